From an optimization exercise on the open Yosys and OpenROAD flow, aimed at small area; shortcuts taken in it are not production practice.
At most, simulation tests tie the RTL to the original design; equivalence was not proved.
Runs are listed by start time; runs that overlapped did not see each other's results, and the first one shown may already differ from the original design.
The series may have gaps, and a smaller design here may also do less where the tests do not look.
Function not checked in runs 4 to 9 and 11: the RTL went through the layout flow alone.
The clock port is modelled as an ideal driver; clocking choices that lean on that would not hold on a real chip.

File: design.v
`timescale 1ns / 1ps
module uart(
            input          mclk,    
            input          rst_n,           
            input  [ 3:0]  baud_set,      
            input  [7:0]  data_byte,    
            input          send_en,      
            output  reg   rs232_tx,     
            output  reg   tx_done       
    );
reg           uart_state;
reg   [15:0]  bps_DR;    
reg           bps_clk;    
reg    [15:0] div_cnt;    
reg    [ 3:0] bps_cnt;    
reg    [7:0] r_data_byte;   
parameter START_BIT = 0,
            STOP_BIT = 1;
 always @(posedge mclk or negedge rst_n)
 begin
     if(!rst_n)
          bps_DR <= 16'b0;    
      else 
      begin
      case(baud_set)
        0: bps_DR <= 31; 
        1: bps_DR <= 2603; 
        2: bps_DR <= 1302; 
        3: bps_DR <= 867; 
        default: bps_DR <= 5207; 
        endcase
        end
 end
 always @(posedge mclk, negedge rst_n)
 begin
    if(!rst_n)
    begin
        bps_clk <= 1'b0;
        div_cnt <= 1'b0;
    end
    else if(uart_state)
    begin
        if(div_cnt == bps_DR) 
        begin
            bps_clk <= 1;
            div_cnt <= 0;
        end
        else
        begin
            bps_clk <= 0;
            div_cnt <= div_cnt + 1;
        end
    end
 end               
	 always @(posedge mclk or negedge rst_n) 
 begin
    if(!rst_n)
        bps_cnt <= 0;
    else if(tx_done)
        bps_cnt <= 0;
    else 
    begin
        if (bps_cnt == 11)
            bps_cnt <= 0;
        else if(bps_clk)
            bps_cnt <= bps_cnt + 1;
        else 
            bps_cnt <= bps_cnt;
    end
 end
always @(posedge mclk or negedge rst_n)
      begin
         if(!rst_n)
             r_data_byte <= 8'b0;
         else if(send_en == 1)           
             r_data_byte <= data_byte;       
      end
 always @(posedge mclk or negedge rst_n)
      begin
         if(!rst_n)
             rs232_tx <= 0;
         else 
         begin
             case(bps_cnt)
             0:rs232_tx <= 1; 
             1:rs232_tx <= START_BIT;
             2:rs232_tx <= r_data_byte[0];
             3:rs232_tx <= r_data_byte[1];
             4:rs232_tx <= r_data_byte[2];
             5:rs232_tx <= r_data_byte[3];
             6:rs232_tx <= r_data_byte[4];
             7:rs232_tx <= r_data_byte[5];
             8:rs232_tx <= r_data_byte[6];
             9:rs232_tx <= r_data_byte[7];    
              10:rs232_tx <= STOP_BIT;
             default:rs232_tx <= 1;
             endcase
         end
      end   
  always @(posedge mclk or negedge rst_n)
  begin
          if(!rst_n)
                  tx_done <= 0;
           else if(bps_cnt == 14)
                  tx_done <= 1;
                else
                  tx_done <= 0;
  end    
  always @(posedge mclk or negedge rst_n)
      begin
         if(!rst_n)
             uart_state <= 0;
         else if(send_en)
             uart_state <= 1;
         else if(tx_done)
             uart_state <= 0;
         else 
             uart_state <= uart_state;
     end
endmodule
module smg_control_module
(
    input CLK,
    input RSTn,
    input [23:0]Number_Sig,
    output [3:0]Number_Data
);
    parameter T1MS = 6'd49;             
    reg [5:0]C1;
    always @ ( posedge CLK or negedge RSTn )
        if( !RSTn )
            C1 <= 6'd0;
        else if( C1 == T1MS )
            C1 <= 6'd0;
        else
            C1 <= C1 + 1'b1;
    reg [3:0]i;
    reg [3:0]rNumber;
    always @ ( posedge CLK or negedge RSTn )
        if( !RSTn )
            begin
                i <= 4'd0;
                rNumber <= 4'd0;
            end
        else  begin
            case( i )
                0:
                if( C1 == T1MS ) i <= i + 1'b1;
                else rNumber <= Number_Sig[23:20];    
                1:
                if( C1 == T1MS ) i <= i + 1'b1;
                else rNumber <= Number_Sig[19:16];    
                2:
                if( C1 == T1MS ) i <= i + 1'b1;
                else rNumber <= Number_Sig[15:12];    
                3:
                if( C1 == T1MS ) i <= i + 1'b1;
                else rNumber <= Number_Sig[11:8];     
                4:
                if( C1 == T1MS ) i <= i + 1'b1;
                else rNumber <= Number_Sig[7:4];      
                5:
                if( C1 == T1MS ) i <= 4'd0;
                else rNumber <= Number_Sig[3:0];      
            endcase
        end
    assign Number_Data = rNumber;
endmodule
module smg_scan_module
(
    input CLK,
    input RSTn,
    output [5:0]Scan_Sig
);
    parameter T1MS = 6'd49;             
    reg [5:0]C1;
    always @ ( posedge CLK or negedge RSTn )
        if( !RSTn )
            C1 <= 6'd0;
        else if( C1 == T1MS )
            C1 <= 6'd0;
        else
            C1 <= C1 + 1'b1;
    reg [3:0]i;
    reg [5:0]rScan;
    always @ ( posedge CLK or negedge RSTn )
        if( !RSTn )
            begin
                i <= 4'd0;
                rScan <= 6'b100_000;
            end
        else
            case( i )
                0:
                if( C1 == T1MS ) i <= i + 1'b1;
                else rScan <= 6'b011_111;     
                1:
                if( C1 == T1MS ) i <= i + 1'b1;
                else rScan <= 6'b101_111;     
                2:
                if( C1 == T1MS ) i <= i + 1'b1;
                else rScan <= 6'b110_111;     
                3:
                if( C1 == T1MS ) i <= i + 1'b1;
                else rScan <= 6'b111_011;     
                4:
                if( C1 == T1MS ) i <= i + 1'b1;
                else rScan <= 6'b111_101;     
                5:
                if( C1 == T1MS ) i <= 4'd0;
                else rScan <= 6'b111_110;     
            endcase
    assign Scan_Sig = rScan;
endmodule
module smg_encode_module
(
    input CLK,
    input RSTn,
    input [3:0]Number_Data,
    output [7:0]SMG_Data
);
    parameter _0 = 8'b1100_0000, _1 = 8'b1111_1001, _2 = 8'b1010_0100,
              _3 = 8'b1011_0000, _4 = 8'b1001_1001, _5 = 8'b1001_0010,
              _6 = 8'b1000_0010, _7 = 8'b1111_1000, _8 = 8'b1000_0000,
              _9 = 8'b1001_0000,_X = 8'b1011_1111;
    reg [7:0]rSMG;
    always @ ( posedge CLK or negedge RSTn )
        if( !RSTn )
            begin
                rSMG <= 8'b1111_1111;
            end
        else
            case( Number_Data )
                4'd0 : rSMG <= _0;
                4'd1 : rSMG <= _1;
                4'd2 : rSMG <= _2;
                4'd3 : rSMG <= _3;
                4'd4 : rSMG <= _4;
                4'd5 : rSMG <= _5;
                4'd6 : rSMG <= _6;
                4'd7 : rSMG <= _7;
                4'd8 : rSMG <= _8;
                4'd9 : rSMG <= _9;
                4'd10 : rSMG <= _X;
                default : ;
            endcase
    assign SMG_Data = rSMG;
endmodule
module smg_interface
(
    input CLK,
    input RSTn,
    input [23:0]Number_Sig,
    output [7:0]SMG_Data,
    output [5:0]Scan_Sig
);
    wire [3:0]Number_Data;
    smg_control_module U1
    (
        .CLK( CLK ),
        .RSTn( RSTn ),
        .Number_Sig( Number_Sig ),     
        .Number_Data( Number_Data )    
    );
    smg_encode_module U2
    (
        .CLK( CLK ),
        .RSTn( RSTn ),
        .Number_Data( Number_Data ),   
        .SMG_Data( SMG_Data )          
    );
    smg_scan_module U3
    (
        .CLK( CLK ),
        .RSTn( RSTn ),
        .Scan_Sig( Scan_Sig )          
    );
endmodule
module demo_control_module(
	input clk,
	input rst,
	input confirm,
	input key,
	output [23:0]number_sig,
	output [3:0]led,
	output [7:0]data,
	output flag_reg_8s
);
reg  key_confirm , key_key;
reg [9:0] count;
always@(posedge clk)
begin if(!rst)
	begin
		count <= 10'd0;
		key_confirm <= 1'b1;
		key_key <= 1'b1;
	end
		else
begin if(count == 10'd999)
     begin
       count <= 10'b0;
		 key_confirm <= confirm ;
		 key_key <= key;
     end
	    else  count <= count +10'b1;
		 end  end
reg  led_guide;
reg [4:0]count_confirm;
reg flag_confirm;
always@(posedge clk)
if(!rst) begin count_confirm <= 0;  led_guide<= 1; flag_confirm <= 1; end
else begin case(key_confirm)
			  1'b0: begin if(flag_confirm)  begin
					 count_confirm <= count_confirm +1'b1; flag_confirm<=0; led_guide <= led_guide +1'b1; end
							  else count_confirm <= count_confirm ; end
			  1'b1: begin flag_confirm <= 1; end
            endcase  end
reg [7:0]count_key;
reg flag_key;
always@(posedge clk)
if(!rst) begin count_key[7:0] <= 0; flag_key <= 1; end
else begin case(key_key)
			  1'b0: begin if(flag_key) begin
					 count_key[count_confirm] <= 1'b1; flag_key <= 0; end
									else count_key<= count_key ; end
				1'b1:begin flag_key <= 1; end
				endcase end
reg flag_led1, flag_led2, flag_final;
always@(posedge clk)
if(!rst) begin  flag_led1 <= 0; flag_led2 <= 0; flag_final <= 0; end
else  case(count_confirm)
		5'd4:     begin flag_led1 <= 1; flag_led2 <= 0; flag_final <= 0; end
		5'd8:     begin flag_led1 <= 0; flag_led2 <= 1; flag_final <= 1; end
		default : begin flag_led1 <= 0; flag_led2 <= 0; flag_final <= 0; end
      endcase
reg led_reg1, led_reg2;
assign led={(flag_led1|led_reg1),(flag_led2^led_reg2)};
reg [3:0]number1;
reg flag_record1;
always@(posedge clk)
	if(!rst)
	begin number1 <= 0;   flag_record1 <= 1; end
	else if(flag_led1&flag_record1)
	     begin number1 <= count_key[3:0]; flag_record1 <= 0; end
reg [3:0]number2;
reg flag_record2;
always@(posedge clk)
	if(!rst)
	begin number2 <= 0;   flag_record2 <= 1; end
	else if(flag_led2&flag_record2)
		  begin number2 <= count_key[7:4]; flag_record2 <= 0; end
reg [3:0]number_large;
reg flag_1,flag_2,flag_m;
always@(posedge clk)
	if((!rst)|(!flag_final)) begin number_large <= 0; flag_1 <=0; flag_2<=0; flag_m <=0; end
	else if(number1 > number2) begin number_large <= number1; flag_1 <=1; flag_m <=0; flag_2 <=0;end
			else if( number1 == number2) begin number_large <= number1 ; flag_m <= 1;flag_1 <=0; flag_2 <=0; end
					else begin number_large <= number2; flag_2 <= 1; flag_m <=0; flag_1 <=0;end
reg [23:0] lins;
always@(posedge clk)
begin
lins[3:0] <= number_large;
lins[19:16] <= number2;
lins[23:20] <= number1;
lins[11:8] <=number_large;
lins[15:12] <= 4'd10;
lins[7:4] <=4'd10;
end
reg flag;
always@(posedge clk) begin
if(!rst)
begin flag <= 0; end
else if(count_confirm > 5'd7) begin flag <= 1; end
end
reg flag_8s;
reg [18:0] counter;
reg [15:0]count05;
always@(posedge clk) begin
if(!flag) begin counter <= 0; flag_8s <= 0; count05 <= 0; end
else begin  count05 <= count05 + 1'b1;
				if(counter == 19'd399999) begin
				flag_8s <= 1;
				counter <=0;
				end
				else counter <= counter +1'b1; end
		end
always@(posedge clk)  begin
if(!rst) begin led_reg1 <= 0; led_reg2 <= 0; end
else begin if(count05< 16'd34500) begin
		case({flag_1,flag_2,flag_m})
		3'b100: begin led_reg1 <= 1; led_reg2 <= 0; end
		3'b010: begin led_reg1 <= 0; led_reg2 <= 1; end
		3'b001: begin led_reg1 <= 1; led_reg2 <= 1; end
		default: ;
		endcase  end
		else begin led_reg1 <= 0; led_reg2 <= 0;  end end end
assign flag_reg_8s = flag_8s;
assign number_sig[23:0] = lins[23:0] ;
assign data = {4'd0,lins[11:8]};
endmodule
module smg_interface_demo
(
    input CLK,                       
    input RSTn,                      
    input R1,                        
    input key,                       
    output [7:0]SMG_Data,            
    output [5:0]Scan_Sig,            
    output [3:0] led,
    output rx                        
);
wire flag_8s;
wire rst_int = RSTn & ~flag_8s;
    wire [23:0]Number_Sig;
    wire [7:0] data;
    demo_control_module U1
    (
        .clk( CLK ),
        .rst( rst_int ),
        .confirm(R1),
        .key(key),
        .number_sig( Number_Sig ),
        .led(led),
        .data(data),
        .flag_reg_8s(flag_8s)
    );
    smg_interface U2
    (
        .CLK( CLK ),
        .RSTn( rst_int ),
        .Number_Sig( Number_Sig ),
        .SMG_Data( SMG_Data ),
        .Scan_Sig( Scan_Sig )
    );
    uart u_uart(
    .mclk(CLK),
    .rst_n(RSTn),
    .baud_set(4'd1),
    .data_byte(data),
    .send_en(1'd1),
    .rs232_tx(rx),
    .tx_done()
    );
endmodule
File: run.sh
#!/bin/bash
# synth_recipe.tcl (not shown) runs the flow's synth.tcl, then flattens the netlist and writes it again
# the make line also repeats each setting of config.mk as NAME=value (left out here)
make -C /OpenROAD-flow-scripts/flow DESIGN_CONFIG=/design/flow/config.mk WORK_HOME=/design/flow/orfs CLKGATE_MAP_FILE= SYNTH_SCRIPT=/design/flow/synth_recipe.tcl finish
File: config.mk
export PLATFORM = sky130hd
export DESIGN_NAME = smg_interface_demo
export DESIGN_NICKNAME = smg_interface_demo
export VERILOG_FILES = /design/flow/design.v
export SDC_FILE = /design/flow/constraint.sdc
export NUM_CORES = 4
export LEC_CHECK = 0
export CAP_MARGIN = 20
export CORE_MARGIN = 2
export CORE_UTILIZATION = 40
export SLEW_MARGIN = 20
File: constraint.sdc
create_clock -name core_clock -period 10.0 [get_ports {CLK}]
set_input_delay 2.0000 -clock core_clock [delete_from_list [all_inputs] [get_ports {CLK}]]
set_output_delay 2.0000 -clock core_clock [all_outputs]
set_load 0.01 [all_outputs]
==> results of run 1 <==
## cells in the mapped netlist, types with 12 or more instances
| master | number | share of area |
|---|---|---|
| sky130_fd_sc_hd__a21oi_1 | 29 | 0.021 |
| sky130_fd_sc_hd__clkbuf_1 | 25 | 0.013 |
| sky130_fd_sc_hd__dfrtp_1 | 57 | 0.20 |
| sky130_fd_sc_hd__dfxtp_1 | 97 | 0.28 |
| sky130_fd_sc_hd__ha_1 | 18 | 0.032 |
| sky130_fd_sc_hd__inv_1 | 22 | 0.012 |
| sky130_fd_sc_hd__nand2_1 | 54 | 0.029 |
| sky130_fd_sc_hd__nand2b_1 | 12 | 0.011 |
| sky130_fd_sc_hd__nand3_1 | 40 | 0.029 |
| sky130_fd_sc_hd__nand4_1 | 16 | 0.014 |
| sky130_fd_sc_hd__nor2_1 | 100 | 0.054 |
| sky130_fd_sc_hd__nor3_1 | 25 | 0.018 |
| sky130_fd_sc_hd__nor4_1 | 14 | 0.012 |
| sky130_fd_sc_hd__o21ai_0 | 29 | 0.021 |
| sky130_fd_sc_hd__xnor2_1 | 40 | 0.050 |
| sky130_fd_sc_hd__xor2_1 | 31 | 0.039 |
## metal layers
metal	up-vias	track usage	share of wire
li1	2597	-	-
met1	2434	0.179	0.47
met2	59	0.247	0.49
met3	15	0.0373	0.029
met4	0	0.0590	0.012
met5	-	0	0
## cell families after synthesis
| family | count (synthesis) |
|---|---|
| AND/OR/NAND/NOR | 318 |
| flip-flops | 162 |
| AO/OA/AOI/OAI | 108 |
| XOR/XNOR | 71 |
| buffers and inverters | 54 |
| adder cells (fa/ha/maj) | 18 |
| multiplexers | 6 |
| other | 2 |
## flip-flops by register name (all words and copies together) (netlist names), 4 cells and up
signal,flops
U2.U3.C1,6
U1.counter,19
U2.U2.rSMG,7
U2.U1.rNumber,4
U2.U3.rScan,6
u_uart.bps_cnt,4
u_uart.div_cnt,16
U1.number_large,4
U2.U1.i,4
u_uart.r_data_byte,4
U1.count05,16
U1.count_key,8
U1.number1,4
U1.count,10
U2.U1.C1,6
U1.count_confirm,5
U2.U3.i,4
U1.lins,12
U1.number2,4
## worst max path at each step
stage,end,from,slack [ps]
floorplan,U1.flag_record1,RSTn,6050
global placement,U1.led_reg2,RSTn,5190
detailed placement,U1.led_reg2,RSTn,5090
CTS,U1.led_reg2,RSTn,5540
global route,U1.led_reg2,RSTn,5240
finish,U1.led_reg2,RSTn,5660
## placed cells by master, fill, tap and decap left out, types with 3 or more instances in the layout
master and count:
sky130_fd_sc_hd__clkinv_2 4, sky130_fd_sc_hd__or4_1 5, sky130_fd_sc_hd__nand2b_1 12, sky130_fd_sc_hd__a21oi_1 29, sky130_fd_sc_hd__nor4bb_1 4, sky130_fd_sc_hd__and2_1 6, sky130_fd_sc_hd__and3_1 8, sky130_fd_sc_hd__nor4_1 14
sky130_fd_sc_hd__a31oi_1 6, sky130_fd_sc_hd__nor2_1 100, sky130_fd_sc_hd__nand3_1 40, sky130_fd_sc_hd__clkdlybuf4s50_1 19, sky130_fd_sc_hd__o21a_1 4, sky130_fd_sc_hd__dfstp_2 8, sky130_fd_sc_hd__nand4_1 16, sky130_fd_sc_hd__clkbuf_1 4
sky130_fd_sc_hd__nand3b_1 7, sky130_fd_sc_hd__ha_1 18, sky130_fd_sc_hd__mux2i_1 4, sky130_fd_sc_hd__xnor2_1 40, sky130_fd_sc_hd__a22o_1 3, sky130_fd_sc_hd__inv_1 22, sky130_fd_sc_hd__clkbuf_16 19, sky130_fd_sc_hd__conb_1 4
sky130_fd_sc_hd__xor2_1 31, sky130_fd_sc_hd__nand2_1 54, sky130_fd_sc_hd__a22oi_1 3, sky130_fd_sc_hd__dfxtp_1 97, sky130_fd_sc_hd__nor3_1 25, sky130_fd_sc_hd__o31ai_1 6, sky130_fd_sc_hd__dfrtp_1 57, sky130_fd_sc_hd__nor2b_1 7
sky130_fd_sc_hd__o21ai_0 29, sky130_fd_sc_hd__or3_1 4, sky130_fd_sc_hd__and4_1 5
## metrics by stage
stage	instance area (µm²)	setup slack, ps	utilization	cells
floorplan	7020	6050	-	741
global placement	7380	5190	0.428	957
detailed placement	7380	5090	0.428	957
CTS	7960	5540	0.462	989
global route	7960	5240	0.462	989
finish	7960	5660	0.462	989
## final cells by class
| cell class | count | area share |
|---|---|---|
| Inverter | 24 | 0.0113 |
| Clock buffer | 24 | 0.0633 |
| Multi-Input combinational cell | 525 | 0.405 |
| Tap cell | 225 | 0.0354 |
| Timing Repair Buffer | 21 | 0.0258 |
| Sequential cell | 162 | 0.449 |
| Clock inverter | 8 | 0.00943 |
==> results.cfg, run 1 <==
[yosys]
synth_top_family_by_area = simple AND/OR/NAND/NOR gates
count_of_different_cell_masters_after_synthesis = 65
edff_count_synth = 0
synth-warning-count = 5
syn-cell-area_um2 = 7010
syn-mean-instance-area_um2 = 9.48
yosys.area_share.adder = 0.0321
async_s_r_ff_share_synth = 0.401
yosys_most_used_dff = sky130_fd_sc_hd__dfxtp_1
synthesis.instances = 739
post_synth_mux_area_share = 0.00893
post_synth_xor_area_fraction = 0.0887
synthSimpleGateAreaFrac = 0.230
synth-compound-area-share = 0.0982
synth-seq-cells = 162
synth_sequential_area_ratio = 0.511

[floorplan]
die_x_um = 136
initial_utilization = 0.407
core_region_area_um2 = 17200
core.rowCount = 48
design.portCount = 23
die_area_um2 = 18600
fp.dieH_um = 136

[drt]
routed-via-count = 5105
detailedRoute.firstIterationViolations = 270
number_of_routed_nets_with_antenna_violations = 0
routed_wire_length_per_instance_um = 13.0
postRouteWirelength_mm = 12.9
drt-vias-per-instance = 5.16
remaining_drc_errors = 0
detail_route.first_pass.iterations = 4

[worst_setup_path]
path_max_fanout = 43
timing_worst_setup_path_type = in -> reg
cp_slowest_cell = sky130_fd_sc_hd__nand2b_1
worstSetupPathDepth = 7
timing.critical_path.from_type = input pin
max_stage_delay_ps = 550
regToRegStartpoint = U1.flag_8s
reg2reg_slack_ps = 7710
rr_endpoint = U1.led_reg2
cp_data_arrival_time_ps = 4680
timing.critical_path.cells = clkdlybuf4s50_1 > buf_4 > nand2b_1 > inv_2 > buf_4 > o211ai_1 > a211oi_1
reg2regPathDepth = 5
required_ps = 10340
path_common_cell = sky130_fd_sc_hd__buf_4
worst-path-buf-inv = 4
end_kind = flip-flop
path_delay_family = buffers and inverters

[placement]
place.detailed.hpwl_mm = 8.91
gpl.final_weighted_congestion = 0.829
portBuffers = 19

[sta]
finalCriticalPeriod_ps = 4340
report.final.slew_viol_count = 0
clock_skew_ps = 9.96
slew_headroom = 0.312
max_slew.worst_pin.slew_ps = 1020
grt_setup_unrepaired = false
timing.final.crit_share = 0.434
finalSetupTns_ps = 0
timing.final.setup_violations = 0
report.final.hold_viol_count = 0
fmaxAchievable_mhz = 230
worst_hold_slack_across_all_endpoints_ps = 334

[global_route]
grt_max_degree = 44
grt.total_usage = 0.147
grt_antenna_before_repair = 0
globalRoute.totalOverflow = 0
first_pass_grt_wire_length_mm = 22.2
via_count_of_the_first_global_routing_pass = 4919

[clock_tree]
cts-resized-gates = 0
clk_latency_ps = 420
cts_made_buffers = 17
cts.sinks = 162
cts_tree = built
cts_max_level = 4
cts-hold-fix-buffers = 0
clkSlewWorstSetupHoldPaths_ps = 60
post_cts_buffers = 0
clk_root_buffer_cell = sky130_fd_sc_hd__clkbuf_16
max-clock-path-buffers = 2

[layout]
flow.area_growth_from_synthesis_pct = 13.6
finish.net_count = 773
post_route_cells_drive_above_1_share = 0.0668
multi_input_logic_area_um2 = 3230
fillCellCount = 1592
ff_latch_area_um2 = 3580
antenna_cells_inserted = 0

[min_path]
holdCritPathClass = reg -> reg
hold_path_startpoint = U1.number_large[1]
hold_path_depth = 0
holdPathEnd = U1.lins[9]

[status]
status = timing/DRC/antenna clean

[job]
cap_violations = 0
Power of run 1 is not shown: the default activity estimate is doubtful for this run.
==> run 2: changes to the inputs <==
==> design.v (replaced) <==
module smg_interface_demo
(
    input CLK,                       
    input RSTn,                      
    input R1,                        
    input key,                       
    output [7:0]SMG_Data,            
    output [5:0]Scan_Sig,            
    output [3:0] led,
    output rx                        
);
reg f8;
wire rst = RSTn & ~f8;
reg [5:0] c1;
reg [4:0] q;
wire c1_end = (c1 == 6'd49);
wire samp = c1_end & (q == 5'd19);            
wire cnt0 = (q == 5'd0);
wire ph01  = cnt0 & (c1[5:1] == 5'd0);        
wire ph012 = cnt0 & (c1 <= 6'd2);             
wire ph0   = cnt0 & (c1 == 6'd0);             
always @(posedge CLK)
    if (!rst) begin
        c1 <= 6'd0;
        q <= 5'd0;
    end else begin
        c1 <= c1_end ? 6'd0 : c1 + 6'd1;
        if (c1_end) q <= (q == 5'd19) ? 5'd0 : q + 5'd1;
    end
reg kc, kk, p;
wire pc = samp & kc & ~R1;
wire pk = samp & kk & ~key;
reg [4:0] cc;            
reg [7:0] ck;            
reg rec1, rec2;          
reg F;                   
reg [18:0] E;            
reg lr1, lr2;
always @(posedge CLK)
    if (!rst) begin
        kc <= 1'b1; kk <= 1'b1; p <= 1'b0;
    end else if (samp) begin
        kc <= R1; kk <= key; p <= pc;
    end
wire [4:0] cc_m1 = cc - 5'd1;
wire [4:0] cc_o1 = (ph01 & p) ? cc_m1 : cc;      
wire [4:0] cc_o2 = (ph012 & p) ? cc_m1 : cc;     
wire fl1 = (cc_o1 == 5'd4);
wire ff  = (cc_o1 == 5'd8);
wire v   = (cc_o2 == 5'd8);
wire c1rec = (cc_o2 == 5'd4);
wire cc_ge8 = (ph0 & p) ? (cc_m1[4] | cc_m1[3]) : (cc[4] | cc[3]);
wire [3:0] n1d = rec1 ? ck[3:0] : 4'd0;
wire [3:0] n2d = rec2 ? ck[7:4] : 4'd0;
wire gt = n1d > n2d;
wire eq = n1d == n2d;
wire f1 = v & gt;
wire f2 = v & ~gt & ~eq;
wire fm = v & eq;
wire [3:0] nl = v ? (gt ? n1d : n2d) : 4'd0;
always @(posedge CLK)
    if (!rst) begin
        cc <= 5'd0; ck <= 8'd0; rec1 <= 1'b0; rec2 <= 1'b0; F <= 1'b0;
        lr1 <= 1'b0; lr2 <= 1'b0;
    end else begin
        if (pc) cc <= cc + 5'd1;
        if (pk & ~cc[4] & ~cc[3] & ~(cc[2] ? rec2 : rec1)) ck[cc[2:0]] <= 1'b1;
        rec1 <= rec1 | c1rec;
        rec2 <= rec2 | v;
        F <= F | cc_ge8;
        if (E[15:0] < 16'd34500) begin
            if (f1) begin lr1 <= 1'b1; lr2 <= 1'b0; end
            else if (f2) begin lr1 <= 1'b0; lr2 <= 1'b1; end
            else if (fm) begin lr1 <= 1'b1; lr2 <= 1'b1; end
        end else begin
            lr1 <= 1'b0; lr2 <= 1'b0;
        end
    end
always @(posedge CLK)
    if (!F) begin
        E <= 19'd0; f8 <= 1'b0;
    end else begin
        E <= E + 19'd1;
        if (E == 19'd399999) f8 <= 1'b1;
    end
assign led = {2'b00, fl1 | lr1, ff ^ lr2};
reg [3:0] nld;           
always @(posedge CLK) nld <= nl;
reg [2:0] j;
reg [3:0] rnum;
reg [3:0] dn;            
wire [2:0] dig = (j == 3'd7) ? 3'd0 :
                 (c1 == 6'd0) ? ((j == 3'd5) ? 3'd0 : j + 3'd1) : j;
reg [3:0] selv;
always @(*)
    case (dig)
        3'd0: selv = n1d;
        3'd1: selv = n2d;
        3'd3, 3'd5: selv = nld;
        default: selv = 4'd10;
    endcase
always @(posedge CLK or negedge rst)
    if (!rst) begin
        j <= 3'd7; rnum <= 4'd0; dn <= 4'd0;
    end else begin
        j <= dig;
        if (!c1_end) rnum <= selv;
        if (rnum <= 4'd10) dn <= ~rnum;
    end
reg [5:0] scan;
always @(*)
    case (j)
        3'd0: scan = 6'b011_111;
        3'd1: scan = 6'b101_111;
        3'd2: scan = 6'b110_111;
        3'd3: scan = 6'b111_011;
        3'd4: scan = 6'b111_101;
        3'd5: scan = 6'b111_110;
        default: scan = 6'b100_000;
    endcase
assign Scan_Sig = scan;
reg [7:0] seg;
always @(*)
    case (~dn)
        4'd0: seg = 8'b1100_0000;
        4'd1: seg = 8'b1111_1001;
        4'd2: seg = 8'b1010_0100;
        4'd3: seg = 8'b1011_0000;
        4'd4: seg = 8'b1001_1001;
        4'd5: seg = 8'b1001_0010;
        4'd6: seg = 8'b1000_0010;
        4'd7: seg = 8'b1111_1000;
        4'd8: seg = 8'b1000_0000;
        4'd9: seg = 8'b1001_0000;
        4'd10: seg = 8'b1011_1111;
        default: seg = 8'b1111_1111;
    endcase
assign SMG_Data = seg;
reg [11:0] div;          
reg [3:0] bc;            
reg b, tx;
wire div0 = (div == 12'd2603);
wire [3:0] bc_n = div0 ? ((bc == 4'd10) ? 4'd0 : bc + 4'd1) : bc;
reg bit_n;
always @(*)
    case (bc_n)
        4'd1: bit_n = 1'b0;
        4'd2: bit_n = nld[0];
        4'd3: bit_n = nld[1];
        4'd4: bit_n = nld[2];
        4'd5: bit_n = nld[3];
        4'd6, 4'd7, 4'd8, 4'd9: bit_n = 1'b0;
        default: bit_n = 1'b1;
    endcase
always @(posedge CLK or negedge RSTn)
    if (!RSTn) begin
        div <= 12'd0; bc <= 4'd15; b <= 1'b1; tx <= 1'b0;
    end else begin
        div <= (div == 12'd0) ? 12'd2603 : div - 12'd1;
        bc <= bc_n;
        b <= bit_n;
        tx <= b;
    end
assign rx = tx;
endmodule
==> results.cfg, run 2 <==
[status]
status = timing/DRC/antenna clean

[clock_tree]
cts_max_level = 3
max-clock-path-buffers = 2
cts-resized-gates = 0
cts-hold-fix-buffers = 0
post_cts_buffers = 0
clk_root_buffer_cell = sky130_fd_sc_hd__clkbuf_16
clkSlewWorstSetupHoldPaths_ps = 60
cts_made_buffers = 9
cts_tree = built
cts.sinks = 85
clk_latency_ps = 340

[floorplan]
initial_utilization = 0.407
die_area_um2 = 13100
die_x_um = 114
core.rowCount = 40
fp.dieH_um = 114
design.portCount = 23
core_region_area_um2 = 12000

[global_route]
first_pass_grt_wire_length_mm = 17.5
grt_antenna_before_repair = 0
globalRoute.totalOverflow = 0
via_count_of_the_first_global_routing_pass = 3714
grt_max_degree = 26
grt.total_usage = 0.165

[layout]
finish.utilization = 0.458
ff_latch_area_um2 = 1860
top_register = E
multi_input_logic_area_um2 = 2830
most_common_library_cell_in_the_layout_ignoring_fill_and_taps = sky130_fd_sc_hd__nor2_1
final_cell_count_no_fill = 729
fillCellCount = 1164
max_ffs_per_register = 19
flow.area_growth_from_synthesis_pct = 12.3
antenna_cells_inserted = 0
post_route_cells_drive_above_1_share = 0.0619
largestRegisters = E: 19 flops, div: 12 flops, ck: 8 flops
layout_common_cells = sky130_fd_sc_hd__nor2_1 (63), sky130_fd_sc_hd__dfxtp_1 (56), sky130_fd_sc_hd__nand2_1 (46)
finish.net_count = 610

[worst_setup_path]
path_max_fanout = 12
max_stage_delay_ps = 560
timing.critical_path.from_type = flip-flop
reg2reg_slack_ps = 7420
regToRegStartpoint = c1[3]
reg2regPathDepth = 5
rr_endpoint = lr1
end_kind = primary output
timing.critical_path.cells = inv_1 > ha_1 > nor3b_1 > xnor2_1 > nand3_1 > a211oi_1 > xor2_1 > clkdlybuf4s50_1
critPathLaunch = cc[0]
crit_end = led[0]
cp_slowest_cell = sky130_fd_sc_hd__clkdlybuf4s50_1
cp_data_arrival_time_ps = 3100
required_ps = 8000
timing_worst_setup_path_type = reg -> out

[drt]
postRouteWirelength_mm = 9.91
routed_wire_length_per_instance_um = 13.6
detail_route.first_pass.iterations = 5
drt-vias-per-instance = 5.36
detailedRoute.firstIterationViolations = 124
remaining_drc_errors = 0
number_of_routed_nets_with_antenna_violations = 0
routed-via-count = 3904

[yosys]
synth-warning-count = 1
count_of_different_cell_masters_after_synthesis = 61
syn-cell-area_um2 = 4870
synth-seq-cells = 85
yosys_most_used_dff = sky130_fd_sc_hd__dfxtp_1
synth.top_cells.by_count = sky130_fd_sc_hd__nor2_1 (63), sky130_fd_sc_hd__dfxtp_1 (56), sky130_fd_sc_hd__nand2_1 (46), sky130_fd_sc_hd__a21oi_1 (36), sky130_fd_sc_hd__ha_1 (29)
edff_count_synth = 0
synth_area_leader_cell = sky130_fd_sc_hd__dfxtp_1
synthesis.instances = 569
syn-mean-instance-area_um2 = 8.56
synth_top_area_share = 0.230
synth_sequential_area_ratio = 0.381
async_s_r_ff_share_synth = 0.341
netlist_top_cells_area = sky130_fd_sc_hd__dfxtp_1 (23%), sky130_fd_sc_hd__dfrtp_1 (11%), sky130_fd_sc_hd__ha_1 (7.4%)
synth_most_common_cell = sky130_fd_sc_hd__nor2_1

[placement]
portBuffers = 19
place.detailed.hpwl_mm = 7.04
numPlacedInstances = 713
gpl.final_weighted_congestion = 0.857

[sta]
finalCriticalPeriod_ps = 5100
report.final.slew_viol_count = 0
max_slew.worst_pin.slew_ps = 847
finalSetupTns_ps = 0
grt_setup_unrepaired = false
clock_skew_ps = 7.11
slew_headroom = 0.430
timing.final.crit_share = 0.510
timing.final.setup_violations = 0
fmaxAchievable_mhz = 196
report.final.hold_viol_count = 0

[min_path]
holdCritPathClass = reg -> reg

[job]
cap_violations = 0
## run 2: cell types whose count changed after synthesis, moves of 7 or more
cell                      delta
sky130_fd_sc_hd__nor2_1     -37
sky130_fd_sc_hd__nor3_1      -8
sky130_fd_sc_hd__nand3_1    -19
sky130_fd_sc_hd__ha_1       +11
sky130_fd_sc_hd__dfxtp_1    -41
sky130_fd_sc_hd__nand2_1     -8
sky130_fd_sc_hd__dfrtp_1    -36
sky130_fd_sc_hd__and2_1     +15
sky130_fd_sc_hd__o21ai_0    -13
sky130_fd_sc_hd__xor2_1     -14
sky130_fd_sc_hd__xnor2_1    -16
sky130_fd_sc_hd__a21oi_1     +7
## run 2: metal layers
layer,vias up,part of all wire,GRT usage,wire length (µm)
li1,2017,-,-,-
met1,1797,0.50,0.225,4910
met2,75,0.45,0.258,4460
met3,15,0.036,0.0318,352
met4,0,0.019,0.0626,188
met5,-,0,0,0
## run 2: cell families (layout without fill, tap and decap cells)
logic type | after synthesis | in the layout | share of synthesized area
AOI/OAI and AO/OA | 98 | 98 | 0.128
xor gates and xnor gates | 41 | 41 | 0.0737
adders and majority gates | 29 | 29 | 0.0745
buffers and inverters | 48 | 60 | 0.0395
DFF | 85 | 85 | 0.381
muxes | 10 | 10 | 0.0218
other | 2 | 3 | 0.00154
and+or+nand+nor | 256 | 256 | 0.280
## run 2: worst min path at each step
stage                     end  cells past startpoint  slack, ps  from
after floorplan            tx                      0        380     b
after global placement     tx                      0        380     b
after detailed placement   tx                      0        380     b
after CTS                  tx                      0        390     b
after global routing       tx                      0        400     b
final                      tx                      0        390     b
## run 2: per-stage QoR
stage	setup WS (ps)	hold slack, ps	cell area (µm²)
CTS	4870	390	5470
global placement	5310	381	5160
global route	4660	399	5470
detailed placement	5310	382	5160
finish	4900	388	5470
floorplan	5920	379	4880
## run 2: layout make-up
class,count,share of cell area
clock buffer,13,0.0496
clock inverter,3,0.00777
inverter,23,0.0158
multi-input combinational,437,0.517
sequential,85,0.339
tap,147,0.0336
timing repair buffer,21,0.0375
## run 2: worst max-delay path, delay by kind of cell, from the launching register on
family                     cells  cell delay, ps
AOI/OAI and AO/OA              1             390
xor gates and xnor gates       2             410
buffers and inverters          2             690
adders and majority gates      1             330
DFF                            1             410
and+or+nand+nor                2             530
Power of run 2 is not shown: the default activity estimate is doubtful for this run.
==> run 3: changes to the inputs <==
--- a/design.v
+++ b/design.v
@@ -34,7 +34,6 @@
 reg [7:0] ck;            
 reg rec1, rec2;          
 reg F;                   
-reg [18:0] E;            
 reg lr1, lr2;
 always @(posedge CLK)
     if (!rst) begin
@@ -68,7 +67,7 @@
         rec1 <= rec1 | c1rec;
         rec2 <= rec2 | v;
         F <= F | cc_ge8;
-        if (E[15:0] < 16'd34500) begin
+        if (L) begin
             if (f1) begin lr1 <= 1'b1; lr2 <= 1'b0; end
             else if (f2) begin lr1 <= 1'b0; lr2 <= 1'b1; end
             else if (fm) begin lr1 <= 1'b1; lr2 <= 1'b1; end
@@ -76,12 +75,20 @@
             lr1 <= 1'b0; lr2 <= 1'b0;
         end
     end
+reg [15:0] B;
+reg [2:0] K;
+reg L;
+wire bfb = B[15] ^ B[14] ^ B[12] ^ B[3] ^ (B[14:0] == 15'd0);
+wire bwrap = (B == 16'h8000);                
 always @(posedge CLK)
     if (!F) begin
-        E <= 19'd0; f8 <= 1'b0;
+        B <= 16'd0; K <= 3'd0; L <= 1'b1; f8 <= 1'b0;
     end else begin
-        E <= E + 19'd1;
-        if (E == 19'd399999) f8 <= 1'b1;
+        B <= {B[14:0], bfb};
+        if (bwrap) K <= K + 3'd1;
+        if (B == 16'hc099) L <= 1'b0;           
+        else if (bwrap) L <= 1'b1;
+        if (K == 3'd6 && B == 16'h177c) f8 <= 1'b1;    
     end
 assign led = {2'b00, fl1 | lr1, ff ^ lr2};
 reg [3:0] nld;           
@@ -136,10 +143,13 @@
         default: seg = 8'b1111_1111;
     endcase
 assign SMG_Data = seg;
-reg [11:0] div;          
+reg [1:0] uj;
+reg [1:0] u3;
+reg [2:0] u7;
+reg [4:0] u31;
 reg [3:0] bc;            
 reg b, tx;
-wire div0 = (div == 12'd2603);
+wire div0 = (uj == 2'b01) & (u3 == 2'b11) & (u7 == 3'b010) & (u31 == 5'b00010);
 wire [3:0] bc_n = div0 ? ((bc == 4'd10) ? 4'd0 : bc + 4'd1) : bc;
 reg bit_n;
 always @(*)
@@ -154,9 +164,13 @@
     endcase
 always @(posedge CLK or negedge RSTn)
     if (!RSTn) begin
-        div <= 12'd0; bc <= 4'd15; b <= 1'b1; tx <= 1'b0;
+        uj <= 2'b00; u3 <= 2'b01; u7 <= 3'b001; u31 <= 5'b00001;
+        bc <= 4'd15; b <= 1'b1; tx <= 1'b0;
     end else begin
-        div <= (div == 12'd0) ? 12'd2603 : div - 12'd1;
+        uj <= {uj[0], ~uj[1]};
+        u3 <= {u3[0], u3[1] ^ u3[0]};
+        u7 <= {u7[1:0], u7[2] ^ u7[1]};
+        u31 <= {u31[3:0], u31[4] ^ u31[2]};
         bc <= bc_n;
         b <= bit_n;
         tx <= b;
==> results.cfg, run 3 <==
[floorplan]
design.portCount = 23
die_x_um = 110
fp.dieH_um = 110
initial_utilization = 0.414
core_region_area_um2 = 10900
core.rowCount = 38
die_area_um2 = 12200

[status]
status = timing/DRC/antenna clean

[layout]
largestRegisters = B: 16 flops, ck: 8 flops, c1: 6 flops
ff_latch_area_um2 = 1880
fillCellCount = 1057
top_register = B
max_ffs_per_register = 16
finish.net_count = 538
post_route_cells_drive_above_1_share = 0.0848
multi_input_logic_area_um2 = 2400
finish.utilization = 0.463
antenna_cells_inserted = 0
flow.area_growth_from_synthesis_pct = 11.9
layout_common_cells = sky130_fd_sc_hd__dfxtp_1 (57), sky130_fd_sc_hd__nor2_1 (45), sky130_fd_sc_hd__a21oi_1 (36)
most_common_library_cell_in_the_layout_ignoring_fill_and_taps = sky130_fd_sc_hd__dfxtp_1

[min_path]
holdCritPathClass = reg -> reg
hold_path_depth = 0

[placement]
portBuffers = 19
place.detailed.hpwl_mm = 6.21
gpl.final_weighted_congestion = 0.815

[worst_setup_path]
worst-path-buf-inv = 2
reg2regPathDepth = 8
worstSetupPathDepth = 9
critPathLaunch = q[0]
end_kind = primary output
timing_worst_setup_path_type = reg -> out
path_max_fanout = 5
reg2reg_slack_ps = 7340
timing.critical_path.cells = inv_1 > ha_1 > or4bb_1 > nor4_1 > nand2_1 > xnor2_1 > nor3b_1 > xor2_1 > clkdlybuf4s50_1
path_delay_family = simple AND/OR/NAND/NOR gates
required_ps = 8000
cp_slowest_cell = sky130_fd_sc_hd__clkdlybuf4s50_1
timing.critical_path.from_type = flip-flop
rr_endpoint = lr2
cp_data_arrival_time_ps = 3290
max_stage_delay_ps = 560
regToRegStartpoint = q[0]
crit_end = led[0]

[drt]
detailedRoute.firstIterationViolations = 158
drt-vias-per-instance = 5.20
routed_wire_length_per_instance_um = 13.3
detail_route.first_pass.iterations = 4
remaining_drc_errors = 0
postRouteWirelength_mm = 8.59
number_of_routed_nets_with_antenna_violations = 0
routed-via-count = 3366

[yosys]
syn-cell-area_um2 = 4530
synth.top_cells.by_count = sky130_fd_sc_hd__dfxtp_1 (57), sky130_fd_sc_hd__nor2_1 (45), sky130_fd_sc_hd__a21oi_1 (36), sky130_fd_sc_hd__ha_1 (32), sky130_fd_sc_hd__nand2_1 (32)
edff_count_synth = 0
netlist_top_cells_area = sky130_fd_sc_hd__dfxtp_1 (25%), sky130_fd_sc_hd__dfrtp_1 (9.9%), sky130_fd_sc_hd__ha_1 (8.8%)
async_s_r_ff_share_synth = 0.337
yosys_most_used_dff = sky130_fd_sc_hd__dfxtp_1
synth_most_common_cell = sky130_fd_sc_hd__dfxtp_1
synth-warning-count = 1
synth_sequential_area_ratio = 0.415
synthesis.instances = 494
synth-seq-cells = 86
synth_top_area_share = 0.252
count_of_different_cell_masters_after_synthesis = 63
synth_area_leader_cell = sky130_fd_sc_hd__dfxtp_1
syn-mean-instance-area_um2 = 9.17

[sta]
clock_skew_ps = 7.47
timing.final.setup_violations = 0
max_slew.worst_pin.slew_ps = 883
finalCriticalPeriod_ps = 5290
report.final.slew_viol_count = 0
timing.final.crit_share = 0.529
slew_headroom = 0.411
report.final.hold_viol_count = 0
finalSetupTns_ps = 0
grt_setup_unrepaired = false
fmaxAchievable_mhz = 189

[clock_tree]
clkSlewWorstSetupHoldPaths_ps = 60
cts.sinks = 86
cts_tree = built
cts-resized-gates = 0
cts_max_level = 3
post_cts_buffers = 0
clk_latency_ps = 330
clk_root_buffer_cell = sky130_fd_sc_hd__clkbuf_16
cts-hold-fix-buffers = 0
max-clock-path-buffers = 2
cts_made_buffers = 9

[global_route]
grt_antenna_before_repair = 0
globalRoute.totalOverflow = 0
grt.total_usage = 0.147
grt_max_degree = 25
first_pass_grt_wire_length_mm = 15.1
via_count_of_the_first_global_routing_pass = 3202

[job]
cap_violations = 0
[run 3: cell count changes in the layout (fill, tap and decap cells not counted), sizes merged, moves of 8 or more]
| cell | before | now |
|---|---|---|
| and2 | 21 | 29 |
| nor2 | 64 | 45 |
| nand3 | 21 | 11 |
| xnor2 | 24 | 11 |
| nand2 | 46 | 32 |
| inv | 23 | 32 |
[run 3: area by class of cell]
type,count,area share
Clock buffer,10,0.0452
Tap cell,140,0.0346
Inverter,31,0.0230
Multi-Input combinational cell,354,0.474
Timing Repair Buffer,20,0.0390
Clock inverter,6,0.0136
Sequential cell,86,0.371
[run 3: kinds of logic after synthesis]
logic type | count (synthesis) | synth area share
AND/OR/NAND/NOR | 187 | 0.224
AO/OA/AOI/OAI | 96 | 0.141
flip-flops | 86 | 0.415
buffers and inverters | 55 | 0.0558
adder cells (fa/ha/maj) | 32 | 0.0884
XOR/XNOR | 22 | 0.0425
multiplexers | 14 | 0.0312
other | 2 | 0.00166
[run 3: worst register-to-register path: cells and delay by family (launching register included)]
kind                       cells  cell delay, ps
and+or+nand+nor                2             600
AOI/OAI and AO/OA              2             820
buffers and inverters          1              70
muxes                          2             560
DFF                            1             350
adders and majority gates      1             130
[run 3: routing by layer]
metal / track usage / routed length, µm / vias to the layer above
met1: 0.197 / 4240 / 1568
met5: 0 / 0 / -
li1: - / - / 1737
met2: 0.237 / 3960 / 49
met3: 0.0329 / 269 / 12
met4: 0.0467 / 126 / 0
[run 3: stage by stage]
| stage | area [µm²] | hold WS, ps | worst slack [ps] | instances |
|---|---|---|---|---|
| after floorplan | 4530 | 301 | 5870 | 495 |
| after global placement | 4770 | 353 | 4830 | 631 |
| after global routing | 5070 | 384 | 4500 | 647 |
| after detailed placement | 4770 | 362 | 4720 | 631 |
| final | 5070 | 373 | 4710 | 647 |
| after CTS | 5070 | 377 | 4710 | 647 |
[run 3: worst min path at each step]
| stage | from | to |
|---|---|---|
| 6_report | u31[1] | u31[2] |
| 5_1_grt | u31[1] | u31[2] |
| 4_1_cts | u31[1] | u31[2] |
| 3_5_place_dp | u31[1] | u31[2] |
| 3_3_place_gp | u31[1] | u31[2] |
| 2_1_floorplan | f8 | dn[0] |
Power of run 3 is not shown: the default activity estimate is doubtful for this run.
==> run 4: changes to the inputs <==
--- a/design.v
+++ b/design.v
@@ -41,14 +41,17 @@
     end else if (samp) begin
         kc <= R1; kk <= key; p <= pc;
     end
-wire [4:0] cc_m1 = cc - 5'd1;
-wire [4:0] cc_o1 = (ph01 & p) ? cc_m1 : cc;      
-wire [4:0] cc_o2 = (ph012 & p) ? cc_m1 : cc;     
-wire fl1 = (cc_o1 == 5'd4);
-wire ff  = (cc_o1 == 5'd8);
-wire v   = (cc_o2 == 5'd8);
-wire c1rec = (cc_o2 == 5'd4);
-wire cc_ge8 = (ph0 & p) ? (cc_m1[4] | cc_m1[3]) : (cc[4] | cc[3]);
+wire pd1 = ph01 & p;
+wire pd2 = ph012 & p;
+wire cc4 = (cc == 5'd4);
+wire cc5 = (cc == 5'd5);
+wire cc8 = (cc == 5'd8);
+wire cc9 = (cc == 5'd9);
+wire fl1 = pd1 ? cc5 : cc4;
+wire ff  = pd1 ? cc9 : cc8;
+wire v   = pd2 ? cc9 : cc8;
+wire c1rec = pd2 ? cc5 : cc4;
+wire cc_ge8 = (cc[4] | cc[3]) & ~(ph0 & p & cc8);
 wire [3:0] n1d = rec1 ? ck[3:0] : 4'd0;
 wire [3:0] n2d = rec2 ? ck[7:4] : 4'd0;
 wire gt = n1d > n2d;
--- a/config.mk
+++ b/config.mk
@@ -8,4 +8,7 @@
 export CAP_MARGIN = 20
 export CORE_MARGIN = 2
 export CORE_UTILIZATION = 40
+export CTS_BUF_LIST = sky130_fd_sc_hd__clkbuf_4 sky130_fd_sc_hd__clkbuf_8
+export CTS_CLUSTER_DIAMETER = 60
+export CTS_CLUSTER_SIZE = 20
 export SLEW_MARGIN = 20
==> results.cfg, run 4 <==
[status]
status = timing/DRC/antenna clean

[sta]
fmaxAchievable_mhz = 222
report.final.hold_viol_count = 0
timing.final.setup_violations = 0
grt_setup_unrepaired = false
report.final.slew_viol_count = 0
finalSetupTns_ps = 0
clock_skew_ps = 11.9
max_slew.worst_pin.slew_ps = 826
timing.final.crit_share = 0.450
slew_headroom = 0.448
finalCriticalPeriod_ps = 4500

[layout]
antenna_cells_inserted = 0
finish.net_count = 542
largestRegisters = B: 16 flops, ck: 8 flops, c1: 6 flops
multi_input_logic_area_um2 = 2330
flow.area_growth_from_synthesis_pct = 11.6
fillCellCount = 1046
most_common_library_cell_in_the_layout_ignoring_fill_and_taps = sky130_fd_sc_hd__nor2_1
top_register = B
max_ffs_per_register = 16
ff_latch_area_um2 = 1880
layout_common_cells = sky130_fd_sc_hd__nor2_1 (64), sky130_fd_sc_hd__dfxtp_1 (57), sky130_fd_sc_hd__nand2_1 (42)
post_route_cells_drive_above_1_share = 0.0859

[yosys]
yosys_most_used_dff = sky130_fd_sc_hd__dfxtp_1
synth-seq-cells = 86
async_s_r_ff_share_synth = 0.337
synth-warning-count = 1
netlist_top_cells_area = sky130_fd_sc_hd__dfxtp_1 (26%), sky130_fd_sc_hd__dfrtp_1 (10%), sky130_fd_sc_hd__ha_1 (8.8%)
synthSimpleGateAreaFrac = 0.223
post_synth_mux_area_share = 0.0286
edff_count_synth = 0
synthesis.instances = 496
synth.top_cells.by_count = sky130_fd_sc_hd__nor2_1 (64), sky130_fd_sc_hd__dfxtp_1 (57), sky130_fd_sc_hd__nand2_1 (42), sky130_fd_sc_hd__a21oi_1 (34), sky130_fd_sc_hd__ha_1 (31)
synth_area_leader_cell = sky130_fd_sc_hd__dfxtp_1
synth-compound-area-share = 0.147
synth_top_family_by_area = simple AND/OR/NAND/NOR gates
synth_top_area_share = 0.258
syn-cell-area_um2 = 4420
synth_most_common_cell = sky130_fd_sc_hd__nor2_1
syn-mean-instance-area_um2 = 8.91
yosys.area_share.adder = 0.0878
count_of_different_cell_masters_after_synthesis = 61
post_synth_xor_area_fraction = 0.0377
synth_sequential_area_ratio = 0.426

[clock_tree]
clkSlewWorstSetupHoldPaths_ps = 80
cts_made_buffers = 9
max-clock-path-buffers = 2
clk_root_buffer_cell = sky130_fd_sc_hd__clkbuf_8
post_cts_buffers = 0
cts_max_level = 3
cts-resized-gates = 0
cts_tree = built
clk_latency_ps = 360
cts-hold-fix-buffers = 0
cts.sinks = 86

[placement]
portBuffers = 19
place.detailed.hpwl_mm = 6.35
gpl.final_weighted_congestion = 0.862

[global_route]
gr-usage-met1 = 0.203
met3_usage = 0.0424
grt.total_usage = 0.156
via_count_of_the_first_global_routing_pass = 3169
top_usage_layer = met2
use_met2 = 0.246
globalRoute.totalOverflow = 0
grt_max_degree = 23
grt_antenna_before_repair = 0
first_pass_grt_wire_length_mm = 14.6

[drt]
routed_wire_length_per_instance_um = 13.2
detailedRoute.firstIterationViolations = 177
detail_route.first_pass.iterations = 4
number_of_routed_nets_with_antenna_violations = 0
postRouteWirelength_mm = 8.59
remaining_drc_errors = 0
routed-via-count = 3364
drt-vias-per-instance = 5.16

[floorplan]
initial_utilization = 0.409
core_region_area_um2 = 10800
fp.dieH_um = 109
design.portCount = 23
die_x_um = 109
core.rowCount = 38
die_area_um2 = 11900

[min_path]
holdCritPathClass = reg -> reg

[worst_setup_path]
timing_worst_setup_path_type = in -> reg
end_kind = flip-flop
cp_data_arrival_time_ps = 4790
timing.critical_path.from_type = input pin
required_ps = 10290
path_max_fanout = 22

[job]
cap_violations = 0
run 4: routing by layer:
layer	wire [µm]	vias up
li1	-	1737
met1	4280	1572
met2	3950	42
met3	223	13
met4	127	0
met5	0	-
run 4: final timing paths:
kind                            slack, ps  depth (start not counted)    from       to
worst max-delay path                 5500                          5    RSTn    c1[2]
worst min-delay path                  370                          0  u31[1]   u31[2]
worst max register to register       7650                          9    j[0]  rnum[3]
worst min register to register        370                          0  u31[1]   u31[2]
max in group asynchronous            6030                          3    RSTn    dn[0]
min in group asynchronous            1030                          2      f8  rnum[3]
run 4: through the flow:
stage / cells / hold slack [ps] / cell area, µm² / util / worst slack [ps]
6_report: 652 / 371 / 4930 / 0.457 / 5500
3_3_place_gp: 636 / 360 / 4680 / 0.434 / 5130
5_1_grt: 652 / 386 / 4930 / 0.457 / 5150
4_1_cts: 652 / 371 / 4930 / 0.457 / 5400
3_5_place_dp: 636 / 358 / 4680 / 0.434 / 5010
2_1_floorplan: 497 / 346 / 4420 / - / 6600
run 4: layout make-up:
class	count	area share
multi-input cells	361	0.472
repair buffers	19	0.0386
flip-flops and latches	86	0.381
clock buffers	12	0.0309
inverters	30	0.0228
well taps	140	0.0355
clock inverters	4	0.0193
run 4: logic make-up (layout without fill, tap and decap cells):
| logic type | Yosys count | in the layout |
|---|---|---|
| muxes | 12 | 12 |
| adders and majority gates | 31 | 31 |
| AOI/OAI and AO/OA | 104 | 104 |
| DFF | 86 | 86 |
| buffers and inverters | 50 | 65 |
| other | 2 | 3 |
| xor gates and xnor gates | 19 | 19 |
| and+or+nand+nor | 192 | 192 |
run 4: worst max-delay path, stage by stage:
cell	delay (ps)
sky130_fd_sc_hd__clkdlybuf4s50_1	1010
sky130_fd_sc_hd__nand2b_1	640
sky130_fd_sc_hd__inv_1	730
sky130_fd_sc_hd__nand2_1	250
sky130_fd_sc_hd__nor2_1	150
Power of run 4 is not shown: the default activity estimate is doubtful for this run.
==> run 5: changes to the inputs <==
--- a/config.mk
+++ b/config.mk
@@ -8,7 +8,5 @@
 export CAP_MARGIN = 20
 export CORE_MARGIN = 2
 export CORE_UTILIZATION = 40
-export CTS_BUF_LIST = sky130_fd_sc_hd__clkbuf_4 sky130_fd_sc_hd__clkbuf_8
-export CTS_CLUSTER_DIAMETER = 60
-export CTS_CLUSTER_SIZE = 20
+export CTS_BUF_LIST = sky130_fd_sc_hd__clkbuf_8
 export SLEW_MARGIN = 20
==> results.cfg, run 5 <==
[layout]
post_route_cells_drive_above_1_share = 0.0820
final_cell_count_no_fill = 652
antenna_cells_inserted = 0
max_ffs_per_register = 16
layout_common_cells = sky130_fd_sc_hd__nor2_1 (64), sky130_fd_sc_hd__dfxtp_1 (57), sky130_fd_sc_hd__nand2_1 (42)
largestRegisters = B: 16 flops, ck: 8 flops, c1: 6 flops
finalInstanceArea_um2 = 4920
finish.net_count = 542
most_common_library_cell_in_the_layout_ignoring_fill_and_taps = sky130_fd_sc_hd__nor2_1
top_register = B
flow.area_growth_from_synthesis_pct = 11.4

[placement]
post_dp_cell_area_um2 = 4680
portBuffers = 19
gpl.final_weighted_congestion = 0.862
dp_slack_ps = 5010
numPlacedInstances = 636
place.detailed.hpwl_mm = 6.35

[clock_tree]
cts-hold-fix-buffers = 0
cts.sinks = 86
cts_tree = built
cts-resized-gates = 0
post_cts_buffers = 0
cts_made_buffers = 9
clkSlewWorstSetupHoldPaths_ps = 80
clk_latency_ps = 360
max-clock-path-buffers = 2
clk_root_buffer_cell = sky130_fd_sc_hd__clkbuf_8
cts_max_level = 3

[yosys]
synth.top_cells.by_count = sky130_fd_sc_hd__nor2_1 (64), sky130_fd_sc_hd__dfxtp_1 (57), sky130_fd_sc_hd__nand2_1 (42), sky130_fd_sc_hd__a21oi_1 (34), sky130_fd_sc_hd__ha_1 (31)
async_s_r_ff_share_synth = 0.337
syn-cell-area_um2 = 4420
synth_top_area_share = 0.258
synth-seq-cells = 86
syn-mean-instance-area_um2 = 8.91
synth-warning-count = 1
count_of_different_cell_masters_after_synthesis = 61
edff_count_synth = 0
synthesis.instances = 496
synth_sequential_area_ratio = 0.426
yosys_most_used_dff = sky130_fd_sc_hd__dfxtp_1
synth_most_common_cell = sky130_fd_sc_hd__nor2_1
synth_area_leader_cell = sky130_fd_sc_hd__dfxtp_1
netlist_top_cells_area = sky130_fd_sc_hd__dfxtp_1 (26%), sky130_fd_sc_hd__dfrtp_1 (10%), sky130_fd_sc_hd__ha_1 (8.8%)

[sta]
report.final.hold_viol_count = 0
finalWorstSetupSlack_ps = 5490
finalCriticalPeriod_ps = 4510
timing.final.crit_share = 0.451
clock_skew_ps = 11.8
finalSetupTns_ps = 0
slew_headroom = 0.448
grt_setup_unrepaired = false
timing.final.setup_violations = 0
report.final.slew_viol_count = 0
fmaxAchievable_mhz = 222
max_slew.worst_pin.slew_ps = 826

[worst_setup_path]
required_ps = 10290
timing.critical_path.cells = clkdlybuf4s50_1 > nand2b_1 > inv_1 > nand2_1 > nor2_1
timing.critical_path.from_type = input pin
end_kind = flip-flop
cp_slowest_cell = sky130_fd_sc_hd__clkdlybuf4s50_1
worst-path-buf-inv = 2
path_delay_family = buffers and inverters
max_stage_delay_ps = 1010
path_max_fanout = 22
cp_data_arrival_time_ps = 4810
timing_worst_setup_path_type = in -> reg

[floorplan]
core.rowCount = 38
die_area_um2 = 11900
design.portCount = 23
initial_utilization = 0.409
die_x_um = 109
fp.dieH_um = 109
core_region_area_um2 = 10800

[global_route]
grt_max_degree = 23
grt_antenna_before_repair = 0
via_count_of_the_first_global_routing_pass = 3167
globalRoute.totalOverflow = 0
grt.total_usage = 0.156
first_pass_grt_wire_length_mm = 14.6

[drt]
routed-via-count = 3375
detail_route.first_pass.iterations = 4
number_of_routed_nets_with_antenna_violations = 0
drt-vias-per-instance = 5.18
routed_wire_length_per_instance_um = 13.2
postRouteWirelength_mm = 8.59
remaining_drc_errors = 0
detailedRoute.firstIterationViolations = 178

[min_path]
holdCritPathClass = reg -> reg

[status]
status = timing/DRC/antenna clean

[job]
cap_violations = 0
==> run 5: cell families (layout without fill, tap and decap cells) <==
kind of cell / count (synthesis) / count (layout) / share of synthesized area
and+or+nand+nor: 192 / 192 / 0.223
xor gates and xnor gates: 19 / 19 / 0.0377
adders and majority gates: 31 / 31 / 0.0878
DFF: 86 / 86 / 0.426
buffers and inverters: 50 / 65 / 0.0490
other: 2 / 3 / 0.00170
AOI/OAI and AO/OA: 104 / 104 / 0.147
muxes: 12 / 12 / 0.0286
==> run 5: layer usage <==
layer  vias to the layer above  global-route usage  share of wire
li1                       1738                   -              -
met1                      1579               0.203           0.50
met2                        45               0.246           0.46
met3                        13              0.0424          0.029
met4                         0              0.0568          0.015
met5                         -                   0              0
==> run 5: metrics by stage <==
stage	hold slack (ps)	utilization
6_report	371	0.456
5_1_grt	386	0.456
4_1_cts	371	0.456
3_5_place_dp	358	0.434
3_3_place_gp	360	0.434
2_1_floorplan	346	-
==> run 5: layout make-up <==
| type | count | area, µm² |
|---|---|---|
| Inverter | 30 | 113 |
| Tap cell | 140 | 175 |
| Multi-Input combinational cell | 361 | 2330 |
| Clock inverter | 6 | 103 |
| Timing Repair Buffer | 19 | 190 |
| Sequential cell | 86 | 1880 |
| Fill cell | 1048 | 5870 |
| Clock buffer | 10 | 138 |
==> run 5: worst paths after layout <==
path | startpoint | to | slack (ps) | depth (start not counted)
setup / recovery | RSTn | c1[2] | 5490 | 5
hold / removal | u31[1] | u31[2] | 370 | 0
setup reg to reg | j[0] | rnum[3] | 7650 | 9
hold reg to reg | u31[1] | u31[2] | 370 | 0
max in group asynchronous | RSTn | dn[0] | 6020 | 3
min in group asynchronous | f8 | rnum[3] | 1050 | 2
==> run 5: worst reg2reg max path, delay by kind of cell (launching register included) <==
kind,cells,cell delay [ps]
AO/OA/AOI/OAI,5,830
AND/OR/NAND/NOR,2,360
adder cells (fa/ha/maj),1,300
flip-flops,1,630
buffers and inverters,1,160
Power of run 5 is not shown: the default activity estimate is doubtful for this run.
==> run 6: changes to the inputs <==
--- a/design.v
+++ b/design.v
@@ -13,12 +13,8 @@
 wire rst = RSTn & ~f8;
 reg [5:0] c1;
 reg [4:0] q;
-wire c1_end = (c1 == 6'd49);
-wire samp = c1_end & (q == 5'd19);            
-wire cnt0 = (q == 5'd0);
-wire ph01  = cnt0 & (c1[5:1] == 5'd0);        
-wire ph012 = cnt0 & (c1 <= 6'd2);             
-wire ph0   = cnt0 & (c1 == 6'd0);             
+wire c1_end = c1[5] & c1[4] & c1[0];         
+wire samp = c1_end & q[4] & q[1] & q[0];     
 always @(posedge CLK)
     if (!rst) begin
         c1 <= 6'd0;
@@ -40,9 +36,11 @@
         kc <= 1'b1; kk <= 1'b1; p <= 1'b0;
     end else if (samp) begin
         kc <= R1; kk <= key; p <= pc;
+    end else if (c1[1]) begin
+        p <= 1'b0;
     end
-wire pd1 = ph01 & p;
-wire pd2 = ph012 & p;
+wire pd1 = p & ~c1[1];                       
+wire pd2 = p;                                
 wire cc4 = (cc == 5'd4);
 wire cc5 = (cc == 5'd5);
 wire cc8 = (cc == 5'd8);
@@ -51,7 +49,7 @@
 wire ff  = pd1 ? cc9 : cc8;
 wire v   = pd2 ? cc9 : cc8;
 wire c1rec = pd2 ? cc5 : cc4;
-wire cc_ge8 = (cc[4] | cc[3]) & ~(ph0 & p & cc8);
+wire cc_ge8 = (cc[4] | cc[3]) & ~(pd1 & ~c1[0] & cc8);
 wire [3:0] n1d = rec1 ? ck[3:0] : 4'd0;
 wire [3:0] n2d = rec2 ? ck[7:4] : 4'd0;
 wire gt = n1d > n2d;
@@ -91,7 +89,7 @@
         if (bwrap) K <= K + 3'd1;
         if (B == 16'hc099) L <= 1'b0;           
         else if (bwrap) L <= 1'b1;
-        if (K == 3'd6 && B == 16'h177c) f8 <= 1'b1;    
+        if (K[2] & K[1] & (B == 16'h177c)) f8 <= 1'b1;    
     end
 assign led = {2'b00, fl1 | lr1, ff ^ lr2};
 reg [3:0] nld;           
==> flow/run.sh (new file) <==
#!/bin/bash
# Own flow: the standard layout, with the settings below added to config.mk.
set -e
cp standard.sh standard_sh.log
cp config.mk config_orig.log
bash standard.sh > standard.log 2>&1
==> standard.sh (new file) <==
#!/bin/bash
# synth_recipe.tcl (not shown) runs the flow's synth.tcl, then flattens the netlist and writes it again
# the make line also repeats each setting of config.mk as NAME=value (left out here)
make -C /OpenROAD-flow-scripts/flow DESIGN_CONFIG=/design/flow/config.mk WORK_HOME=/design/flow/orfs CLKGATE_MAP_FILE= SYNTH_SCRIPT=/design/flow/synth_recipe.tcl "${@:-finish}"
--- a/config.mk
+++ b/config.mk
@@ -8,5 +8,4 @@
 export CAP_MARGIN = 20
 export CORE_MARGIN = 2
 export CORE_UTILIZATION = 40
-export CTS_BUF_LIST = sky130_fd_sc_hd__clkbuf_8
 export SLEW_MARGIN = 20
removed: run.sh
==> results.cfg, run 6 <==
[yosys]
syn-cell-area_um2 = 4220
netlist_top_cells_area = sky130_fd_sc_hd__dfxtp_1 (27%), sky130_fd_sc_hd__dfrtp_1 (11%), sky130_fd_sc_hd__dfstp_2 (6.9%)
synthesis.instances = 463
count_of_different_cell_masters_after_synthesis = 62
synth.top_cells.by_count = sky130_fd_sc_hd__dfxtp_1 (57), sky130_fd_sc_hd__nor2_1 (53), sky130_fd_sc_hd__nand2_1 (41), sky130_fd_sc_hd__a21oi_1 (31), sky130_fd_sc_hd__ha_1 (23)
synth_top_area_share = 0.271
synth-seq-cells = 86
synth_top_family_by_area = simple AND/OR/NAND/NOR gates
syn-mean-instance-area_um2 = 9.10
yosys_most_used_dff = sky130_fd_sc_hd__dfxtp_1
synth_sequential_area_ratio = 0.446
post_synth_xor_area_fraction = 0.0395
post_synth_mux_area_share = 0.0353
synth-compound-area-share = 0.136
edff_count_synth = 0
synth_most_common_cell = sky130_fd_sc_hd__dfxtp_1
yosys.area_share.adder = 0.0683
async_s_r_ff_share_synth = 0.337
synth-warning-count = 1
synthSimpleGateAreaFrac = 0.233
synth_area_leader_cell = sky130_fd_sc_hd__dfxtp_1

[job]
cap_violations = 0

[layout]
finish.utilization = 0.457
finalInstanceArea_um2 = 4690
multi_input_logic_area_um2 = 2170
fillCellCount = 1019
antenna_cells_inserted = 0
layout_common_cells = sky130_fd_sc_hd__dfxtp_1 (57), sky130_fd_sc_hd__nor2_1 (53), sky130_fd_sc_hd__nand2_1 (41)
top_register = B
most_common_library_cell_in_the_layout_ignoring_fill_and_taps = sky130_fd_sc_hd__dfxtp_1
post_route_cells_drive_above_1_share = 0.0917
max_ffs_per_register = 16
finish.net_count = 502
ff_latch_area_um2 = 1880
largestRegisters = B: 16 flops, ck: 8 flops, c1: 6 flops
flow.area_growth_from_synthesis_pct = 11.4

[drt]
detail_route.first_pass.iterations = 4
routed_wire_length_per_instance_um = 13.3
drt-vias-per-instance = 5.17
number_of_routed_nets_with_antenna_violations = 0
remaining_drc_errors = 0
detailedRoute.firstIterationViolations = 129
postRouteWirelength_mm = 8.22
routed-via-count = 3185

[worst_setup_path]
max_stage_delay_ps = 990
cp_data_arrival_time_ps = 4790
timing.critical_path.from_type = input pin
path_max_fanout = 25
reg2reg_slack_ps = 7490
path_delay_family = buffers and inverters
reg2regPathDepth = 8
timing_worst_setup_path_type = in -> reg
timing.critical_path.cells = clkdlybuf4s50_1 > nand2b_1 > inv_1 > nand2_1 > a211oi_1
cp_slowest_cell = sky130_fd_sc_hd__clkdlybuf4s50_1
required_ps = 10280
worst-path-buf-inv = 2
end_kind = flip-flop
critPathLaunch = RSTn
rr_endpoint = rnum[2]
worstSetupPathDepth = 5
crit_end = lr2
regToRegStartpoint = c1[0]

[clock_tree]
cts.sinks = 86
cts-resized-gates = 0
clk_root_buffer_cell = sky130_fd_sc_hd__clkbuf_8
clkSlewWorstSetupHoldPaths_ps = 90
cts-hold-fix-buffers = 0
cts_made_buffers = 9
max-clock-path-buffers = 2
cts_max_level = 3
post_cts_buffers = 0
cts_tree = built
clk_latency_ps = 360

[floorplan]
fp.dieH_um = 107
die_area_um2 = 11400
core.rowCount = 37
initial_utilization = 0.410
core_region_area_um2 = 10300
design.portCount = 23
die_x_um = 107

[sta]
finalSetupTns_ps = 0
max_slew.worst_pin.slew_ps = 924
clock_skew_ps = 9.29
finalCriticalPeriod_ps = 4510
report.final.hold_viol_count = 0
timing.final.setup_violations = 0
report.final.slew_viol_count = 0
grt_setup_unrepaired = false
slew_headroom = 0.384
finalWorstSetupSlack_ps = 5490
fmaxAchievable_mhz = 222
timing.final.crit_share = 0.451

[placement]
place.detailed.hpwl_mm = 6.01
post_dp_cell_area_um2 = 4500
gpl.final_weighted_congestion = 0.781
dp_slack_ps = 5040
portBuffers = 19

[global_route]
grt_antenna_before_repair = 0
grt_max_degree = 26
first_pass_grt_wire_length_mm = 14.2
grt.total_usage = 0.158
globalRoute.totalOverflow = 0
via_count_of_the_first_global_routing_pass = 2996

[status]
status = timing/DRC/antenna clean

[min_path]
hold_path_depth = 0
hold_path_startpoint = uj[0]
holdCritPathClass = reg -> reg
-- run 6: stage by stage --
step / hold slack, ps / instances
floorplan: 346 / 464
global placement: 358 / 600
global route: 389 / 616
finish: 378 / 616
detailed placement: 360 / 600
CTS: 381 / 616
-- run 6: kinds of logic (layout without fill, tap and decap cells) --
logic type,Yosys count,in the layout
flip-flops,86,86
multiplexers,13,13
buffers and inverters,42,58
adder cells (fa/ha/maj),23,23
XOR/XNOR,19,19
AND/OR/NAND/NOR,189,189
AO/OA/AOI/OAI,89,89
other,2,3
-- run 6: worst min-delay path by stage --
stage              to  slack (ps)
6_report        uj[1]         380
5_1_grt         uj[1]         390
4_1_cts         uj[1]         380
3_5_place_dp    uj[1]         360
3_3_place_gp   u31[2]         360
2_1_floorplan   uj[1]         350
-- run 6: final cells by class --
class | instances | share of cell area
clock buffers | 10 | 0.0272
flip-flops and latches | 86 | 0.401
inverters | 23 | 0.0184
multi-input cells | 336 | 0.462
clock inverters | 6 | 0.0152
repair buffers | 19 | 0.0405
well taps | 136 | 0.0362
-- run 6: per-layer routing --
metal,share of wire,global-route usage
met2,0.46,0.254
met3,0.028,0.0395
met5,0,0
met4,0.016,0.0557
met1,0.50,0.208
Power of run 6 is not shown: the default activity estimate is doubtful for this run.
==> run 7: changes to the inputs <==
==> flow/run.sh (replaced) <==
#!/bin/bash
# Own flow: the standard layout with a few ORFS settings added to config.mk.
# Port buffers use the smallest buffer and CTS inserts no dummy loads.
set -e
cat >> config.mk <<'EOC'
export CTS_ARGS = -sink_clustering_enable -repair_clock_nets -dont_use_dummy_load -buf_list sky130_fd_sc_hd__clkbuf_8
export RECOVER_POWER = 100
export BUFFER_PORTS_ARGS = -buffer_cell sky130_fd_sc_hd__buf_1
EOC
bash standard.sh > standard.log 2>&1
--- a/config.mk
+++ b/config.mk
@@ -9,3 +9,6 @@
 export CORE_MARGIN = 2
 export CORE_UTILIZATION = 40
 export SLEW_MARGIN = 20
+export CTS_ARGS = -sink_clustering_enable -repair_clock_nets -dont_use_dummy_load -buf_list sky130_fd_sc_hd__clkbuf_8
+export RECOVER_POWER = 100
+export BUFFER_PORTS_ARGS = -buffer_cell sky130_fd_sc_hd__buf_1
==> results.cfg, run 7 <==
[yosys]
synth_top_area_share = 0.271
async_s_r_ff_share_synth = 0.337
syn-mean-instance-area_um2 = 9.10
yosys_most_used_dff = sky130_fd_sc_hd__dfxtp_1
synth_sequential_area_ratio = 0.446
netlist_top_cells_area = sky130_fd_sc_hd__dfxtp_1 (27%), sky130_fd_sc_hd__dfrtp_1 (11%), sky130_fd_sc_hd__dfstp_2 (6.9%)
synth-warning-count = 1
synth_most_common_cell = sky130_fd_sc_hd__dfxtp_1
syn-cell-area_um2 = 4220
synth-seq-cells = 86
synthesis.instances = 463
edff_count_synth = 0
count_of_different_cell_masters_after_synthesis = 62
synth_area_leader_cell = sky130_fd_sc_hd__dfxtp_1
synth.top_cells.by_count = sky130_fd_sc_hd__dfxtp_1 (57), sky130_fd_sc_hd__nor2_1 (53), sky130_fd_sc_hd__nand2_1 (41), sky130_fd_sc_hd__a21oi_1 (31), sky130_fd_sc_hd__ha_1 (23)

[layout]
most_common_library_cell_in_the_layout_ignoring_fill_and_taps = sky130_fd_sc_hd__dfxtp_1
top_register = B
antenna_cells_inserted = 0
max_ffs_per_register = 16
fillCellCount = 1027
post_route_cells_drive_above_1_share = 0.0677
largestRegisters = B: 16 flops, ck: 8 flops, c1: 6 flops
layout_common_cells = sky130_fd_sc_hd__dfxtp_1 (57), sky130_fd_sc_hd__nor2_1 (53), sky130_fd_sc_hd__nand2_1 (41)
multi_input_logic_area_um2 = 2170
final_cell_count_no_fill = 609
flow.area_growth_from_synthesis_pct = 6.77
ff_latch_area_um2 = 1880
finish.net_count = 502

[floorplan]
die_x_um = 107
core_region_area_um2 = 10300
die_area_um2 = 11400
initial_utilization = 0.410
design.portCount = 23
fp.dieH_um = 107
core.rowCount = 37

[placement]
numPlacedInstances = 600
gpl.final_weighted_congestion = 0.846
place.detailed.hpwl_mm = 6.14
portBuffers = 19

[global_route]
grt.total_usage = 0.156
grt_max_degree = 26
globalRoute.totalOverflow = 0
grt_antenna_before_repair = 0
via_count_of_the_first_global_routing_pass = 3043
first_pass_grt_wire_length_mm = 14.4

[clock_tree]
cts-resized-gates = 0
cts_made_buffers = 9
max-clock-path-buffers = 2
cts_tree = built
cts-hold-fix-buffers = 0
clk_root_buffer_cell = sky130_fd_sc_hd__clkbuf_8
cts.sinks = 86
cts_max_level = 3
clkSlewWorstSetupHoldPaths_ps = 80
clk_latency_ps = 340
post_cts_buffers = 0

[sta]
finalCriticalPeriod_ps = 4270
timing.final.crit_share = 0.427
max_slew.worst_pin.slew_ps = 921
finalSetupTns_ps = 0
slew_headroom = 0.386
timing.final.setup_violations = 0
report.final.slew_viol_count = 0
fmaxAchievable_mhz = 234
clock_skew_ps = 22.3
report.final.hold_viol_count = 0
grt_setup_unrepaired = false

[drt]
remaining_drc_errors = 0
postRouteWirelength_mm = 8.24
drt-vias-per-instance = 5.25
routed-via-count = 3200
number_of_routed_nets_with_antenna_violations = 0
routed_wire_length_per_instance_um = 13.5
detailedRoute.firstIterationViolations = 187
detail_route.first_pass.iterations = 4

[min_path]
holdCritPathClass = reg -> reg
holdPathEnd = uj[1]
hold_path_startpoint = uj[0]
hold_path_depth = 0

[status]
status = timing/DRC/antenna clean

[job]
cap_violations = 0

[worst_setup_path]
reg2reg_slack_ps = 7430
end_kind = flip-flop
cp_data_arrival_time_ps = 4510
timing_worst_setup_path_type = in -> reg
reg2regPathDepth = 8
path_max_fanout = 25
required_ps = 10240
rr_endpoint = rnum[2]
regToRegStartpoint = c1[0]
timing.critical_path.from_type = input pin
## run 7: cell count changes in the layout (fill, tap and decap cells not counted), sizes merged
| cell | delta |
|---|---|
| clkinv | -2 |
| inv | -1 |
| clkdlybuf4s50 | -19 |
| bufinv | -1 |
| buf | +18 |
| clkinvlp | -2 |
## run 7: worst max-delay path: stages
cell and delay [ps]:
sky130_fd_sc_hd__clkbuf_1 660, sky130_fd_sc_hd__nand2b_1 730, sky130_fd_sc_hd__inv_1 720, sky130_fd_sc_hd__nand2_1 150
sky130_fd_sc_hd__a211oi_1 240
## run 7: metal layers
layer  track usage  part of all wire  wire length, µm  vias up
met5             0                 0                0        -
met4        0.0417             0.010               85        0
met3        0.0365             0.033              269        6
met2         0.241              0.45             3700       43
met1         0.220              0.51             4190     1528
li1              -                 -                -     1623
## run 7: worst max-delay path by stage
| stage | from | end | slack (ps) |
|---|---|---|---|
| after floorplan | j[2] | Scan_Sig[5] | 6470 |
| after global placement | RSTn | lr2 | 5340 |
| after detailed placement | RSTn | lr2 | 5230 |
| after CTS | RSTn | lr2 | 5560 |
| after global routing | RSTn | lr2 | 5340 |
| final | RSTn | lr2 | 5730 |
## run 7: final cells by class
class                      count  share of cell area
timing repair buffer          19              0.0158
inverter                      23              0.0192
sequential                    86               0.418
multi-input combinational    336               0.482
clock buffer                   9              0.0275
tap                          136              0.0378
## run 7: cell families after synthesis
kind of cell | Yosys count | share of synthesized area
and+or+nand+nor | 189 | 0.233
AOI/OAI and AO/OA | 89 | 0.136
DFF | 86 | 0.446
buffers and inverters | 42 | 0.0404
adders and majority gates | 23 | 0.0683
xor gates and xnor gates | 19 | 0.0395
muxes | 13 | 0.0353
other | 2 | 0.00178
## run 7: per-stage QoR
| stage | hold WS (ps) | utilization | area (µm²) | setup slack [ps] |
|---|---|---|---|---|
| floorplan | 346 | - | 4220 | 6470 |
| global placement | 357 | 0.426 | 4380 | 5340 |
| detailed placement | 372 | 0.426 | 4380 | 5230 |
| CTS | 372 | 0.438 | 4500 | 5560 |
| global route | 388 | 0.438 | 4500 | 5340 |
| finish | 369 | 0.438 | 4500 | 5730 |
Power of run 7 is not shown: the default activity estimate is doubtful for this run.
==> run 8: changes to the inputs <==
==> flow/run.sh (replaced) <==
#!/bin/bash
# Own flow: the standard layout with a few ORFS settings added to config.mk.
# Port buffers use the smallest buffer and CTS inserts no dummy loads.
set -e
cat >> config.mk <<'EOC'
export CTS_ARGS = -sink_clustering_enable -repair_clock_nets -dont_use_dummy_load
export BUFFER_PORTS_ARGS = -buffer_cell sky130_fd_sc_hd__buf_1
EOC
bash standard.sh > standard.log 2>&1
--- a/config.mk
+++ b/config.mk
@@ -9,6 +9,5 @@
 export CORE_MARGIN = 2
 export CORE_UTILIZATION = 40
 export SLEW_MARGIN = 20
-export CTS_ARGS = -sink_clustering_enable -repair_clock_nets -dont_use_dummy_load -buf_list sky130_fd_sc_hd__clkbuf_8
-export RECOVER_POWER = 100
+export CTS_ARGS = -sink_clustering_enable -repair_clock_nets -dont_use_dummy_load
 export BUFFER_PORTS_ARGS = -buffer_cell sky130_fd_sc_hd__buf_1
==> results.cfg, run 8 <==
[global_route]
via_count_of_the_first_global_routing_pass = 3043
met3_usage = 0.0365
globalRoute.totalOverflow = 0
top_usage_layer = met2
first_pass_grt_wire_length_mm = 14.4
grt.total_usage = 0.156
use_met2 = 0.241
grt_antenna_before_repair = 0
gr-usage-met1 = 0.220
grt_max_degree = 26

[yosys]
count_of_different_cell_masters_after_synthesis = 62
yosys.area_share.adder = 0.0683
synth-warning-count = 1
syn-cell-area_um2 = 4220
synthesis.instances = 463
syn-mean-instance-area_um2 = 9.10
synth.top_cells.by_count = sky130_fd_sc_hd__dfxtp_1 (57), sky130_fd_sc_hd__nor2_1 (53), sky130_fd_sc_hd__nand2_1 (41), sky130_fd_sc_hd__a21oi_1 (31), sky130_fd_sc_hd__ha_1 (23)
synth_sequential_area_ratio = 0.446
edff_count_synth = 0
synth_top_area_share = 0.271
synthSimpleGateAreaFrac = 0.233
synth_most_common_cell = sky130_fd_sc_hd__dfxtp_1
synth-seq-cells = 86
synth_area_leader_cell = sky130_fd_sc_hd__dfxtp_1
synth_top_family_by_area = simple AND/OR/NAND/NOR gates
synth-compound-area-share = 0.136
post_synth_mux_area_share = 0.0353
async_s_r_ff_share_synth = 0.337
post_synth_xor_area_fraction = 0.0395
yosys_most_used_dff = sky130_fd_sc_hd__dfxtp_1
netlist_top_cells_area = sky130_fd_sc_hd__dfxtp_1 (27%), sky130_fd_sc_hd__dfrtp_1 (11%), sky130_fd_sc_hd__dfstp_2 (6.9%)

[worst_setup_path]
regToRegStartpoint = c1[0]
path_max_fanout = 25
timing.critical_path.from_type = input pin
cp_slowest_cell = sky130_fd_sc_hd__nand2b_1
worst-path-buf-inv = 2
timing_worst_setup_path_type = in -> reg
required_ps = 10240
cp_data_arrival_time_ps = 4500
critPathLaunch = RSTn
max_stage_delay_ps = 730
timing.critical_path.cells = buf_1 > nand2b_1 > inv_1 > nand2_1 > a211oi_1
path_delay_family = buffers and inverters
end_kind = flip-flop

[sta]
report.final.slew_viol_count = 0
timing.final.setup_violations = 0
worst_hold_slack_across_all_endpoints_ps = 369
fmaxAchievable_mhz = 235
report.final.hold_viol_count = 0
finalCriticalPeriod_ps = 4260
max_slew.worst_pin.slew_ps = 916
clock_skew_ps = 22.3
finalSetupTns_ps = 0
grt_setup_unrepaired = false
timing.final.crit_share = 0.426
slew_headroom = 0.389

[clock_tree]
clk_root_buffer_cell = sky130_fd_sc_hd__clkbuf_8
cts-hold-fix-buffers = 0
cts_tree = built
max-clock-path-buffers = 2
cts_made_buffers = 9
cts-resized-gates = 0
clk_latency_ps = 340
clkSlewWorstSetupHoldPaths_ps = 80
post_cts_buffers = 0
cts.sinks = 86
cts_max_level = 3

[drt]
number_of_routed_nets_with_antenna_violations = 0
detail_route.first_pass.iterations = 4
postRouteWirelength_mm = 8.24
remaining_drc_errors = 0
drt-vias-per-instance = 5.26
routed-via-count = 3205
routed_wire_length_per_instance_um = 13.5
detailedRoute.firstIterationViolations = 192

[floorplan]
die_area_um2 = 11400
core_region_area_um2 = 10300
die_x_um = 107
design.portCount = 23
initial_utilization = 0.410
fp.dieH_um = 107
core.rowCount = 37

[placement]
portBuffers = 19
place.detailed.hpwl_mm = 6.14
gpl.final_weighted_congestion = 0.846

[layout]
antenna_cells_inserted = 0
flow.area_growth_from_synthesis_pct = 6.77
most_common_library_cell_in_the_layout_ignoring_fill_and_taps = sky130_fd_sc_hd__dfxtp_1
finish.net_count = 502
top_register = B
post_route_cells_drive_above_1_share = 0.0803
max_ffs_per_register = 16
multi_input_logic_area_um2 = 2170
fillCellCount = 1027
largestRegisters = B: 16 flops, ck: 8 flops, c1: 6 flops
layout_common_cells = sky130_fd_sc_hd__dfxtp_1 (57), sky130_fd_sc_hd__nor2_1 (53), sky130_fd_sc_hd__nand2_1 (41)
ff_latch_area_um2 = 1880

[status]
status = timing/DRC/antenna clean

[min_path]
holdCritPathClass = reg -> reg
hold_path_startpoint = uj[0]

[job]
cap_violations = 0
==> run 8: kinds of logic after synthesis <==
family,count (synthesis)
adders and majority gates,23
other,2
AOI/OAI and AO/OA,89
and+or+nand+nor,189
xor gates and xnor gates,19
muxes,13
DFF,86
buffers and inverters,42
==> run 8: worst paths after layout <==
path | endpoint | slack (ps) | cells past startpoint
hold reg to reg | uj[1] | 370 | 0
setup / recovery | lr2 | 5740 | 5
hold / removal | uj[1] | 370 | 0
max in group asynchronous | j[0] | 6320 | 3
min in group asynchronous | dn[3] | 1100 | 2
setup reg to reg | rnum[2] | 7490 | 8
==> run 8: per-stage QoR <==
step	cell area, µm²	utilization	std cells	worst slack, ps
after detailed placement	4380	0.426	600	5230
final	4500	0.438	609	5740
after global routing	4500	0.438	609	5350
after global placement	4380	0.426	600	5340
after CTS	4500	0.438	609	5560
after floorplan	4220	-	464	6470
==> run 8: final cells by class <==
cell class                      count  area share
Sequential cell                    86       0.418
Multi-Input combinational cell    336       0.482
Clock buffer                        9      0.0275
Inverter                           23      0.0192
Tap cell                          136      0.0378
Timing Repair Buffer               19      0.0158
==> run 8: routing by layer <==
| metal | vias up | wire [µm] |
|---|---|---|
| li1 | 1623 | - |
| met1 | 1533 | 4170 |
| met2 | 43 | 3680 |
| met3 | 6 | 298 |
| met4 | 0 | 85 |
| met5 | - | 0 |
==> run 8: worst reg2reg max path: cells and delay by family, from the launching register on <==
family	cells	cell delay, ps
AO/OA/AOI/OAI	1	350
adder cells (fa/ha/maj)	1	160
buffers and inverters	2	220
flip-flops	1	380
multiplexers	2	660
AND/OR/NAND/NOR	2	660
Power of run 8 is not shown: the default activity estimate is doubtful for this run.
==> run 9: changes to the inputs <==
==> flow/run.sh (replaced) <==
#!/bin/bash
# Own flow: the standard layout (same ORFS steps, same synthesis script up to
# technology mapping), with these changes:
#  - ABC maps the logic with an area-oriented script (flow/area.abc) and the
#    adders are left to ABC instead of being mapped to half/full-adder cells;
#  - port buffers use the smallest buffer cell;
#  - CTS inserts no dummy loads.
# Registers come from the same synthesis steps as the standard flow.
set -euo pipefail
W=$PWD
cp config.mk flow_config.mk
cat >> flow_config.mk <<EOC
export ADDER_MAP_FILE =
export CTS_ARGS = -sink_clustering_enable -repair_clock_nets -dont_use_dummy_load
export BUFFER_PORTS_ARGS = -buffer_cell sky130_fd_sc_hd__buf_1
EOC
# The standard flow's synthesis script, with ABC's mapping script replaced
cat > flow_synth.tcl <<EOT
proc abc {args} {
  set out {}
  set skip 0
  foreach a \$args {
    if {\$skip} { set skip 0; continue }
    if {\$a eq "-script" || \$a eq "-constr"} { set skip 1; continue }
    lappend out \$a
  }
  yosys abc -script $W/flow/area.abc {*}\$out
}
EOT
cat synth_recipe.tcl >> flow_synth.tcl
make -C "$FLOW_HOME" DESIGN_CONFIG=$W/flow_config.mk WORK_HOME=$W/orfs CLKGATE_MAP_FILE= \
  SYNTH_SCRIPT=$W/flow_synth.tcl finish > make.log 2>&1
R=$W/orfs/results/sky130hd/smg_interface_demo/base
: # left out here: write the final layout as DEF
==> flow/area.abc (new file) <==
strash; scorr; dc2; dretime; strash; balance -l; resub -K 6 -l; rewrite -l; resub -K 6 -N 2 -l; refactor -l; resub -K 8 -l; balance -l; resub -K 8 -N 2 -l; rewrite -l; resub -K 10 -l; rewrite -z -l; resub -K 10 -N 2 -l; balance -l; resub -K 12 -l; refactor -z -l; resub -K 12 -N 2 -l; rewrite -z -l; balance -l; balance -l; resub -K 6 -l; rewrite -l; resub -K 6 -N 2 -l; refactor -l; resub -K 8 -l; balance -l; resub -K 8 -N 2 -l; rewrite -l; resub -K 10 -l; rewrite -z -l; resub -K 10 -N 2 -l; balance -l; resub -K 12 -l; refactor -z -l; resub -K 12 -N 2 -l; rewrite -z -l; balance -l; dch -f; amap; topo
--- a/config.mk
+++ b/config.mk
@@ -9,5 +9,3 @@
 export CORE_MARGIN = 2
 export CORE_UTILIZATION = 40
 export SLEW_MARGIN = 20
-export CTS_ARGS = -sink_clustering_enable -repair_clock_nets -dont_use_dummy_load
-export BUFFER_PORTS_ARGS = -buffer_cell sky130_fd_sc_hd__buf_1
==> results.cfg, run 9 <==
[floorplan]
core_region_area_um2 = 8590
design.portCount = 23
die_area_um2 = 9500
core.rowCount = 34
initial_utilization = 0.407
fp.dieH_um = 97.5
die_x_um = 97.5

[global_route]
grt.total_usage = 0.148
via_count_of_the_first_global_routing_pass = 2742
first_pass_grt_wire_length_mm = 11.6
globalRoute.totalOverflow = 0
grt_max_degree = 23
grt_antenna_before_repair = 0

[yosys]
synth_most_common_cell = sky130_fd_sc_hd__nor2_1
synthesis.instances = 428
syn-mean-instance-area_um2 = 8.16
async_s_r_ff_share_synth = 0.337
synth.top_cells.by_count = sky130_fd_sc_hd__nor2_1 (100), sky130_fd_sc_hd__clkinv_1 (67), sky130_fd_sc_hd__dfxtp_1 (57), sky130_fd_sc_hd__nand2_1 (35), sky130_fd_sc_hd__nor3_1 (23)
count_of_different_cell_masters_after_synthesis = 31
synth_top_area_share = 0.327
synth_sequential_area_ratio = 0.538
edff_count_synth = 0
synth_area_leader_cell = sky130_fd_sc_hd__dfxtp_1
synth-warning-count = 1
syn-cell-area_um2 = 3490
yosys_most_used_dff = sky130_fd_sc_hd__dfxtp_1
synth-seq-cells = 86
netlist_top_cells_area = sky130_fd_sc_hd__dfxtp_1 (33%), sky130_fd_sc_hd__dfrtp_1 (13%), sky130_fd_sc_hd__nor2_1 (11%)

[worst_setup_path]
required_ps = 10270
timing.critical_path.from_type = input pin
cp_data_arrival_time_ps = 4230
reg2regPathDepth = 10
cp_slowest_cell = sky130_fd_sc_hd__buf_1
max_stage_delay_ps = 660
end_kind = flip-flop
timing_worst_setup_path_type = in -> reg
timing.critical_path.cells = buf_1 > nor2b_1 > buf_4 > clkinv_1 > o21a_1 > a221oi_1
path_max_fanout = 22

[layout]
largestRegisters = B: 16 flops, ck: 8 flops, c1: 6 flops
final_cell_count_no_fill = 563
finish.net_count = 461
flow.area_growth_from_synthesis_pct = 9.13
max_ffs_per_register = 16
most_common_library_cell_in_the_layout_ignoring_fill_and_taps = sky130_fd_sc_hd__nor2_1
antenna_cells_inserted = 0
top_register = B
layout_common_cells = sky130_fd_sc_hd__nor2_1 (100), sky130_fd_sc_hd__clkinv_1 (67), sky130_fd_sc_hd__dfxtp_1 (57)
post_route_cells_drive_above_1_share = 0.0462
finalInstanceArea_um2 = 3810

[clock_tree]
cts-resized-gates = 0
cts_tree = built
post_cts_buffers = 0
cts-hold-fix-buffers = 0
cts.sinks = 86
cts_made_buffers = 9
clk_root_buffer_cell = sky130_fd_sc_hd__clkbuf_8
clkSlewWorstSetupHoldPaths_ps = 80
cts_max_level = 3
max-clock-path-buffers = 2
clk_latency_ps = 360

[drt]
detailedRoute.firstIterationViolations = 126
detail_route.first_pass.iterations = 5
drt-vias-per-instance = 5.00
routed_wire_length_per_instance_um = 11.5
remaining_drc_errors = 0
number_of_routed_nets_with_antenna_violations = 0
routed-via-count = 2816
postRouteWirelength_mm = 6.45

[placement]
numPlacedInstances = 554
post_dp_cell_area_um2 = 3690
portBuffers = 19
gpl.final_weighted_congestion = 0.796
place.detailed.hpwl_mm = 4.92

[sta]
report.final.hold_viol_count = 0
grt_setup_unrepaired = false
timing.final.crit_share = 0.396
max_slew.worst_pin.slew_ps = 909
report.final.slew_viol_count = 0
timing.final.setup_violations = 0
finalCriticalPeriod_ps = 3960
finalSetupTns_ps = 0
clock_skew_ps = 23.3
fmaxAchievable_mhz = 252
slew_headroom = 0.394

[job]
cap_violations = 0

[min_path]
holdCritPathClass = reg -> async

[status]
status = timing/DRC/antenna clean
## run 9: logic make-up after synthesis
family	Yosys count	synth area share
xor gates and xnor gates	1	0.00251
and+or+nand+nor	192	0.237
AOI/OAI and AO/OA	77	0.142
buffers and inverters	70	0.0784
DFF	86	0.538
other	2	0.00215
## run 9: final cells by class
type	instances	area [µm²]
flip-flops and latches	86	1880
clock buffers	9	124
fillers	878	4780
inverters	67	251
multi-input cells	273	1340
repair buffers	20	78.8
well taps	108	135
## run 9: worst paths after layout
check | startpoint | end | slack, ps
min in group core_clock | u31[3] | u31[4] | 380
worst min-delay path | f8 | dn[0] | 280
max in group asynchronous | RSTn | j[0] | 7330
worst max register to register | c1[0] | cc[4] | 7350
worst min register to register | f8 | dn[0] | 280
worst max-delay path | RSTn | q[4] | 6040
## run 9: stage by stage
stage               setup slack, ps   util  hold WS [ps]
floorplan                      6020      -           353
global placement               5620  0.429           310
detailed placement             5550  0.429           309
CTS                            5920  0.444           302
global route                   5660  0.444           357
finish                         6040  0.444           282
## run 9: per-layer routing
layer / wire, µm / GRT usage
met1: 3240 / 0.192
met2: 2860 / 0.233
met3: 233 / 0.0417
met4: 125 / 0.0641
met5: 0 / 0
## run 9: worst max-delay path, delay by kind of cell
kind / cells / cell delay [ps]
buf+inv: 3 / 1440
compound gates: 2 / 550
simple gates: 1 / 220
Power of run 9 is not shown: the default activity estimate is doubtful for this run.
==> run 10: changes to the inputs <==
--- a/design.v
+++ b/design.v
@@ -13,14 +13,15 @@
 wire rst = RSTn & ~f8;
 reg [5:0] c1;
 reg [4:0] q;
-wire c1_end = c1[5] & c1[4] & c1[0];         
+wire c1_end = ~c1[5] & ~c1[3] & ~c1[1] & ~c1[0];    
+wire c1_zero = ~c1[4] & ~c1[3] & ~c1[2] & ~c1[1];   
 wire samp = c1_end & q[4] & q[1] & q[0];     
 always @(posedge CLK)
     if (!rst) begin
-        c1 <= 6'd0;
+        c1 <= 6'b000001;
         q <= 5'd0;
     end else begin
-        c1 <= c1_end ? 6'd0 : c1 + 6'd1;
+        c1 <= c1_end ? 6'b000001 : {c1[4:0], c1[5] ^ c1[0]};
         if (c1_end) q <= (q == 5'd19) ? 5'd0 : q + 5'd1;
     end
 reg kc, kk, p;
@@ -36,10 +37,10 @@
         kc <= 1'b1; kk <= 1'b1; p <= 1'b0;
     end else if (samp) begin
         kc <= R1; kk <= key; p <= pc;
-    end else if (c1[1]) begin
+    end else if (c1[2]) begin
         p <= 1'b0;
     end
-wire pd1 = p & ~c1[1];                       
+wire pd1 = p & ~c1[2];                       
 wire pd2 = p;                                
 wire cc4 = (cc == 5'd4);
 wire cc5 = (cc == 5'd5);
@@ -49,7 +50,7 @@
 wire ff  = pd1 ? cc9 : cc8;
 wire v   = pd2 ? cc9 : cc8;
 wire c1rec = pd2 ? cc5 : cc4;
-wire cc_ge8 = (cc[4] | cc[3]) & ~(pd1 & ~c1[0] & cc8);
+wire cc_ge8 = (cc[4] | cc[3]) & ~(pd1 & ~c1[1] & cc8);
 wire [3:0] n1d = rec1 ? ck[3:0] : 4'd0;
 wire [3:0] n2d = rec2 ? ck[7:4] : 4'd0;
 wire gt = n1d > n2d;
@@ -98,7 +99,7 @@
 reg [3:0] rnum;
 reg [3:0] dn;            
 wire [2:0] dig = (j == 3'd7) ? 3'd0 :
-                 (c1 == 6'd0) ? ((j == 3'd5) ? 3'd0 : j + 3'd1) : j;
+                 c1_zero ? ((j == 3'd5) ? 3'd0 : j + 3'd1) : j;
 reg [3:0] selv;
 always @(*)
     case (dig)
==> results.cfg, run 10 <==
[status]
status = timing/DRC/antenna clean

[worst_setup_path]
path_max_fanout = 4
required_ps = 8000
regToRegStartpoint = c1[5]
cp_data_arrival_time_ps = 1810
end_kind = primary output
critPathLaunch = p
timing.critical_path.from_type = flip-flop
timing_worst_setup_path_type = reg -> out

[layout]
post_route_cells_drive_above_1_share = 0.0500
most_common_library_cell_in_the_layout_ignoring_fill_and_taps = sky130_fd_sc_hd__nor2_1
finalInstanceArea_um2 = 3770
max_ffs_per_register = 16
fillCellCount = 833
multi_input_logic_area_um2 = 1310
largestRegisters = B: 16 flops, ck: 8 flops, c1: 6 flops
finish.net_count = 446
top_register = B
antenna_cells_inserted = 0
flow.area_growth_from_synthesis_pct = 9.36
ff_latch_area_um2 = 1880
layout_common_cells = sky130_fd_sc_hd__nor2_1 (91), sky130_fd_sc_hd__clkinv_1 (64), sky130_fd_sc_hd__dfxtp_1 (57)

[floorplan]
die_x_um = 96.8
fp.dieH_um = 96.8
initial_utilization = 0.415
core_region_area_um2 = 8300
core.rowCount = 33
die_area_um2 = 9380
design.portCount = 23

[yosys]
synth_area_leader_cell = sky130_fd_sc_hd__dfxtp_1
syn-cell-area_um2 = 3450
async_s_r_ff_share_synth = 0.337
synth_most_common_cell = sky130_fd_sc_hd__nor2_1
synth-warning-count = 1
syn-mean-instance-area_um2 = 8.37
synthesis.instances = 412
synth_sequential_area_ratio = 0.546
yosys_most_used_dff = sky130_fd_sc_hd__dfxtp_1
netlist_top_cells_area = sky130_fd_sc_hd__dfxtp_1 (33%), sky130_fd_sc_hd__dfrtp_1 (13%), sky130_fd_sc_hd__nor2_1 (9.9%)
synth.top_cells.by_count = sky130_fd_sc_hd__nor2_1 (91), sky130_fd_sc_hd__clkinv_1 (64), sky130_fd_sc_hd__dfxtp_1 (57), sky130_fd_sc_hd__nand2_1 (33), sky130_fd_sc_hd__o21ai_0 (21)
synth-seq-cells = 86
synth_top_area_share = 0.331
count_of_different_cell_masters_after_synthesis = 34
edff_count_synth = 0

[clock_tree]
clk_root_buffer_cell = sky130_fd_sc_hd__clkbuf_8
cts_tree = built
post_cts_buffers = 0
cts-hold-fix-buffers = 0
clkSlewWorstSetupHoldPaths_ps = 90
cts.sinks = 86
cts_max_level = 3
cts_made_buffers = 9
clk_latency_ps = 360
cts-resized-gates = 0
max-clock-path-buffers = 2

[sta]
finalSetupTns_ps = 0
report.final.hold_viol_count = 0
finalCriticalPeriod_ps = 3810
max_slew.worst_pin.slew_ps = 613
fmaxAchievable_mhz = 262
grt_setup_unrepaired = false
timing.final.setup_violations = 0
clock_skew_ps = 30.7
report.final.slew_viol_count = 0
timing.final.crit_share = 0.381
slew_headroom = 0.589

[global_route]
first_pass_grt_wire_length_mm = 11.2
grt.total_usage = 0.144
globalRoute.totalOverflow = 0
via_count_of_the_first_global_routing_pass = 2529
grt_max_degree = 25
grt_antenna_before_repair = 0

[placement]
post_dp_cell_area_um2 = 3650
portBuffers = 19
gpl.final_weighted_congestion = 0.804
place.detailed.hpwl_mm = 4.78

[drt]
routed-via-count = 2719
detailedRoute.firstIterationViolations = 100
detail_route.first_pass.iterations = 5
number_of_routed_nets_with_antenna_violations = 0
remaining_drc_errors = 0
drt-vias-per-instance = 4.99
postRouteWirelength_mm = 6.33
routed_wire_length_per_instance_um = 11.6

[min_path]
holdCritPathClass = reg -> async

[job]
cap_violations = 0
[run 10: cell types whose count changed after synthesis, sizes merged, moves of 4 or more]
| cell | before | now |
|---|---|---|
| nor2 | 100 | 91 |
| or4 | 0 | 4 |
| nor3 | 23 | 15 |
| nand3 | 6 | 2 |
| nor2b | 4 | 8 |
| o21ai | 17 | 21 |
[run 10: path summary, 6_finish.rpt]
path                                to  slack, ps  depth (start not counted)
worst max-delay path            led[0]       6190                          7
worst min-delay path             dn[2]        340                          2
worst max register to register   cc[4]       7090                         13
worst min register to register   dn[2]        340                          2
max in group asynchronous         j[0]       7710                          4
min in group core_clock         u31[2]        380                          0
[run 10: kinds of logic after synthesis]
logic type             count (synthesis)  share of synthesized area
AO/OA/AOI/OAI                         76                      0.141
buffers and inverters                 67                     0.0762
flip-flops                            86                      0.546
other                                  2                    0.00218
AND/OR/NAND/NOR                      181                      0.235
[run 10: stage by stage]
stage	std cells	util	setup slack [ps]	hold WS (ps)
detailed placement	536	0.439	5950	320
CTS	545	0.454	6150	361
floorplan	413	-	5900	346
finish	545	0.454	6190	343
global route	545	0.454	6030	396
global placement	536	0.439	6010	317
[run 10: critical path, stage by stage, from the launching register on]
cell and delay, ps:
sky130_fd_sc_hd__dfxtp_1 360, sky130_fd_sc_hd__clkinv_1 100, sky130_fd_sc_hd__nor2_1 230, sky130_fd_sc_hd__clkinv_1 160, sky130_fd_sc_hd__o22ai_1 250, sky130_fd_sc_hd__nand2_1 80, sky130_fd_sc_hd__o21ai_0 110, sky130_fd_sc_hd__buf_1 180
[run 10: cell type report]
| class | count | area share |
|---|---|---|
| clock buffers | 9 | 0.0329 |
| inverters | 64 | 0.0637 |
| multi-input cells | 260 | 0.347 |
| flip-flops and latches | 86 | 0.499 |
| well taps | 105 | 0.0348 |
| repair buffers | 21 | 0.0229 |
[run 10: routing by layer]
metal  vias to the layer above  share of wire  global-route usage
met5                         -              0                   0
met4                         0          0.018              0.0553
met3                        10          0.037              0.0354
met2                        39           0.44               0.222
met1                      1225           0.51               0.195
li1                       1445              -                   -
Power of run 10 is not shown: the default activity estimate is doubtful for this run.
==> run 11: changes to the inputs <==
--- a/design.v
+++ b/design.v
@@ -34,12 +34,12 @@
 reg lr1, lr2;
 always @(posedge CLK)
     if (!rst) begin
-        kc <= 1'b1; kk <= 1'b1; p <= 1'b0;
+        kc <= 1'b1; kk <= 1'b1;
     end else if (samp) begin
-        kc <= R1; kk <= key; p <= pc;
-    end else if (c1[2]) begin
-        p <= 1'b0;
+        kc <= R1; kk <= key;
     end
+always @(posedge CLK)
+    p <= samp ? pc : (p & ~c1[2]);
 wire pd1 = p & ~c1[2];                       
 wire pd2 = p;                                
 wire cc4 = (cc == 5'd4);
@@ -95,11 +95,13 @@
 assign led = {2'b00, fl1 | lr1, ff ^ lr2};
 reg [3:0] nld;           
 always @(posedge CLK) nld <= nl;
-reg [2:0] j;
+reg [2:0] jn;             
+wire [2:0] j = ~jn;
 reg [3:0] rnum;
 reg [3:0] dn;            
-wire [2:0] dig = (j == 3'd7) ? 3'd0 :
-                 c1_zero ? ((j == 3'd5) ? 3'd0 : j + 3'd1) : j;
+wire j7 = j[2] & j[1];
+wire [2:0] dig = j7 ? 3'd0 :
+                 c1_zero ? ((j[2] & j[0]) ? 3'd0 : j + 3'd1) : j;
 reg [3:0] selv;
 always @(*)
     case (dig)
@@ -110,24 +112,19 @@
     endcase
 always @(posedge CLK or negedge rst)
     if (!rst) begin
-        j <= 3'd7; rnum <= 4'd0; dn <= 4'd0;
+        jn <= 3'd0; dn <= 4'd0;
     end else begin
-        j <= dig;
-        if (!c1_end) rnum <= selv;
+        jn <= ~dig;
         if (rnum <= 4'd10) dn <= ~rnum;
     end
-reg [5:0] scan;
-always @(*)
-    case (j)
-        3'd0: scan = 6'b011_111;
-        3'd1: scan = 6'b101_111;
-        3'd2: scan = 6'b110_111;
-        3'd3: scan = 6'b111_011;
-        3'd4: scan = 6'b111_101;
-        3'd5: scan = 6'b111_110;
-        default: scan = 6'b100_000;
-    endcase
-assign Scan_Sig = scan;
+always @(posedge CLK)
+    rnum <= selv;
+assign Scan_Sig = {j[2] | j[1] | j[0],
+                   ~(j[0] & ~(j[2] ^ j[1])),
+                   ~(j[1] & ~(j[2] ^ j[0])),
+                   ~(j[1] & j[0]),
+                   ~(j[2] & ~(j[1] ^ j[0])),
+                   ~(j[2] & j[0])};
 reg [7:0] seg;
 always @(*)
     case (~dn)
@@ -142,7 +139,8 @@
         4'd8: seg = 8'b1000_0000;
         4'd9: seg = 8'b1001_0000;
         4'd10: seg = 8'b1011_1111;
-        default: seg = 8'b1111_1111;
+        4'd15: seg = 8'b1111_1111;
+        default: seg = 8'bxxxx_xxxx;   
     endcase
 assign SMG_Data = seg;
 reg [1:0] uj;
@@ -151,31 +149,23 @@
 reg [4:0] u31;
 reg [3:0] bc;            
 reg b, tx;
-wire div0 = (uj == 2'b01) & (u3 == 2'b11) & (u7 == 3'b010) & (u31 == 5'b00010);
-wire [3:0] bc_n = div0 ? ((bc == 4'd10) ? 4'd0 : bc + 4'd1) : bc;
-reg bit_n;
-always @(*)
-    case (bc_n)
-        4'd1: bit_n = 1'b0;
-        4'd2: bit_n = nld[0];
-        4'd3: bit_n = nld[1];
-        4'd4: bit_n = nld[2];
-        4'd5: bit_n = nld[3];
-        4'd6, 4'd7, 4'd8, 4'd9: bit_n = 1'b0;
-        default: bit_n = 1'b1;
-    endcase
+wire div0 = (uj == 2'b01) & (u3 == 2'b01) & (u7 == 3'b001) & (u31 == 5'b00001);
+wire [3:0] bc_n = div0 ? ((bc[3] & bc[1]) ? 4'd0 : bc + 4'd1) : bc;
+wire bit_n = bc_n[3] ? bc_n[1] :
+             bc_n[2] ? (~bc_n[1] & (bc_n[0] ? nld[3] : nld[2])) :
+             bc_n[1] ? (bc_n[0] ? nld[1] : nld[0]) : ~bc_n[0];
 always @(posedge CLK or negedge RSTn)
     if (!RSTn) begin
-        uj <= 2'b00; u3 <= 2'b01; u7 <= 3'b001; u31 <= 5'b00001;
-        bc <= 4'd15; b <= 1'b1; tx <= 1'b0;
+        uj <= 2'b00; u3 <= 2'b00; u7 <= 3'b000; u31 <= 5'b00000;
+        bc <= 4'd15; tx <= 1'b0;
     end else begin
         uj <= {uj[0], ~uj[1]};
-        u3 <= {u3[0], u3[1] ^ u3[0]};
-        u7 <= {u7[1:0], u7[2] ^ u7[1]};
-        u31 <= {u31[3:0], u31[4] ^ u31[2]};
+        u3 <= {u3[0], ~(u3[1] ^ u3[0])};
+        u7 <= {u7[1:0], ~(u7[2] ^ u7[1])};
+        u31 <= {u31[3:0], ~(u31[4] ^ u31[2])};
         bc <= bc_n;
-        b <= bit_n;
         tx <= b;
     end
+always @(posedge CLK) b <= bit_n;
 assign rx = tx;
 endmodule
==> flow/area.abc (replaced) <==
strash; dc2; balance -l; resub -K 6 -l; rewrite -l; resub -K 6 -N 2 -l; refactor -l; resub -K 8 -l; balance -l; resub -K 8 -N 2 -l; rewrite -l; resub -K 10 -l; rewrite -z -l; resub -K 10 -N 2 -l; balance -l; resub -K 12 -l; refactor -z -l; resub -K 12 -N 2 -l; rewrite -z -l; balance -l; balance -l; resub -K 6 -l; rewrite -l; resub -K 6 -N 2 -l; refactor -l; resub -K 8 -l; balance -l; resub -K 8 -N 2 -l; rewrite -l; resub -K 10 -l; rewrite -z -l; resub -K 10 -N 2 -l; balance -l; resub -K 12 -l; refactor -z -l; resub -K 12 -N 2 -l; rewrite -z -l; balance -l; &get -n; &dch -f; &nf -a -R 1000; &put; strash; dch -f; &get -n; &nf -a -R 1000; &put
==> results.cfg, run 11 <==
[layout]
top_register = B
most_common_library_cell_in_the_layout_ignoring_fill_and_taps = sky130_fd_sc_hd__dfxtp_1
finalInstanceArea_um2 = 3670
max_ffs_per_register = 16
largestRegisters = B: 16 flops, ck: 8 flops, c1: 6 flops
multi_input_logic_area_um2 = 1450
flow.area_growth_from_synthesis_pct = 9.41
layout_common_cells = sky130_fd_sc_hd__dfxtp_1 (62), sky130_fd_sc_hd__nor2_1 (42), sky130_fd_sc_hd__nand2_1 (40)
fillCellCount = 811
antenna_cells_inserted = 0
ff_latch_area_um2 = 1850
finish.net_count = 393
post_route_cells_drive_above_1_share = 0.0362

[placement]
place.detailed.hpwl_mm = 4.26
post_dp_cell_area_um2 = 3540
gpl.final_weighted_congestion = 0.795
portBuffers = 19
dp_slack_ps = 5860

[floorplan]
core.rowCount = 33
initial_utilization = 0.410
design.portCount = 23
die_area_um2 = 9130
core_region_area_um2 = 8180
die_x_um = 95.5
fp.dieH_um = 95.5

[clock_tree]
clk_latency_ps = 340
cts.sinks = 86
cts_made_buffers = 9
cts-hold-fix-buffers = 0
cts_max_level = 3
max-clock-path-buffers = 2
cts-resized-gates = 0
cts_tree = built
clkSlewWorstSetupHoldPaths_ps = 80
post_cts_buffers = 0
clk_root_buffer_cell = sky130_fd_sc_hd__clkbuf_8

[yosys]
synth_top_area_share = 0.370
syn-mean-instance-area_um2 = 9.31
synth_most_common_cell = sky130_fd_sc_hd__dfxtp_1
synth-warning-count = 1
netlist_top_cells_area = sky130_fd_sc_hd__dfxtp_1 (37%), sky130_fd_sc_hd__dfrtp_1 (15%), sky130_fd_sc_hd__nor2_1 (4.7%)
yosys_most_used_dff = sky130_fd_sc_hd__dfxtp_1
edff_count_synth = 0
synth.top_cells.by_count = sky130_fd_sc_hd__dfxtp_1 (62), sky130_fd_sc_hd__nor2_1 (42), sky130_fd_sc_hd__nand2_1 (40), sky130_fd_sc_hd__a21oi_1 (27), sky130_fd_sc_hd__and2_0 (25)
syn-cell-area_um2 = 3350
synthesis.instances = 360
synth_sequential_area_ratio = 0.551
async_s_r_ff_share_synth = 0.279
synth_area_leader_cell = sky130_fd_sc_hd__dfxtp_1
count_of_different_cell_masters_after_synthesis = 46
synth-seq-cells = 86

[sta]
report.final.slew_viol_count = 0
report.final.hold_viol_count = 0
finalSetupTns_ps = 0
worst_hold_slack_across_all_endpoints_ps = 331
fmaxAchievable_mhz = 257
finalWorstSetupSlack_ps = 6100
max_slew.worst_pin.slew_ps = 790
timing.final.crit_share = 0.390
finalCriticalPeriod_ps = 3900
timing.final.setup_violations = 0
slew_headroom = 0.474
clock_skew_ps = 21.5
grt_setup_unrepaired = false

[worst_setup_path]
end_kind = primary output
timing.critical_path.from_type = flip-flop
required_ps = 8000
cp_data_arrival_time_ps = 1900
path_max_fanout = 9
timing_worst_setup_path_type = reg -> out

[job]
cap_violations = 0

[global_route]
via_count_of_the_first_global_routing_pass = 2291
globalRoute.totalOverflow = 0
grt_antenna_before_repair = 0
grt.total_usage = 0.146
first_pass_grt_wire_length_mm = 10.4
grt_max_degree = 22

[drt]
drt-vias-per-instance = 5.05
detailedRoute.firstIterationViolations = 105
detail_route.first_pass.iterations = 4
remaining_drc_errors = 0
number_of_routed_nets_with_antenna_violations = 0
routed_wire_length_per_instance_um = 12.1
postRouteWirelength_mm = 5.95
routed-via-count = 2483

[status]
status = timing/DRC/antenna clean

[min_path]
holdCritPathClass = reg -> reg
==> run 11: cell types whose count changed in the layout (fill, tap and decap cells not counted), moves of 9 or more <==
cell	change
sky130_fd_sc_hd__nor2_1	-49
sky130_fd_sc_hd__a21oi_1	+12
sky130_fd_sc_hd__xnor2_1	+9
sky130_fd_sc_hd__o21ai_0	-11
sky130_fd_sc_hd__nand3_1	+15
sky130_fd_sc_hd__and2_0	+25
sky130_fd_sc_hd__clkinv_1	-53
==> run 11: worst paths after layout <==
kind	from	endpoint	slack [ps]	cells past startpoint
hold / removal	b	tx	330	0
setup reg to reg	c1[1]	cc[4]	7340	11
max in group asynchronous	RSTn	dn[1]	7150	4
min in group asynchronous	f8	jn[0]	890	2
setup / recovery	cc[0]	led[0]	6100	6
hold reg to reg	b	tx	330	0
==> run 11: kinds of logic after synthesis <==
logic type | count (synthesis) | share of synthesized area
flip-flops | 86 | 0.551
multiplexers | 1 | 0.00336
XOR/XNOR | 12 | 0.0314
buffers and inverters | 14 | 0.0190
AO/OA/AOI/OAI | 70 | 0.132
AND/OR/NAND/NOR | 175 | 0.261
other | 2 | 0.00224
==> run 11: critical path, stage by stage, from the launching register on <==
cell and delay [ps]:
sky130_fd_sc_hd__dfxtp_1 460, sky130_fd_sc_hd__nor2b_1 260, sky130_fd_sc_hd__nor2b_1 250, sky130_fd_sc_hd__a21oi_1 90, sky130_fd_sc_hd__a21oi_1 170, sky130_fd_sc_hd__xor2_1 180, sky130_fd_sc_hd__buf_1 160
==> run 11: per-stage QoR <==
stage                util  std cells
floorplan               -        361
global placement    0.433        483
detailed placement  0.433        483
CTS                 0.449        492
global route        0.449        492
finish              0.449        492
==> run 11: final cells by class <==
cell class                      count  area share
Tap cell                          105      0.0358
Inverter                           11      0.0113
Multi-Input combinational cell    261       0.394
Sequential cell                    86       0.504
Clock buffer                        9      0.0338
Timing Repair Buffer               20      0.0215
==> run 11: routing by layer <==
metal / global-route usage / share of wire
met1: 0.201 / 0.53
met2: 0.216 / 0.42
met3: 0.0387 / 0.033
met5: 0 / 0
met4: 0.0607 / 0.015
Power of run 11 is not shown: the default activity estimate is doubtful for this run.
==> run 12: changes to the inputs <==
--- a/design.v
+++ b/design.v
@@ -83,10 +83,11 @@
 wire bfb = B[15] ^ B[14] ^ B[12] ^ B[3] ^ (B[14:0] == 15'd0);
 wire bwrap = (B == 16'h8000);                
 always @(posedge CLK)
+    B <= {B[14:0], F & bfb};
+always @(posedge CLK)
     if (!F) begin
-        B <= 16'd0; K <= 3'd0; L <= 1'b1; f8 <= 1'b0;
+        K <= 3'd0; L <= 1'b1; f8 <= 1'b0;
     end else begin
-        B <= {B[14:0], bfb};
         if (bwrap) K <= K + 3'd1;
         if (B == 16'hc099) L <= 1'b0;           
         else if (bwrap) L <= 1'b1;
==> results.cfg, run 12 <==
[status]
status = timing/DRC/antenna clean

[clock_tree]
max-clock-path-buffers = 2
cts.sinks = 86
cts-resized-gates = 0
cts_tree = built
clkSlewWorstSetupHoldPaths_ps = 70
cts-hold-fix-buffers = 0
clk_latency_ps = 350
cts_made_buffers = 9
cts_max_level = 3
clk_root_buffer_cell = sky130_fd_sc_hd__clkbuf_8
post_cts_buffers = 0

[global_route]
gr-usage-met1 = 0.195
grt_max_degree = 22
via_count_of_the_first_global_routing_pass = 2200
grt_antenna_before_repair = 0
globalRoute.totalOverflow = 0
first_pass_grt_wire_length_mm = 9.95
use_met2 = 0.213
grt.total_usage = 0.143
top_usage_layer = met2
met3_usage = 0.0311

[drt]
routed-via-count = 2434
number_of_routed_nets_with_antenna_violations = 0
detailedRoute.firstIterationViolations = 96
remaining_drc_errors = 0
drt-vias-per-instance = 5.17
postRouteWirelength_mm = 5.88
detail_route.first_pass.iterations = 4
routed_wire_length_per_instance_um = 12.5

[floorplan]
initial_utilization = 0.418
core_region_area_um2 = 7810
design.portCount = 23
die_area_um2 = 8900
core.rowCount = 32
fp.dieH_um = 94.4
die_x_um = 94.4

[worst_setup_path]
regToRegStartpoint = c1[3]
path_delay_family = simple AND/OR/NAND/NOR gates
path_max_fanout = 8
worst-path-buf-inv = 1
max_stage_delay_ps = 480
reg2regPathDepth = 10
end_kind = primary output
timing.critical_path.cells = nor3b_1 > nand2_1 > o21ai_0 > xor2_1 > buf_1
worstSetupPathDepth = 5
crit_end = led[0]
cp_slowest_cell = sky130_fd_sc_hd__nor3b_1
critPathLaunch = cc[2]
reg2reg_slack_ps = 7310
cp_data_arrival_time_ps = 1860
required_ps = 8000
timing_worst_setup_path_type = reg -> out
rr_endpoint = cc[4]
timing.critical_path.from_type = flip-flop

[sta]
fmaxAchievable_mhz = 259
timing.final.crit_share = 0.386
finalCriticalPeriod_ps = 3860
slew_headroom = 0.482
report.final.slew_viol_count = 0
max_slew.worst_pin.slew_ps = 778
clock_skew_ps = 19.8
finalSetupTns_ps = 0
timing.final.setup_violations = 0
grt_setup_unrepaired = false
report.final.hold_viol_count = 0

[yosys]
syn-cell-area_um2 = 3270
async_s_r_ff_share_synth = 0.279
synth-seq-cells = 86
netlist_top_cells_area = sky130_fd_sc_hd__dfxtp_1 (38%), sky130_fd_sc_hd__dfrtp_1 (15%), sky130_fd_sc_hd__nor2_1 (4.9%)
synth_area_leader_cell = sky130_fd_sc_hd__dfxtp_1
edff_count_synth = 0
synth-warning-count = 1
synth_most_common_cell = sky130_fd_sc_hd__dfxtp_1
syn-mean-instance-area_um2 = 9.55
count_of_different_cell_masters_after_synthesis = 48
yosys_most_used_dff = sky130_fd_sc_hd__dfxtp_1
synth.top_cells.by_count = sky130_fd_sc_hd__dfxtp_1 (62), sky130_fd_sc_hd__nor2_1 (43), sky130_fd_sc_hd__nand2_1 (37), sky130_fd_sc_hd__a21oi_1 (30), sky130_fd_sc_hd__dfrtp_1 (20)
synthesis.instances = 342
synth_sequential_area_ratio = 0.566
synth_top_area_share = 0.380

[layout]
max_ffs_per_register = 16
most_common_library_cell_in_the_layout_ignoring_fill_and_taps = sky130_fd_sc_hd__dfxtp_1
post_route_cells_drive_above_1_share = 0.0379
antenna_cells_inserted = 0
layout_common_cells = sky130_fd_sc_hd__dfxtp_1 (62), sky130_fd_sc_hd__nor2_1 (43), sky130_fd_sc_hd__nand2_1 (37)
flow.area_growth_from_synthesis_pct = 9.54
top_register = B
finish.net_count = 375
largestRegisters = B: 16 flops, ck: 8 flops, c1: 6 flops
finish.utilization = 0.458

[job]
cap_violations = 0

[min_path]
holdCritPathClass = reg -> reg

[placement]
portBuffers = 19
gpl.final_weighted_congestion = 0.732
place.detailed.hpwl_mm = 4.23
[run 12: cell types whose count changed after synthesis, sizes merged, moves of 2 or more]
| cell | before | now |
|---|---|---|
| and2 | 25 | 7 |
| a21o | 5 | 8 |
| a21oi | 27 | 30 |
| clkinv | 11 | 8 |
| nand2 | 40 | 37 |
| nor2b | 6 | 3 |
| nor3b | 2 | 5 |
| nor4 | 6 | 3 |
| nor3 | 13 | 11 |
| o2111ai | 0 | 2 |
| o21ai | 10 | 8 |
| or4 | 1 | 3 |
[run 12: area by class of cell]
type	count	area, µm²
multi-input cells	246	1370
inverters	8	30.0
flip-flops and latches	86	1850
fillers	755	4230
clock buffers	9	124
repair buffers	20	78.8
well taps	102	128
[run 12: worst min-delay path by stage]
stage	start	endpoint	cells past startpoint
floorplan	b	tx	0
global placement	b	tx	0
detailed placement	b	tx	0
CTS	b	tx	0
global route	b	tx	0
finish	b	tx	0
[run 12: kinds of logic (layout without fill, tap and decap cells)]
family,after synthesis,after routing,synth area share
flip-flops,86,86,0.566
XOR/XNOR,12,12,0.0322
AND/OR/NAND/NOR,156,156,0.237
AO/OA/AOI/OAI,74,74,0.144
buffers and inverters,11,37,0.0161
other,2,3,0.00230
multiplexers,1,1,0.00307
[run 12: layer usage]
metal	up-vias	part of all wire
li1	1260	-
met1	1127	0.51
met2	35	0.44
met3	12	0.030
met4	0	0.023
met5	-	0
[run 12: worst register-to-register path: cells and delay by family, from the launching register on]
kind             cells  cell delay, ps
AND/OR/NAND/NOR      9            2090
XOR/XNOR             1             150
flip-flops           1             310
[run 12: per-stage QoR]
stage	instances	setup slack, ps	hold slack (ps)	instance area, µm²
3_3_place_gp	462	5980	328	3450
5_1_grt	471	5950	335	3580
2_1_floorplan	343	6740	316	3270
4_1_cts	471	6150	333	3580
6_report	471	6140	330	3580
3_5_place_dp	462	5910	324	3450
Power of run 12 is not shown: the default activity estimate is doubtful for this run.
==> run 13: changes to the inputs <==
--- a/flow/run.sh
+++ b/flow/run.sh
@@ -4,15 +4,19 @@
 #  - ABC maps the logic with an area-oriented script (flow/area.abc) and the
 #    adders are left to ABC instead of being mapped to half/full-adder cells;
 #  - port buffers use the smallest buffer cell;
-#  - CTS inserts no dummy loads.
+#  - CTS inserts no dummy loads and builds the tree from clkbuf_8; afterwards
+#    leaf buffers whose flip-flops keep a low clock slew become clkbuf_4
+#    (flow/post_cts.tcl).
 # Registers come from the same synthesis steps as the standard flow.
 set -euo pipefail
 W=$PWD
 cp config.mk flow_config.mk
 cat >> flow_config.mk <<EOC
 export ADDER_MAP_FILE =
-export CTS_ARGS = -sink_clustering_enable -repair_clock_nets -dont_use_dummy_load
+export CTS_ARGS = -sink_clustering_enable -repair_clock_nets -dont_use_dummy_load -buf_list sky130_fd_sc_hd__clkbuf_8
 export BUFFER_PORTS_ARGS = -buffer_cell sky130_fd_sc_hd__buf_1
+export CTS_BUF_LIST = sky130_fd_sc_hd__clkbuf_8
+export POST_CTS_TCL = $W/flow/post_cts.tcl
 EOC
 # The standard flow's synthesis script, with ABC's mapping script replaced
 cat > flow_synth.tcl <<EOT
==> flow/post_cts.tcl (new file) <==
estimate_parasitics -placement
proc leaf_worst_slew {inst} {
  set onet [get_nets -of_objects [get_pins -of_objects $inst -filter "direction==output"]]
  set w 0
  foreach p [get_pins -of_objects $onet -filter "direction==input"] {
    set s [get_property $p slew_max]
    if {$s > $w} { set w $s }
  }
  return $w
}
proc drives_flops {inst} {
  set onet [get_nets -of_objects [get_pins -of_objects $inst -filter "direction==output"]]
  foreach p [get_pins -of_objects $onet -filter "direction==input"] {
    if {[get_property $p name] eq "CLK"} { return 1 }
  }
  return 0
}
foreach inst [get_cells -quiet clkbuf_*] {
  if {[get_property $inst ref_name] ne "sky130_fd_sc_hd__clkbuf_8"} continue
  if {![drives_flops $inst]} continue
  replace_cell $inst sky130_fd_sc_hd__clkbuf_4
  estimate_parasitics -placement
  set w [leaf_worst_slew $inst]
  if {$w > 0.100} {
    replace_cell $inst sky130_fd_sc_hd__clkbuf_8
    estimate_parasitics -placement
    puts "post_cts: [get_property $inst name] kept clkbuf_8 (clkbuf_4 slew $w)"
  } else {
    puts "post_cts: [get_property $inst name] -> clkbuf_4 (slew $w)"
  }
}
detailed_placement
==> results.cfg, run 13 <==
[layout]
max_ffs_per_register = 16
finish.net_count = 375
fillCellCount = 758
top_register = B
antenna_cells_inserted = 0
flow.area_growth_from_synthesis_pct = 8.97
ff_latch_area_um2 = 1850
final_cell_count_no_fill = 471
most_common_library_cell_in_the_layout_ignoring_fill_and_taps = sky130_fd_sc_hd__dfxtp_1
post_route_cells_drive_above_1_share = 0.0379
multi_input_logic_area_um2 = 1370
layout_common_cells = sky130_fd_sc_hd__dfxtp_1 (62), sky130_fd_sc_hd__nor2_1 (43), sky130_fd_sc_hd__nand2_1 (37)
largestRegisters = B: 16 flops, ck: 8 flops, c1: 6 flops

[worst_setup_path]
max_stage_delay_ps = 480
worst-path-buf-inv = 1
cp_slowest_cell = sky130_fd_sc_hd__nor3b_1
end_kind = primary output
required_ps = 8000
timing.critical_path.cells = nor3b_1 > nand2_1 > o21ai_0 > xor2_1 > buf_1
cp_data_arrival_time_ps = 1880
timing.critical_path.from_type = flip-flop
path_delay_family = simple AND/OR/NAND/NOR gates
path_max_fanout = 8
timing_worst_setup_path_type = reg -> out

[sta]
max_slew.worst_pin.slew_ps = 778
worst_hold_slack_across_all_endpoints_ps = 330
slew_headroom = 0.482
fmaxAchievable_mhz = 258
grt_setup_unrepaired = false
finalSetupTns_ps = 0
timing.final.crit_share = 0.388
clock_skew_ps = 27.2
report.final.hold_viol_count = 0
report.final.slew_viol_count = 0
finalWorstSetupSlack_ps = 6120
timing.final.setup_violations = 0
finalCriticalPeriod_ps = 3880

[placement]
dp_slack_ps = 5910
portBuffers = 19
place.detailed.hpwl_mm = 4.23
numPlacedInstances = 462
gpl.final_weighted_congestion = 0.732

[yosys]
count_of_different_cell_masters_after_synthesis = 48
yosys_most_used_dff = sky130_fd_sc_hd__dfxtp_1
synth_sequential_area_ratio = 0.566
async_s_r_ff_share_synth = 0.279
synth-warning-count = 1
synth_most_common_cell = sky130_fd_sc_hd__dfxtp_1
edff_count_synth = 0
synthesis.instances = 342
synth.top_cells.by_count = sky130_fd_sc_hd__dfxtp_1 (62), sky130_fd_sc_hd__nor2_1 (43), sky130_fd_sc_hd__nand2_1 (37), sky130_fd_sc_hd__a21oi_1 (30), sky130_fd_sc_hd__dfrtp_1 (20)
syn-mean-instance-area_um2 = 9.55
synth_top_area_share = 0.380
synth_area_leader_cell = sky130_fd_sc_hd__dfxtp_1
netlist_top_cells_area = sky130_fd_sc_hd__dfxtp_1 (38%), sky130_fd_sc_hd__dfrtp_1 (15%), sky130_fd_sc_hd__nor2_1 (4.9%)
syn-cell-area_um2 = 3270
synth-seq-cells = 86

[floorplan]
die_area_um2 = 8900
die_x_um = 94.4
initial_utilization = 0.418
design.portCount = 23
core.rowCount = 32
core_region_area_um2 = 7810
fp.dieH_um = 94.4

[global_route]
grt_max_degree = 22
via_count_of_the_first_global_routing_pass = 2200
grt_antenna_before_repair = 0
grt.total_usage = 0.143
globalRoute.totalOverflow = 0
first_pass_grt_wire_length_mm = 9.96

[drt]
postRouteWirelength_mm = 5.90
detail_route.first_pass.iterations = 4
detailedRoute.firstIterationViolations = 95
routed_wire_length_per_instance_um = 12.5
number_of_routed_nets_with_antenna_violations = 0
routed-via-count = 2422
remaining_drc_errors = 0
drt-vias-per-instance = 5.14

[clock_tree]
clkSlewWorstSetupHoldPaths_ps = 80
clk_latency_ps = 350
cts_tree = built
cts.sinks = 86

[job]
cap_violations = 0

[min_path]
holdCritPathClass = reg -> reg

[status]
status = timing/DRC/antenna clean
run 13: cells by family (layout without fill, tap and decap cells):
logic type,count (synthesis),count (layout),share of synthesized area
AOI/OAI and AO/OA,74,74,0.144
xor gates and xnor gates,12,12,0.0322
buffers and inverters,11,37,0.0161
DFF,86,86,0.566
muxes,1,1,0.00307
other,2,3,0.00230
and+or+nand+nor,156,156,0.237
run 13: path summary, 6_finish.rpt:
path	cells after the start	from	end	slack [ps]
worst max-delay path	5	cc[2]	led[0]	6120
worst min-delay path	0	b	tx	330
worst max register to register	10	c1[3]	cc[4]	7310
worst min register to register	0	b	tx	330
max in group asynchronous	4	RSTn	dn[0]	7210
min in group asynchronous	2	f8	jn[0]	850
run 13: per-stage QoR:
stage          instance area, µm²  utilization
2_1_floorplan                3270            -
3_3_place_gp                 3450        0.442
3_5_place_dp                 3450        0.442
5_1_grt                      3560        0.456
6_report                     3560        0.456
run 13: cell type report:
cell class                      count  area share
Sequential cell                    86       0.519
Tap cell                          102      0.0359
Timing Repair Buffer               20      0.0222
Inverter                            8     0.00844
Clock buffer                        9      0.0295
Multi-Input combinational cell    246       0.385
run 13: routing by layer:
layer  up-vias  global-route usage  part of all wire
li1       1261                   -                 -
met1      1108               0.195              0.51
met2        44               0.213              0.44
met3         9              0.0431             0.038
met4         0              0.0616             0.017
met5         -                   0                 0
Power of run 13 is not shown: the default activity estimate is doubtful for this run.
==> run 14: changes to the inputs <==
--- a/config.mk
+++ b/config.mk
@@ -7,5 +7,5 @@
 export LEC_CHECK = 0
 export CAP_MARGIN = 20
 export CORE_MARGIN = 2
-export CORE_UTILIZATION = 40
+export CORE_UTILIZATION = 60
 export SLEW_MARGIN = 20
==> results.cfg, run 14 <==
[drt]
remaining_drc_errors = 0
drt-vias-per-instance = 5.70
detailedRoute.firstIterationViolations = 179
postRouteWirelength_mm = 6.01
detail_route.first_pass.iterations = 4
routed_wire_length_per_instance_um = 13.7
number_of_routed_nets_with_antenna_violations = 0
routed-via-count = 2501

[layout]
flow.area_growth_from_synthesis_pct = 7.74
top_register = B
fillCellCount = 413
finish.utilization = 0.680
max_ffs_per_register = 16
layout_common_cells = sky130_fd_sc_hd__dfxtp_1 (62), sky130_fd_sc_hd__nor2_1 (43), sky130_fd_sc_hd__nand2_1 (37)
most_common_library_cell_in_the_layout_ignoring_fill_and_taps = sky130_fd_sc_hd__dfxtp_1
antenna_cells_inserted = 0
largestRegisters = B: 16 flops, ck: 8 flops, c1: 6 flops
finish.net_count = 375
post_route_cells_drive_above_1_share = 0.0379

[floorplan]
design.portCount = 23
initial_utilization = 0.631
core.rowCount = 26
die_x_um = 77.8
fp.dieH_um = 77.8
core_region_area_um2 = 5170
die_area_um2 = 6050

[placement]
gpl.final_weighted_congestion = 0.810
portBuffers = 19
place.detailed.hpwl_mm = 4.27

[yosys]
syn-mean-instance-area_um2 = 9.55
synthSimpleGateAreaFrac = 0.237
synth-warning-count = 1
synth.top_cells.by_count = sky130_fd_sc_hd__dfxtp_1 (62), sky130_fd_sc_hd__nor2_1 (43), sky130_fd_sc_hd__nand2_1 (37), sky130_fd_sc_hd__a21oi_1 (30), sky130_fd_sc_hd__dfrtp_1 (20)
post_synth_mux_area_share = 0.00307
count_of_different_cell_masters_after_synthesis = 48
synthesis.instances = 342
post_synth_xor_area_fraction = 0.0322
syn-cell-area_um2 = 3270
yosys_most_used_dff = sky130_fd_sc_hd__dfxtp_1
synth-compound-area-share = 0.144
synth_area_leader_cell = sky130_fd_sc_hd__dfxtp_1
yosys.area_share.adder = 0
netlist_top_cells_area = sky130_fd_sc_hd__dfxtp_1 (38%), sky130_fd_sc_hd__dfrtp_1 (15%), sky130_fd_sc_hd__nor2_1 (4.9%)
edff_count_synth = 0
synth_sequential_area_ratio = 0.566
synth_top_family_by_area = simple AND/OR/NAND/NOR gates
synth_top_area_share = 0.380
synth-seq-cells = 86
synth_most_common_cell = sky130_fd_sc_hd__dfxtp_1
async_s_r_ff_share_synth = 0.279

[worst_setup_path]
reg2regPathDepth = 8
required_ps = 8000
timing_worst_setup_path_type = reg -> out
end_kind = primary output
cp_data_arrival_time_ps = 1990
regToRegStartpoint = c1[3]
rr_endpoint = ck[4]
path_max_fanout = 5
reg2reg_slack_ps = 7290
timing.critical_path.from_type = flip-flop

[clock_tree]
clk_latency_ps = 350
cts.sinks = 86
clkSlewWorstSetupHoldPaths_ps = 100
cts_tree = built

[sta]
timing.final.crit_share = 0.399
report.final.hold_viol_count = 0
fmaxAchievable_mhz = 251
timing.final.setup_violations = 0
report.final.slew_viol_count = 0
clock_skew_ps = 29.1
grt_setup_unrepaired = false
max_slew.worst_pin.slew_ps = 753
slew_headroom = 0.498
finalCriticalPeriod_ps = 3990
finalSetupTns_ps = 0

[global_route]
via_count_of_the_first_global_routing_pass = 2286
grt_antenna_before_repair = 0
first_pass_grt_wire_length_mm = 10.4
globalRoute.totalOverflow = 0
grt.total_usage = 0.215
grt_max_degree = 22

[status]
status = timing/DRC/antenna clean

[min_path]
holdPathEnd = tx
hold_path_depth = 0
hold_path_startpoint = b
holdCritPathClass = reg -> reg

[job]
cap_violations = 0
[run 14: logic make-up after synthesis]
family          Yosys count
compound gates           74
xor+xnor                 12
buf+inv                  11
flops                    86
mux                       1
other cells               2
simple gates            156
[run 14: cell type report]
cell class | instances | area, µm² | share of cell area
multi-input cells | 246 | 1370 | 0.389
flip-flops and latches | 86 | 1850 | 0.525
repair buffers | 20 | 78.8 | 0.0224
well taps | 70 | 87.6 | 0.0249
clock buffers | 9 | 105 | 0.0299
inverters | 8 | 30.0 | 0.00853
[run 14: metal layers]
metal | vias up | global-route usage | part of all wire
li1 | 1270 | - | -
met1 | 1178 | 0.303 | 0.51
met2 | 51 | 0.325 | 0.45
met3 | 2 | 0.0523 | 0.040
met4 | 0 | 0.0696 | 0.0032
met5 | - | 0 | 0
[run 14: worst max-delay path by stage]
| stage | slack, ps | endpoint | startpoint | cells after the start |
|---|---|---|---|---|
| after global placement | 6000 | q[2] | RSTn | 6 |
| final | 6010 | led[0] | cc[3] | 5 |
| after global routing | 5930 | led[0] | cc[3] | 5 |
| after detailed placement | 6000 | c1[4] | RSTn | 5 |
| after floorplan | 6740 | led[0] | cc[2] | 4 |
[run 14: stage by stage]
stage          instance area [µm²]  std cells  hold slack [ps]  worst slack [ps]
2_1_floorplan                 3270        343              316              6740
3_3_place_gp                  3410        430              320              6000
3_5_place_dp                  3410        430              320              6000
5_1_grt                       3520        439              348              5930
6_report                      3520        439              332              6010
[run 14: critical path: stages, from the launching register on]
cell	delay (ps)
sky130_fd_sc_hd__dfxtp_1	380
sky130_fd_sc_hd__nor3b_1	540
sky130_fd_sc_hd__nand2_1	120
sky130_fd_sc_hd__o21ai_0	210
sky130_fd_sc_hd__xor2_1	210
sky130_fd_sc_hd__buf_1	170
Power of run 14 is not shown: the default activity estimate is doubtful for this run.
==> run 15: changes to the inputs <==
--- a/config.mk
+++ b/config.mk
@@ -7,5 +7,5 @@
 export LEC_CHECK = 0
 export CAP_MARGIN = 20
 export CORE_MARGIN = 2
-export CORE_UTILIZATION = 60
+export CORE_UTILIZATION = 88
 export SLEW_MARGIN = 20
==> results.cfg, run 15 <==
[status]
status = stopped before the end
halt_point_of_the_flow = global placement without I/O
run.stop_error = [ERROR GPL-0301] Utilization 101.648 % exceeds 100%.

[yosys]
synth_sequential_area_ratio = 0.566
syn-mean-instance-area_um2 = 9.55
synth_top_area_share = 0.380
synth_area_leader_cell = sky130_fd_sc_hd__dfxtp_1
synth-warning-count = 1
syn-cell-area_um2 = 3270
edff_count_synth = 0
yosys_most_used_dff = sky130_fd_sc_hd__dfxtp_1
synthesis.instances = 342
netlist_top_cells_area = sky130_fd_sc_hd__dfxtp_1 (38%), sky130_fd_sc_hd__dfrtp_1 (15%), sky130_fd_sc_hd__nor2_1 (4.9%)
synth.top_cells.by_count = sky130_fd_sc_hd__dfxtp_1 (62), sky130_fd_sc_hd__nor2_1 (43), sky130_fd_sc_hd__nand2_1 (37), sky130_fd_sc_hd__a21oi_1 (30), sky130_fd_sc_hd__dfrtp_1 (20)
async_s_r_ff_share_synth = 0.279
synth-seq-cells = 86
synth_most_common_cell = sky130_fd_sc_hd__dfxtp_1
count_of_different_cell_masters_after_synthesis = 48

[floorplan]
core.rowCount = 22
initial_utilization = 0.906
die_x_um = 64.9
fp.dieH_um = 64.9
==> run 15: cell families after synthesis <==
kind of cell    count (synthesis)  share of synthesized area
buf+inv                        11                     0.0161
simple gates                  156                      0.237
compound gates                 74                      0.144
flops                          86                      0.566
other cells                     2                    0.00230
mux                             1                    0.00307
xor+xnor                       12                     0.0322
==> run 16: changes to the inputs <==
--- a/config.mk
+++ b/config.mk
@@ -7,5 +7,5 @@
 export LEC_CHECK = 0
 export CAP_MARGIN = 20
 export CORE_MARGIN = 2
-export CORE_UTILIZATION = 88
+export CORE_UTILIZATION = 75
 export SLEW_MARGIN = 20
==> results.cfg, run 16 <==
[status]
status = timing/DRC/antenna clean

[yosys]
synthesis.instances = 342
synth_top_area_share = 0.380
synth-seq-cells = 86
synth_area_leader_cell = sky130_fd_sc_hd__dfxtp_1
syn-cell-area_um2 = 3270
edff_count_synth = 0
yosys_most_used_dff = sky130_fd_sc_hd__dfxtp_1
count_of_different_cell_masters_after_synthesis = 48
synth-warning-count = 1
async_s_r_ff_share_synth = 0.279
synth_sequential_area_ratio = 0.566
syn-mean-instance-area_um2 = 9.55
synth_most_common_cell = sky130_fd_sc_hd__dfxtp_1
netlist_top_cells_area = sky130_fd_sc_hd__dfxtp_1 (38%), sky130_fd_sc_hd__dfrtp_1 (15%), sky130_fd_sc_hd__nor2_1 (4.9%)
synth.top_cells.by_count = sky130_fd_sc_hd__dfxtp_1 (62), sky130_fd_sc_hd__nor2_1 (43), sky130_fd_sc_hd__nand2_1 (37), sky130_fd_sc_hd__a21oi_1 (30), sky130_fd_sc_hd__dfrtp_1 (20)

[min_path]
holdCritPathClass = reg -> reg

[drt]
routed_wire_length_per_instance_um = 15.2
drt-vias-per-instance = 6.11
remaining_drc_errors = 0
detailedRoute.firstIterationViolations = 178
routed-via-count = 2552
number_of_routed_nets_with_antenna_violations = 0
detail_route.first_pass.iterations = 4
postRouteWirelength_mm = 6.37

[global_route]
grt_max_degree = 22
grt_antenna_before_repair = 0
first_pass_grt_wire_length_mm = 11.1
globalRoute.totalOverflow = 0
grt.total_usage = 0.288
via_count_of_the_first_global_routing_pass = 2375

[layout]
max_ffs_per_register = 16
fillCellCount = 244
antenna_cells_inserted = 0
top_register = B
largestRegisters = B: 16 flops, ck: 8 flops, c1: 6 flops
post_route_cells_drive_above_1_share = 0.0353
most_common_library_cell_in_the_layout_ignoring_fill_and_taps = sky130_fd_sc_hd__dfxtp_1
layout_common_cells = sky130_fd_sc_hd__dfxtp_1 (62), sky130_fd_sc_hd__nor2_1 (43), sky130_fd_sc_hd__nand2_1 (37)
flow.area_growth_from_synthesis_pct = 6.55
finish.net_count = 374

[worst_setup_path]
worst-path-buf-inv = 1
required_ps = 8000
path_delay_family = simple AND/OR/NAND/NOR gates
timing_worst_setup_path_type = reg -> out
end_kind = primary output
timing.critical_path.from_type = flip-flop
timing.critical_path.cells = nor3b_1 > nand2_1 > o21ai_0 > xor2_1 > buf_1
cp_data_arrival_time_ps = 2000
max_stage_delay_ps = 550
path_max_fanout = 8
cp_slowest_cell = sky130_fd_sc_hd__nor3b_1

[floorplan]
initial_utilization = 0.799
core_region_area_um2 = 4090
core.rowCount = 23
fp.dieH_um = 70.0
die_x_um = 70.0
design.portCount = 23
die_area_um2 = 4900

[sta]
timing.final.setup_violations = 0
clock_skew_ps = 21.6
grt_setup_unrepaired = false
finalCriticalPeriod_ps = 4000
report.final.slew_viol_count = 0
max_slew.worst_pin.slew_ps = 895
finalSetupTns_ps = 0
slew_headroom = 0.404
timing.final.crit_share = 0.400
report.final.hold_viol_count = 0
fmaxAchievable_mhz = 250

[clock_tree]
cts_tree = built
cts.sinks = 86
clk_latency_ps = 350
clkSlewWorstSetupHoldPaths_ps = 90

[job]
cap_violations = 0

[placement]
portBuffers = 19
place.detailed.hpwl_mm = 4.43
gpl.final_weighted_congestion = 0.889
-- run 16: final cells by class --
| type | count | area [µm²] | share of cell area |
|---|---|---|---|
| inverters | 8 | 30.0 | 0.00863 |
| repair buffers | 19 | 71.3 | 0.0205 |
| multi-input cells | 246 | 1370 | 0.394 |
| clock buffers | 9 | 98.8 | 0.0284 |
| flip-flops and latches | 86 | 1850 | 0.531 |
| well taps | 50 | 62.6 | 0.0180 |
-- run 16: final timing paths --
kind                        from      to  slack, ps  cells after the start
setup reg to reg           c1[3]   ck[7]       7180                      8
max in group asynchronous   RSTn   dn[2]       6650                      3
hold reg to reg                b      tx        350                      0
hold / removal                 b      tx        350                      0
min in group asynchronous     f8   jn[1]        880                      2
setup / recovery           cc[2]  led[0]       6000                      5
-- run 16: layer usage --
layer / track usage / part of all wire
met5: 0 / 0
met2: 0.453 / 0.48
met3: 0.0837 / 0.049
met1: 0.381 / 0.45
met4: 0.107 / 0.019
-- run 16: cell families (layout without fill, tap and decap cells) --
kind of cell	after synthesis	count (layout)	share of synthesized area
muxes	1	1	0.00307
buffers and inverters	11	36	0.0161
AOI/OAI and AO/OA	74	74	0.144
other	2	3	0.00230
xor gates and xnor gates	12	12	0.0322
DFF	86	86	0.566
and+or+nand+nor	156	156	0.237
-- run 16: metrics by stage --
stage	instances	area [µm²]	setup slack, ps	utilization	hold slack (ps)
floorplan	343	3270	6740	-	316
global placement	409	3380	5770	0.827	321
detailed placement	409	3380	5670	0.827	332
global route	418	3480	5660	0.852	372
finish	418	3480	6000	0.852	351
Power of run 16 is not shown: the default activity estimate is doubtful for this run.
==> run 17: changes to the inputs <==
--- a/design.v
+++ b/design.v
@@ -29,8 +29,10 @@
 wire pk = samp & kk & ~key;
 reg [4:0] cc;            
 reg [7:0] ck;            
-reg rec1, rec2;          
 reg F;                   
+reg [15:0] B;            
+reg [2:0] K;
+wire rec2 = F & ~((K == 3'd0) & (B[15:1] == 15'd0));
 reg lr1, lr2;
 always @(posedge CLK)
     if (!rst) begin
@@ -39,9 +41,9 @@
         kc <= R1; kk <= key;
     end
 always @(posedge CLK)
-    p <= samp ? pc : (p & ~c1[2]);
+    p <= samp ? pc : (p & ~c1[3]);
 wire pd1 = p & ~c1[2];                       
-wire pd2 = p;                                
+wire pd2 = p & ~c1[3];                       
 wire cc4 = (cc == 5'd4);
 wire cc5 = (cc == 5'd5);
 wire cc8 = (cc == 5'd8);
@@ -49,7 +51,7 @@
 wire fl1 = pd1 ? cc5 : cc4;
 wire ff  = pd1 ? cc9 : cc8;
 wire v   = pd2 ? cc9 : cc8;
-wire c1rec = pd2 ? cc5 : cc4;
+wire rec1 = F | cc[4] | cc[3] | (cc[2] & (cc[1] | cc[0] | ~p));
 wire cc_ge8 = (cc[4] | cc[3]) & ~(pd1 & ~c1[1] & cc8);
 wire [3:0] n1d = rec1 ? ck[3:0] : 4'd0;
 wire [3:0] n2d = rec2 ? ck[7:4] : 4'd0;
@@ -61,13 +63,11 @@
 wire [3:0] nl = v ? (gt ? n1d : n2d) : 4'd0;
 always @(posedge CLK)
     if (!rst) begin
-        cc <= 5'd0; ck <= 8'd0; rec1 <= 1'b0; rec2 <= 1'b0; F <= 1'b0;
+        cc <= 5'd0; ck <= 8'd0; F <= 1'b0;
         lr1 <= 1'b0; lr2 <= 1'b0;
     end else begin
         if (pc) cc <= cc + 5'd1;
-        if (pk & ~cc[4] & ~cc[3] & ~(cc[2] ? rec2 : rec1)) ck[cc[2:0]] <= 1'b1;
-        rec1 <= rec1 | c1rec;
-        rec2 <= rec2 | v;
+        if (pk & ~F) ck[cc[2:0]] <= 1'b1;
         F <= F | cc_ge8;
         if (L) begin
             if (f1) begin lr1 <= 1'b1; lr2 <= 1'b0; end
@@ -77,8 +77,6 @@
             lr1 <= 1'b0; lr2 <= 1'b0;
         end
     end
-reg [15:0] B;
-reg [2:0] K;
 reg L;
 wire bfb = B[15] ^ B[14] ^ B[12] ^ B[3] ^ (B[14:0] == 15'd0);
 wire bwrap = (B == 16'h8000);                
==> results.cfg, run 17 <==
[drt]
number_of_routed_nets_with_antenna_violations = 0
topmost_layer_with_routed_signal_wires = met4
routed_wire_length_per_instance_um = 15.1
route.met2.wl_mm = 2.95
routed-via-count = 2502
detail_route.first_pass.iterations = 5
drt-vias-per-instance = 6.09
detailedRoute.firstIterationViolations = 151
met3_wirelength_um = 392
remaining_drc_errors = 0
met1_length_mm = 2.70
postRouteWirelength_mm = 6.21

[yosys]
synthesis.instances = 334
netlist_top_cells_area = sky130_fd_sc_hd__dfxtp_1 (37%), sky130_fd_sc_hd__dfrtp_1 (15%), sky130_fd_sc_hd__a21oi_1 (4.2%)
edff_count_synth = 0
synth-seq-cells = 84
async_s_r_ff_share_synth = 0.286
synth_most_common_cell = sky130_fd_sc_hd__dfxtp_1
synth_area_leader_cell = sky130_fd_sc_hd__dfxtp_1
synth.top_cells.by_count = sky130_fd_sc_hd__dfxtp_1 (60), sky130_fd_sc_hd__nor2_1 (34), sky130_fd_sc_hd__nand2_1 (31), sky130_fd_sc_hd__a21oi_1 (27), sky130_fd_sc_hd__dfrtp_1 (20)
count_of_different_cell_masters_after_synthesis = 46
synth_sequential_area_ratio = 0.559
synth_top_area_share = 0.372
syn-mean-instance-area_um2 = 9.68
syn-cell-area_um2 = 3230
yosys_most_used_dff = sky130_fd_sc_hd__dfxtp_1
synth-warning-count = 1

[sta]
max_slew.worst_pin.slew_ps = 850
timing.final.crit_share = 0.368
fmaxAchievable_mhz = 272
clock_skew_ps = 36.4
report.final.hold_viol_count = 0
finalSetupTns_ps = 0
grt_setup_unrepaired = false
timing.final.setup_violations = 0
finalCriticalPeriod_ps = 3680
slew_headroom = 0.433
report.final.slew_viol_count = 0
finalWorstSetupSlack_ps = 6320

[job]
cap_violations = 0

[worst_setup_path]
path_max_fanout = 5
cp_slowest_cell = sky130_fd_sc_hd__dfrtp_1
max_stage_delay_ps = 430
timing.critical_path.from_type = flip-flop
timing_worst_setup_path_type = reg -> out
timing.critical_path.cells = nand2_1 > o21ai_0 > a21boi_0 > o22ai_1 > buf_1
cp_data_arrival_time_ps = 1680
end_kind = primary output
required_ps = 8000

[layout]
flow.area_growth_from_synthesis_pct = 6.85
max_ffs_per_register = 16
largestRegisters = B: 16 flops, ck: 8 flops, c1: 6 flops
fillCellCount = 248
top_register = B
layout_common_cells = sky130_fd_sc_hd__dfxtp_1 (60), sky130_fd_sc_hd__nor2_1 (34), sky130_fd_sc_hd__nand2_1 (31)
most_common_library_cell_in_the_layout_ignoring_fill_and_taps = sky130_fd_sc_hd__dfxtp_1
finish.net_count = 367
antenna_cells_inserted = 0
post_route_cells_drive_above_1_share = 0.0388

[floorplan]
die_x_um = 69.6
fp.dieH_um = 69.6
design.portCount = 23
core_region_area_um2 = 4090
core.rowCount = 23
initial_utilization = 0.791
die_area_um2 = 4850

[min_path]
holdCritPathClass = reg -> reg

[global_route]
globalRoute.totalOverflow = 0
grt_max_degree = 22
via_count_of_the_first_global_routing_pass = 2428
first_pass_grt_wire_length_mm = 11.1
grt_antenna_before_repair = 0
grt.total_usage = 0.288

[placement]
place.detailed.hpwl_mm = 4.37
dp_slack_ps = 5970
gpl.final_weighted_congestion = 0.856
portBuffers = 19

[clock_tree]
clkSlewWorstSetupHoldPaths_ps = 100
cts.sinks = 84
cts_tree = built
clk_latency_ps = 360

[status]
status = timing/DRC/antenna clean
run 17: changes by cell type in the layout (fill, tap and decap cells not counted), sizes merged, moves of 3 or more:
cell    before  now
a21oi       30   27
and2         7   13
nand3       18   10
xnor2        8   14
nor3b        5    2
a21o         8    5
clkinv       8   12
a31oi        3    6
nand2       37   31
o21ai        8   14
nor2        43   34
run 17: per-layer routing:
metal  track usage  vias to the layer above
li1              -                     1236
met1         0.382                     1154
met2         0.448                       94
met3        0.0887                       18
met4         0.107                        0
met5             0                        -
run 17: layout make-up:
cell class                 count  area (µm²)  share of cell area
timing repair buffer          20        78.8              0.0228
sequential                    84        1810               0.523
clock buffer                   9        98.8              0.0286
inverter                      12        45.0              0.0130
multi-input combinational    236        1360               0.394
tap                           50        62.6              0.0181
run 17: through the flow:
stage / instances / hold WS [ps] / area, µm² / utilization
global placement: 402 / 322 / 3350 / 0.821
finish: 411 / 345 / 3450 / 0.845
detailed placement: 402 / 323 / 3350 / 0.821
floorplan: 335 / 316 / 3240 / -
global route: 411 / 343 / 3450 / 0.845
run 17: kinds of logic (layout without fill, tap and decap cells):
kind of cell | Yosys count | count (layout) | synth area share
flops | 84 | 84 | 0.559
xor+xnor | 16 | 16 | 0.0434
other cells | 2 | 3 | 0.00232
compound gates | 79 | 79 | 0.153
simple gates | 138 | 138 | 0.221
buf+inv | 15 | 41 | 0.0209
run 17: worst paths after layout:
path	from	to	slack, ps	cells past startpoint
setup / recovery	dn[1]	SMG_Data[6]	6320	5
hold / removal	b	tx	340	0
setup reg to reg	B[8]	nld[1]	7050	10
hold reg to reg	b	tx	340	0
max in group asynchronous	RSTn	dn[3]	7210	4
min in group asynchronous	f8	dn[2]	880	2
run 17: critical path, delay by kind of cell, from the launching register on:
family / cells / cell delay, ps
AOI/OAI and AO/OA: 3 / 600
DFF: 1 / 430
buffers and inverters: 1 / 150
and+or+nand+nor: 1 / 140
Power of run 17 is not shown: the default activity estimate is doubtful for this run.
==> run 18: changes to the inputs <==
==> flow/area.abc (replaced) <==
strash; &get -n; &syn4; &put; balance -l; resub -K 6 -l; rewrite -l; resub -K 6 -N 2 -l; refactor -l; resub -K 8 -l; balance -l; resub -K 8 -N 2 -l; rewrite -l; resub -K 10 -l; rewrite -z -l; resub -K 10 -N 2 -l; balance -l; resub -K 12 -l; refactor -z -l; resub -K 12 -N 2 -l; rewrite -z -l; balance -l; &get -n; &dch -f; &nf -a -R 1000; &put; strash; dch -f; &get -n; &nf -a -R 1000; &put
==> results.cfg, run 18 <==
[status]
status = timing/DRC/antenna clean

[layout]
flow.area_growth_from_synthesis_pct = 6.66
multi_input_logic_area_um2 = 1340
ff_latch_area_um2 = 1810
largestRegisters = B: 16 flops, ck: 8 flops, c1: 6 flops
antenna_cells_inserted = 0
most_common_library_cell_in_the_layout_ignoring_fill_and_taps = sky130_fd_sc_hd__dfxtp_1
top_register = B
fillCellCount = 237
finish.net_count = 371
layout_common_cells = sky130_fd_sc_hd__dfxtp_1 (60), sky130_fd_sc_hd__nand2_1 (50), sky130_fd_sc_hd__nor2_1 (29)
post_route_cells_drive_above_1_share = 0.0356
max_ffs_per_register = 16

[sta]
finalSetupTns_ps = 0
fmaxAchievable_mhz = 241
finalCriticalPeriod_ps = 4140
report.final.slew_viol_count = 0
clock_skew_ps = 18.9
timing.final.setup_violations = 0
timing.final.crit_share = 0.414
max_slew.worst_pin.slew_ps = 892
grt_setup_unrepaired = false
report.final.hold_viol_count = 0
slew_headroom = 0.405

[global_route]
globalRoute.totalOverflow = 0
grt_antenna_before_repair = 0
first_pass_grt_wire_length_mm = 10.5
grt_max_degree = 24
grt.total_usage = 0.274
via_count_of_the_first_global_routing_pass = 2414

[yosys]
post_synth_xor_area_fraction = 0.0327
synthesis.instances = 339
netlist_top_cells_area = sky130_fd_sc_hd__dfxtp_1 (37%), sky130_fd_sc_hd__dfrtp_1 (16%), sky130_fd_sc_hd__nand2_1 (5.8%)
synthSimpleGateAreaFrac = 0.245
synth_most_common_cell = sky130_fd_sc_hd__dfxtp_1
synth-seq-cells = 84
syn-mean-instance-area_um2 = 9.48
synth-warning-count = 1
synth_area_leader_cell = sky130_fd_sc_hd__dfxtp_1
yosys_most_used_dff = sky130_fd_sc_hd__dfxtp_1
syn-cell-area_um2 = 3210
async_s_r_ff_share_synth = 0.286
synth.top_cells.by_count = sky130_fd_sc_hd__dfxtp_1 (60), sky130_fd_sc_hd__nand2_1 (50), sky130_fd_sc_hd__nor2_1 (29), sky130_fd_sc_hd__a21oi_1 (20), sky130_fd_sc_hd__dfrtp_1 (20)
synth-compound-area-share = 0.134
yosys.area_share.adder = 0.00312
count_of_different_cell_masters_after_synthesis = 46
synth_top_family_by_area = simple AND/OR/NAND/NOR gates
post_synth_mux_area_share = 0
synth_sequential_area_ratio = 0.562
synth_top_area_share = 0.374
edff_count_synth = 0

[job]
cap_violations = 0

[floorplan]
initial_utilization = 0.792
fp.dieH_um = 69.5
core_region_area_um2 = 4060
die_x_um = 69.5
die_area_um2 = 4820
design.portCount = 23
core.rowCount = 23

[placement]
place.detailed.hpwl_mm = 4.49
gpl.final_weighted_congestion = 0.837
portBuffers = 19

[worst_setup_path]
cp_slowest_cell = sky130_fd_sc_hd__clkinv_1
required_ps = 10220
end_kind = flip-flop
path_delay_family = buffers and inverters
timing.critical_path.from_type = input pin
worst-path-buf-inv = 2
path_max_fanout = 23
timing_worst_setup_path_type = in -> reg
cp_data_arrival_time_ps = 4360
timing.critical_path.cells = buf_1 > nand2b_1 > clkinv_1 > nand3_1 > o21ai_0 > nand2_1 > o311ai_0
max_stage_delay_ps = 730

[drt]
number_of_routed_nets_with_antenna_violations = 0
detailedRoute.firstIterationViolations = 179
detail_route.first_pass.iterations = 5
drt-vias-per-instance = 6.14
met3_wirelength_um = 339
postRouteWirelength_mm = 6.24
routed_wire_length_per_instance_um = 15.0
routed-via-count = 2547
topmost_layer_with_routed_signal_wires = met4
met1_length_mm = 2.74
remaining_drc_errors = 0
route.met2.wl_mm = 2.99

[clock_tree]
clk_latency_ps = 350
cts_tree = built
clkSlewWorstSetupHoldPaths_ps = 80
cts.sinks = 84

[min_path]
holdCritPathClass = reg -> reg
[run 18: logic make-up after synthesis]
logic type	after synthesis
simple gates	157
flops	84
compound gates	68
buf+inv	15
xor+xnor	12
other cells	2
fa+ha+maj	1
[run 18: worst register-to-register path: stages, from the launching register on]
cell	delay (ps)
sky130_fd_sc_hd__dfxtp_1	340
sky130_fd_sc_hd__nor4_1	400
sky130_fd_sc_hd__nand4_1	210
sky130_fd_sc_hd__o41a_1	520
sky130_fd_sc_hd__nand2_1	200
sky130_fd_sc_hd__nand3_1	100
sky130_fd_sc_hd__maj3_1	390
sky130_fd_sc_hd__o21a_1	210
sky130_fd_sc_hd__or2_0	280
sky130_fd_sc_hd__nor3b_1	180
[run 18: per-layer routing]
| metal | up-vias | track usage |
|---|---|---|
| met4 | 0 | 0.135 |
| met5 | - | 0 |
| li1 | 1241 | - |
| met2 | 89 | 0.442 |
| met1 | 1197 | 0.347 |
| met3 | 20 | 0.0640 |
[run 18: path summary, 6_finish.rpt]
| check | endpoint | depth (start not counted) | slack, ps | start |
|---|---|---|---|---|
| worst max register to register | lr2 | 9 | 7060 | B[9] |
| worst min-delay path | tx | 0 | 330 | b |
| min in group asynchronous | jn[1] | 2 | 760 | f8 |
| max in group asynchronous | jn[2] | 3 | 6710 | RSTn |
| worst min register to register | tx | 0 | 330 | b |
| worst max-delay path | q[4] | 7 | 5860 | RSTn |
[run 18: area by class of cell]
cell class	instances	area share
flip-flops and latches	84	0.527
inverters	12	0.0131
repair buffers	19	0.0208
multi-input cells	241	0.392
well taps	50	0.0183
clock buffers	9	0.0288
[run 18: metrics by stage]
stage	instance area [µm²]	instances	hold WS (ps)	util	setup WS, ps
2_1_floorplan	3220	340	316	-	6600
3_3_place_gp	3330	406	320	0.820	5620
3_5_place_dp	3330	406	324	0.820	5450
5_1_grt	3430	415	335	0.845	5520
6_report	3430	415	334	0.845	5860
Power of run 18 is not shown: the default activity estimate is doubtful for this run.
==> run 19: changes to the inputs <==
==> flow/area.abc (replaced) <==
strash; dc2; balance -l; resub -K 6 -l; rewrite -l; resub -K 6 -N 2 -l; refactor -l; resub -K 8 -l; balance -l; resub -K 8 -N 2 -l; rewrite -l; resub -K 10 -l; rewrite -z -l; resub -K 10 -N 2 -l; balance -l; resub -K 12 -l; refactor -z -l; resub -K 12 -N 2 -l; rewrite -z -l; balance -l; balance -l; resub -K 6 -l; rewrite -l; resub -K 6 -N 2 -l; refactor -l; resub -K 8 -l; balance -l; resub -K 8 -N 2 -l; rewrite -l; resub -K 10 -l; rewrite -z -l; resub -K 10 -N 2 -l; balance -l; resub -K 12 -l; refactor -z -l; resub -K 12 -N 2 -l; rewrite -z -l; balance -l; &get -n; &dch -f; &nf -a -R 1000; &put; strash; dch -f; &get -n; &nf -a -R 1000; &put
--- a/flow/post_cts.tcl
+++ b/flow/post_cts.tcl
@@ -30,3 +30,28 @@
   }
 }
 detailed_placement
+# Then try a clkbuf_4 root: keep it only if every flip-flop clock pin still
+# sees at most 100 ps.
+proc worst_ff_clk_slew {} {
+  set w 0
+  foreach p [get_pins -hierarchical */CLK] {
+    set s [get_property $p slew_max]
+    if {$s > $w} { set w $s }
+  }
+  return $w
+}
+foreach inst [get_cells -quiet clkbuf_*] {
+  if {[drives_flops $inst]} continue
+  if {[get_property $inst ref_name] ne "sky130_fd_sc_hd__clkbuf_8"} continue
+  replace_cell $inst sky130_fd_sc_hd__clkbuf_4
+  estimate_parasitics -placement
+  set w [worst_ff_clk_slew]
+  if {$w > 0.100} {
+    replace_cell $inst sky130_fd_sc_hd__clkbuf_8
+    estimate_parasitics -placement
+    puts "post_cts: root [get_property $inst name] kept clkbuf_8 (worst $w)"
+  } else {
+    puts "post_cts: root [get_property $inst name] -> clkbuf_4 (worst $w)"
+  }
+}
+detailed_placement
==> results.cfg, run 19 <==
[status]
status = timing/DRC/antenna clean

[floorplan]
fp.dieH_um = 69.6
design.portCount = 23
die_x_um = 69.6
initial_utilization = 0.791
core_region_area_um2 = 4090
core.rowCount = 23
die_area_um2 = 4850

[worst_setup_path]
regToRegStartpoint = B[8]
cp_slowest_cell = sky130_fd_sc_hd__dfrtp_1
worst-path-buf-inv = 1
path_max_fanout = 5
reg2reg_slack_ps = 6990
required_ps = 8000
timing.critical_path.from_type = flip-flop
timing.critical_path.cells = nand2_1 > o21ai_0 > a21boi_0 > o22ai_1 > buf_1
end_kind = primary output
timing_worst_setup_path_type = reg -> out
critPathLaunch = dn[1]
rr_endpoint = nld[1]
path_delay_family = compound AO/OA/AOI/OAI gates
cp_data_arrival_time_ps = 1750
reg2regPathDepth = 10
max_stage_delay_ps = 430

[sta]
clock_skew_ps = 37.6
finalCriticalPeriod_ps = 3750
timing.final.setup_violations = 0
slew_headroom = 0.418
grt_setup_unrepaired = false
worst_hold_slack_across_all_endpoints_ps = 343
finalSetupTns_ps = 0
report.final.slew_viol_count = 0
max_slew.worst_pin.slew_ps = 873
timing.final.crit_share = 0.375
fmaxAchievable_mhz = 267
report.final.hold_viol_count = 0

[yosys]
synth_most_common_cell = sky130_fd_sc_hd__dfxtp_1
synth_sequential_area_ratio = 0.559
synth-compound-area-share = 0.153
post_synth_xor_area_fraction = 0.0434
netlist_top_cells_area = sky130_fd_sc_hd__dfxtp_1 (37%), sky130_fd_sc_hd__dfrtp_1 (15%), sky130_fd_sc_hd__a21oi_1 (4.2%)
synth_area_leader_cell = sky130_fd_sc_hd__dfxtp_1
yosys_most_used_dff = sky130_fd_sc_hd__dfxtp_1
post_synth_mux_area_share = 0
count_of_different_cell_masters_after_synthesis = 46
synth-seq-cells = 84
synthSimpleGateAreaFrac = 0.221
synth_top_family_by_area = simple AND/OR/NAND/NOR gates
edff_count_synth = 0
synth.top_cells.by_count = sky130_fd_sc_hd__dfxtp_1 (60), sky130_fd_sc_hd__nor2_1 (34), sky130_fd_sc_hd__nand2_1 (31), sky130_fd_sc_hd__a21oi_1 (27), sky130_fd_sc_hd__dfrtp_1 (20)
async_s_r_ff_share_synth = 0.286
yosys.area_share.adder = 0
synth_top_area_share = 0.372
synthesis.instances = 334
synth-warning-count = 1
syn-cell-area_um2 = 3230
syn-mean-instance-area_um2 = 9.68

[layout]
largestRegisters = B: 16 flops, ck: 8 flops, c1: 6 flops
layout_common_cells = sky130_fd_sc_hd__dfxtp_1 (60), sky130_fd_sc_hd__nor2_1 (34), sky130_fd_sc_hd__nand2_1 (31)
finalInstanceArea_um2 = 3450
finish.net_count = 367
max_ffs_per_register = 16
most_common_library_cell_in_the_layout_ignoring_fill_and_taps = sky130_fd_sc_hd__dfxtp_1
top_register = B
post_route_cells_drive_above_1_share = 0.0388
flow.area_growth_from_synthesis_pct = 6.66
antenna_cells_inserted = 0

[placement]
portBuffers = 19
gpl.final_weighted_congestion = 0.856
post_dp_cell_area_um2 = 3350
place.detailed.hpwl_mm = 4.37

[drt]
detailedRoute.firstIterationViolations = 148
routed_wire_length_per_instance_um = 15.2
detail_route.first_pass.iterations = 5
postRouteWirelength_mm = 6.25
drt-vias-per-instance = 6.11
routed-via-count = 2513
number_of_routed_nets_with_antenna_violations = 0
remaining_drc_errors = 0

[clock_tree]
clk_latency_ps = 430
cts.sinks = 84
clkSlewWorstSetupHoldPaths_ps = 100
cts_tree = built

[global_route]
grt_max_degree = 22
first_pass_grt_wire_length_mm = 11.1
grt.total_usage = 0.288
grt_antenna_before_repair = 0
via_count_of_the_first_global_routing_pass = 2428
globalRoute.totalOverflow = 0
met3_usage = 0.0887
gr-usage-met1 = 0.382
top_usage_layer = met2
use_met2 = 0.448

[min_path]
hold_path_startpoint = b
holdPathEnd = tx
hold_path_depth = 0
holdCritPathClass = reg -> reg

[job]
cap_violations = 0
==> run 19: kinds of logic after synthesis <==
logic type | Yosys count
compound gates | 79
xor+xnor | 16
buf+inv | 15
flops | 84
other cells | 2
simple gates | 138
==> run 19: metrics by stage <==
step                      std cells   util  setup slack [ps]
after floorplan                 335      -              6800
after global placement          402  0.821              6120
after detailed placement        402  0.821              5970
after global routing            411  0.844              6020
final                           411  0.844              6250
==> run 19: routing by layer <==
metal  vias to the layer above  share of wire
met5                         -              0
met4                         0          0.028
met3                        20          0.063
met2                        97           0.46
met1                      1163           0.44
li1                       1233              -
==> run 19: layout make-up <==
class / instances / area, µm²
flip-flops and latches: 84 / 1810
multi-input cells: 236 / 1360
fillers: 249 / 639
clock buffers: 9 / 92.6
repair buffers: 20 / 78.8
well taps: 50 / 62.6
inverters: 12 / 45.0
==> run 19: how the worst max path moves through the flow <==
stage | cells after the start | to
finish | 5 | SMG_Data[6]
global route | 5 | SMG_Data[6]
detailed placement | 5 | c1[1]
global placement | 5 | c1[4]
floorplan | 3 | c1[1]
==> run 19: worst reg2reg max path: cells and delay by family (launching register included) <==
family	cells	cell delay [ps]
AND/OR/NAND/NOR	8	2170
flip-flops	1	320
AO/OA/AOI/OAI	2	440
Power of run 19 is not shown: the default activity estimate is doubtful for this run.
==> run 20: changes to the inputs <==
--- a/flow/run.sh
+++ b/flow/run.sh
@@ -6,7 +6,7 @@
 #  - port buffers use the smallest buffer cell;
 #  - CTS inserts no dummy loads and builds the tree from clkbuf_8; afterwards
 #    leaf buffers whose flip-flops keep a low clock slew become clkbuf_4
-#    (flow/post_cts.tcl).
+#    (flow/post_cts.tcl), and the root too if the flip-flops still see a low slew.
 # Registers come from the same synthesis steps as the standard flow.
 set -euo pipefail
 W=$PWD
==> flow/area.abc (replaced) <==
strash; &get -n; &syn4; &put; balance -l; resub -K 6 -l; rewrite -l; resub -K 6 -N 2 -l; refactor -l; resub -K 8 -l; balance -l; resub -K 8 -N 2 -l; rewrite -l; resub -K 10 -l; rewrite -z -l; resub -K 10 -N 2 -l; balance -l; resub -K 12 -l; refactor -z -l; resub -K 12 -N 2 -l; rewrite -z -l; balance -l; &get -n; &dch -f; &nf -a -R 1000; &put; strash; dch -f; &get -n; &nf -a -R 1000; &put
==> results.cfg, run 20 <==
[sta]
finalSetupTns_ps = 0
max_slew.worst_pin.slew_ps = 895
finalCriticalPeriod_ps = 4050
fmaxAchievable_mhz = 247
clock_skew_ps = 21.7
timing.final.crit_share = 0.405
timing.final.setup_violations = 0
report.final.hold_viol_count = 0
grt_setup_unrepaired = false
slew_headroom = 0.403
worst_hold_slack_across_all_endpoints_ps = 334
report.final.slew_viol_count = 0

[floorplan]
core_region_area_um2 = 4060
core.rowCount = 23
fp.dieH_um = 69.5
die_x_um = 69.5
die_area_um2 = 4820
design.portCount = 23
initial_utilization = 0.792

[global_route]
via_count_of_the_first_global_routing_pass = 2414
globalRoute.totalOverflow = 0
grt.total_usage = 0.274
grt_max_degree = 24
grt_antenna_before_repair = 0
first_pass_grt_wire_length_mm = 10.5

[yosys]
synth_area_leader_cell = sky130_fd_sc_hd__dfxtp_1
synth_most_common_cell = sky130_fd_sc_hd__dfxtp_1
synth_top_area_share = 0.374
synth-compound-area-share = 0.134
count_of_different_cell_masters_after_synthesis = 46
yosys_most_used_dff = sky130_fd_sc_hd__dfxtp_1
netlist_top_cells_area = sky130_fd_sc_hd__dfxtp_1 (37%), sky130_fd_sc_hd__dfrtp_1 (16%), sky130_fd_sc_hd__nand2_1 (5.8%)
synth.top_cells.by_count = sky130_fd_sc_hd__dfxtp_1 (60), sky130_fd_sc_hd__nand2_1 (50), sky130_fd_sc_hd__nor2_1 (29), sky130_fd_sc_hd__a21oi_1 (20), sky130_fd_sc_hd__dfrtp_1 (20)
synth-seq-cells = 84
yosys.area_share.adder = 0.00312
edff_count_synth = 0
synthesis.instances = 339
post_synth_xor_area_fraction = 0.0327
syn-mean-instance-area_um2 = 9.48
synth_sequential_area_ratio = 0.562
synth-warning-count = 1
synth_top_family_by_area = simple AND/OR/NAND/NOR gates
syn-cell-area_um2 = 3210
post_synth_mux_area_share = 0
async_s_r_ff_share_synth = 0.286
synthSimpleGateAreaFrac = 0.245

[placement]
post_dp_cell_area_um2 = 3330
gpl.final_weighted_congestion = 0.837
portBuffers = 19
place.detailed.hpwl_mm = 4.49

[clock_tree]
cts.sinks = 84
clk_latency_ps = 430
cts_tree = built
clkSlewWorstSetupHoldPaths_ps = 80

[layout]
flow.area_growth_from_synthesis_pct = 6.46
layout_common_cells = sky130_fd_sc_hd__dfxtp_1 (60), sky130_fd_sc_hd__nand2_1 (50), sky130_fd_sc_hd__nor2_1 (29)
max_ffs_per_register = 16
multi_input_logic_area_um2 = 1340
post_route_cells_drive_above_1_share = 0.0356
fillCellCount = 239
largestRegisters = B: 16 flops, ck: 8 flops, c1: 6 flops
finalInstanceArea_um2 = 3420
finish.net_count = 371
top_register = B
antenna_cells_inserted = 0
most_common_library_cell_in_the_layout_ignoring_fill_and_taps = sky130_fd_sc_hd__dfxtp_1
ff_latch_area_um2 = 1810

[min_path]
holdCritPathClass = reg -> reg

[drt]
routed-via-count = 2556
number_of_routed_nets_with_antenna_violations = 0
drt-vias-per-instance = 6.16
detail_route.first_pass.iterations = 4
remaining_drc_errors = 0
routed_wire_length_per_instance_um = 15.0
postRouteWirelength_mm = 6.23
detailedRoute.firstIterationViolations = 173

[worst_setup_path]
path_max_fanout = 23
reg2regPathDepth = 9
critPathLaunch = RSTn
reg2reg_slack_ps = 7090
required_ps = 10300
timing.critical_path.from_type = input pin
timing_worst_setup_path_type = in -> reg
rr_endpoint = lr2
end_kind = flip-flop
cp_data_arrival_time_ps = 4340
regToRegStartpoint = B[9]
crit_end = q[4]

[job]
cap_violations = 0

[status]
status = timing/DRC/antenna clean
-- run 20: cells by family (layout without fill, tap and decap cells) --
| group | after synthesis | after routing |
|---|---|---|
| compound gates | 68 | 68 |
| flops | 84 | 84 |
| fa+ha+maj | 1 | 1 |
| xor+xnor | 12 | 12 |
| simple gates | 157 | 157 |
| other cells | 2 | 3 |
| buf+inv | 15 | 40 |
-- run 20: final cells by class --
| cell class | count | share of cell area |
|---|---|---|
| Tap cell | 50 | 0.0183 |
| Multi-Input combinational cell | 241 | 0.392 |
| Timing Repair Buffer | 19 | 0.0208 |
| Inverter | 12 | 0.0132 |
| Sequential cell | 84 | 0.528 |
| Clock buffer | 9 | 0.0271 |
-- run 20: worst max-delay path, stage by stage --
cell and delay (ps):
sky130_fd_sc_hd__buf_1 380, sky130_fd_sc_hd__nand2b_1 590, sky130_fd_sc_hd__clkinv_1 720, sky130_fd_sc_hd__nand3_1 320, sky130_fd_sc_hd__o21ai_0 120, sky130_fd_sc_hd__nand2_1 90
sky130_fd_sc_hd__o311ai_0 120
-- run 20: how the worst min path moves through the flow --
stage	from	end	depth (start not counted)
floorplan	b	tx	0
global placement	b	tx	0
detailed placement	b	tx	0
global route	b	tx	0
finish	b	tx	0
-- run 20: per-stage QoR --
stage / instances / utilization / setup slack (ps)
after floorplan: 340 / - / 6600
after global placement: 406 / 0.820 / 5620
after detailed placement: 406 / 0.820 / 5450
after global routing: 415 / 0.843 / 5600
final: 415 / 0.843 / 5950
-- run 20: per-layer routing --
| layer | routed length (µm) | share of wire | vias to the layer above | track usage |
|---|---|---|---|---|
| met3 | 380 | 0.061 | 18 | 0.0640 |
| met2 | 2960 | 0.48 | 104 | 0.442 |
| met5 | 0 | 0 | - | 0 |
| li1 | - | - | 1244 | - |
| met4 | 167 | 0.027 | 0 | 0.135 |
| met1 | 2720 | 0.44 | 1190 | 0.347 |
Power of run 20 is not shown: the default activity estimate is doubtful for this run.

port drivers added, routing unchanged:
The results above use ideal ports. As a check the final layouts listed here were re-extracted and re-timed, cells and wires unchanged.
Step 1 assumes that a clkbuf_16 drives the clock port and a buf_2 every other input.
Step 2 times the ports against the registers' clock, not the clock port: input delays grow and output delays shrink by t, the midpoint of the rising clock arrivals with the driver on.
a / b / c = no drivers / after step 1 / after step 2; a / b = the first two.
run | t (ns) | setup slack, ns | worst setup path at the end
run 1 | 0.461 | 5.658 / 5.674 / 5.213 | input to register
run 2 | 0.373 | 4.896 / 4.860 / 5.233 | register to output
run 3 | 0.369 | 4.715 / 4.674 / 4.833 | input to register
run 4 | 0.387 | 5.501 / 5.509 / 5.123 | input to register
run 5 | 0.387 | 5.486 / 5.493 / 5.107 | input to register
run 6 | 0.389 | 5.489 / 5.497 / 5.108 | input to register
run 7 | 0.366 | 5.730 / 5.735 / 5.369 | input to register
run 8 | 0.366 | 5.737 / 5.744 / 5.377 | input to register
run 9 | 0.374 | 6.039 / 6.043 / 5.669 | input to register
run 10 | 0.371 | 6.185 / 6.157 / 6.015 | input to register
run 11 | 0.364 | 6.105 / 6.075 / 5.889 | input to register
run 12 | 0.371 | 6.143 / 6.112 / 5.960 | input to register
run 13 | 0.370 | 6.117 / 6.086 / 5.978 | input to register
run 14 | 0.360 | 6.014 / 5.987 / 6.005 | input to register
run 16 | 0.372 | 5.998 / 5.970 / 5.699 | input to register
run 17 | 0.367 | 6.323 / 6.296 / 5.977 | input to register
run 18 | 0.372 | 5.858 / 5.863 / 5.491 | input to register
run 19 | 0.433 | 6.255 / 6.230 / 5.955 | input to register
run 20 | 0.447 | 5.951 / 5.954 / 5.507 | input to register
After both steps every run listed still meets setup and hold. The setup slack of run 1, which loses most, moves by +0.016 ns with the drivers and by -0.445 ns with both steps.
